What follows belongs to an exercise in optimizing a design on an open flow for a short achievable clock period and few clock cycles; a production flow would make more cautious choices.
RTL that was checked went through simulation tests only; none was proved equivalent to the original.
The runs stand in the order in which they began. Some may have run side by side, so a run need not build on the results above it, and the first need not be the original design.
The series may have gaps, and a smaller design here may also do less where the tests do not look.
For runs 2 to 4, only the layout was checked, not whether the RTL still works.
Power is estimated from default activity; no workload was simulated.

File: flow/config.mk
export PLATFORM = sky130hd
export DESIGN_NAME = ARM
export DESIGN_NICKNAME = ARM
export VERILOG_FILES = /design/flow/design.v
export SDC_FILE = /design/flow/constraint.sdc
export NUM_CORES = 4
export LEC_CHECK = 0
export CAP_MARGIN = 20
export CORE_MARGIN = 2
export CORE_UTILIZATION = 40
export SLEW_MARGIN = 20
File: flow/constraint.sdc
create_clock -name core_clock -period 11.0 [get_ports {clk}]
set_input_delay 2.2000 -clock core_clock [delete_from_list [all_inputs] [get_ports {clk}]]
set_output_delay 2.2000 -clock core_clock [all_outputs]
set_load 0.01 [all_outputs]
File: flow/design.v
module pc_module(
    input [31:0] pc_in,
    input freeze,
    input clk,
    input rst,
    output reg [31:0] pc_out
);
always @(posedge clk, posedge rst) begin
    if (rst == 1) begin
        pc_out <= 0;
    end
    else if(freeze == 1) begin
        pc_out <= pc_out;
    end
    else begin
        pc_out <= pc_in;
    end
end
endmodule 
module adder(
    input [31:0] a,
    input [31:0] b,
    input rst,
    output [31:0] result
);
assign result = rst ? 32'b0: a+b;
endmodule  
module multiplexer(
    input [31:0] a,
    input [31:0] b,
    input select,
    output [31:0] out
);
assign out = select ? b : a;
endmodule  
module instruction_fetch(
    input clk,
    input rst,
    input freeze,
    input branch_taken,
    input [31:0] branch_adr,
    output [31:0] pc_out,
    output [31:0] imem_addr,
    input [31:0] imem_data,
    output [31:0] instruction 
);
wire [31:0] pc_wire;
wire [31:0] mux_out;
wire [31:0] pc_out_wire;
pc_module pcm(.pc_in    (mux_out),.freeze   (freeze && !branch_taken),.clk   (clk),.rst  (rst),.pc_out   (pc_wire));
multiplexer mux(.a  (pc_out_wire),.b    (branch_adr),.select    (branch_taken),.out     (mux_out));
adder adder(.a     (pc_wire),.b    (32'd4), .rst     (rst), .result    (pc_out_wire));
assign imem_addr = pc_wire;
assign instruction = rst ? 32'b0 : imem_data;
assign pc_out = rst ? 32'b0 : pc_out_wire;
endmodule
module instruction_fetch_register(
    input clk,
    input rst,
    input freeze,
    input flush,
    input [31:0] pc_in,
    input [31:0] instruction_in,
    output reg [31:0] pc,
    output reg [31:0] instruction
);
always@(posedge clk, posedge rst) begin
    if (rst) begin
        pc <= 32'b0;
        instruction <= 32'b0;			
    end else if (flush) begin
        pc <= 32'b0;
        instruction <= 32'b0;			
    end
    else if(freeze == 1'b0) begin
        pc <= pc_in;
        instruction <= instruction_in;
    end else begin
        pc <= pc;
        instruction <= instruction;
    end
end
endmodule  
module control_unit (
  input [1:0] mode,
  input [3:0] opcode,
  input s,
  output [3:0] execute_command,
  output mem_read, mem_write,
  output wb_enable,
  output b,
  output update_state
);
  assign update_state = s && mode == 2'b00;
  assign b = (opcode[3] == 1'b0 && mode == 2'b10) ? 1'b1 : 1'b0;
  assign wb_enable = ((mode == 2'b00 && (opcode == 4'b1101 || opcode == 4'b1111 || opcode == 4'b0100 || opcode == 4'b0101 || opcode == 4'b0010 || opcode == 4'b0110 || opcode == 4'b0000 || opcode == 4'b1100 || opcode == 4'b0001)) || (opcode == 4'b0100 && s == 1'b1 && mode == 2'b01)) ? 1'b1 : 0;
  assign mem_read = (opcode == 4'b0100 && mode == 2'b01 && s == 1'b1 ) ? 1 : 0;
  assign mem_write = (opcode == 4'b0100 && mode == 2'b01 && s == 1'b0 ) ? 1 : 0;
  assign execute_command = (opcode == 4'b1101 ? 4'b0001 : (opcode == 4'b1111 ? 4'b1001 : (opcode == 4'b0100 ? 4'b0010 :
   (opcode == 4'b0101 ? 4'b0011 : (opcode == 4'b0010 ? 4'b0100 : (opcode == 4'b0110 ?  4'b0101 : (opcode == 4'b0000 ? 4'b0110 : (opcode == 4'b1100 ? 4'b0111 :
   (opcode == 4'b0001 ? 4'b1000 : (opcode == 4'b1010 ? 4'b0100 : (opcode == 4'b1101 ? 4'b0110 : (opcode == 4'b1000 ? 4'b0110 : 4'b0))))))))))));
endmodule
module condition_check (
    input[3:0] condition,
    input[3:0] condState,
    output check
);
    assign check = ((condition == 4'b0000 && condState[2] == 1'b1) || (condition == 4'b0001 && condState[2] == 1'b0) || (condition == 4'b0010 && condState[1] == 1'b1)
    || (condition == 4'b0011 && condState[1] == 1'b0) || (condition == 4'b0100 && condState[3] == 1'b1) || (condition == 4'b0101 && condState[3] == 1'b0) 
    || (condition == 4'b0110 && condState[0] == 1'b1) || (condition == 4'b0111 && condState[0] == 1'b0) || (condition == 4'b1000 && condState[1] == 1'b1 && condState[2] == 1'b0)
    || (condition == 4'b1001 && (condState[1] == 1'b0 || condState[2] == 1'b1)) || (condition == 4'b1010 && condState[3] == condState[0]) || (condition == 4'b1011 && condState[3] != condState[0]) 
    || (condition == 4'b1100 && condState[2] == 1'b0 && condState[3] == condState[0]) || (condition == 4'b1101 && (condState[2] == 1'b1 || condState[3] != condState[0])) || (condition == 4'b1110) || (condition == 4'b1111)) ? 1'b1 : 1'b0;
endmodule
module register_file ( 
  input clk, rst,
  input[3:0] src1, src2, dest_wb, 
  input[31:0] result_wb, 
  input write_back_enable,
  output [31:0] reg1, reg2
);
  reg[31:0] regs[15:0];
  assign reg1 = (write_back_enable && dest_wb == src1) ? result_wb : regs[src1];
  assign reg2 = (write_back_enable && dest_wb == src2) ? result_wb : regs[src2];
  integer i;
	always @(posedge clk, posedge rst) begin
		if (rst) begin
			for (i = 0; i < 16; i = i + 1) begin
				regs[i] <= i;
			end
		end
		else if (write_back_enable) begin 
			regs[dest_wb] <= result_wb;
		end
	end
endmodule
module instrcution_decode(
    input clk,
    input rst,
    input [31:0] instruction,
    input [31:0] result_wb,
    input write_back_enable,
    input [3:0] dest_wb,
    input hazard,
    input [3:0] sr,
    input [31:0] pc_in,
    output wb_en,
    output mem_r_en,
    output mem_w_en,
    output b,
    output s,
    output [3:0] exec_cmd,
    output [31:0] val_rn,
    output [31:0] val_rm,
    output imm,
    output [11:0] shift_operand,
    output [23:0] signed_imm_24,
    output [3:0] dest,
    output [3:0] src1,
    output [3:0] src2,
    output two_src,
    output [31:0] pc_out
);
assign shift_operand = instruction[11:0];
assign imm = instruction[25];
assign signed_imm_24 = instruction[23:0];
assign pc_out = pc_in;
assign dest = instruction[15:12];
wire check;
wire[3:0] exec_cmd_wire;
wire mem_r_en_wire;
wire mem_w_en_wire;
wire wb_en_wire;
wire b_wire;
wire s_wire;
assign two_src = !instruction[25] || mem_w_en_wire;
control_unit cu(
    .mode   (instruction[27:26]),
    .opcode (instruction[24:21]),
    .s  (instruction[20]),
    .execute_command    (exec_cmd_wire),
    .mem_read   (mem_r_en_wire),
    .mem_write  (mem_w_en_wire),
    .wb_enable  (wb_en_wire),
    .b  (b_wire),
    .update_state   (s_wire)
);
condition_check cc(
    .condition  (instruction[31:28]),
    .condState  (sr),
    .check  (check)
);
wire cond_or_hazard;
assign cond_or_hazard = hazard || !check;
assign s = !cond_or_hazard ? s_wire : 0;
assign b = !cond_or_hazard ? b_wire : 0;
assign wb_en = !cond_or_hazard ? wb_en_wire : 0;
assign mem_w_en = !cond_or_hazard ? mem_w_en_wire : 0;
assign mem_r_en = !cond_or_hazard ? mem_r_en_wire : 0;
wire [3:0] src2_wire;
assign exec_cmd = !cond_or_hazard ? exec_cmd_wire : 0;
assign src1 = instruction[19:16];
assign src2 = src2_wire;
assign src2_wire = mem_w_en_wire ? dest : instruction[3:0];
register_file rf(
    .clk   (clk),
    .rst   (rst),
    .src1  (instruction[19:16]),
    .src2  (src2_wire),
    .dest_wb   (dest_wb),
    .result_wb (result_wb),
    .write_back_enable (write_back_enable),
    .reg1  (val_rn),
    .reg2  (val_rm)
);
endmodule  
module instruction_decode_register(
    input clk,
    input rst,
    input flush,
    input wb_en_in,
    input mem_r_en_in,
    input mem_w_en_in,
    input b_in,
    input s_in,
    input [3:0] exe_cmd_in,
    input [31:0] pc_in,
    input [31:0] val_rn_in,
    input [31:0] val_rm_in,
    input imm_in,
    input [11:0] shift_operand_in,
    input [23:0] signed_imm_24_in,
    input [3:0] dest_in,
    input [3:0] sr_in,
    input [3:0] src1_in,
    input [3:0] src2_in,
    output reg wb_en,
    output reg mem_r_en,
    output reg mem_w_en,
    output reg b,
    output reg s,
    output reg [3:0] exe_cmd,
    output reg [31:0] pc,
    output reg [31:0] val_rn,
    output reg [31:0] val_rm,
    output reg imm,
    output reg [11:0] shift_operand,
    output reg [23:0] signed_imm_24,
    output reg [3:0] dest,
    output reg [3:0] sr_out,
    output reg [3:0] src1_out,
    output reg [3:0] src2_out
);
always@(posedge clk, posedge rst) begin
    if (rst) begin
        wb_en <= 0;
        mem_r_en <= 0;
        mem_w_en <= 0;
        b <= 0;
        s <= 0;
        exe_cmd <= 0;
        pc <= 0;
        val_rm <= 0;
        val_rn <= 0;
        imm <= 0;
        shift_operand <= 0;
        signed_imm_24 <= 0;
        dest <= 0;
        src1_out <= 0;
        src2_out <= 0;
        sr_out <= 0;
    end else if (flush) begin
        wb_en <= 0;
        mem_r_en <= 0;
        mem_w_en <= 0;
        b <= 0;
        s <= 0;
        exe_cmd <= 0;
        pc <= 0;
        val_rm <= 0;
        val_rn <= 0;
        imm <= 0;
        shift_operand <= 0;
        signed_imm_24 <= 0;
        dest <= 0;
        src1_out <= 0;
        src2_out <= 0;
        sr_out <= 0;
    end else begin
        wb_en <= wb_en_in;
        mem_r_en <= mem_r_en_in;
        mem_w_en <= mem_w_en_in;
        b <= b_in;
        s <= s_in;
        exe_cmd <= exe_cmd_in;
        pc <= pc_in;
        val_rm <= val_rm_in;
        val_rn <= val_rn_in;
        imm <= imm_in;
        shift_operand <= shift_operand_in;
        signed_imm_24 <= signed_imm_24_in;
        dest <= dest_in;
        src1_out <= src1_in;
        src2_out <= src2_in;
        sr_out <= sr_in;
    end
end
endmodule  
module alu(
    input[3:0] exec_command,
    input[31:0] in1,
    input[31:0] in2,
    input carry_in,
    output[31:0] result,
    output c,
    output n,
    output z,
    output v
);
    wire [32:0] result_extend;
    wire [32:0] in1_extend;
    wire [32:0] in2_extend;
    assign in1_extend = {in1[31],in1};
    assign in2_extend = {in2[31],in2};
    assign result_extend = exec_command == 4'b0001 ? in2_extend : (exec_command == 4'b1001 ? ~in2_extend : (exec_command == 4'b0010 ? (in2_extend + in1_extend) : 
    (exec_command == 4'b0011 ? (in1_extend + in2_extend + carry_in) : (exec_command == 4'b0100 ? (in1_extend - in2_extend) : (exec_command == 4'b0101 ? (in1_extend - in2_extend - 1) : 
    (exec_command == 4'b0110 ? (in1_extend & in2_extend) : (exec_command == 4'b0111 ? (in1_extend | in2_extend) : (exec_command == 4'b1000 ? (in2_extend ^ in1_extend) : 
    (in1_extend))))))))) ;
    assign result = result_extend[31:0];
    assign c = result_extend[32] == 1'b1 && result_extend[31] == 1'b0;
    assign n = result[31];
    assign z = (result == 0);
    assign v = ((exec_command == 4'b0010 || exec_command == 4'b0011) && in1[31] == in2[31] && in1[31] != result[31]) || ((exec_command == 4'b0100 || exec_command == 4'b0101) && in1[31] == ~in2[31] && in1[31] != result[31]);
endmodule  
module val2_gen(
    input[31:0] val_rm,
    input imm,
    input mem_en,
    input [11:0] shift_operand,
    output reg [31:0] result
);
wire [31:0] imm8 = {24'b0, shift_operand[7:0]};
wire [4:0] imm_rot = {shift_operand[11:8], 1'b0};
wire [4:0] sh_amt = shift_operand[11:7];
wire [63:0] imm_dbl = {imm8, imm8} >> imm_rot;
wire [63:0] rm_dbl = {val_rm, val_rm} >> sh_amt;
always @(*) begin
    if(mem_en == 1) begin
       result = {20'b0, shift_operand};
    end
    else if (imm == 1) begin
        result = imm_dbl[31:0];
    end else if(imm == 0 && shift_operand[4] == 0) begin
        case (shift_operand[6:5])
            2'b00: result = val_rm << sh_amt;
            2'b01: result = val_rm >> sh_amt;
            2'b10: result = val_rm >>> sh_amt;
            default: result = rm_dbl[31:0];
        endcase
    end else begin
        result = val_rm;
    end
end
endmodule
module status_register(
    input clk,
    input rst,
    input n,
    input z,
    input c,
    input v,
    input s,
    output [3:0] cond
);
reg[3:0] cond_reg;
always @(posedge clk, posedge rst) begin
    if(rst == 1'b1) begin
        cond_reg <= 4'b0;
    end else if (s == 1'b1) begin
        cond_reg <= {n,z,c,v};
    end
end
assign cond = s == 1'b1 ? {n,z,c,v} : cond_reg;
endmodule
module execution(
    input clk,
    input rst,
    input s,
    input [3:0] exec_cmd,
    input mem_r_en, mem_w_en,
    input [31:0] pc,
    input [31:0] val_rn,val_rm,
    input imm,
    input [11:0] shift_operand,
    input [23:0] signed_imm_24,
    input [3:0] sr,
    output[31:0] alu_result,br_addr,
    output[3:0] status,
    output[31:0] val_rm_out
);
wire[31:0] signed_imm_24_extended;
assign signed_imm_24_extended = {signed_imm_24[23],signed_imm_24[23],signed_imm_24[23],signed_imm_24[23],signed_imm_24[23],signed_imm_24[23],signed_imm_24[23],signed_imm_24[23],signed_imm_24};
assign br_addr = pc + (signed_imm_24_extended << 2);
wire mem_en;
wire c,n,z,v;
assign mem_en = mem_r_en | mem_w_en;
wire [31:0] mux_before_alu_out_wire;
wire[31:0] val2_gen_wire;
val2_gen val2_gen(
    .val_rm (val_rm_out),
    .imm    (imm),
    .mem_en (mem_en),
    .shift_operand  (shift_operand),
    .result (val2_gen_wire)
);
alu alu(
    .exec_command (exec_cmd),
    .in1    (mux_before_alu_out_wire),
    .in2    (val2_gen_wire),
    .carry_in   (sr[1]),
    .result (alu_result),
    .c  (c),
    .n  (n),
    .z  (z),
    .v  (v)
);
status_register sreg(
    .clk   (clk),
    .rst   (rst),
    .n (n),
    .z (z),
    .c (c),
    .v (v),
    .s (s),
    .cond  (status)
);
assign val_rm_out = val_rm;
assign mux_before_alu_out_wire = val_rn;
endmodule 
module execution_register(
    input clk,
    input rst,
    input wb_en_in,
    input mem_r_en_in,
    input mem_w_en_in,
    input [31:0] alu_result_in,
    input [31:0] st_val_in,
    input [3:0] dest_in,
    output reg wb_en,
    output reg mem_r_en,
    output reg mem_w_en,
    output reg [31:0] alu_result,
    output reg [31:0] st_val,
    output reg [3:0] dest
);
always @(posedge clk, posedge rst) begin
    if (rst) begin
        wb_en <= 0;
        mem_r_en <= 0;
        mem_w_en <= 0;
        alu_result <= 0;
        st_val <= 0;
        dest <= 0;
    end else begin
        wb_en <= wb_en_in;
        mem_r_en <= mem_r_en_in;
        mem_w_en <= mem_w_en_in;
        alu_result <= alu_result_in;
        st_val <= st_val_in;
        dest <= dest_in;
    end
end
endmodule  
module memory_register(
    input clk,
    input rst,
    input wb_en_in,
    input mem_r_en_in,
    input [31:0] alu_result_in,
    input [31:0] mem_read_value_in,
    input [3:0] dest_in,
    output reg [31:0] alu_result,
    output reg [31:0] mem_read_value,
    output reg [3:0] dest,
    output reg wb_en,
    output reg mem_r_en
);
always @(posedge clk, posedge rst) begin
    if (rst) begin
        alu_result <= 0;
        mem_read_value <= 0;
        dest <= 0;
        wb_en <= 0;
        mem_r_en <= 0;
    end else begin
        dest <= dest_in;
        mem_read_value <= mem_read_value_in;
        alu_result <= alu_result_in;
        wb_en <= wb_en_in;
        mem_r_en <= mem_r_en_in;
    end
end
endmodule  
module write_back(
    input [31:0] alu_result,
    input [31:0] mem_result,
    input mem_r_en,
    output [31:0] out
);
assign out = mem_r_en ? mem_result : alu_result;
endmodule  
module hazard_detection_unit_old(
    input [3:0] src1,
    input [3:0] src2,
    input [3:0] exe_dest,
    input exe_wb_en,
    input mem_wb_en,
    input two_src,
    input [3:0] mem_dest,
    output reg hazard_detected
);
always @(*) begin
    if(mem_wb_en && src1 == mem_dest) begin
        hazard_detected <= 1;
    end else if(exe_wb_en && src1 == exe_dest) begin
        hazard_detected <= 1;
    end else if(two_src && mem_wb_en && src2 == mem_dest) begin
        hazard_detected <= 1;
    end else if(two_src && exe_wb_en && src2 == exe_dest) begin
        hazard_detected <= 1;
    end else begin
        hazard_detected <= 0;
    end
end
endmodule  
module ARM(
    input clk,
    input rst,
    output [31:0] imem_addr,
    input [31:0] imem_data,
    output [31:0] dmem_addr,
    output [31:0] dmem_wdata,
    output dmem_we,
    input [31:0] dmem_rdata
);
wire hazard;
wire branch_taken;
wire [31:0] branch_adr;
wire [31:0] pc_if_out;
wire [31:0] instruction_if_out;
instruction_fetch inst_fetch(
	.clk	(clk),
	.rst	(rst),
	.freeze	(hazard),
	.branch_taken	(branch_taken),
	.branch_adr	(branch_adr),
	.pc_out	(pc_if_out),
	.imem_addr	(imem_addr),
	.imem_data	(imem_data),
	.instruction	(instruction_if_out)
);
wire [31:0] pc_if_reg_out;
wire [31:0] instruction_if_reg_out;
instruction_fetch_register inst_fetch_reg(
	.clk	(clk),
	.rst	(rst),
	.freeze	(hazard),
	.flush	(branch_taken),
	.pc_in(pc_if_out),
	.instruction_in	(instruction_if_out),
	.pc	(pc_if_reg_out),
	.instruction	(instruction_if_reg_out)
);
wire[31:0] result_wb;
wire write_back_enable;
wire [3:0] dest_wb;
wire [3:0] sr;
wire wb_en_id_out;
wire mem_r_en_id_out;
wire mem_w_en_id_out;
wire b_id_out;
wire s_id_out;
wire [3:0] exec_cmd_id_out;
wire [31:0] val_rn_id_out;
wire [31:0] val_rm_id_out;
wire imm_id_out;
wire [11:0] shift_operand_id_out;
wire [23:0] signed_imm_24_id_out;
wire [3:0] dest_id_out;
wire [3:0] src1_id_out;
wire [3:0] src2_id_out;
wire two_src_id_out;
wire [31:0] pc_id_out;
instrcution_decode inst_decode(
	.clk	(clk),
	.rst	(rst),
	.instruction	(instruction_if_reg_out),
	.result_wb	(result_wb),
	.write_back_enable	(write_back_enable),
	.dest_wb	(dest_wb),
	.hazard	(hazard),
	.sr	(sr),
	.pc_in	(pc_if_reg_out),
	.wb_en	(wb_en_id_out),
	.mem_r_en	(mem_r_en_id_out),
	.mem_w_en	(mem_w_en_id_out),
	.b	(b_id_out),
	.s	(s_id_out),
	.exec_cmd	(exec_cmd_id_out),
	.val_rn	(val_rn_id_out),
	.val_rm	(val_rm_id_out),
	.imm		(imm_id_out),
	.shift_operand	(shift_operand_id_out),
	.signed_imm_24	(signed_imm_24_id_out),
	.dest	(dest_id_out),
	.src1	(src1_id_out),
	.src2	(src2_id_out),
	.two_src	(two_src_id_out),
	.pc_out	(pc_id_out)
);
wire wb_en_id_reg_out;
wire mem_r_en_id_reg_out;
wire mem_w_en_id_reg_out;
wire b_id_reg_out;
wire s_id_reg_out;
wire [3:0] exe_cmd_id_reg_out;
wire [31:0] pc_id_reg_out;
wire [31:0] val_rn_id_reg_out;
wire [31:0] val_rm_id_reg_out;
wire imm_id_reg_out;
wire [11:0] shift_operand_id_reg_out;
wire [23:0] signed_imm_24_id_reg_out;
wire [3:0] dest_id_reg_out;
wire [3:0] sr_id_reg_out;
wire [3:0] src1_id_reg_out;
wire [3:0] src2_id_reg_out;
instruction_decode_register inst_decode_reg(
	.clk	(clk),
	.rst	(rst),
	.flush	(branch_taken),
	.wb_en_in	(wb_en_id_out),
	.mem_r_en_in	(mem_r_en_id_out),
	.mem_w_en_in	(mem_w_en_id_out),
	.b_in	(b_id_out),
	.s_in	(s_id_out),
	.exe_cmd_in	(exec_cmd_id_out),
	.pc_in	(pc_id_out),
	.val_rn_in	(val_rn_id_out),
	.val_rm_in	(val_rm_id_out),
	.imm_in	(imm_id_out),
	.shift_operand_in	(shift_operand_id_out),
	.signed_imm_24_in	(signed_imm_24_id_out),
	.dest_in	(dest_id_out),
	.sr_in	(sr),
	.src1_in	(src1_id_out),
	.src2_in	(src2_id_out),
	.wb_en	(wb_en_id_reg_out),
	.mem_r_en	(mem_r_en_id_reg_out),
	.mem_w_en	(mem_w_en_id_reg_out),
	.b (branch_taken),
	.s (s_id_reg_out),
	.exe_cmd	(exe_cmd_id_reg_out),
	.pc	(pc_id_reg_out),
	.val_rn	(val_rn_id_reg_out),
	.val_rm	(val_rm_id_reg_out),
	.imm	(imm_id_reg_out),
	.shift_operand	(shift_operand_id_reg_out),
	.signed_imm_24	(signed_imm_24_id_reg_out),
	.dest	(dest_id_reg_out),
	.sr_out	(sr_id_reg_out),
	.src1_out	(src1_id_reg_out),
	.src2_out	(src2_id_reg_out)
);
wire [31:0] alu_result_exe_reg_out;
wire [31:0] alu_result_exe_out;
wire [31:0] val_rm_exe_out;
execution exe(
	.clk	(clk),
	.rst 	(rst),
	.s	(s_id_reg_out),
	.exec_cmd	(exe_cmd_id_reg_out),
	.mem_r_en	(mem_r_en_id_reg_out),
	.mem_w_en	(mem_w_en_id_reg_out),
	.pc	(pc_id_reg_out),
	.val_rn	(val_rn_id_reg_out),
	.val_rm	(val_rm_id_reg_out),
	.imm	(imm_id_reg_out),
	.shift_operand	(shift_operand_id_reg_out),
	.signed_imm_24	(signed_imm_24_id_reg_out),
	.sr	(sr_id_reg_out),
	.alu_result	(alu_result_exe_out),
	.br_addr	(branch_adr),
	.status	(sr),
	.val_rm_out	(val_rm_exe_out)
);
wire wb_en_exe_reg_out;
wire mem_r_en_exe_reg_out;
wire mem_w_en_exe_reg_out;
wire [3:0] dest_exe_reg_out;
wire [31:0] val_rm_exe_reg_out;
execution_register exe_reg(
	.clk	(clk),
	.rst	(rst),
	.wb_en_in	(wb_en_id_reg_out),
	.mem_r_en_in	(mem_r_en_id_reg_out),
	.mem_w_en_in	(mem_w_en_id_reg_out),
	.alu_result_in	(alu_result_exe_out),
	.st_val_in	(val_rm_exe_out),
	.dest_in	(dest_id_reg_out),
	.wb_en	(wb_en_exe_reg_out),
	.mem_r_en	(mem_r_en_exe_reg_out),
	.mem_w_en	(mem_w_en_exe_reg_out),
	.alu_result	(alu_result_exe_reg_out),
	.st_val	(val_rm_exe_reg_out),
	.dest	(dest_exe_reg_out)
);
wire [31:0] mem_result_out;
assign dmem_addr = alu_result_exe_reg_out;
assign dmem_wdata = val_rm_exe_reg_out;
assign dmem_we = mem_w_en_exe_reg_out;
assign mem_result_out = mem_r_en_exe_reg_out ? dmem_rdata : 32'b0;
wire [31:0] alu_result_mem_reg_out;
wire [31:0] mem_read_val_mem_reg_out;
wire mem_r_en_mem_reg_out;
memory_register mem_reg(
	.clk	(clk),
	.rst	(rst),
	.wb_en_in	(wb_en_exe_reg_out),
	.mem_r_en_in	(mem_r_en_exe_reg_out),
	.alu_result_in	(alu_result_exe_reg_out),
	.mem_read_value_in	(mem_result_out),
	.dest_in	(dest_exe_reg_out),
	.alu_result	(alu_result_mem_reg_out),
	.mem_read_value	(mem_read_val_mem_reg_out),
	.dest	(dest_wb),
	.wb_en	(write_back_enable),
	.mem_r_en	(mem_r_en_mem_reg_out)
);
write_back wb(
	.alu_result	(alu_result_mem_reg_out),
	.mem_result	(mem_read_val_mem_reg_out),
	.mem_r_en	(mem_r_en_mem_reg_out),
	.out	(result_wb)
);
hazard_detection_unit_old hdu(
	.src1	(src1_id_out),
	.src2	(src2_id_out),
	.exe_dest	(dest_id_reg_out),
	.exe_wb_en	(wb_en_id_reg_out),
	.mem_wb_en	(wb_en_exe_reg_out),
	.two_src	(two_src_id_out),
	.mem_dest	(dest_exe_reg_out),
	.hazard_detected	(hazard)
);
endmodule  
File: flow/run.sh
#!/bin/bash
# synth_recipe.tcl (not shown) runs the flow's synth.tcl, then flattens the netlist and writes it again
# the make line also repeats each setting of config.mk as NAME=value (left out here)
make -C /OpenROAD-flow-scripts/flow DESIGN_CONFIG=/design/flow/config.mk WORK_HOME=/design/flow/orfs CLKGATE_MAP_FILE= SYNTH_SCRIPT=/design/flow/synth_recipe.tcl finish
==> flow_metrics.env, run 1 <==
export IMPL_instances_no_fill=8123
export IMPL_min_path_type="flip-flop to flip-flop"
export IMPL_yosys_top_cells_count="dfrtp_1 (852), nor2_1 (706), a21oi_1 (630), nand2_1 (495), clkbuf_1 (410)"
export IMPL_multi_input_area_mm2=0.03079
export IMPL_ys_flop_type="dfrtp_1"
export IMPL_leakage_nw=26.10
export IMPL_antenna_found_initial=22
export IMPL_via_count=54390
export IMPL_cts_buffers=97
export IMPL_dpl_cell_area_mm2=0.05905
export IMPL_ant_nets=0
export IMPL_syn_num_nets=6473
export IMPL_finalWeightedCongestion=1.059
export IMPL_totalWireLength_um=266600
export IMPL_crit_path_max_incr_delay_ns=0.94
export IMPL_crit_fanout=46
export IMPL_die_area_mm2=0.1405
export IMPL_root_buffer="clkbuf_16"
export IMPL_fmax_mhz=98.74
export IMPL_critPathTopFamily="compound AO/OA/AOI/OAI gates"
export IMPL_vias_per_cell=6.696
export IMPL_drv_cap=0
export IMPL_yosysWarnings=10
export IMPL_grt_first_pass_wirelength_um=380100
export IMPL_port_buffers=162
export IMPL_skew_ns=0.08810
export IMPL_rsz0062_at_grt="no"
export IMPL_slew_violations=0
export IMPL_start_util_pct=40.16
export IMPL_clk_latency_ns=0.76
export IMPL_drt_iter0_drc=7630
export IMPL_worstSetupStartpointType="flip-flop"
export IMPL_n_fill_cell=13250
export IMPL_reg2reg_slack_ns=0.87
export IMPL_required_ns=11.61
export IMPL_final_cell_area_mm2=0.06259
export IMPL_syn_to_final_growth_pct=13.79
export IMPL_cp_end_kind="flip-flop"
export IMPL_grt_overflow_total=0
export IMPL_fin_crit_ns=10.13
export IMPL_crit_arrival_ns=10.73
export IMPL_die_x_um=374.8
export IMPL_relSlewSlack_pct=18.23
export IMPL_post_cts_buffers=0
export IMPL_setup_violations=0
export IMPL_cts_resized=0
export IMPL_drt_pass1_iterations=8
export IMPL_netlist_instances=6275
export IMPL_synth_seq_cells=884
export IMPL_criticalPathCategory="flip-flop to flip-flop"
export IMPL_cts_tree="done"
export IMPL_remaining_drc_errors=0
export IMPL_fin_nets=6439
export IMPL_synth_cell_types=114
export IMPL_htreeDepth=3
export IMPL_ys_seq_area_share_pct=40.29
export IMPL_top_register="inst_decode.rf.regs"
export IMPL_hold_buffers=0
export IMPL_ios=163
export IMPL_period_share_pct=92.07
export IMPL_worst_pin_slew_ns=1.227
export IMPL_regArea_mm2=0.02218
export IMPL_drive_gt1_share_pct=11.62
export IMPL_grt_max_degree=160
export IMPL_synth_top_area_share_pct=38.76
export IMPL_grtUsageTotal_pct=37.11
export IMPL_grt_pass1_vias=52600
export IMPL_synthTopCellsByArea="dfrtp_1 (39%), a21oi_1 (5.7%), nor2_1 (4.8%)"
export IMPL_clockBufferDepth=3
export IMPL_synth_top_cell_by_area="dfrtp_1"
export IMPL_syn_cell_area_mm2=0.05501
export IMPL_max_vdd_ir_drop_mv=0.2277
export IMPL_yosysMostFrequentCell="dfrtp_1"
export IMPL_core_area_mm2=0.1370
export IMPL_cp_num_buf_inv=3
export IMPL_rows=136
export IMPL_wl_per_cell_um=32.82
export IMPL_die_h_um=374.8
export IMPL_hold_violations=0
export IMPL_cts_sinks=884
export IMPL_hpwlAfterDp_um=177100
export IMPL_synth_edf_count=0
export IMPL_power_density_mw_per_mm2=411.6
export IMPL_status="complete, no violations"
export IMPL_crit_slowest_cell="nor4_2"
export IMPL_syn_avg_cell_area_um2=8.766
export IMPL_place_inst=7936
export IMPL_power_total_mw=25.77
export IMPL_clkTransAtPathRegs_ns=0.07
export IMPL_largest_reg_flops=512
export IMPL_async_reset_ff_share_pct=100.0
metal layers:
metal | up-vias | wire length, um | track usage, %
met5 | - | 114 | 0
met4 | 18 | 17820 | 21.24
met3 | 984 | 30140 | 9.282
met2 | 3699 | 113600 | 54.80
met1 | 26590 | 104900 | 49.42
li1 | 23100 | - | -
worst paths after layout:
path / start / to / cells after the start
min: exe_reg.alu_result[28] / mem_reg.alu_result[28] / 0
max in group asynchronous: rst / inst_decode.rf.regs[7][13] / 4
max: inst_decode_reg.shift_operand[7] / inst_decode_reg.mem_r_en / 25
min in group asynchronous: rst / exe_reg.alu_result[4] / 2
max reg2reg: inst_decode_reg.shift_operand[7] / inst_decode_reg.mem_r_en / 25
min reg2reg: exe_reg.alu_result[28] / mem_reg.alu_result[28] / 0
cells in the final DEF, fill, tap and decap left out, types with 98 or more instances in the layout:
cell type        count
a21oi_1            630
a22o_1             107
a22oi_1            341
buf_4              202
clkbuf_16           98
clkdlybuf4s50_1    162
dfrtp_1            844
ha_1               129
inv_1              144
mux2i_1            104
nand2_1            494
nand3_1            181
nor2_1             670
nor3_1             103
o21ai_0            387
final cells by class:
| cell class | instances | share of cell area [%] |
|---|---|---|
| diodes | 4 | 0.01599 |
| multi-input cells | 4736 | 49.18 |
| flip-flops and latches | 884 | 35.44 |
| repair buffers | 371 | 5.223 |
| clock inverters | 55 | 1.287 |
| inverters | 151 | 0.9115 |
| clock buffers | 128 | 4.354 |
| well taps | 1794 | 3.586 |
metrics by stage:
stage / util (%) / setup TNS [ns] / worst slack [ns] / hold WS [ns]
4_1_cts: 45.68 / 0 / 1.064 / 0.3780
5_1_grt: 45.69 / 0 / 0.1476 / 0.3870
3_3_place_gp: 43.09 / 0 / 1.179 / 0.3556
2_1_floorplan: - / -3339.63 / -6.626 / 0.3519
6_report: 45.69 / 0 / 0.8726 / 0.3762
3_5_place_dp: 43.10 / 0 / 1.134 / 0.3631
cell families (layout without fill, tap and decap cells):
group | after synthesis | in the layout | synth area share, %
buffers and inverters | 655 | 705 | 4.631
adders and majority gates | 132 | 132 | 3.043
muxes | 277 | 277 | 6.512
and+or+nand+nor | 2018 | 2018 | 17.35
other | 0 | 4 | 0
AOI/OAI and AO/OA | 2149 | 2149 | 25.61
xor gates and xnor gates | 160 | 160 | 2.561
DFF | 884 | 884 | 40.29
where the power goes:
part,internal (mW),switching [mW],total (mW),leakage [nW]
Sequential,4.46,1.54,6.00,11.6
Clock,2.10,1.53,3.63,1.70
Combinational,5.26,10.9,16.1,12.8
Testbench counts, summed over its fixed seeds: cycles 105,820.
==> run 2: changes to the inputs <==
==> flow/design.v (replaced) <==
module ARM(
    input clk,
    input rst,
    output [31:0] imem_addr,
    input [31:0] imem_data,
    output [31:0] dmem_addr,
    output [31:0] dmem_wdata,
    output dmem_we,
    input [31:0] dmem_rdata
);
reg [31:0] pc;
reg        d_valid;
reg [31:0] d_ins;
reg [31:0] d_pc4;
reg [31:0] d_tgt;
reg        d_pred;
reg        e_valid;
reg [3:0]  e_cond;
reg        e_wb, e_setf, e_ld, e_st, e_b, e_pred;
reg [3:0]  e_op;         
reg        e_dp;         
reg [3:0]  e_rd;
reg [31:0] e_a, e_m;
reg        e_fa, e_fm;   
reg        e_useimm;
reg [31:0] e_imm;
reg        e_shen;
reg [1:0]  e_shtype;
reg [4:0]  e_shamt;
reg [31:0] e_alt;
reg        m_wb, m_ld, m_st;
reg [3:0]  m_rd;
reg [31:0] m_res, m_sdata;
reg [3:0]  flags;        
reg [31:0] regs [0:15];
wire [31:0] w_val = m_ld ? dmem_rdata : m_res;
assign dmem_addr  = m_res;
assign dmem_wdata = m_sdata;
assign dmem_we    = m_st;
wire c_n = flags[3], c_z = flags[2], c_c = flags[1], c_v = flags[0];
reg cond_pass;
always @(*) begin
    case (e_cond)
        4'h0: cond_pass = c_z;
        4'h1: cond_pass = !c_z;
        4'h2: cond_pass = c_c;
        4'h3: cond_pass = !c_c;
        4'h4: cond_pass = c_n;
        4'h5: cond_pass = !c_n;
        4'h6: cond_pass = c_v;
        4'h7: cond_pass = !c_v;
        4'h8: cond_pass = c_c && !c_z;
        4'h9: cond_pass = !c_c || c_z;
        4'hA: cond_pass = c_n == c_v;
        4'hB: cond_pass = c_n != c_v;
        4'hC: cond_pass = !c_z && (c_n == c_v);
        4'hD: cond_pass = c_z || (c_n != c_v);
        default: cond_pass = 1'b1;
    endcase
end
wire [31:0] op_a = (e_fa && m_wb) ? m_res : e_a;
wire [31:0] op_m = (e_fm && m_wb) ? m_res : e_m;
wire [63:0] rm_dbl = {op_m, op_m} >> e_shamt;
reg [31:0] sh;
always @(*) begin
    if (!e_shen) sh = op_m;
    else case (e_shtype)
        2'b00: sh = op_m << e_shamt;
        2'b11: sh = rm_dbl[31:0];
        default: sh = op_m >> e_shamt;
    endcase
end
wire [31:0] op_b = e_useimm ? e_imm : sh;
wire is_add = e_op == 4'b0100;
wire is_adc = e_op == 4'b0101;
wire is_sub = e_op == 4'b0010 || e_op == 4'b1010;
wire is_sbc = e_op == 4'b0110;
wire arith  = is_add || is_adc || is_sub || is_sbc;
wire inv_b  = is_sub || is_sbc;
wire cin    = is_sub ? 1'b1 : (is_adc ? c_c : 1'b0);
wire [31:0] b_in = inv_b ? ~op_b : op_b;
wire [32:0] sum = {1'b0, op_a} + {1'b0, b_in} + {32'b0, cin};
wire sum33 = op_a[31] ^ b_in[31] ^ sum[32];
reg [31:0] lres;
always @(*) begin
    case (e_op)
        4'b1101: lres = op_b;
        4'b1111: lres = ~op_b;
        4'b0000, 4'b1000: lres = op_a & op_b;
        4'b1100: lres = op_a | op_b;
        4'b0001: lres = op_a ^ op_b;
        default: lres = op_a;
    endcase
end
wire [31:0] res = arith ? sum[31:0] : lres;
wire f_n = res[31];
wire f_z = (res == 32'b0);
wire f_c = arith && sum33 && !sum[31];
wire f_v = ((is_add || is_adc) && op_a[31] == op_b[31] && op_a[31] != sum[31]) ||
           ((is_sub || is_sbc) && op_a[31] != op_b[31] && op_a[31] != sum[31]);
wire e_go   = e_valid && cond_pass;
wire e_take = e_go && e_b;
wire mispredict = e_valid && e_b && (e_take != e_pred);
wire [3:0] i_cond = d_ins[31:28];
wire [1:0] i_mode = d_ins[27:26];
wire       i_I    = d_ins[25];
wire [3:0] i_op   = d_ins[24:21];
wire       i_S    = d_ins[20];
wire [3:0] i_rn   = d_ins[19:16];
wire [3:0] i_rd   = d_ins[15:12];
wire       i_dp   = i_mode == 2'b00;
wire       i_mem  = i_mode == 2'b01 && i_op == 4'b0100;
wire       i_ld   = i_mem && i_S;
wire       i_st   = i_mem && !i_S;
wire       i_b    = i_mode == 2'b10 && !i_op[3];
wire       i_dpwb = i_op == 4'b1101 || i_op == 4'b1111 || i_op == 4'b0100 || i_op == 4'b0101 ||
                    i_op == 4'b0010 || i_op == 4'b0110 || i_op == 4'b0000 || i_op == 4'b1100 ||
                    i_op == 4'b0001;
wire       i_wb   = (i_dp && i_dpwb) || i_ld;
wire       i_setf = i_dp && i_S;
wire [3:0] i_rm   = i_st ? i_rd : d_ins[3:0];
wire       i_use_n = i_mem || (i_dp && i_op != 4'b1101 && i_op != 4'b1111);
wire       i_use_m = i_st || (i_dp && !i_I);
wire [31:0] imm8 = {24'b0, d_ins[7:0]};
wire [63:0] imm_dbl = {imm8, imm8} >> {d_ins[11:8], 1'b0};
wire [31:0] i_imm = i_mem ? {20'b0, d_ins[11:0]} : imm_dbl[31:0];
wire [31:0] rd_a = (m_wb && m_rd == i_rn) ? w_val : regs[i_rn];
wire [31:0] rd_m = (m_wb && m_rd == i_rm) ? w_val : regs[i_rm];
wire stall = d_valid && e_valid && e_ld &&
             ((i_use_n && e_rd == i_rn) || (i_use_m && e_rd == i_rm));
wire [31:0] pc4 = pc + 32'd4;
wire        f_b = imem_data[27:26] == 2'b10 && !imem_data[24];
wire [31:0] f_tgt = pc4 + {{6{imem_data[23]}}, imem_data[23:0], 2'b00};
wire        f_pred = f_b && (imem_data[31:29] == 3'b111 || imem_data[23]);
assign imem_addr = pc;
always @(posedge clk, posedge rst) begin
    if (rst) begin
        pc <= 32'b0;
    end else if (mispredict) begin
        pc <= e_alt;
    end else if (!stall) begin
        pc <= f_pred ? f_tgt : pc4;
    end
end
always @(posedge clk, posedge rst) begin
    if (rst) begin
        d_valid <= 1'b0;
        d_ins <= 32'b0;
        d_pc4 <= 32'b0;
        d_tgt <= 32'b0;
        d_pred <= 1'b0;
    end else if (mispredict) begin
        d_valid <= 1'b0;
    end else if (!stall) begin
        d_valid <= 1'b1;
        d_ins <= imem_data;
        d_pc4 <= pc4;
        d_tgt <= f_tgt;
        d_pred <= f_pred;
    end
end
always @(posedge clk, posedge rst) begin
    if (rst) begin
        e_valid <= 1'b0;
        e_cond <= 4'b0;
        e_wb <= 1'b0; e_setf <= 1'b0; e_ld <= 1'b0; e_st <= 1'b0; e_b <= 1'b0; e_pred <= 1'b0;
        e_op <= 4'b0; e_dp <= 1'b0; e_rd <= 4'b0;
        e_a <= 32'b0; e_m <= 32'b0; e_fa <= 1'b0; e_fm <= 1'b0;
        e_useimm <= 1'b0; e_imm <= 32'b0;
        e_shen <= 1'b0; e_shtype <= 2'b0; e_shamt <= 5'b0;
        e_alt <= 32'b0;
    end else begin
        e_valid <= d_valid && !stall && !mispredict;
        e_cond <= i_cond;
        e_wb <= i_wb; e_setf <= i_setf; e_ld <= i_ld; e_st <= i_st; e_b <= i_b; e_pred <= d_pred;
        e_op <= i_op; e_dp <= i_dp; e_rd <= i_rd;
        e_a <= rd_a; e_m <= rd_m;
        e_fa <= e_valid && e_wb && e_rd == i_rn;
        e_fm <= e_valid && e_wb && e_rd == i_rm;
        e_useimm <= i_mem || i_I;
        e_imm <= i_imm;
        e_shen <= !d_ins[4];
        e_shtype <= d_ins[6:5];
        e_shamt <= d_ins[11:7];
        e_alt <= d_pred ? d_pc4 : d_tgt;
    end
end
always @(posedge clk, posedge rst) begin
    if (rst) begin
        m_wb <= 1'b0; m_ld <= 1'b0; m_st <= 1'b0;
        m_rd <= 4'b0; m_res <= 32'b0; m_sdata <= 32'b0;
    end else begin
        m_wb <= e_go && e_wb;
        m_ld <= e_go && e_ld;
        m_st <= e_go && e_st;
        m_rd <= e_rd;
        m_res <= res;
        m_sdata <= op_m;
    end
end
always @(posedge clk, posedge rst) begin
    if (rst) begin
        flags <= 4'b0;
    end else if (e_go && e_setf) begin
        flags <= {f_n, f_z, f_c, f_v};
    end
end
integer i;
always @(posedge clk, posedge rst) begin
    if (rst) begin
        for (i = 0; i < 16; i = i + 1) regs[i] <= i;
    end else if (m_wb) begin
        regs[m_rd] <= w_val;
    end
end
endmodule
==> run 2 against run 1 <==
Compared with the run above:
- maximum frequency is 12% higher
- non-clock buffer count down 49
- design area shrank 8.1%
- critical path type unchanged
- largest cell class unchanged
- largest power group unchanged
==> flow_metrics.env, run 2 <==
export IMPL_status="complete, no violations"
export IMPL_wl_met2_um=92320
export IMPL_root_buffer="clkbuf_16"
export IMPL_cp_end_kind="flip-flop"
export IMPL_grt_first_pass_wirelength_um=320100
export IMPL_hold_violations=0
export IMPL_synth_top_cell_by_area="dfrtp_1"
export IMPL_crit_path_max_incr_delay_ns=0.92
export IMPL_timing_setup_tns_ns=0
export IMPL_setup_violations=0
export IMPL_largest_reg_flops=512
export IMPL_ant_nets=0
export IMPL_synth_edf_count=0
export IMPL_antenna_found_initial=17
export IMPL_clk_latency_ns=0.74
export IMPL_rsz0062_at_grt="no"
export IMPL_drive_gt1_share_pct=11.26
export IMPL_cts_resized=0
export IMPL_port_buffers=162
export IMPL_grt_overflow_total=0
export IMPL_grtUsageTotal_pct=33.46
export IMPL_fin_util_pct=45.86
export IMPL_remaining_drc_errors=0
export IMPL_htreeDepth=3
export IMPL_slew_violations=0
export IMPL_n_fill_cell=11960
export IMPL_skew_ns=0.05122
export IMPL_via_count=46990
export IMPL_wl_per_cell_um=30.73
export IMPL_fmax_mhz=110.2
export IMPL_drt_iter0_drc=7124
export IMPL_ios=163
export IMPL_netlist_instances=5455
export IMPL_cts_buffers=95
export IMPL_grt_pass1_vias=45920
export IMPL_drt_pass1_iterations=8
export IMPL_crit_slowest_cell="dfrtp_1"
export IMPL_hpwlAfterDp_um=138100
export IMPL_final_cell_mix="dfrtp_1 (837), a21oi_1 (602), nor2_1 (598)"
export IMPL_die_x_um=359.1
export IMPL_yosysMostFrequentCell="dfrtp_1"
export IMPL_synthTopCellsByArea="dfrtp_1 (42%), a21oi_1 (6.0%), a22oi_1 (5.7%)"
export IMPL_ys_seq_area_share_pct=43.39
export IMPL_die_area_mm2=0.1289
export IMPL_max_vdd_ir_drop_mv=0.2122
export IMPL_syn_avg_cell_area_um2=9.246
export IMPL_worstSetupStartpointType="flip-flop"
export IMPL_cts_tree="done"
export IMPL_crit_fanout=24
export IMPL_start_util_pct=40.22
export IMPL_grt_max_degree=183
export IMPL_clockBufferDepth=3
export IMPL_top_layer_used="met5"
export IMPL_async_reset_ff_share_pct=100.0
export IMPL_fin_nets=5645
export IMPL_finalWeightedCongestion=1.059
export IMPL_synth_seq_cells=873
export IMPL_crit_arrival_ns=9.74
export IMPL_preCtsSetupSlack_ns=2.325
export IMPL_cts_sinks=873
export IMPL_hold_buffers=0
export IMPL_ys_flop_type="dfrtp_1"
export IMPL_yosysWarnings=2
export IMPL_syn_num_nets=5651
export IMPL_synth_top_area_share_pct=41.73
export IMPL_leakage_nw=22.83
export IMPL_worst_pin_slew_ns=1.153
export IMPL_wl_met1_um=87710
export IMPL_totalWireLength_um=220900
export IMPL_vias_per_cell=6.537
export IMPL_period_share_pct=82.49
export IMPL_mostFrequentLayoutCell="dfrtp_1"
export IMPL_min_path_type="flip-flop to flip-flop"
export IMPL_power_density_mw_per_mm2=301.1
export IMPL_clkTransAtPathRegs_ns=0.06
export IMPL_relSlewSlack_pct=23.14
export IMPL_top_register="regs"
export IMPL_die_h_um=359.1
export IMPL_yosys_top_cells_count="dfrtp_1 (841), nor2_1 (629), a21oi_1 (602), nand2_1 (556), a22oi_1 (382)"
export IMPL_syn_to_final_growth_pct=14.04
export IMPL_wl_met3_um=27670
export IMPL_drv_cap=0
export IMPL_fin_ws_ns=1.926
export IMPL_post_cts_buffers=0
export IMPL_core_area_mm2=0.1254
export IMPL_synth_cell_types=93
export IMPL_required_ns=11.66
export IMPL_syn_cell_area_mm2=0.05044
export IMPL_criticalPathCategory="flip-flop to flip-flop"
export IMPL_fin_crit_ns=9.074
export IMPL_rows=130
export IMPL_path_cells="and2_1 > buf_4 > mux2i_1 > inv_1 > a222oi_1 > a21oi_1 > o31ai_1 > a41oi_1 > xnor2_1 > ha_1 > nor2b_1 > o31ai_1 > a21oi_1 > a211o_1 > o211ai_1 > a31oi_1 > or4_1 > o211ai_1 > a31oi_1 > or4b_1 > nor4_1 > nand4b_1 > nor4_1 > a21o_1"
-- run 2: cell count changes after synthesis, moves of 33 or more --
cell / before / now
nor2b_1: 92 / 13
a22oi_1: 341 / 382
nand3_1: 181 / 130
a22o_1: 107 / 55
clkbuf_1: 410 / 353
nor2_1: 706 / 629
xor2_1: 69 / 36
nand2_1: 495 / 556
nor3_1: 112 / 58
mux4_2: 55 / 110
mux2i_1: 125 / 213
o21ai_0: 388 / 262
a211oi_1: 61 / 23
mux2_2: 97 / 52
-- run 2: worst paths after layout --
check                      cells after the start      start  slack, ns     endpoint
max                                           24       m_wb       1.93     flags[2]
max in group asynchronous                      4        rst       6.64         m_ld
min in group asynchronous                      2        rst       1.96  regs[8][13]
min                                            0  d_ins[30]       0.38    e_cond[2]
max reg2reg                                   24       m_wb       1.93     flags[2]
min reg2reg                                    0  d_ins[30]       0.38    e_cond[2]
-- run 2: cell type report --
class | instances | area, um^2 | share of cell area, %
flip-flops and latches | 873 | 21890 | 38.06
multi-input cells | 4024 | 26740 | 46.48
clock buffers | 134 | 2675 | 4.651
diodes | 8 | 20.02 | 0.03481
repair buffers | 322 | 2873 | 4.995
clock inverters | 45 | 755.7 | 1.314
well taps | 1650 | 2064 | 3.589
inverters | 133 | 503.0 | 0.8745
-- run 2: where the power goes --
part / internal (mW) / switching [mW]
registers: 4.52 / 1.47
logic: 3.13 / 4.67
clock network: 2.09 / 1.45
-- run 2: metal layers --
| layer | up-vias | GRT usage [%] |
|---|---|---|
| met3 | 772 | 10.96 |
| li1 | 19990 | - |
| met5 | - | 0.1850 |
| met1 | 23060 | 44.85 |
| met2 | 3151 | 48.10 |
| met4 | 20 | 17.23 |
-- run 2: metrics by stage --
step           std cells  instance area [um^2]  power [mW]  hold WS [ns]
2_1_floorplan       5455                 50440       10.47        0.3519
3_3_place_gp        7001                 54060       13.43        0.3589
3_5_place_dp        7002                 54070       13.50        0.3677
4_1_cts             7181                 57500       17.08        0.3775
5_1_grt             7181                 57500       18.19        0.3877
6_report            7189                 57520       17.32        0.3777
-- run 2: kinds of logic after synthesis --
kind of cell	share of synthesized area, %
compound gates	22.28
buf+inv	4.356
xor+xnor	2.449
simple gates	13.92
fa+ha+maj	3.270
flops	43.39
mux	10.33
-- run 2: worst max-delay path: cells and delay by family (launching register included) --
kind            cells  cell delay [ns]
xor+xnor            1             0.38
compound gates     12             3.86
flops               1             0.92
fa+ha+maj           1             0.27
buf+inv             2             0.53
simple gates        7             2.61
mux                 1             0.42
==> run 3: changes to the inputs <==
--- a/flow/config.mk
+++ b/flow/config.mk
@@ -5,7 +5,10 @@
 export SDC_FILE = /design/flow/constraint.sdc
 export NUM_CORES = 4
 export LEC_CHECK = 0
+export ABC_CLOCK_PERIOD_IN_PS = 3000
 export CAP_MARGIN = 20
 export CORE_MARGIN = 2
 export CORE_UTILIZATION = 40
+export SETUP_SLACK_MARGIN = 5
 export SLEW_MARGIN = 20
+export TNS_END_PERCENT = 100
==> run 3 against run 2 <==
Compared with the run above:
- global-route usage increased by 1.1 points
- first-iteration DRC count shrank 0.31%
- synthesized cell count unchanged
- critical path type unchanged
- highest routed layer unchanged
- critical endpoint unchanged
- total power is 2.5% higher
- still clean
- maximum frequency rose by 36%
- hold slack worse by 0.0052 ns
- largest cell class unchanged
==> flow_metrics.env, run 3 <==
export IMPL_status="complete, no violations"
export IMPL_mostFrequentLayoutCell="dfrtp_1"
export IMPL_reg2reg_from="e_fm"
export IMPL_yosysWarnings=2
export IMPL_period_share_pct=60.51
export IMPL_totalWireLength_um=228300
export IMPL_yosys_top_cells_count="dfrtp_1 (841), nor2_1 (629), a21oi_1 (602), nand2_1 (556), a22oi_1 (382)"
export IMPL_hold_depth=0
export IMPL_drv_cap=0
export IMPL_min_from="d_ins[28]"
export IMPL_final_cell_mix="dfrtp_1 (831), a21oi_1 (595), nor2_1 (587)"
export IMPL_ant_nets=0
export IMPL_vias_per_cell=6.552
export IMPL_relSlewSlack_pct=25.92
export IMPL_worst_pin_slew_ns=1.107
export IMPL_start_util_pct=40.22
export IMPL_root_buffer="clkbuf_16"
export IMPL_clockBufferDepth=3
export IMPL_hpwlAfterDp_um=142500
export IMPL_port_buffers=162
export IMPL_core_area_mm2=0.1254
export IMPL_max_vdd_ir_drop_mv=0.1710
export IMPL_critPathLaunch="e_fm"
export IMPL_ios=163
export IMPL_finalWeightedCongestion=1.009
export IMPL_ys_flop_type="dfrtp_1"
export IMPL_crit_slowest_cell="or4b_4"
export IMPL_yosysMostFrequentCell="dfrtp_1"
export IMPL_cp_end_kind="flip-flop"
export IMPL_met3_usage_pct=11.63
export IMPL_cts_tree="done"
export IMPL_synth_cell_types=93
export IMPL_synth_edf_count=0
export IMPL_grt_busiest_layer="met2"
export IMPL_slew_violations=0
export IMPL_synth_top_area_share_pct=41.73
export IMPL_drive_gt1_share_pct=14.03
export IMPL_min_path_type="flip-flop to flip-flop"
export IMPL_required_ns=11.68
export IMPL_rsz0062_at_grt="yes"
export IMPL_fmax_mhz=150.2
export IMPL_cts_sinks=873
export IMPL_antenna_found_initial=7
export IMPL_cp_num_buf_inv=4
export IMPL_drt_pass1_iterations=8
export IMPL_syn_num_nets=5651
export IMPL_grtUsageTotal_pct=34.61
export IMPL_syn_avg_cell_area_um2=9.246
export IMPL_fin_nets=5703
export IMPL_syn_to_final_growth_pct=16.46
export IMPL_grtUsageMet1_pct=47.03
export IMPL_rows=130
export IMPL_die_area_mm2=0.1289
export IMPL_critPathTopFamily="simple AND/OR/NAND/NOR gates"
export IMPL_cts_buffers=96
export IMPL_preCtsSetupSlack_ns=2.605
export IMPL_grt_use_met2_pct=49.72
export IMPL_remaining_drc_errors=0
export IMPL_synthTopCellsByArea="dfrtp_1 (42%), a21oi_1 (6.0%), a22oi_1 (5.7%)"
export IMPL_via_count=47450
export IMPL_synth_seq_cells=873
export IMPL_die_x_um=359.1
export IMPL_drt_iter0_drc=7102
export IMPL_netlist_instances=5455
export IMPL_leakage_nw=23.27
export IMPL_wl_per_cell_um=31.52
export IMPL_r2r_end="flags[2]"
export IMPL_largest_reg_flops=512
export IMPL_power_density_mw_per_mm2=302.3
export IMPL_top_register="regs"
export IMPL_worstSetupStartpointType="flip-flop"
export IMPL_grt_overflow_total=0
export IMPL_fin_ws_ns=4.344
export IMPL_setup_violations=0
export IMPL_fin_crit_ns=6.656
export IMPL_htreeDepth=3
export IMPL_hold_buffers=0
export IMPL_grt_max_degree=148
export IMPL_reg2reg_depth=25
export IMPL_clk_latency_ns=0.74
export IMPL_skew_ns=0.05583
export IMPL_die_h_um=359.1
export IMPL_reg2reg_slack_ns=4.34
export IMPL_crit_path_max_incr_delay_ns=0.59
export IMPL_clkTransAtPathRegs_ns=0.06
export IMPL_grt_pass1_vias=45600
export IMPL_synth_top_cell_by_area="dfrtp_1"
export IMPL_ys_seq_area_share_pct=43.39
export IMPL_hold_violations=0
export IMPL_hold_end="e_cond[0]"
export IMPL_crit_fanout=7
export IMPL_async_reset_ff_share_pct=100.0
export IMPL_criticalPathCategory="flip-flop to flip-flop"
export IMPL_crit_arrival_ns=7.33
export IMPL_syn_cell_area_mm2=0.05044
export IMPL_fin_util_pct=46.84
export IMPL_grt_first_pass_wirelength_um=328600
[run 3: cell counts after synthesis]
Identical to the previous run, type by type.
[run 3: area by class of cell]
class | instances | area, um^2
Fill cell | 11870 | 66670
Multi-Input combinational cell | 4026 | 27380
Sequential cell | 873 | 21900
Timing Repair Buffer | 376 | 3456
Clock buffer | 137 | 2789
Tap cell | 1650 | 2064
Clock inverter | 44 | 600.6
Inverter | 133 | 528.0
Timing Repair inverter | 1 | 8.758
Antenna cell | 2 | 5.005
[run 3: worst max path at each step]
stage	endpoint	slack, ns	depth (start not counted)
after global placement	flags[2]	2.76	23
after CTS	flags[2]	4.45	23
after detailed placement	flags[2]	2.60	23
after global routing	flags[2]	4.25	26
final	flags[2]	4.34	25
after floorplan	d_ins[0]	-3.18	1
[run 3: worst reg2reg max path, delay by kind of cell (launching register included)]
kind | cells | cell delay (ns)
compound gates | 8 | 1.49
fa+ha+maj | 1 | 0.37
simple gates | 8 | 2.00
buf+inv | 4 | 0.60
flops | 1 | 0.56
xor+xnor | 1 | 0.10
mux | 3 | 1.50
[run 3: metrics by stage]
| step | power (mW) | instances | hold WS, ns | area (um^2) | setup TNS, ns |
|---|---|---|---|---|---|
| after floorplan | 10.48 | 5455 | 0.3519 | 50450 | -2670.76 |
| after global placement | 13.53 | 6999 | 0.3578 | 54070 | 0 |
| after detailed placement | 13.57 | 7000 | 0.3609 | 54090 | 0 |
| after CTS | 17.42 | 7235 | 0.3742 | 58500 | 0 |
| after global routing | 18.64 | 7240 | 0.3833 | 58730 | 0 |
| final | 17.76 | 7242 | 0.3725 | 58740 | 0 |
[run 3: logic make-up (layout without fill, tap and decap cells)]
family | Yosys count | count (layout) | share of synthesized area [%]
flip-flops | 873 | 873 | 43.39
buffers and inverters | 558 | 691 | 4.356
adder cells (fa/ha/maj) | 130 | 130 | 3.270
XOR/XNOR | 141 | 141 | 2.449
other | 0 | 2 | 0
AO/OA/AOI/OAI | 1751 | 1751 | 22.28
multiplexers | 376 | 376 | 10.33
AND/OR/NAND/NOR | 1626 | 1628 | 13.92
[run 3: what timing repair did]
item                       in CTS  in global routing
pin swaps                      33                 17
setup endpoints to repair      32                 16
resized for setup             118                 44
buffers inserted               49                  5
gates cloned                    5                  0
[run 3: power breakdown]
group	total (mW)	leakage [nW]	internal [mW]	switching (mW)
Sequential	6.02	9.15	4.52	1.50
Clock	3.47	1.66	2.02	1.46
Combinational	8.26	12.5	3.37	4.90
[run 3: per-layer routing]
metal	vias up	wire, um
met5	-	65
met4	10	12300
met3	757	28830
met2	3087	95590
met1	23460	91510
li1	20140	-
==> run 4: changes to the inputs <==
--- a/flow/design.v
+++ b/flow/design.v
@@ -20,13 +20,8 @@
 reg [3:0]  e_op;         
 reg        e_dp;         
 reg [3:0]  e_rd;
-reg [31:0] e_a, e_m;
-reg        e_fa, e_fm;   
-reg        e_useimm;
-reg [31:0] e_imm;
-reg        e_shen;
-reg [1:0]  e_shtype;
-reg [4:0]  e_shamt;
+reg [31:0] e_a, e_op2, e_sd;    
+reg        e_fa, e_fb, e_fsd;  
 reg [31:0] e_alt;
 reg        m_wb, m_ld, m_st;
 reg [3:0]  m_rd;
@@ -58,19 +53,9 @@
         default: cond_pass = 1'b1;
     endcase
 end
-wire [31:0] op_a = (e_fa && m_wb) ? m_res : e_a;
-wire [31:0] op_m = (e_fm && m_wb) ? m_res : e_m;
-wire [63:0] rm_dbl = {op_m, op_m} >> e_shamt;
-reg [31:0] sh;
-always @(*) begin
-    if (!e_shen) sh = op_m;
-    else case (e_shtype)
-        2'b00: sh = op_m << e_shamt;
-        2'b11: sh = rm_dbl[31:0];
-        default: sh = op_m >> e_shamt;
-    endcase
-end
-wire [31:0] op_b = e_useimm ? e_imm : sh;
+wire [31:0] op_a = e_fa ? m_res : e_a;
+wire [31:0] op_b = e_fb ? m_res : e_op2;
+wire [31:0] op_sd = e_fsd ? m_res : e_sd;
 wire is_add = e_op == 4'b0100;
 wire is_adc = e_op == 4'b0101;
 wire is_sub = e_op == 4'b0010 || e_op == 4'b1010;
@@ -94,7 +79,8 @@
 end
 wire [31:0] res = arith ? sum[31:0] : lres;
 wire f_n = res[31];
-wire f_z = (res == 32'b0);
+wire [31:0] zx = (op_a ^ b_in) ^ {op_a[30:0] | b_in[30:0], cin};
+wire f_z = arith ? (zx == 32'b0) : (lres == 32'b0);
 wire f_c = arith && sum33 && !sum[31];
 wire f_v = ((is_add || is_adc) && op_a[31] == op_b[31] && op_a[31] != sum[31]) ||
            ((is_sub || is_sbc) && op_a[31] != op_b[31] && op_a[31] != sum[31]);
@@ -126,8 +112,23 @@
 wire [31:0] i_imm = i_mem ? {20'b0, d_ins[11:0]} : imm_dbl[31:0];
 wire [31:0] rd_a = (m_wb && m_rd == i_rn) ? w_val : regs[i_rn];
 wire [31:0] rd_m = (m_wb && m_rd == i_rm) ? w_val : regs[i_rm];
-wire stall = d_valid && e_valid && e_ld &&
-             ((i_use_n && e_rd == i_rn) || (i_use_m && e_rd == i_rm));
+wire       i_useimm = i_mem || i_I;
+wire [4:0] i_shamt  = d_ins[11:7];
+wire       i_shift  = !i_useimm && !d_ins[4] && i_shamt != 5'd0;
+wire [63:0] rm_dbl = {rd_m, rd_m} >> i_shamt;
+reg [31:0] sh;
+always @(*) begin
+    case (d_ins[6:5])
+        2'b00: sh = rd_m << i_shamt;
+        2'b11: sh = rm_dbl[31:0];
+        default: sh = rd_m >> i_shamt;
+    endcase
+end
+wire [31:0] i_op2 = i_useimm ? i_imm : (i_shift ? sh : rd_m);
+wire e_hit_n = e_valid && e_wb && e_rd == i_rn;
+wire e_hit_m = e_valid && e_wb && e_rd == i_rm;
+wire stall = d_valid && ((e_ld && ((i_use_n && e_hit_n) || (i_use_m && e_hit_m))) ||
+                         (i_shift && e_hit_m));
 wire [31:0] pc4 = pc + 32'd4;
 wire        f_b = imem_data[27:26] == 2'b10 && !imem_data[24];
 wire [31:0] f_tgt = pc4 + {{6{imem_data[23]}}, imem_data[23:0], 2'b00};
@@ -165,23 +166,18 @@
         e_cond <= 4'b0;
         e_wb <= 1'b0; e_setf <= 1'b0; e_ld <= 1'b0; e_st <= 1'b0; e_b <= 1'b0; e_pred <= 1'b0;
         e_op <= 4'b0; e_dp <= 1'b0; e_rd <= 4'b0;
-        e_a <= 32'b0; e_m <= 32'b0; e_fa <= 1'b0; e_fm <= 1'b0;
-        e_useimm <= 1'b0; e_imm <= 32'b0;
-        e_shen <= 1'b0; e_shtype <= 2'b0; e_shamt <= 5'b0;
+        e_a <= 32'b0; e_op2 <= 32'b0; e_sd <= 32'b0;
+        e_fa <= 1'b0; e_fb <= 1'b0; e_fsd <= 1'b0;
         e_alt <= 32'b0;
     end else begin
         e_valid <= d_valid && !stall && !mispredict;
         e_cond <= i_cond;
         e_wb <= i_wb; e_setf <= i_setf; e_ld <= i_ld; e_st <= i_st; e_b <= i_b; e_pred <= d_pred;
         e_op <= i_op; e_dp <= i_dp; e_rd <= i_rd;
-        e_a <= rd_a; e_m <= rd_m;
-        e_fa <= e_valid && e_wb && e_rd == i_rn;
-        e_fm <= e_valid && e_wb && e_rd == i_rm;
-        e_useimm <= i_mem || i_I;
-        e_imm <= i_imm;
-        e_shen <= !d_ins[4];
-        e_shtype <= d_ins[6:5];
-        e_shamt <= d_ins[11:7];
+        e_a <= rd_a; e_op2 <= i_op2; e_sd <= rd_m;
+        e_fa <= e_hit_n && cond_pass;
+        e_fb <= e_hit_m && cond_pass && !i_useimm;
+        e_fsd <= e_hit_m && cond_pass;
         e_alt <= d_pred ? d_pc4 : d_tgt;
     end
 end
@@ -195,7 +191,7 @@
         m_st <= e_go && e_st;
         m_rd <= e_rd;
         m_res <= res;
-        m_sdata <= op_m;
+        m_sdata <= op_sd;
     end
 end
 always @(posedge clk, posedge rst) begin
==> flow/flow/run.sh (new file) <==
#!/bin/bash
# The standard layout (standard.sh), with timing repair aiming for
# setup slack well beyond the 11 ns clock so that the achieved period shrinks.
set -uo pipefail
bash standard.sh SETUP_SLACK_MARGIN=7.5 finish > standard_flow.log 2>&1
==> flow/standard.sh (new file) <==
#!/bin/bash
# synth_recipe.tcl (not shown) runs the flow's synth.tcl, then flattens the netlist and writes it again
# the make line also repeats each setting of config.mk as NAME=value (left out here)
make -C /OpenROAD-flow-scripts/flow DESIGN_CONFIG=/design/flow/config.mk WORK_HOME=/design/flow/orfs CLKGATE_MAP_FILE= SYNTH_SCRIPT=/design/flow/synth_recipe.tcl "${@:-finish}"
--- a/flow/config.mk
+++ b/flow/config.mk
@@ -9,6 +9,5 @@
 export CAP_MARGIN = 20
 export CORE_MARGIN = 2
 export CORE_UTILIZATION = 40
-export SETUP_SLACK_MARGIN = 5
 export SLEW_MARGIN = 20
 export TNS_END_PERCENT = 100
removed: flow/run.sh
==> run 4 against run 3 <==
Compared with the run above:
- sequential cell count down 8
- design area up 32%
- die area up 13%
- register-to-register slack better by 2.1 ns
- wire length up 59%
- largest power group unchanged
- still clean
- largest cell class unchanged
- area after synthesis up 13%
- count of clock-buffer cells in the layout down 1
- global-route usage up 13 points
- clock power up 5%
==> flow_metrics.env, run 4 <==
export IMPL_grt_pass1_vias=60790
export IMPL_drive_gt1_share_pct=30.50
export IMPL_fin_util_pct=54.73
export IMPL_clockBufferDepth=3
export IMPL_cts_sinks=865
export IMPL_yosys_top_cells_count="dfrtp_1 (833), nand2_1 (682), a21oi_1 (619), nor2_1 (596), o21ai_0 (485)"
export IMPL_die_h_um=381.7
export IMPL_drt_pass1_iterations=14
export IMPL_min_path_type="flip-flop to flip-flop"
export IMPL_remaining_drc_errors=0
export IMPL_netlist_instances=6598
export IMPL_largest_reg_flops=512
export IMPL_fin_nets=7404
export IMPL_cts_buffers=102
export IMPL_status="complete, no violations"
export IMPL_hold_violations=0
export IMPL_mostFrequentLayoutCell="dfrtp_1"
export IMPL_yosysMostFrequentCell="dfrtp_1"
export IMPL_final_cell_mix="dfrtp_1 (752), nand2_1 (622), buf_4 (558)"
export IMPL_rows=138
export IMPL_hpwlAfterDp_um=211600
export IMPL_relSlewSlack_pct=13.28
export IMPL_grt_overflow_total=0
export IMPL_die_area_mm2=0.1457
export IMPL_r2r_end="e_op2[4]"
export IMPL_ys_flop_type="dfrtp_1"
export IMPL_pwr_share_clk_pct=15.2
export IMPL_grt_first_pass_wirelength_um=489600
export IMPL_fmax_mhz=217.9
export IMPL_ios=163
export IMPL_hold_buffers=0
export IMPL_skew_ns=0.08676
export IMPL_period_share_pct=41.72
export IMPL_syn_avg_cell_area_um2=8.650
export IMPL_syn_num_nets=6823
export IMPL_worst_pin_slew_ns=1.296
export IMPL_totalWireLength_um=362800
export IMPL_grtUsageTotal_pct=47.62
export IMPL_critPathLaunch="d_ins[27]"
export IMPL_synthTopCellsByArea="dfrtp_1 (37%), a21oi_1 (5.4%), mux2i_1 (5.1%)"
export IMPL_start_util_pct=40.31
export IMPL_power_density_mw_per_mm2=307.6
export IMPL_synth_cell_types=115
export IMPL_syn_to_final_growth_pct=35.77
export IMPL_max_vdd_ir_drop_mv=0.2080
export IMPL_syn_cell_area_mm2=0.05707
export IMPL_worstSetupStartpointType="flip-flop"
export IMPL_fin_crit_ns=4.590
export IMPL_criticalPathCategory="flip-flop to flip-flop"
export IMPL_slew_violations=0
export IMPL_via_count=66950
export IMPL_synth_top_cell_by_area="dfrtp_1"
export IMPL_swShare_pct=48.46
export IMPL_power_frac_seq_pct=26.2
export IMPL_clk_latency_ns=0.83
export IMPL_ys_seq_area_share_pct=38.00
export IMPL_drv_cap=0
export IMPL_required_ns=11.66
export IMPL_crit_fanout=7
export IMPL_finalWeightedCongestion=1.123
export IMPL_drt_iter0_drc=13770
export IMPL_fin_hold_ws_ns=0.3737
export IMPL_synth_edf_count=0
export IMPL_cp_end_kind="flip-flop"
export IMPL_ant_nets=0
export IMPL_wl_per_cell_um=39.42
export IMPL_root_buffer="clkbuf_16"
export IMPL_synth_top_area_share_pct=36.52
export IMPL_combPwrFrac_pct=58.6
export IMPL_reg2reg_depth=16
export IMPL_antenna_found_initial=29
export IMPL_top_register="regs"
export IMPL_crit_arrival_ns=5.25
export IMPL_setup_violations=0
export IMPL_reg2reg_slack_ns=6.41
export IMPL_async_reset_ff_share_pct=100.0
export IMPL_p_sw_mw=11.55
export IMPL_vias_per_cell=7.275
export IMPL_cts_tree="done"
export IMPL_reg2reg_from="d_ins[27]"
export IMPL_clkTransAtPathRegs_ns=0.07
export IMPL_grt_max_degree=163
export IMPL_rsz0062_at_grt="yes"
export IMPL_p_int_mw=12.28
export IMPL_leakage_nw=31.59
export IMPL_synth_seq_cells=865
export IMPL_htreeDepth=3
export IMPL_port_buffers=162
export IMPL_core_area_mm2=0.1416
export IMPL_yosysWarnings=2
export IMPL_worstSetupEndpoint="e_op2[4]"
export IMPL_n_fill_cell=12400
export IMPL_die_x_um=381.7
run 4: cell types whose count changed in the layout (fill, tap and decap cells not counted), moves of 56 or more:
cell             previous run  this run
o21ai_0                   256       390
dfrtp_2                     8        64
a22oi_1                   380       288
dfrtp_1                   831       752
buf_4                     194       558
buf_12                      8        98
buf_6                       6       178
clkdlybuf4s50_1           162        27
mux4_2                    110        30
mux2_2                     52       121
nand2_1                   550       622
run 4: logic make-up (layout without fill, tap and decap cells):
group / after synthesis / after routing / share of synthesized area (%)
buf+inv: 746 / 1403 / 5.338
compound gates: 2225 / 2225 / 25.46
other cells: 0 / 50 / 0
simple gates: 1951 / 1958 / 15.73
xor+xnor: 201 / 201 / 3.085
fa+ha+maj: 159 / 159 / 3.525
flops: 865 / 865 / 38.00
mux: 451 / 451 / 8.861
run 4: how the worst min path moves through the flow:
stage,from,endpoint,slack (ns),cells after the start
floorplan,d_ins[24],e_op[3],0.35,0
global placement,d_pc4[1],e_alt[1],0.36,0
detailed placement,d_ins[30],e_cond[2],0.36,0
CTS,d_ins[30],e_cond[2],0.37,0
global route,d_ins[29],e_cond[1],0.39,0
finish,d_ins[30],e_cond[2],0.37,0
run 4: area by class of cell:
type	instances	area (um^2)	share of cell area, %
multi-input cells	4994	37260	48.09
clock inverters	51	640.6	0.8268
well taps	1890	2365	3.052
repair inverters	1	16.27	0.02099
inverters	166	694.4	0.8962
flip-flops and latches	865	21830	28.17
diodes	50	125.1	0.1615
clock buffers	136	2810	3.627
repair buffers	1049	11740	15.16
run 4: power by group through the flow:
stage,Clock [mW],Combinational [mW],Sequential [mW]
4_1_cts,3.60,12.4,6.03
3_3_place_gp,0,9.59,6.25
6_report,3.63,14.0,6.24
3_5_place_dp,0,9.66,6.27
2_1_floorplan,0,6.21,5.40
5_1_grt,3.73,14.3,6.25
run 4: metrics by stage:
step | cell area [um^2] | power [mW] | instances | setup TNS [ns] | setup WS (ns)
after floorplan | 57660 | 11.61 | 6598 | -2552.14 | -3.064
after detailed placement | 61320 | 15.92 | 8287 | 0 | 4.907
after global routing | 77390 | 24.32 | 9162 | 0 | 6.341
final | 77490 | 23.83 | 9202 | 0 | 6.410
after global placement | 61270 | 15.84 | 8287 | 0 | 4.881
after CTS | 74610 | 22.01 | 9016 | 0 | 6.488
run 4: layer usage:
metal | up-vias | global-route usage, % | share of wire (%)
met2 | 6650 | 62.32 | 37
met5 | - | 6.118 | 0.30
met1 | 32450 | 57.63 | 36
met4 | 35 | 34.16 | 10
met3 | 2297 | 26.30 | 16
li1 | 25510 | - | -
run 4: critical path, stage by stage, from the launching register on:
cell and delay [ns]:
dfrtp_2 0.44, nor4b_4 0.38, buf_12 0.16, nand2_8 0.07
buf_16 0.16, buf_12 0.14, buf_16 0.15, a21o_4 0.24
a222oi_1 0.69, a41o_1 0.43, mux2i_1 0.12, buf_4 0.20
mux2i_4 0.19, mux2i_2 0.13, mux2_4 0.32, a221o_1 0.36
a221o_1 0.30
run 4: timing repair:
| action | in CTS | in global routing |
|---|---|---|
| gates cloned | 62 | 11 |
| buffers inserted | 480 | 123 |
| setup endpoints to repair | 731 | 502 |
| pin swaps | 248 | 189 |
| resized for setup | 1460 | 368 |
==> run 5: changes to the inputs <==
--- a/flow/design.v
+++ b/flow/design.v
@@ -1,3 +1,34 @@
+module ks_add #(parameter W = 32) (
+    input  [W-1:0] a,
+    input  [W-1:0] b,
+    input          cin,
+    output [W-1:0] s,
+    output         cout
+);
+localparam LV = (W > 16) ? 5 : (W > 8) ? 4 : (W > 4) ? 3 : (W > 2) ? 2 : 1;
+wire [W-1:0] p = a ^ b;
+wire [W-1:0] g = a & b;
+wire [W-1:0] gg [0:LV];
+wire [W-1:0] pp [0:LV];
+assign gg[0] = {g[W-1:1], g[0] | (p[0] & cin)};
+assign pp[0] = p;
+genvar l, i;
+generate
+    for (l = 0; l < LV; l = l + 1) begin : lvl
+        for (i = 0; i < W; i = i + 1) begin : bit_
+            if (i >= (1 << l)) begin : comb
+                assign gg[l+1][i] = gg[l][i] | (pp[l][i] & gg[l][i - (1 << l)]);
+                assign pp[l+1][i] = pp[l][i] & pp[l][i - (1 << l)];
+            end else begin : pass
+                assign gg[l+1][i] = gg[l][i];
+                assign pp[l+1][i] = pp[l][i];
+            end
+        end
+    end
+endgenerate
+assign s = p ^ {gg[LV][W-2:0], cin};
+assign cout = gg[LV][W-1];
+endmodule
 module ARM(
     input clk,
     input rst,
@@ -11,6 +42,9 @@
 reg [31:0] pc;
 reg        d_valid;
 reg [31:0] d_ins;
+reg [31:0] d_a, d_m, d_d;        
+reg        d_mh_a, d_mh_m, d_mh_d;  
+reg        d_wh_a, d_wh_m, d_wh_d;  
 reg [31:0] d_pc4;
 reg [31:0] d_tgt;
 reg        d_pred;
@@ -18,14 +52,14 @@
 reg [3:0]  e_cond;
 reg        e_wb, e_setf, e_ld, e_st, e_b, e_pred;
 reg [3:0]  e_op;         
-reg        e_dp;         
 reg [3:0]  e_rd;
-reg [31:0] e_a, e_op2, e_sd;    
+reg [31:0] e_a, e_op2, e_sd;   
 reg        e_fa, e_fb, e_fsd;  
 reg [31:0] e_alt;
 reg        m_wb, m_ld, m_st;
 reg [3:0]  m_rd;
 reg [31:0] m_res, m_sdata;
+reg [31:0] w_q;          
 reg [3:0]  flags;        
 reg [31:0] regs [0:15];
 wire [31:0] w_val = m_ld ? dmem_rdata : m_res;
@@ -53,8 +87,8 @@
         default: cond_pass = 1'b1;
     endcase
 end
-wire [31:0] op_a = e_fa ? m_res : e_a;
-wire [31:0] op_b = e_fb ? m_res : e_op2;
+wire [31:0] op_a  = e_fa  ? m_res : e_a;
+wire [31:0] op_b  = e_fb  ? m_res : e_op2;
 wire [31:0] op_sd = e_fsd ? m_res : e_sd;
 wire is_add = e_op == 4'b0100;
 wire is_adc = e_op == 4'b0101;
@@ -64,7 +98,8 @@
 wire inv_b  = is_sub || is_sbc;
 wire cin    = is_sub ? 1'b1 : (is_adc ? c_c : 1'b0);
 wire [31:0] b_in = inv_b ? ~op_b : op_b;
-wire [32:0] sum = {1'b0, op_a} + {1'b0, b_in} + {32'b0, cin};
+wire [32:0] sum;
+ks_add #(32) alu_add (.a(op_a), .b(b_in), .cin(cin), .s(sum[31:0]), .cout(sum[32]));
 wire sum33 = op_a[31] ^ b_in[31] ^ sum[32];
 reg [31:0] lres;
 always @(*) begin
@@ -78,8 +113,8 @@
     endcase
 end
 wire [31:0] res = arith ? sum[31:0] : lres;
+wire [31:0] zx = (op_a ^ b_in) ^ {op_a[30:0] | b_in[30:0], cin};
 wire f_n = res[31];
-wire [31:0] zx = (op_a ^ b_in) ^ {op_a[30:0] | b_in[30:0], cin};
 wire f_z = arith ? (zx == 32'b0) : (lres == 32'b0);
 wire f_c = arith && sum33 && !sum[31];
 wire f_v = ((is_add || is_adc) && op_a[31] == op_b[31] && op_a[31] != sum[31]) ||
@@ -94,6 +129,7 @@
 wire       i_S    = d_ins[20];
 wire [3:0] i_rn   = d_ins[19:16];
 wire [3:0] i_rd   = d_ins[15:12];
+wire [3:0] i_rm   = d_ins[3:0];
 wire       i_dp   = i_mode == 2'b00;
 wire       i_mem  = i_mode == 2'b01 && i_op == 4'b0100;
 wire       i_ld   = i_mem && i_S;
@@ -104,35 +140,46 @@
                     i_op == 4'b0001;
 wire       i_wb   = (i_dp && i_dpwb) || i_ld;
 wire       i_setf = i_dp && i_S;
-wire [3:0] i_rm   = i_st ? i_rd : d_ins[3:0];
 wire       i_use_n = i_mem || (i_dp && i_op != 4'b1101 && i_op != 4'b1111);
-wire       i_use_m = i_st || (i_dp && !i_I);
+wire       i_use_m = i_dp && !i_I;
+wire       i_use_d = i_st;
 wire [31:0] imm8 = {24'b0, d_ins[7:0]};
 wire [63:0] imm_dbl = {imm8, imm8} >> {d_ins[11:8], 1'b0};
 wire [31:0] i_imm = i_mem ? {20'b0, d_ins[11:0]} : imm_dbl[31:0];
-wire [31:0] rd_a = (m_wb && m_rd == i_rn) ? w_val : regs[i_rn];
-wire [31:0] rd_m = (m_wb && m_rd == i_rm) ? w_val : regs[i_rm];
+wire [31:0] id_a = d_mh_a ? w_val : (d_wh_a ? w_q : d_a);
+wire [31:0] id_m = d_mh_m ? w_val : (d_wh_m ? w_q : d_m);
+wire [31:0] id_d = d_mh_d ? w_val : (d_wh_d ? w_q : d_d);
 wire       i_useimm = i_mem || i_I;
 wire [4:0] i_shamt  = d_ins[11:7];
-wire       i_shift  = !i_useimm && !d_ins[4] && i_shamt != 5'd0;
-wire [63:0] rm_dbl = {rd_m, rd_m} >> i_shamt;
+wire       i_shift  = i_dp && !i_I && !d_ins[4] && i_shamt != 5'd0;
+wire [31:0] sh_in = d_mh_m ? m_res : (d_wh_m ? w_q : d_m);
+wire [63:0] rm_dbl = {sh_in, sh_in} >> i_shamt;
 reg [31:0] sh;
 always @(*) begin
     case (d_ins[6:5])
-        2'b00: sh = rd_m << i_shamt;
+        2'b00: sh = sh_in << i_shamt;
         2'b11: sh = rm_dbl[31:0];
-        default: sh = rd_m >> i_shamt;
+        default: sh = sh_in >> i_shamt;
     endcase
 end
-wire [31:0] i_op2 = i_useimm ? i_imm : (i_shift ? sh : rd_m);
+wire [31:0] i_op2 = i_useimm ? i_imm : (i_shift ? sh : id_m);
 wire e_hit_n = e_valid && e_wb && e_rd == i_rn;
 wire e_hit_m = e_valid && e_wb && e_rd == i_rm;
-wire stall = d_valid && ((e_ld && ((i_use_n && e_hit_n) || (i_use_m && e_hit_m))) ||
-                         (i_shift && e_hit_m));
+wire e_hit_d = e_valid && e_wb && e_rd == i_rd;
+wire stall = d_valid && ((e_ld && ((i_use_n && e_hit_n) || (i_use_m && e_hit_m) ||
+                                   (i_use_d && e_hit_d))) ||
+                         (i_shift && (e_hit_m || (m_ld && d_mh_m))));
+wire e_wr = e_go && e_wb;
 wire [31:0] pc4 = pc + 32'd4;
-wire        f_b = imem_data[27:26] == 2'b10 && !imem_data[24];
-wire [31:0] f_tgt = pc4 + {{6{imem_data[23]}}, imem_data[23:0], 2'b00};
-wire        f_pred = f_b && (imem_data[31:29] == 3'b111 || imem_data[23]);
+wire [31:0] f_ins = imem_data;
+wire        f_b = f_ins[27:26] == 2'b10 && !f_ins[24];
+wire [31:0] f_tgt;
+ks_add #(32) tgt_add (.a(pc4), .b({{6{f_ins[23]}}, f_ins[23:0], 2'b00}), .cin(1'b0),
+                      .s(f_tgt), .cout());
+wire        f_pred = f_b && (f_ins[31:29] == 3'b111 || f_ins[23]);
+wire [3:0]  f_rn = f_ins[19:16];
+wire [3:0]  f_rd = f_ins[15:12];
+wire [3:0]  f_rm = f_ins[3:0];
 assign imem_addr = pc;
 always @(posedge clk, posedge rst) begin
     if (rst) begin
@@ -147,14 +194,30 @@
     if (rst) begin
         d_valid <= 1'b0;
         d_ins <= 32'b0;
+        d_a <= 32'b0; d_m <= 32'b0; d_d <= 32'b0;
+        d_mh_a <= 1'b0; d_mh_m <= 1'b0; d_mh_d <= 1'b0;
+        d_wh_a <= 1'b0; d_wh_m <= 1'b0; d_wh_d <= 1'b0;
         d_pc4 <= 32'b0;
         d_tgt <= 32'b0;
         d_pred <= 1'b0;
     end else if (mispredict) begin
         d_valid <= 1'b0;
-    end else if (!stall) begin
+    end else if (stall) begin
+        d_a <= id_a; d_m <= id_m; d_d <= id_d;
+        d_mh_a <= e_wr && e_rd == i_rn;
+        d_mh_m <= e_wr && e_rd == i_rm;
+        d_mh_d <= e_wr && e_rd == i_rd;
+        d_wh_a <= 1'b0; d_wh_m <= 1'b0; d_wh_d <= 1'b0;
+    end else begin
         d_valid <= 1'b1;
-        d_ins <= imem_data;
+        d_ins <= f_ins;
+        d_a <= regs[f_rn]; d_m <= regs[f_rm]; d_d <= regs[f_rd];
+        d_mh_a <= e_wr && e_rd == f_rn;
+        d_mh_m <= e_wr && e_rd == f_rm;
+        d_mh_d <= e_wr && e_rd == f_rd;
+        d_wh_a <= m_wb && m_rd == f_rn;
+        d_wh_m <= m_wb && m_rd == f_rm;
+        d_wh_d <= m_wb && m_rd == f_rd;
         d_pc4 <= pc4;
         d_tgt <= f_tgt;
         d_pred <= f_pred;
@@ -165,7 +228,7 @@
         e_valid <= 1'b0;
         e_cond <= 4'b0;
         e_wb <= 1'b0; e_setf <= 1'b0; e_ld <= 1'b0; e_st <= 1'b0; e_b <= 1'b0; e_pred <= 1'b0;
-        e_op <= 4'b0; e_dp <= 1'b0; e_rd <= 4'b0;
+        e_op <= 4'b0; e_rd <= 4'b0;
         e_a <= 32'b0; e_op2 <= 32'b0; e_sd <= 32'b0;
         e_fa <= 1'b0; e_fb <= 1'b0; e_fsd <= 1'b0;
         e_alt <= 32'b0;
@@ -173,11 +236,11 @@
         e_valid <= d_valid && !stall && !mispredict;
         e_cond <= i_cond;
         e_wb <= i_wb; e_setf <= i_setf; e_ld <= i_ld; e_st <= i_st; e_b <= i_b; e_pred <= d_pred;
-        e_op <= i_op; e_dp <= i_dp; e_rd <= i_rd;
-        e_a <= rd_a; e_op2 <= i_op2; e_sd <= rd_m;
+        e_op <= i_op; e_rd <= i_rd;
+        e_a <= id_a; e_op2 <= i_op2; e_sd <= id_d;
         e_fa <= e_hit_n && cond_pass;
         e_fb <= e_hit_m && cond_pass && !i_useimm;
-        e_fsd <= e_hit_m && cond_pass;
+        e_fsd <= e_hit_d && cond_pass;
         e_alt <= d_pred ? d_pc4 : d_tgt;
     end
 end
@@ -196,6 +259,13 @@
 end
 always @(posedge clk, posedge rst) begin
     if (rst) begin
+        w_q <= 32'b0;
+    end else begin
+        w_q <= w_val;
+    end
+end
+always @(posedge clk, posedge rst) begin
+    if (rst) begin
         flags <= 4'b0;
     end else if (e_go && e_setf) begin
         flags <= {f_n, f_z, f_c, f_v};
==> flow/run.sh (new file) <==
#!/bin/bash
# synth_recipe.tcl (not shown) runs the flow's synth.tcl, then flattens the netlist and writes it again
# the make line also repeats each setting of config.mk as NAME=value (left out here)
make -C /OpenROAD-flow-scripts/flow DESIGN_CONFIG=/design/flow/config.mk WORK_HOME=/design/flow/orfs CLKGATE_MAP_FILE= SYNTH_SCRIPT=/design/flow/synth_recipe.tcl finish
--- a/flow/config.mk
+++ b/flow/config.mk
@@ -9,5 +9,6 @@
 export CAP_MARGIN = 20
 export CORE_MARGIN = 2
 export CORE_UTILIZATION = 40
+export SETUP_SLACK_MARGIN = 5
 export SLEW_MARGIN = 20
 export TNS_END_PERCENT = 100
removed: flow/flow/run.sh
removed: flow/standard.sh
==> run 5 against run 4 <==
Compared with the run above:
- still clean
- sequential cell count increased by 134
- design area is 13% lower
- synthesized cell count up 4.3%
- critical path type is now input pin to flip-flop
- critical endpoint is now d_tgt[28]
- largest cell class unchanged
- largest power group unchanged
==> flow_metrics.env, run 5 <==
export IMPL_top_register="regs"
export IMPL_hpwlAfterDp_um=168200
export IMPL_power_density_mw_per_mm2=300.3
export IMPL_reg2reg_slack_ns=5.63
export IMPL_syn_avg_cell_area_um2=8.732
export IMPL_async_reset_ff_share_pct=100.0
export IMPL_combPwrFrac_pct=44.3
export IMPL_wl_per_cell_um=30.75
export IMPL_slew_violations=0
export IMPL_grtUsageTotal_pct=34.76
export IMPL_period_share_pct=50.59
export IMPL_required_ns=11.66
export IMPL_setup_violations=0
export IMPL_drv_cap=0
export IMPL_crit_fanout=12
export IMPL_worst_pin_slew_ns=1.200
export IMPL_mostFrequentLayoutCell="dfrtp_1"
export IMPL_grt_max_degree=178
export IMPL_ios=163
export IMPL_p_sw_mw=9.239
export IMPL_ant_nets=0
export IMPL_drt_iter0_drc=9371
export IMPL_skew_ns=0.07020
export IMPL_yosysWarnings=3
export IMPL_grt_first_pass_wirelength_um=391500
export IMPL_rsz0062_at_grt="no"
export IMPL_syn_cell_area_mm2=0.06010
export IMPL_hold_violations=0
export IMPL_min_path_type="flip-flop to flip-flop"
export IMPL_synth_top_area_share_pct=40.26
export IMPL_grt_overflow_total=0
export IMPL_antenna_found_initial=23
export IMPL_dpl_cell_area_mm2=0.06374
export IMPL_cts_tree="done"
export IMPL_fin_crit_ns=5.565
export IMPL_cts_resized=0
export IMPL_via_count=58030
export IMPL_preCtsSetupSlack_ns=4.733
export IMPL_status="complete, no violations"
export IMPL_criticalPathCategory="input pin to flip-flop"
export IMPL_cts_sinks=999
export IMPL_fin_nets=6961
export IMPL_cts_buffers=112
export IMPL_port_buffers=162
export IMPL_crit_slowest_cell="clkdlybuf4s50_1"
export IMPL_htreeDepth=3
export IMPL_final_cell_mix="dfrtp_1 (951), nand2_1 (805), a21oi_1 (680)"
export IMPL_cp_end_kind="flip-flop"
export IMPL_vias_per_cell=6.555
export IMPL_yosys_top_cells_count="dfrtp_1 (967), nand2_1 (807), a21oi_1 (681), nor2_1 (643), o21ai_0 (616)"
export IMPL_path_cells="clkdlybuf4s50_1 > ha_1 > fa_1 > a21oi_1 > o211ai_1 > a221oi_2 > o221ai_1 > a2111oi_0 > nor3_1 > xor2_1 > mux2_2"
export IMPL_netlist_instances=6883
export IMPL_finalWeightedCongestion=1.029
export IMPL_post_cts_buffers=0
export IMPL_fin_hold_ws_ns=0.3724
export IMPL_worstSetupStartpointType="input pin"
export IMPL_grt_pass1_vias=54870
export IMPL_max_vdd_ir_drop_mv=0.1680
export IMPL_synth_seq_cells=999
export IMPL_synth_edf_count=0
export IMPL_critPathTopFamily="compound AO/OA/AOI/OAI gates"
export IMPL_die_x_um=391.6
export IMPL_pwr_share_clk_pct=19.5
export IMPL_largest_reg_flops=512
export IMPL_power_total_mw=20.30
export IMPL_root_buffer="clkbuf_16"
export IMPL_clockBufferDepth=3
export IMPL_power_frac_seq_pct=36.2
export IMPL_synthTopCellsByArea="dfrtp_1 (40%), a22oi_1 (7.4%), a21oi_1 (5.7%)"
export IMPL_p_int_mw=11.06
export IMPL_remaining_drc_errors=0
export IMPL_place_inst=8638
export IMPL_die_h_um=391.6
export IMPL_syn_num_nets=7108
export IMPL_fin_ws_ns=5.435
export IMPL_drive_gt1_share_pct=9.640
export IMPL_drt_pass1_iterations=11
export IMPL_hold_buffers=0
export IMPL_syn_to_final_growth_pct=12.47
export IMPL_die_area_mm2=0.1534
export IMPL_cp_num_buf_inv=1
export IMPL_crit_path_max_incr_delay_ns=0.76
export IMPL_relSlewSlack_pct=19.23
export IMPL_timing_setup_tns_ns=0
export IMPL_fin_util_pct=45.18
export IMPL_leakage_nw=26.80
export IMPL_clk_latency_ns=0.79
export IMPL_ys_flop_type="dfrtp_1"
export IMPL_instances_no_fill=8853
export IMPL_n_fill_cell=14590
export IMPL_swShare_pct=45.51
export IMPL_crit_arrival_ns=6.22
export IMPL_ys_seq_area_share_pct=41.66
export IMPL_totalWireLength_um=272300
export IMPL_clkTransAtPathRegs_ns=0.06
export IMPL_start_util_pct=40.18
export IMPL_rows=142
export IMPL_synth_cell_types=91
export IMPL_final_cell_area_mm2=0.06760
export IMPL_yosysMostFrequentCell="dfrtp_1"
export IMPL_fmax_mhz=179.7
export IMPL_synth_top_cell_by_area="dfrtp_1"
export IMPL_core_area_mm2=0.1496
## run 5: cells by family after synthesis
logic type / count (synthesis) / share of synthesized area (%)
and+or+nand+nor: 1898 / 13.57
xor gates and xnor gates: 216 / 3.170
AOI/OAI and AO/OA: 2443 / 25.38
buffers and inverters: 771 / 5.075
DFF: 999 / 41.66
muxes: 397 / 7.800
adders and majority gates: 159 / 3.347
## run 5: worst paths after layout
check | from | to | cells after the start
worst max-delay path | imem_data[0] | d_tgt[28] | 11
worst min-delay path | d_pc4[1] | e_alt[1] | 0
worst max register to register | e_fb | flags[0] | 14
worst min register to register | d_pc4[1] | e_alt[1] | 0
max in group asynchronous | rst | regs[3][5] | 4
min in group asynchronous | rst | m_sdata[21] | 2
## run 5: area by class of cell
class                           count  area (um^2)  area share, %
Multi-Input combinational cell   5113        32540          48.14
Timing Repair Buffer              322         2898          4.287
Antenna cell                       11        27.53        0.04072
Clock buffer                      160         3173          4.694
Tap cell                         2016         2522          3.732
Inverter                          188        714.4          1.057
Sequential cell                   999        25060          37.07
Clock inverter                     44        658.1         0.9736
## run 5: routing by layer
| metal | global-route usage [%] | part of all wire (%) |
|---|---|---|
| met5 | 0.2871 | 0.054 |
| met3 | 12.24 | 13 |
| met1 | 45.16 | 39 |
| met2 | 50.53 | 42 |
| met4 | 18.54 | 6.8 |
## run 5: power groups by stage
stage | Combinational (mW) | Sequential, mW | Clock, mW
floorplan | 5.77 | 6.67 | 0
finish | 8.99 | 7.35 | 3.96
global placement | 8.59 | 7.23 | 0
CTS | 8.76 | 7.22 | 4.00
global route | 9.73 | 7.49 | 4.15
detailed placement | 8.72 | 7.27 | 0
Testbench counts for the RTL of run 5, summed over its fixed seeds: cycles 79,639.
==> run 6: changes to the inputs <==
--- a/flow/design.v
+++ b/flow/design.v
@@ -46,7 +46,6 @@
 reg        d_mh_a, d_mh_m, d_mh_d;  
 reg        d_wh_a, d_wh_m, d_wh_d;  
 reg [31:0] d_pc4;
-reg [31:0] d_tgt;
 reg        d_pred;
 reg        e_valid;
 reg [3:0]  e_cond;
@@ -146,6 +145,9 @@
 wire [31:0] imm8 = {24'b0, d_ins[7:0]};
 wire [63:0] imm_dbl = {imm8, imm8} >> {d_ins[11:8], 1'b0};
 wire [31:0] i_imm = i_mem ? {20'b0, d_ins[11:0]} : imm_dbl[31:0];
+wire [31:0] i_tgt;
+ks_add #(32) id_tgt_add (.a(d_pc4), .b({{6{d_ins[23]}}, d_ins[23:0], 2'b00}), .cin(1'b0),
+                         .s(i_tgt), .cout());
 wire [31:0] id_a = d_mh_a ? w_val : (d_wh_a ? w_q : d_a);
 wire [31:0] id_m = d_mh_m ? w_val : (d_wh_m ? w_q : d_m);
 wire [31:0] id_d = d_mh_d ? w_val : (d_wh_d ? w_q : d_d);
@@ -198,7 +200,6 @@
         d_mh_a <= 1'b0; d_mh_m <= 1'b0; d_mh_d <= 1'b0;
         d_wh_a <= 1'b0; d_wh_m <= 1'b0; d_wh_d <= 1'b0;
         d_pc4 <= 32'b0;
-        d_tgt <= 32'b0;
         d_pred <= 1'b0;
     end else if (mispredict) begin
         d_valid <= 1'b0;
@@ -219,7 +220,6 @@
         d_wh_m <= m_wb && m_rd == f_rm;
         d_wh_d <= m_wb && m_rd == f_rd;
         d_pc4 <= pc4;
-        d_tgt <= f_tgt;
         d_pred <= f_pred;
     end
 end
@@ -241,7 +241,7 @@
         e_fa <= e_hit_n && cond_pass;
         e_fb <= e_hit_m && cond_pass && !i_useimm;
         e_fsd <= e_hit_d && cond_pass;
-        e_alt <= d_pred ? d_pc4 : d_tgt;
+        e_alt <= d_pred ? d_pc4 : i_tgt;
     end
 end
 always @(posedge clk, posedge rst) begin
==> flow/flow/run.sh (new file) <==
#!/bin/bash
# The standard layout (standard.sh), with timing repair aiming for
# setup slack well beyond the 11 ns clock so that the achieved period shrinks.
set -uo pipefail
bash standard.sh SETUP_SLACK_MARGIN=7.5 finish > standard_flow.log 2>&1
==> flow/standard.sh (new file) <==
#!/bin/bash
# synth_recipe.tcl (not shown) runs the flow's synth.tcl, then flattens the netlist and writes it again
# the make line also repeats each setting of config.mk as NAME=value (left out here)
make -C /OpenROAD-flow-scripts/flow DESIGN_CONFIG=/design/flow/config.mk WORK_HOME=/design/flow/orfs CLKGATE_MAP_FILE= SYNTH_SCRIPT=/design/flow/synth_recipe.tcl "${@:-finish}"
--- a/flow/config.mk
+++ b/flow/config.mk
@@ -9,6 +9,5 @@
 export CAP_MARGIN = 20
 export CORE_MARGIN = 2
 export CORE_UTILIZATION = 40
-export SETUP_SLACK_MARGIN = 5
 export SLEW_MARGIN = 20
 export TNS_END_PERCENT = 100
removed: flow/run.sh
==> run 6 against run 5 <==
Compared with the run above:
- design area increased by 18%
- final cell count rose by 6.1%
- global-route usage up 1.5 points
- critical path depth up 3
- critical endpoint is now pc[28]
- largest cell class unchanged
- largest power group unchanged
==> flow_metrics.env, run 6 <==
export IMPL_drt_iter0_drc=11120
export IMPL_fin_crit_ns=4.261
export IMPL_htreeDepth=3
export IMPL_via_count=64420
export IMPL_grt_first_pass_wirelength_um=407200
export IMPL_final_cell_mix="dfrtp_1 (866), nand2_1 (675), a21oi_1 (646)"
export IMPL_cts_sinks=969
export IMPL_largest_reg_flops=512
export IMPL_yosysMostFrequentCell="dfrtp_1"
export IMPL_leakage_nw=32.05
export IMPL_ys_flop_type="dfrtp_1"
export IMPL_cp_num_buf_inv=2
export IMPL_setup_violations=0
export IMPL_crit_slowest_cell="fa_2"
export IMPL_ant_nets=0
export IMPL_netlist_instances=6925
export IMPL_grt_max_degree=156
export IMPL_path_cells="buf_12 > ha_4 > fa_2 > a21oi_2 > o21ai_2 > a21oi_2 > o211ai_1 > buf_4 > o31ai_4 > o21bai_4 > nand3_2 > mux2_4 > o311a_1 > o31ai_1"
export IMPL_synthMuxAreaShare_pct=7.943
export IMPL_syn_to_final_growth_pct=32.86
export IMPL_wl_per_cell_um=34.11
export IMPL_status="complete, no violations"
export IMPL_relSlewSlack_pct=15.64
export IMPL_crit_arrival_ns=4.89
export IMPL_synth_top_area_share_pct=39.13
export IMPL_finalWeightedCongestion=0.9878
export IMPL_max_vdd_ir_drop_mv=0.1409
export IMPL_critPathTopFamily="compound AO/OA/AOI/OAI gates"
export IMPL_grtUsageTotal_pct=36.21
export IMPL_fmax_mhz=234.7
export IMPL_grt_overflow_total=0
export IMPL_place_inst=8598
export IMPL_synth_top_cell_by_area="dfrtp_1"
export IMPL_reg2reg_slack_ns=6.92
export IMPL_ios=163
export IMPL_min_path_type="flip-flop to flip-flop"
export IMPL_r2r_end="pc[31]"
export IMPL_top_register="regs"
export IMPL_die_area_mm2=0.1529
export IMPL_cts_tree="done"
export IMPL_worstSetupStartpointType="input pin"
export IMPL_hpwlAfterDp_um=162800
export IMPL_async_reset_ff_share_pct=100.0
export IMPL_drt_pass1_iterations=17
export IMPL_synthSimpleGateAreaFrac_pct=13.44
export IMPL_rows=142
export IMPL_ys_seq_area_share_pct=40.53
export IMPL_clockBufferDepth=3
export IMPL_drive_gt1_share_pct=26.55
export IMPL_instances_no_fill=9397
export IMPL_fin_hold_ws_ns=0.3748
export IMPL_worstSetupEndpoint="pc[28]"
export IMPL_period_share_pct=38.74
export IMPL_synthTopCellsByArea="dfrtp_1 (39%), a22oi_1 (7.3%), a21oi_1 (5.9%)"
export IMPL_yosys_top_cells_count="dfrtp_1 (937), nand2_1 (726), a21oi_1 (708), nor2_1 (643), o21ai_0 (582)"
export IMPL_antenna_found_initial=36
export IMPL_power_total_mw=20.64
export IMPL_drv_cap=0
export IMPL_power_density_mw_per_mm2=259.3
export IMPL_mostFrequentLayoutCell="dfrtp_1"
export IMPL_syn_cell_area_mm2=0.05992
export IMPL_synth_top_family_by_area="compound AO/OA/AOI/OAI gates"
export IMPL_grt_pass1_vias=56980
export IMPL_synth_compound_area_share_pct=25.66
export IMPL_die_x_um=391.1
export IMPL_reg2reg_depth=18
export IMPL_cp_end_kind="flip-flop"
export IMPL_yosysWarnings=3
export IMPL_skew_ns=0.07261
export IMPL_critPathLaunch="imem_data[0]"
export IMPL_slew_violations=0
export IMPL_remaining_drc_errors=0
export IMPL_crit_top_cell="a21oi_2"
export IMPL_hold_buffers=0
export IMPL_vias_per_cell=6.856
export IMPL_clk_latency_ns=0.79
export IMPL_worst_pin_slew_ns=1.252
export IMPL_root_buffer="clkbuf_16"
export IMPL_cts_buffers=106
export IMPL_crit_path_max_incr_delay_ns=0.36
export IMPL_core_area_mm2=0.1492
export IMPL_synth_seq_cells=969
export IMPL_required_ns=11.63
export IMPL_synthAdderAreaFrac_pct=3.996
export IMPL_timing_setup_tns_ns=0
export IMPL_hold_violations=0
export IMPL_start_util_pct=40.15
export IMPL_rsz0062_at_grt="yes"
export IMPL_synth_xor_area_share_pct=3.493
export IMPL_fin_nets=7591
export IMPL_port_buffers=162
export IMPL_die_h_um=391.1
export IMPL_synth_cell_types=78
export IMPL_reg2reg_from="pc[2]"
export IMPL_crit_fanout=2
export IMPL_clkTransAtPathRegs_ns=0.06
export IMPL_totalWireLength_um=320600
export IMPL_syn_avg_cell_area_um2=8.653
export IMPL_criticalPathCategory="input pin to flip-flop"
export IMPL_cp_depth=14
export IMPL_syn_num_nets=7180
export IMPL_synth_edf_count=0
run 6: cell types whose count changed after synthesis, sizes merged, moves of 23 or more:
cell / previous run / this run
nand2: 807 / 727
nand2b: 24 / 51
a21o: 28 / 53
o32ai: 27 / 4
dfrtp: 967 / 937
o22ai: 140 / 110
xor2: 71 / 100
clkbuf: 451 / 483
a21oi: 683 / 708
mux2i: 243 / 318
buf: 132 / 101
o211ai: 36 / 60
ha: 156 / 185
run 6: final cells by class:
class,count,area [um^2]
sequential,969,24390
inverter,183,698.2
tap,1944,2432
antenna,29,72.57
clock buffer,150,3062
fill,13110,69630
clock inverter,46,566.8
timing repair buffer,883,10380
multi-input combinational,5193,38020
run 6: where the power goes:
group	switching (mW)	internal (mW)
Combinational	6.00	4.25
Clock	1.65	2.16
Sequential	1.62	4.97
Total	9.27	11.4
run 6: how the worst min path moves through the flow:
| stage | from | end | cells past startpoint |
|---|---|---|---|
| 3_5_place_dp | d_ins[31] | e_cond[3] | 0 |
| 4_1_cts | d_ins[31] | e_cond[3] | 0 |
| 2_1_floorplan | e_rd[0] | m_rd[0] | 0 |
| 5_1_grt | d_pc4[0] | e_alt[0] | 0 |
| 6_report | d_ins[31] | e_cond[3] | 0 |
| 3_3_place_gp | d_ins[30] | e_cond[2] | 0 |
run 6: logic make-up after synthesis:
family | count (synthesis)
buffers and inverters | 767
AND/OR/NAND/NOR | 1859
flip-flops | 969
multiplexers | 432
XOR/XNOR | 239
AO/OA/AOI/OAI | 2470
adder cells (fa/ha/maj) | 189
run 6: per-stage QoR:
stage,worst slack [ns],cell area [um^2],utilization [%]
2_1_floorplan,-4.519,60480,-
3_3_place_gp,4.888,63880,42.80
3_5_place_dp,4.857,63910,42.82
4_1_cts,6.761,72400,48.51
5_1_grt,6.691,79550,53.30
6_report,6.739,79610,53.35
run 6: timing repair:
action                                  4_1_cts  5_1_grt
cloned                                       21       57
buffers inserted                            221      275
endpoints found under the setup margin      655      697
gates resized for setup                    1175      744
pin swaps                                   123      426
run 6: per-layer routing:
| metal | routed length (um) | track usage [%] | share of wire, % |
|---|---|---|---|
| met3 | 45470 | 11.65 | 14 |
| met2 | 129400 | 52.49 | 40 |
| met5 | 440 | 0.6380 | 0.14 |
| met1 | 114200 | 46.66 | 36 |
| met4 | 31020 | 22.32 | 9.7 |
Testbench counts for the RTL of run 6, summed over its fixed seeds: cycles 79,639.
==> run 7: changes to the inputs <==
--- a/flow/design.v
+++ b/flow/design.v
@@ -50,11 +50,17 @@
 reg        e_valid;
 reg [3:0]  e_cond;
 reg        e_wb, e_setf, e_ld, e_st, e_b, e_pred;
-reg [3:0]  e_op;         
+reg        e_arith;      
+reg        e_invb;       
+reg        e_cin1;       
+reg        e_cinc;       
+reg        e_land, e_lor, e_leor, e_lmov, e_lmvn, e_lrn;   
 reg [3:0]  e_rd;
 reg [31:0] e_a, e_op2, e_sd;   
 reg        e_fa, e_fb, e_fsd;  
 reg [31:0] e_alt;
+reg        e_zk;         
+reg        e_eq;         
 reg        m_wb, m_ld, m_st;
 reg [3:0]  m_rd;
 reg [31:0] m_res, m_sdata;
@@ -87,38 +93,49 @@
     endcase
 end
 wire [31:0] op_a  = e_fa  ? m_res : e_a;
-wire [31:0] op_b  = e_fb  ? m_res : e_op2;
+wire [31:0] b_in  = e_fb  ? (m_res ^ {32{e_invb}}) : e_op2;
 wire [31:0] op_sd = e_fsd ? m_res : e_sd;
-wire is_add = e_op == 4'b0100;
-wire is_adc = e_op == 4'b0101;
-wire is_sub = e_op == 4'b0010 || e_op == 4'b1010;
-wire is_sbc = e_op == 4'b0110;
-wire arith  = is_add || is_adc || is_sub || is_sbc;
-wire inv_b  = is_sub || is_sbc;
-wire cin    = is_sub ? 1'b1 : (is_adc ? c_c : 1'b0);
-wire [31:0] b_in = inv_b ? ~op_b : op_b;
+wire arith  = e_arith;
+wire cin    = e_cin1 || (e_cinc && c_c);
 wire [32:0] sum;
 ks_add #(32) alu_add (.a(op_a), .b(b_in), .cin(cin), .s(sum[31:0]), .cout(sum[32]));
 wire sum33 = op_a[31] ^ b_in[31] ^ sum[32];
-reg [31:0] lres;
-always @(*) begin
-    case (e_op)
-        4'b1101: lres = op_b;
-        4'b1111: lres = ~op_b;
-        4'b0000, 4'b1000: lres = op_a & op_b;
-        4'b1100: lres = op_a | op_b;
-        4'b0001: lres = op_a ^ op_b;
-        default: lres = op_a;
-    endcase
-end
+wire [31:0] lres = ({32{e_lmov}} & b_in) | ({32{e_lmvn}} & ~b_in) |
+                   ({32{e_land}} & (op_a & b_in)) | ({32{e_lor}} & (op_a | b_in)) |
+                   ({32{e_leor}} & (op_a ^ b_in)) | ({32{e_lrn}} & op_a);
 wire [31:0] res = arith ? sum[31:0] : lres;
 wire [31:0] zx = (op_a ^ b_in) ^ {op_a[30:0] | b_in[30:0], cin};
 wire f_n = res[31];
 wire f_z = arith ? (zx == 32'b0) : (lres == 32'b0);
 wire f_c = arith && sum33 && !sum[31];
-wire f_v = ((is_add || is_adc) && op_a[31] == op_b[31] && op_a[31] != sum[31]) ||
-           ((is_sub || is_sbc) && op_a[31] != op_b[31] && op_a[31] != sum[31]);
+wire f_v = arith && op_a[31] == b_in[31] && op_a[31] != sum[31];
 wire e_go   = e_valid && cond_pass;
+wire e_setsf = e_valid && e_setf;
+wire nz = (e_setsf && cond_pass) ? e_eq : c_z;
+reg id_cond;
+always @(*) begin
+    case (d_ins[31:28])
+        4'h0: id_cond = nz;
+        4'h1: id_cond = !nz;
+        4'h2: id_cond = c_c;
+        4'h3: id_cond = !c_c;
+        4'h4: id_cond = c_n;
+        4'h5: id_cond = !c_n;
+        4'h6: id_cond = c_v;
+        4'h7: id_cond = !c_v;
+        4'h8: id_cond = c_c && !c_z;
+        4'h9: id_cond = !c_c || c_z;
+        4'hA: id_cond = c_n == c_v;
+        4'hB: id_cond = c_n != c_v;
+        4'hC: id_cond = !c_z && (c_n == c_v);
+        4'hD: id_cond = c_z || (c_n != c_v);
+        default: id_cond = 1'b1;
+    endcase
+end
+wire id_known = !e_setsf || (d_ins[31:29] == 3'b000 && e_zk);
+wire id_isb   = d_valid && d_ins[27:26] == 2'b10 && !d_ins[24];
+wire id_redirect = id_isb && id_known && (id_cond != d_pred);
+wire id_pred = (id_isb && id_known) ? id_cond : d_pred;
 wire e_take = e_go && e_b;
 wire mispredict = e_valid && e_b && (e_take != e_pred);
 wire [3:0] i_cond = d_ins[31:28];
@@ -165,6 +182,10 @@
     endcase
 end
 wire [31:0] i_op2 = i_useimm ? i_imm : (i_shift ? sh : id_m);
+wire i_cin1  = i_op == 4'b0010 || i_op == 4'b1010;
+wire [31:0] id_a_nold = d_mh_a ? m_res : (d_wh_a ? w_q : d_a);
+wire i_invb  = i_cin1 || i_op == 4'b0110;
+wire i_arith = i_invb || i_op == 4'b0100 || i_op == 4'b0101;
 wire e_hit_n = e_valid && e_wb && e_rd == i_rn;
 wire e_hit_m = e_valid && e_wb && e_rd == i_rm;
 wire e_hit_d = e_valid && e_wb && e_rd == i_rd;
@@ -183,26 +204,33 @@
 wire [3:0]  f_rd = f_ins[15:12];
 wire [3:0]  f_rm = f_ins[3:0];
 assign imem_addr = pc;
+wire [31:0] pc_seq = f_pred ? f_tgt : pc4;
+wire [31:0] pc_alt = mispredict ? e_alt : (id_redirect ? (d_pred ? d_pc4 : i_tgt) : pc);
+wire        pc_use_alt = mispredict || id_redirect || stall;
 always @(posedge clk, posedge rst) begin
     if (rst) begin
         pc <= 32'b0;
-    end else if (mispredict) begin
-        pc <= e_alt;
-    end else if (!stall) begin
-        pc <= f_pred ? f_tgt : pc4;
+    end else begin
+        pc <= pc_use_alt ? pc_alt : pc_seq;
     end
 end
 always @(posedge clk, posedge rst) begin
     if (rst) begin
         d_valid <= 1'b0;
+    end else if (mispredict || id_redirect) begin
+        d_valid <= 1'b0;
+    end else if (!stall) begin
+        d_valid <= 1'b1;
+    end
+end
+always @(posedge clk, posedge rst) begin
+    if (rst) begin
         d_ins <= 32'b0;
         d_a <= 32'b0; d_m <= 32'b0; d_d <= 32'b0;
         d_mh_a <= 1'b0; d_mh_m <= 1'b0; d_mh_d <= 1'b0;
         d_wh_a <= 1'b0; d_wh_m <= 1'b0; d_wh_d <= 1'b0;
         d_pc4 <= 32'b0;
         d_pred <= 1'b0;
-    end else if (mispredict) begin
-        d_valid <= 1'b0;
     end else if (stall) begin
         d_a <= id_a; d_m <= id_m; d_d <= id_d;
         d_mh_a <= e_wr && e_rd == i_rn;
@@ -210,7 +238,6 @@
         d_mh_d <= e_wr && e_rd == i_rd;
         d_wh_a <= 1'b0; d_wh_m <= 1'b0; d_wh_d <= 1'b0;
     end else begin
-        d_valid <= 1'b1;
         d_ins <= f_ins;
         d_a <= regs[f_rn]; d_m <= regs[f_rm]; d_d <= regs[f_rd];
         d_mh_a <= e_wr && e_rd == f_rn;
@@ -228,20 +255,33 @@
         e_valid <= 1'b0;
         e_cond <= 4'b0;
         e_wb <= 1'b0; e_setf <= 1'b0; e_ld <= 1'b0; e_st <= 1'b0; e_b <= 1'b0; e_pred <= 1'b0;
-        e_op <= 4'b0; e_rd <= 4'b0;
+        e_arith <= 1'b0; e_invb <= 1'b0; e_cin1 <= 1'b0; e_cinc <= 1'b0;
+        e_land <= 1'b0; e_lor <= 1'b0; e_leor <= 1'b0; e_lmov <= 1'b0; e_lmvn <= 1'b0; e_lrn <= 1'b0;
+        e_rd <= 4'b0;
         e_a <= 32'b0; e_op2 <= 32'b0; e_sd <= 32'b0;
         e_fa <= 1'b0; e_fb <= 1'b0; e_fsd <= 1'b0;
         e_alt <= 32'b0;
+        e_zk <= 1'b0; e_eq <= 1'b0;
     end else begin
         e_valid <= d_valid && !stall && !mispredict;
         e_cond <= i_cond;
-        e_wb <= i_wb; e_setf <= i_setf; e_ld <= i_ld; e_st <= i_st; e_b <= i_b; e_pred <= d_pred;
-        e_op <= i_op; e_rd <= i_rd;
-        e_a <= id_a; e_op2 <= i_op2; e_sd <= id_d;
+        e_wb <= i_wb; e_setf <= i_setf; e_ld <= i_ld; e_st <= i_st; e_b <= i_b; e_pred <= id_pred;
+        e_arith <= i_arith; e_invb <= i_invb; e_cin1 <= i_cin1; e_cinc <= i_op == 4'b0101;
+        e_land <= i_op == 4'b0000 || i_op == 4'b1000;
+        e_lor  <= i_op == 4'b1100;
+        e_leor <= i_op == 4'b0001;
+        e_lmov <= i_op == 4'b1101;
+        e_lmvn <= i_op == 4'b1111;
+        e_lrn  <= !i_arith && i_op != 4'b0000 && i_op != 4'b1000 && i_op != 4'b1100 &&
+                  i_op != 4'b0001 && i_op != 4'b1101 && i_op != 4'b1111;
+        e_rd <= i_rd;
+        e_a <= id_a; e_op2 <= i_op2 ^ {32{i_invb}}; e_sd <= id_d;
         e_fa <= e_hit_n && cond_pass;
         e_fb <= e_hit_m && cond_pass && !i_useimm;
         e_fsd <= e_hit_d && cond_pass;
         e_alt <= d_pred ? d_pc4 : i_tgt;
+        e_zk <= i_dp && i_I && i_cin1 && !(d_mh_a && m_ld) && !e_hit_n;
+        e_eq <= id_a_nold == i_imm;
     end
 end
 always @(posedge clk, posedge rst) begin
==> run 7 against run 6 <==
Compared with the run above:
- still clean
- design area is 4.0% lower
- first-iteration DRC count fell by 2.8%
- clock power is essentially flat
- die area grew 1.1%
- register-to-register slack lost 0.05 ns
- sequential cell count grew 8
- critical endpoint is now pc[31]
- highest routed layer unchanged
==> flow_metrics.env, run 7 <==
export IMPL_syn_num_nets=7114
export IMPL_hpwlAfterDp_um=174400
export IMPL_skew_ns=0.09146
export IMPL_synthAdderAreaFrac_pct=2.817
export IMPL_synth_top_area_share_pct=39.03
export IMPL_criticalPathCategory="flip-flop to flip-flop"
export IMPL_async_reset_ff_share_pct=100.0
export IMPL_final_cell_mix="dfrtp_1 (863), a21oi_1 (748), nor2_1 (680)"
export IMPL_synth_top_family_by_area="compound AO/OA/AOI/OAI gates"
export IMPL_synth_edf_count=0
export IMPL_synth_top_cell_by_area="dfrtp_1"
export IMPL_clkTransAtPathRegs_ns=0.06
export IMPL_vias_per_cell=6.813
export IMPL_cp_end_kind="flip-flop"
export IMPL_root_buffer="clkbuf_16"
export IMPL_setup_violations=0
export IMPL_syn_avg_cell_area_um2=8.763
export IMPL_port_buffers=162
export IMPL_rsz0062_at_grt="yes"
export IMPL_fin_nets=7304
export IMPL_yosys_top_cells_count="dfrtp_1 (945), a21oi_1 (817), nor2_1 (734), nand2_1 (565), a22oi_1 (552)"
export IMPL_worst_pin_slew_ns=1.267
export IMPL_die_area_mm2=0.1546
export IMPL_grt_pass1_vias=57870
export IMPL_largest_reg_flops=512
export IMPL_synthSimpleGateAreaFrac_pct=14.15
export IMPL_drt_iter0_drc=10820
export IMPL_htreeDepth=3
export IMPL_clk_latency_ns=0.79
export IMPL_die_x_um=393.2
export IMPL_synth_xor_area_share_pct=3.612
export IMPL_clockBufferDepth=3
export IMPL_grt_overflow_total=0
export IMPL_drv_cap=0
export IMPL_dpl_cell_area_mm2=0.06440
export IMPL_worstSetupStartpointType="flip-flop"
export IMPL_rows=142
export IMPL_min_path_type="flip-flop to flip-flop"
export IMPL_power_density_mw_per_mm2=206.4
export IMPL_slew_violations=0
export IMPL_drive_gt1_share_pct=24.83
export IMPL_die_h_um=393.2
export IMPL_syn_cell_area_mm2=0.06059
export IMPL_grt_max_degree=162
export IMPL_fmax_mhz=242.2
export IMPL_ios=163
export IMPL_required_ns=11.64
export IMPL_crit_arrival_ns=4.77
export IMPL_netlist_instances=6914
export IMPL_fin_crit_ns=4.129
export IMPL_relSlewSlack_pct=15.50
export IMPL_hold_buffers=0
export IMPL_final_cell_area_mm2=0.07642
export IMPL_core_area_mm2=0.1501
export IMPL_top_register="regs"
export IMPL_status="complete, no violations"
export IMPL_synth_cell_types=96
export IMPL_syn_to_final_growth_pct=26.13
export IMPL_cts_sinks=977
export IMPL_synth_seq_cells=977
export IMPL_synthMuxAreaShare_pct=7.831
export IMPL_cts_buffers=106
export IMPL_yosysWarnings=3
export IMPL_ys_seq_area_share_pct=40.42
export IMPL_power_total_mw=15.77
export IMPL_totalWireLength_um=307400
export IMPL_cts_tree="done"
export IMPL_max_vdd_ir_drop_mv=0.1460
export IMPL_hold_violations=0
export IMPL_wl_per_cell_um=33.36
export IMPL_grt_first_pass_wirelength_um=421500
export IMPL_crit_fanout=4
export IMPL_ys_flop_type="dfrtp_1"
export IMPL_start_util_pct=40.36
export IMPL_timing_setup_tns_ns=0
export IMPL_synthTopCellsByArea="dfrtp_1 (39%), a22oi_1 (6.8%), a21oi_1 (6.7%)"
export IMPL_period_share_pct=37.54
export IMPL_ant_nets=0
export IMPL_remaining_drc_errors=0
export IMPL_synth_compound_area_share_pct=25.97
export IMPL_via_count=62790
export IMPL_finalWeightedCongestion=1.031
export IMPL_antenna_found_initial=12
export IMPL_leakage_nw=30.08
export IMPL_mostFrequentLayoutCell="dfrtp_1"
export IMPL_grtUsageTotal_pct=37.48
export IMPL_drt_pass1_iterations=14
export IMPL_yosysMostFrequentCell="dfrtp_1"
## run 7: kinds of logic (layout without fill, tap and decap cells)
| group | Yosys count | count (layout) |
|---|---|---|
| AO/OA/AOI/OAI | 2465 | 2465 |
| flip-flops | 977 | 977 |
| other | 0 | 8 |
| AND/OR/NAND/NOR | 1912 | 1916 |
| adder cells (fa/ha/maj) | 134 | 134 |
| buffers and inverters | 806 | 1077 |
| XOR/XNOR | 249 | 249 |
| multiplexers | 371 | 375 |
## run 7: layout make-up
cell class | count | area [um^2]
antenna | 8 | 20.02
clock buffer | 148 | 3030
clock inverter | 49 | 649.4
fill | 13610 | 73720
inverter | 188 | 726.9
multi-input combinational | 5139 | 37430
sequential | 977 | 24620
tap | 2016 | 2522
timing repair buffer | 692 | 7418
## run 7: timing repair
action | CTS | global route
cloned | 15 | 24
pin swaps | 119 | 251
buffers inserted | 201 | 140
gates resized for setup | 1208 | 470
endpoints found under the setup margin | 946 | 648
## run 7: through the flow
stage	util (%)	instances	setup WS, ns	hold slack (ns)
6_report	50.90	9217	6.871	0.4006
3_5_place_dp	42.90	8631	4.852	0.3897
5_1_grt	50.89	9211	6.706	0.4146
2_1_floorplan	-	6914	-4.630	0.3519
4_1_cts	48.30	9044	6.943	0.4017
3_3_place_gp	42.90	8631	4.910	0.3795
## run 7: report_power, final
part / internal, mW / leakage [nW] / switching, mW
Sequential: 4.41 / 10.2 / 0.861
Clock: 2.19 / 1.79 / 1.64
Combinational: 2.72 / 18.1 / 3.95
## run 7: final timing paths
check / start / endpoint / slack [ns] / cells after the start
max: pc[9] / pc[31] / 6.87 / 17
min: d_pc4[1] / e_alt[1] / 0.40 / 0
max reg2reg: pc[9] / pc[31] / 6.87 / 17
min reg2reg: d_pc4[1] / e_alt[1] / 0.40 / 0
max in group asynchronous: rst / d_ins[3] / 7.61 / 4
min in group asynchronous: rst / regs[11][31] / 1.87 / 2
## run 7: critical path, cell delays in order, from the launching register on
cell and delay, ns:
dfrtp_2 0.39, and4_4 0.22, nand4_1 0.19, buf_4 0.23, nor3_1 0.32, xor2_2 0.45
ha_4 0.30, and3_4 0.17, and3_4 0.17, o22ai_4 0.17, o21ai_2 0.10, o21ai_2 0.14
buf_6 0.15, a21oi_4 0.08, o41ai_4 0.25, mux2i_1 0.26, xnor2_1 0.09, a221o_1 0.34
## run 7: per-layer routing
| metal | vias to the layer above | GRT usage (%) | routed length [um] |
|---|---|---|---|
| met3 | 1569 | 15.78 | 44780 |
| met2 | 5065 | 53.56 | 125600 |
| met5 | - | 1.212 | 552 |
| met4 | 20 | 22.77 | 24370 |
| li1 | 25810 | - | - |
| met1 | 30330 | 46.65 | 112100 |
Testbench counts for the RTL of run 7, summed over its fixed seeds: cycles 78,028.
==> run 8: changes to the inputs <==
--- a/flow/design.v
+++ b/flow/design.v
@@ -197,8 +197,9 @@
 wire [31:0] f_ins = imem_data;
 wire        f_b = f_ins[27:26] == 2'b10 && !f_ins[24];
 wire [31:0] f_tgt;
-ks_add #(32) tgt_add (.a(pc4), .b({{6{f_ins[23]}}, f_ins[23:0], 2'b00}), .cin(1'b0),
-                      .s(f_tgt), .cout());
+ks_add #(30) tgt_add (.a(pc[31:2]), .b({{6{f_ins[23]}}, f_ins[23:0]}), .cin(1'b1),
+                      .s(f_tgt[31:2]), .cout());
+assign f_tgt[1:0] = pc[1:0];
 wire        f_pred = f_b && (f_ins[31:29] == 3'b111 || f_ins[23]);
 wire [3:0]  f_rn = f_ins[19:16];
 wire [3:0]  f_rd = f_ins[15:12];
==> run 8 against run 7 <==
Compared with the run above:
- global-route usage fell by 0.91 points
- sequential share of layout area increased by 0.78 points
- clock power rose by 4%
- area after synthesis increased by 0.54%
- critical path type is now input pin to flip-flop
- combinational power fell by 3.4%
- wire length down 3.4%
- critical path depth fell by 1
- final cell count is 0.20% lower
- still clean
- largest cell class unchanged
==> flow_metrics.env, run 8 <==
export IMPL_crit_arrival_ns=4.75
export IMPL_synthTopCellsByArea="dfrtp_1 (39%), a22oi_1 (7.0%), a21oi_1 (6.8%)"
export IMPL_fmax_mhz=242.7
export IMPL_n_fill_cell=13990
export IMPL_power_total_mw=15.76
export IMPL_skew_ns=0.08115
export IMPL_crit_fanout=3
export IMPL_port_buffers=162
export IMPL_mostFrequentLayoutCell="dfrtp_1"
export IMPL_grt_overflow_total=0
export IMPL_hold_violations=0
export IMPL_root_buffer="clkbuf_16"
export IMPL_fin_nets=7263
export IMPL_leakage_nw=29.35
export IMPL_async_reset_ff_share_pct=100.0
export IMPL_syn_cell_area_mm2=0.06091
export IMPL_cts_sinks=977
export IMPL_drt_iter0_drc=9661
export IMPL_timing_setup_tns_ns=0
export IMPL_syn_avg_cell_area_um2=8.703
export IMPL_cts_buffers=109
export IMPL_die_area_mm2=0.1554
export IMPL_period_share_pct=37.45
export IMPL_ant_nets=0
export IMPL_yosys_top_cells_count="dfrtp_1 (945), a21oi_1 (826), nor2_1 (716), a22oi_1 (565), nand2_1 (564)"
export IMPL_required_ns=11.63
export IMPL_start_util_pct=40.20
export IMPL_top_register="regs"
export IMPL_drive_gt1_share_pct=21.82
export IMPL_worstSetupStartpointType="input pin"
export IMPL_drv_cap=0
export IMPL_synth_top_family_by_area="compound AO/OA/AOI/OAI gates"
export IMPL_synth_seq_cells=977
export IMPL_antenna_found_initial=16
export IMPL_synth_cell_types=93
export IMPL_wl_per_cell_um=32.30
export IMPL_max_vdd_ir_drop_mv=0.1530
export IMPL_status="complete, no violations"
export IMPL_hpwlAfterDp_um=174500
export IMPL_fin_crit_ns=4.120
export IMPL_cp_end_kind="flip-flop"
export IMPL_yosysMostFrequentCell="dfrtp_1"
export IMPL_netlist_instances=6999
export IMPL_synth_compound_area_share_pct=25.68
export IMPL_criticalPathCategory="input pin to flip-flop"
export IMPL_finalWeightedCongestion=1.009
export IMPL_setup_violations=0
export IMPL_via_count=61980
export IMPL_htreeDepth=3
export IMPL_synthAdderAreaFrac_pct=2.658
export IMPL_grtUsageTotal_pct=36.57
export IMPL_die_h_um=394.2
export IMPL_syn_num_nets=7192
export IMPL_die_x_um=394.2
export IMPL_cts_tree="done"
export IMPL_grt_first_pass_wirelength_um=420900
export IMPL_grt_max_degree=152
export IMPL_synth_edf_count=0
export IMPL_rows=143
export IMPL_ios=163
export IMPL_clockBufferDepth=3
export IMPL_totalWireLength_um=297100
export IMPL_clkTransAtPathRegs_ns=0.07
export IMPL_slew_violations=0
export IMPL_synthMuxAreaShare_pct=8.013
export IMPL_ys_flop_type="dfrtp_1"
export IMPL_worst_pin_slew_ns=1.092
export IMPL_rsz0062_at_grt="yes"
export IMPL_final_cell_mix="dfrtp_1 (861), a21oi_1 (783), nor2_1 (667)"
export IMPL_core_area_mm2=0.1515
export IMPL_vias_per_cell=6.737
export IMPL_grt_pass1_vias=58220
export IMPL_largest_reg_flops=512
export IMPL_synth_top_cell_by_area="dfrtp_1"
export IMPL_power_density_mw_per_mm2=211.2
export IMPL_min_path_type="flip-flop to flip-flop"
export IMPL_drt_pass1_iterations=12
export IMPL_ys_seq_area_share_pct=40.20
export IMPL_remaining_drc_errors=0
export IMPL_relSlewSlack_pct=27.19
export IMPL_multi_input_area_mm2=0.03698
export IMPL_synth_top_area_share_pct=38.82
export IMPL_regArea_mm2=0.02462
export IMPL_synthSimpleGateAreaFrac_pct=14.41
export IMPL_yosysWarnings=4
export IMPL_clk_latency_ns=0.79
export IMPL_syn_to_final_growth_pct=22.49
export IMPL_synth_xor_area_share_pct=3.652
[run 8: logic make-up after synthesis]
logic type                 after synthesis
xor gates and xnor gates               254
buffers and inverters                  842
adders and majority gates              127
DFF                                    977
and+or+nand+nor                       1944
AOI/OAI and AO/OA                     2471
muxes                                  384
[run 8: path summary, 6_finish.rpt]
kind	startpoint	to	slack, ns	depth (start not counted)
setup / recovery	imem_data[0]	pc[14]	6.88	16
hold / removal	d_pc4[0]	e_alt[0]	0.40	0
max in group asynchronous	rst	flags[3]	7.75	4
setup reg to reg	e_invb	flags[1]	7.04	16
hold reg to reg	d_pc4[0]	e_alt[0]	0.40	0
min in group asynchronous	rst	regs[14][6]	2.03	3
[run 8: report_power, final]
part	total, mW	internal (mW)	leakage [nW]	switching, mW
registers	5.33	4.44	10.2	0.886
logic	6.44	2.62	17.3	3.82
clock network	3.99	2.32	1.89	1.67
total	15.8	9.38	29.3	6.38
[run 8: repair_timing]
action                      CTS  global route
pin swaps                    90           145
gates resized for setup    1095           357
setup endpoints to repair   667           802
hold buffers                  0             0
buffers inserted            141            93
gates cloned                 17            11
[run 8: cell type report]
| class | count | share of cell area (%) |
|---|---|---|
| clock inverter | 55 | 1.041 |
| clock buffer | 149 | 4.157 |
| antenna | 6 | 0.02012 |
| sequential | 977 | 33.00 |
| timing repair buffer | 577 | 7.697 |
| multi-input combinational | 5195 | 49.57 |
| inverter | 210 | 1.117 |
| tap | 2030 | 3.404 |
[run 8: critical path, stage by stage]
cell      delay [ns]
buf_12          0.11
clkinv_8        0.04
ha_4            0.12
inv_2           0.04
fa_2            0.35
a211oi_2        0.25
o21ai_2         0.09
buf_4           0.13
o211ai_1        0.15
nand3_1         0.14
a21o_1          0.21
a21o_1          0.19
a211oi_2        0.24
o31ai_2         0.10
a221oi_1        0.30
nor3_1          0.10
[run 8: through the flow]
step	area (um^2)	hold slack, ns	instances	setup WS [ns]	util (%)
after floorplan	61260	0.3519	6999	-4.630	-
after global placement	64760	0.3792	8727	4.750	42.73
after detailed placement	64760	0.3885	8727	4.784	42.73
after CTS	72090	0.3955	9089	6.860	47.57
after global routing	74600	0.4231	9193	6.758	49.23
final	74610	0.4027	9199	6.880	49.24
[run 8: routing by layer]
metal  GRT usage, %  routed length [um]  vias to the layer above
met1          46.98              111800                    30020
met4          19.86               20550                       20
met2          52.77              123500                     4693
met5              0                 393                        -
li1               -                   -                    25890
met3          14.08               40860                     1353
Testbench counts for the RTL of run 8, summed over its fixed seeds: cycles 78,028.
==> run 9: changes to the inputs <==
--- a/flow/design.v
+++ b/flow/design.v
@@ -189,9 +189,10 @@
 wire e_hit_n = e_valid && e_wb && e_rd == i_rn;
 wire e_hit_m = e_valid && e_wb && e_rd == i_rm;
 wire e_hit_d = e_valid && e_wb && e_rd == i_rd;
-wire stall = d_valid && ((e_ld && ((i_use_n && e_hit_n) || (i_use_m && e_hit_m) ||
-                                   (i_use_d && e_hit_d))) ||
-                         (i_shift && (e_hit_m || (m_ld && d_mh_m))));
+wire stall = d_valid && ((cond_pass && ((e_ld && ((i_use_n && e_hit_n) || (i_use_m && e_hit_m) ||
+                                                  (i_use_d && e_hit_d))) ||
+                                        (i_shift && e_hit_m))) ||
+                         (i_shift && m_ld && d_mh_m));
 wire e_wr = e_go && e_wb;
 wire [31:0] pc4 = pc + 32'd4;
 wire [31:0] f_ins = imem_data;
==> run 9 against run 8 <==
Compared with the run above:
- global-route usage grew 1.6 points
- still clean on timing, DRC and antenna
- wire length increased by 4.0%
- register-to-register slack better by 0.22 ns
==> flow_metrics.env, run 9 <==
export IMPL_netlist_instances=6849
export IMPL_timing_setup_tns_ns=0
export IMPL_drt_iter0_drc=10980
export IMPL_grt_max_degree=166
export IMPL_n_fill_cell=13710
export IMPL_ant_nets=0
export IMPL_totalWireLength_um=309100
export IMPL_power_density_mw_per_mm2=206.5
export IMPL_die_area_mm2=0.1541
export IMPL_grt_first_pass_wirelength_um=427100
export IMPL_largest_reg_flops=512
export IMPL_cts_tree="done"
export IMPL_fin_crit_ns=4.046
export IMPL_max_vdd_ir_drop_mv=0.1266
export IMPL_crit_slowest_cell="clkdlybuf4s50_1"
export IMPL_synth_seq_cells=977
export IMPL_final_cell_mix="dfrtp_1 (865), a21oi_1 (695), nor2_1 (644)"
export IMPL_power_total_mw=15.82
export IMPL_crit_arrival_ns=4.68
export IMPL_rsz0062_at_grt="yes"
export IMPL_worstSetupStartpointType="input pin"
export IMPL_drv_cap=0
export IMPL_criticalPathCategory="input pin to flip-flop"
export IMPL_remaining_drc_errors=0
export IMPL_grtUsageMet1_pct=48.24
export IMPL_yosys_top_cells_count="dfrtp_1 (945), a21oi_1 (737), nor2_1 (698), nand2_1 (582), clkbuf_1 (489)"
export IMPL_synthTopCellsByArea="dfrtp_1 (39%), a21oi_1 (6.1%), a22oi_1 (5.7%)"
export IMPL_antenna_found_initial=28
export IMPL_vias_per_cell=6.856
export IMPL_die_x_um=392.6
export IMPL_slew_violations=0
export IMPL_synth_top_cell_by_area="dfrtp_1"
export IMPL_cp_num_buf_inv=1
export IMPL_min_path_type="flip-flop to flip-flop"
export IMPL_syn_num_nets=7042
export IMPL_top_register="regs"
export IMPL_syn_cell_area_mm2=0.06040
export IMPL_finalWeightedCongestion=1.013
export IMPL_fmax_mhz=247.2
export IMPL_cts_buffers=107
export IMPL_p_sw_mw=6.443
export IMPL_async_reset_ff_share_pct=100.0
export IMPL_rows=142
export IMPL_p_int_mw=9.379
export IMPL_clkTransAtPathRegs_ns=0.06
export IMPL_setup_violations=0
export IMPL_hpwlAfterDp_um=177900
export IMPL_cts_sinks=977
export IMPL_preCtsSetupSlack_ns=5.013
export IMPL_die_h_um=392.6
export IMPL_cp_end_kind="flip-flop"
export IMPL_hold_violations=0
export IMPL_power_frac_seq_pct=34.7
export IMPL_status="complete, no violations"
export IMPL_grt_overflow_total=0
export IMPL_crit_path_max_incr_delay_ns=0.52
export IMPL_critPathTopFamily="compound AO/OA/AOI/OAI gates"
export IMPL_drive_gt1_share_pct=24.15
export IMPL_ios=163
export IMPL_ys_seq_area_share_pct=40.55
export IMPL_swShare_pct=40.72
export IMPL_clk_latency_ns=0.78
export IMPL_path_cells="clkdlybuf4s50_1 > ha_4 > o21a_1 > o2111ai_1 > a21o_4 > a311oi_4 > a31oi_1 > xor2_1 > o31ai_1 > a221o_1"
export IMPL_met3_usage_pct=14.96
export IMPL_via_count=62970
export IMPL_yosysMostFrequentCell="dfrtp_1"
export IMPL_worst_pin_slew_ns=1.230
export IMPL_synth_cell_types=102
export IMPL_synth_top_area_share_pct=39.15
export IMPL_yosysWarnings=4
export IMPL_mostFrequentLayoutCell="dfrtp_1"
export IMPL_root_buffer="clkbuf_16"
export IMPL_syn_avg_cell_area_um2=8.819
export IMPL_fin_ws_ns=6.954
export IMPL_fin_hold_ws_ns=0.3959
export IMPL_relSlewSlack_pct=17.73
export IMPL_start_util_pct=40.28
export IMPL_grt_use_met2_pct=54.16
export IMPL_htreeDepth=3
export IMPL_skew_ns=0.08598
export IMPL_clockBufferDepth=3
export IMPL_ys_flop_type="dfrtp_1"
export IMPL_grt_busiest_layer="met2"
export IMPL_required_ns=11.64
export IMPL_grtUsageTotal_pct=38.13
export IMPL_crit_fanout=6
export IMPL_leakage_nw=30.29
export IMPL_pwr_share_clk_pct=24.3
export IMPL_grt_pass1_vias=58310
export IMPL_wl_per_cell_um=33.66
export IMPL_synth_edf_count=0
export IMPL_combPwrFrac_pct=41.0
export IMPL_drt_pass1_iterations=13
export IMPL_period_share_pct=36.78
export IMPL_syn_to_final_growth_pct=26.86
export IMPL_port_buffers=162
export IMPL_hold_buffers=0
export IMPL_core_area_mm2=0.1500
export IMPL_fin_nets=7260
-- run 9: final timing paths --
check / startpoint / endpoint / slack, ns / depth (start not counted)
max: imem_data[21] / pc[28] / 6.95 / 10
min: d_pc4[0] / e_alt[0] / 0.40 / 0
max reg2reg: e_fb / flags[1] / 7.26 / 15
min reg2reg: d_pc4[0] / e_alt[0] / 0.40 / 0
max in group asynchronous: rst / m_res[10] / 7.64 / 4
min in group asynchronous: rst / regs[2][31] / 2.17 / 3
-- run 9: power by group through the flow --
stage               clock, mW  sequential (mW)  combinational (mW)
CTS                      3.87             5.39                5.83
floorplan                   0             5.18                3.22
detailed placement          0             5.62                4.81
finish                   3.85             5.49                6.48
global route             4.01             5.54                6.84
global placement            0             5.61                4.73
-- run 9: cell families (layout without fill, tap and decap cells) --
logic type,Yosys count,in the layout,share of synthesized area (%)
AND/OR/NAND/NOR,1895,1896,14.10
AO/OA/AOI/OAI,2407,2409,25.74
XOR/XNOR,259,259,3.756
other,0,11,0
adder cells (fa/ha/maj),127,127,2.681
flip-flops,977,977,40.55
buffers and inverters,783,1080,5.100
multiplexers,401,410,8.081
-- run 9: metal layers --
metal  share of wire [%]  up-vias
li1                    -    25640
met1                  36    30440
met2                  41     5259
met3                  15     1598
met4                 8.0       38
met5                0.28        -
-- run 9: area by class of cell --
class | count | area, um^2 | area share, %
clock inverter | 54 | 658.1 | 0.8589
inverter | 173 | 670.6 | 0.8753
clock buffer | 146 | 3057 | 3.989
antenna | 11 | 27.53 | 0.03592
multi-input combinational | 5101 | 37300 | 48.68
sequential | 977 | 24610 | 32.12
tap | 2016 | 2522 | 3.292
timing repair buffer | 707 | 7779 | 10.15
-- run 9: repair_timing --
item / in CTS / in global routing
gates resized for setup: 1216 / 444
setup buffers: 225 / 113
pin swaps: 137 / 189
cloned: 27 / 18
endpoints found under the setup margin: 799 / 659
-- run 9: through the flow --
step | std cells | util [%] | cell area, um^2
2_1_floorplan | 6849 | - | 60780
3_3_place_gp | 8591 | 42.95 | 64400
3_5_place_dp | 8591 | 42.95 | 64410
5_1_grt | 9174 | 51.08 | 76590
4_1_cts | 9043 | 48.81 | 73190
6_report | 9185 | 51.10 | 76620
Testbench counts for the RTL of run 9, summed over its fixed seeds: cycles 77,837.
==> run 10: changes to the inputs <==
--- a/flow/design.v
+++ b/flow/design.v
@@ -132,7 +132,7 @@
         default: id_cond = 1'b1;
     endcase
 end
-wire id_known = !e_setsf || (d_ins[31:29] == 3'b000 && e_zk);
+wire id_known = !e_setsf || (d_ins[31:29] == 3'b000 && e_zk) || d_ins[31:29] == 3'b111;
 wire id_isb   = d_valid && d_ins[27:26] == 2'b10 && !d_ins[24];
 wire id_redirect = id_isb && id_known && (id_cond != d_pred);
 wire id_pred = (id_isb && id_known) ? id_cond : d_pred;
@@ -197,11 +197,16 @@
 wire [31:0] pc4 = pc + 32'd4;
 wire [31:0] f_ins = imem_data;
 wire        f_b = f_ins[27:26] == 2'b10 && !f_ins[24];
-wire [31:0] f_tgt;
-ks_add #(30) tgt_add (.a(pc[31:2]), .b({{6{f_ins[23]}}, f_ins[23:0]}), .cin(1'b1),
-                      .s(f_tgt[31:2]), .cout());
-assign f_tgt[1:0] = pc[1:0];
-wire        f_pred = f_b && (f_ins[31:29] == 3'b111 || f_ins[23]);
+wire [10:0] f_lo;
+ks_add #(10) tgt_add (.a(pc[11:2]), .b(f_ins[9:0]), .cin(1'b1), .s(f_lo[9:0]), .cout(f_lo[10]));
+wire [19:0] pc_hi_p1, pc_hi_m1;
+ks_add #(20) hi_inc (.a(pc[31:12]), .b(20'h00000), .cin(1'b1), .s(pc_hi_p1), .cout());
+ks_add #(20) hi_dec (.a(pc[31:12]), .b(20'hfffff), .cin(1'b0), .s(pc_hi_m1), .cout());
+wire        f_neg = f_ins[23];
+wire        f_short = f_ins[23:10] == 14'h0000 || f_ins[23:10] == 14'h3fff;
+wire [19:0] f_hi = (f_lo[10] == f_neg) ? pc[31:12] : (f_lo[10] ? pc_hi_p1 : pc_hi_m1);
+wire [31:0] f_tgt = {f_hi, f_lo[9:0], pc[1:0]};
+wire        f_pred = f_b && f_short && (f_ins[31:29] == 3'b111 || f_ins[23]);
 wire [3:0]  f_rn = f_ins[19:16];
 wire [3:0]  f_rd = f_ins[15:12];
 wire [3:0]  f_rm = f_ins[3:0];
==> run 10 against run 9 <==
Compared with the run above:
- critical path depth unchanged
- sequential share of layout area rose by 1.3 points
- wire length fell by 2.5%
- area after synthesis shrank 1.1%
- design area is 3.9% lower
- critical path type unchanged
==> flow_metrics.env, run 10 <==
export IMPL_async_reset_ff_share_pct=100.0
export IMPL_rsz0062_at_grt="yes"
export IMPL_synthMuxAreaShare_pct=6.886
export IMPL_syn_cell_area_mm2=0.05974
export IMPL_instances_no_fill=9013
export IMPL_vias_per_cell=6.848
export IMPL_synthSimpleGateAreaFrac_pct=14.46
export IMPL_grt_max_degree=116
export IMPL_drv_cap=0
export IMPL_hold_violations=0
export IMPL_period_share_pct=39.86
export IMPL_power_density_mw_per_mm2=206.0
export IMPL_synth_top_area_share_pct=39.58
export IMPL_die_x_um=390.5
export IMPL_synth_top_family_by_area="compound AO/OA/AOI/OAI gates"
export IMPL_syn_to_final_growth_pct=23.29
export IMPL_leakage_nw=28.67
export IMPL_synth_compound_area_share_pct=26.53
export IMPL_min_path_type="flip-flop to flip-flop"
export IMPL_htreeDepth=3
export IMPL_crit_arrival_ns=5.05
export IMPL_antenna_found_initial=12
export IMPL_power_total_mw=15.17
export IMPL_rows=141
export IMPL_fin_crit_ns=4.384
export IMPL_fin_nets=7162
export IMPL_final_cell_mix="dfrtp_1 (858), a21oi_1 (725), nor2_1 (722)"
export IMPL_totalWireLength_um=301300
export IMPL_cts_buffers=109
export IMPL_synthAdderAreaFrac_pct=2.354
export IMPL_synth_top_cell_by_area="dfrtp_1"
export IMPL_fin_hold_ws_ns=0.4000
export IMPL_drive_gt1_share_pct=22.13
export IMPL_remaining_drc_errors=0
export IMPL_synth_seq_cells=977
export IMPL_ios=163
export IMPL_ys_flop_type="dfrtp_1"
export IMPL_fin_util_pct=49.76
export IMPL_cts_sinks=977
export IMPL_n_fill_cell=13680
export IMPL_max_vdd_ir_drop_mv=0.1459
export IMPL_yosys_top_cells_count="dfrtp_1 (945), a21oi_1 (794), nor2_1 (778), clkbuf_1 (543), nand2_1 (521)"
export IMPL_clk_latency_ns=0.79
export IMPL_hpwlAfterDp_um=175100
export IMPL_relSlewSlack_pct=25.86
export IMPL_grt_pass1_vias=57930
export IMPL_crit_fanout=5
export IMPL_netlist_instances=6917
export IMPL_via_count=61720
export IMPL_cts_tree="done"
export IMPL_ys_seq_area_share_pct=40.99
export IMPL_setup_violations=0
export IMPL_clockBufferDepth=3
export IMPL_die_h_um=390.5
export IMPL_synth_cell_types=80
export IMPL_finalWeightedCongestion=1.052
export IMPL_drt_iter0_drc=10010
export IMPL_largest_reg_flops=512
export IMPL_skew_ns=0.05252
export IMPL_syn_num_nets=7093
export IMPL_slew_violations=0
export IMPL_fmax_mhz=228.1
export IMPL_yosysWarnings=5
export IMPL_criticalPathCategory="input pin to flip-flop"
export IMPL_ant_nets=0
export IMPL_cp_end_kind="flip-flop"
export IMPL_mostFrequentLayoutCell="dfrtp_1"
export IMPL_core_area_mm2=0.1480
export IMPL_synth_xor_area_share_pct=3.665
export IMPL_root_buffer="clkbuf_16"
export IMPL_required_ns=11.66
export IMPL_grt_overflow_total=0
export IMPL_top_register="regs"
export IMPL_drt_pass1_iterations=10
export IMPL_synth_edf_count=0
export IMPL_yosysMostFrequentCell="dfrtp_1"
export IMPL_place_inst=8538
export IMPL_worstSetupStartpointType="input pin"
export IMPL_port_buffers=162
export IMPL_syn_avg_cell_area_um2=8.637
export IMPL_worst_pin_slew_ns=1.112
export IMPL_wl_per_cell_um=33.43
export IMPL_timing_setup_tns_ns=0
export IMPL_die_area_mm2=0.1525
export IMPL_grt_first_pass_wirelength_um=422600
export IMPL_start_util_pct=40.36
export IMPL_clkTransAtPathRegs_ns=0.06
export IMPL_status="complete, no violations"
export IMPL_synthTopCellsByArea="dfrtp_1 (40%), a21oi_1 (6.7%), a22oi_1 (5.9%)"
export IMPL_grtUsageTotal_pct=37.83
run 10: cell type report:
type	count	area, um^2	area share [%]
antenna	7	17.52	0.02378
timing repair buffer	572	6092	8.271
multi-input combinational	5145	35990	48.87
timing repair inverter	2	10.01	0.01359
clock inverter	61	808.3	1.097
clock buffer	140	2974	4.038
inverter	179	704.4	0.9564
sequential	977	24640	33.46
tap	1930	2415	3.278
run 10: repair_timing:
item / 4_1_cts / 5_1_grt
resized for setup: 1139 / 372
buffers inserted: 158 / 67
hold buffers: 0 / 0
cloned: 34 / 8
pin swaps: 94 / 117
setup endpoints to repair: 1098 / 502
run 10: layer usage:
metal	global-route usage [%]	vias up	share of wire (%)	routed length [um]
met3	13.92	1501	14	41710
met4	22.82	12	8.0	23960
li1	-	25450	-	-
met1	48.12	29840	37	111400
met2	54.56	4917	41	124200
met5	0	-	0.028	83
run 10: through the flow:
stage	area [um^2]	setup slack (ns)
after floorplan	60120	-4.630
after global placement	63400	4.122
after detailed placement	63420	4.058
after CTS	71370	6.734
after global routing	73640	6.562
final	73660	6.616
run 10: cells by family after synthesis:
| kind of cell | count (synthesis) |
|---|---|
| multiplexers | 366 |
| buffers and inverters | 806 |
| adder cells (fa/ha/maj) | 110 |
| flip-flops | 977 |
| AND/OR/NAND/NOR | 1927 |
| XOR/XNOR | 250 |
| AO/OA/AOI/OAI | 2481 |
run 10: critical path, stage by stage:
cell	delay (ns)
clkdlybuf4s50_1	0.63
ha_4	0.42
nor2_2	0.08
o31a_4	0.40
bufbuf_16	0.29
or3_1	0.36
a31o_2	0.28
nor3_2	0.15
a211oi_1	0.07
o21ai_1	0.16
run 10: path summary, 6_finish.rpt:
check,from,slack [ns],end,cells after the start
worst max register to register,e_cond[1],7.11,pc[12],14
max in group asynchronous,rst,7.71,regs[12][3],5
worst min-delay path,d_pc4[0],0.40,e_alt[0],0
worst max-delay path,imem_data[7],6.62,pc[23],10
min in group asynchronous,rst,2.02,regs[14][18],2
worst min register to register,d_pc4[0],0.40,e_alt[0],0
run 10: power by group:
part | internal, mW | switching (mW)
clock network | 2.27 | 1.67
registers | 4.46 | 0.912
logic | 2.34 | 3.52
Testbench counts for the RTL of run 10, summed over its fixed seeds: cycles 77,837.
==> run 11: changes to the inputs <==
--- a/flow/design.v
+++ b/flow/design.v
@@ -132,7 +132,7 @@
         default: id_cond = 1'b1;
     endcase
 end
-wire id_known = !e_setsf || (d_ins[31:29] == 3'b000 && e_zk) || d_ins[31:29] == 3'b111;
+wire id_known = !e_setsf || (d_ins[31:29] == 3'b000 && e_zk);
 wire id_isb   = d_valid && d_ins[27:26] == 2'b10 && !d_ins[24];
 wire id_redirect = id_isb && id_known && (id_cond != d_pred);
 wire id_pred = (id_isb && id_known) ? id_cond : d_pred;
@@ -197,16 +197,11 @@
 wire [31:0] pc4 = pc + 32'd4;
 wire [31:0] f_ins = imem_data;
 wire        f_b = f_ins[27:26] == 2'b10 && !f_ins[24];
-wire [10:0] f_lo;
-ks_add #(10) tgt_add (.a(pc[11:2]), .b(f_ins[9:0]), .cin(1'b1), .s(f_lo[9:0]), .cout(f_lo[10]));
-wire [19:0] pc_hi_p1, pc_hi_m1;
-ks_add #(20) hi_inc (.a(pc[31:12]), .b(20'h00000), .cin(1'b1), .s(pc_hi_p1), .cout());
-ks_add #(20) hi_dec (.a(pc[31:12]), .b(20'hfffff), .cin(1'b0), .s(pc_hi_m1), .cout());
-wire        f_neg = f_ins[23];
-wire        f_short = f_ins[23:10] == 14'h0000 || f_ins[23:10] == 14'h3fff;
-wire [19:0] f_hi = (f_lo[10] == f_neg) ? pc[31:12] : (f_lo[10] ? pc_hi_p1 : pc_hi_m1);
-wire [31:0] f_tgt = {f_hi, f_lo[9:0], pc[1:0]};
-wire        f_pred = f_b && f_short && (f_ins[31:29] == 3'b111 || f_ins[23]);
+wire [31:0] f_tgt;
+ks_add #(30) tgt_add (.a(pc[31:2]), .b({{6{f_ins[23]}}, f_ins[23:0]}), .cin(1'b1),
+                      .s(f_tgt[31:2]), .cout());
+assign f_tgt[1:0] = pc[1:0];
+wire        f_pred = f_b && (f_ins[31:29] == 3'b111 || f_ins[23]);
 wire [3:0]  f_rn = f_ins[19:16];
 wire [3:0]  f_rd = f_ins[15:12];
 wire [3:0]  f_rm = f_ins[3:0];
==> flow/flow/run.sh (replaced) <==
#!/bin/bash
# The standard layout (standard.sh), with timing repair aiming for
# setup slack well beyond the 11 ns clock so that the achieved period shrinks,
# and the port buffers made plain buffers instead of the delay cells that
# buffer_ports picks by default.
set -uo pipefail
bash standard.sh SETUP_SLACK_MARGIN=7.5 "BUFFER_PORTS_ARGS=-buffer_cell sky130_fd_sc_hd__buf_4" finish > standard_flow.log 2>&1
==> run 11 against run 10 <==
Compared with the run above:
- register-to-register slack improved by 0.20 ns
- design area decreased by 0.80%
- hold slack improved by 0.0011 ns
- total power increased by 1.6%
- largest power group unchanged
- count of clock-buffer cells in the layout increased by 18
- utilization decreased by 1.0 points
- largest cell class unchanged
- critical path depth increased by 6
- area after synthesis increased by 1.1%
- combinational power increased by 4.1%
- critical path type unchanged
- non-clock buffer count decreased by 39
- global-route usage decreased by 1.0 points
==> flow_metrics.env, run 11 <==
export IMPL_path_cells="buf_12 > inv_8 > ha_4 > inv_2 > fa_2 > a21o_1 > a41oi_2 > o21ai_4 > nand3_2 > a21o_1 > a311oi_2 > buf_4 > xor2_1 > a21oi_1 > or3_1 > a31oi_1"
export IMPL_htreeDepth=3
export IMPL_preCtsSetupSlack_ns=5.916
export IMPL_drt_pass1_iterations=8
export IMPL_wl_met3_um=39440
export IMPL_final_cell_area_mm2=0.07307
export IMPL_grt_max_degree=139
export IMPL_crit_path_max_incr_delay_ns=0.33
export IMPL_root_buffer="clkbuf_16"
export IMPL_drive_gt1_share_pct=21.17
export IMPL_syn_num_nets=7042
export IMPL_fin_crit_ns=4.061
export IMPL_crit_top_cell="a21o_1"
export IMPL_leakage_nw=28.77
export IMPL_core_area_mm2=0.1500
export IMPL_clockBufferDepth=3
export IMPL_min_path_type="flip-flop to flip-flop"
export IMPL_syn_avg_cell_area_um2=8.819
export IMPL_worst_pin_slew_ns=1.205
export IMPL_period_share_pct=36.91
export IMPL_crit_fanout=3
export IMPL_syn_cell_area_mm2=0.06040
export IMPL_top_register="regs"
export IMPL_dpl_cell_area_mm2=0.06391
export IMPL_max_vdd_ir_drop_mv=0.1241
export IMPL_fmax_mhz=246.3
export IMPL_ios=163
export IMPL_grtUsageTotal_pct=36.83
export IMPL_async_reset_ff_share_pct=100.0
export IMPL_die_h_um=392.6
export IMPL_skew_ns=0.07659
export IMPL_cts_buffers=107
export IMPL_wl_per_cell_um=32.74
export IMPL_rsz0062_at_grt="yes"
export IMPL_synth_seq_cells=977
export IMPL_syn_to_final_growth_pct=20.97
export IMPL_totalWireLength_um=294700
export IMPL_die_area_mm2=0.1541
export IMPL_relSlewSlack_pct=19.66
export IMPL_ys_flop_type="dfrtp_1"
export IMPL_mostFrequentLayoutCell="dfrtp_1"
export IMPL_cp_end_kind="flip-flop"
export IMPL_remaining_drc_errors=0
export IMPL_slew_violations=0
export IMPL_largest_reg_flops=512
export IMPL_final_cell_mix="dfrtp_1 (859), a21oi_1 (707), nor2_1 (651)"
export IMPL_via_count=61150
export IMPL_yosysWarnings=4
export IMPL_grt_overflow_total=0
export IMPL_synthTopCellsByArea="dfrtp_1 (39%), a21oi_1 (6.1%), a22oi_1 (5.7%)"
export IMPL_yosys_top_cells_count="dfrtp_1 (945), a21oi_1 (737), nor2_1 (698), nand2_1 (582), clkbuf_1 (489)"
export IMPL_grt_first_pass_wirelength_um=414600
export IMPL_synth_top_cell_by_area="dfrtp_1"
export IMPL_drt_iter0_drc=10540
export IMPL_clkTransAtPathRegs_ns=0.06
export IMPL_setup_violations=0
export IMPL_hold_violations=0
export IMPL_antenna_found_initial=15
export IMPL_status="complete, no violations"
export IMPL_power_density_mw_per_mm2=210.9
export IMPL_yosysMostFrequentCell="dfrtp_1"
export IMPL_die_x_um=392.6
export IMPL_criticalPathCategory="input pin to flip-flop"
export IMPL_crit_slowest_cell="fa_2"
export IMPL_fin_ws_ns=6.940
export IMPL_cts_sinks=977
export IMPL_ant_nets=0
export IMPL_rows=142
export IMPL_fin_nets=7081
export IMPL_port_buffers=162
export IMPL_clk_latency_ns=0.78
export IMPL_wl_met1_um=110100
export IMPL_synth_top_area_share_pct=39.15
export IMPL_wl_met2_um=121400
export IMPL_netlist_instances=6849
export IMPL_synth_edf_count=0
export IMPL_drv_cap=0
export IMPL_top_layer_used="met5"
export IMPL_worstSetupStartpointType="input pin"
export IMPL_ys_seq_area_share_pct=40.55
export IMPL_crit_arrival_ns=4.74
export IMPL_synth_cell_types=102
export IMPL_cts_tree="done"
export IMPL_grt_pass1_vias=57300
export IMPL_vias_per_cell=6.792
export IMPL_start_util_pct=40.28
export IMPL_required_ns=11.67
export IMPL_timing_setup_tns_ns=0
export IMPL_hpwlAfterDp_um=176500
export IMPL_finalWeightedCongestion=1.049
==> run 11: kinds of logic after synthesis <==
kind of cell / after synthesis / synth area share (%)
buffers and inverters: 783 / 5.100
and+or+nand+nor: 1895 / 14.10
muxes: 401 / 8.081
adders and majority gates: 127 / 2.681
AOI/OAI and AO/OA: 2407 / 25.74
xor gates and xnor gates: 259 / 3.756
DFF: 977 / 40.55
==> run 11: cell type report <==
cell class	instances	area (um^2)
Sequential cell	977	24620
Antenna cell	5	12.51
Multi-Input combinational cell	5095	36120
Timing Repair inverter	1	5.005
Fill cell	13990	76890
Clock buffer	158	3132
Clock inverter	44	599.3
Timing Repair Buffer	533	5385
Tap cell	2016	2522
Inverter	173	668.1
==> run 11: worst paths after layout <==
check / start / endpoint / slack, ns / cells after the start
max: imem_data[0] / pc[26] / 6.94 / 16
min: d_pc4[0] / e_alt[0] / 0.40 / 0
max reg2reg: e_invb / m_res[30] / 7.31 / 19
min reg2reg: d_pc4[0] / e_alt[0] / 0.40 / 0
max in group asynchronous: rst / m_res[8] / 7.53 / 4
min in group asynchronous: rst / e_alt[18] / 1.58 / 2
==> run 11: through the flow <==
stage               power, mW  instances  utilization, %  hold WS (ns)
global route            16.02       8997           48.72        0.4163
detailed placement      10.36       8578           42.62        0.3867
CTS                     14.87       8919           47.39        0.3999
finish                  15.41       9002           48.73        0.4011
global placement        10.29       8578           42.60        0.3803
floorplan               8.407       6849               -        0.3519
==> run 11: critical path: cells and delay by family <==
kind / cells / cell delay (ns)
and+or+nand+nor: 2 / 0.46
adders and majority gates: 2 / 0.47
AOI/OAI and AO/OA: 7 / 1.10
buffers and inverters: 4 / 0.37
xor gates and xnor gates: 1 / 0.15
==> run 11: routing by layer <==
layer	vias to the layer above	GRT usage (%)
met1	29530	47.12
met3	1496	13.46
li1	25260	-
met2	4839	52.92
met4	24	21.93
met5	-	0.3828
==> run 11: timing repair <==
action                     4_1_cts  5_1_grt
hold buffers                     0        0
cloned                          10       10
pin swaps                       77      104
resized for setup              552      288
buffers inserted               129       68
setup endpoints to repair      601      807
==> run 11: power breakdown <==
group | total [mW] | switching, mW | internal, mW | leakage, nW
clock network | 3.86 | 1.65 | 2.22 | 1.80
registers | 5.44 | 0.961 | 4.48 | 10.2
logic | 6.10 | 3.62 | 2.48 | 16.8
Testbench counts for the RTL of run 11, summed over its fixed seeds: cycles 77,837.
==> run 12: changes to the inputs <==
==> flow/flow/run.sh (replaced) <==
#!/bin/bash
# The standard layout (standard.sh), with timing repair aiming for
# setup slack well beyond the 11 ns clock so that the achieved period shrinks.
set -uo pipefail
bash standard.sh SETUP_SLACK_MARGIN=7.0 finish > standard_flow.log 2>&1
==> run 12 against run 11 <==
Compared with the run above:
- combinational power is 7.7% lower
- die area unchanged
- maximum frequency shrank 0.80%
- worst setup slack lost 0.033 ns
- design area decreased by 3.7%
- synthesized cell count did not move
- non-clock buffer count down 84
- final cell count fell by 1.1%
- first-iteration DRC count decreased by 9.5%
==> flow_metrics.env, run 12 <==
export IMPL_crit_path_max_incr_delay_ns=0.55
export IMPL_status="complete, no violations"
export IMPL_cts_buffers=106
export IMPL_netlist_instances=6849
export IMPL_n_fill_cell=14280
export IMPL_start_util_pct=40.28
export IMPL_cp_num_buf_inv=2
export IMPL_instances_no_fill=8907
export IMPL_syn_num_nets=7042
export IMPL_fin_crit_ns=4.093
export IMPL_ant_nets=0
export IMPL_syn_to_final_growth_pct=16.54
export IMPL_crit_fanout=32
export IMPL_htreeDepth=3
export IMPL_cts_sinks=977
export IMPL_die_h_um=392.6
export IMPL_worstSetupStartpointType="input pin"
export IMPL_hpwlAfterDp_um=176500
export IMPL_synth_cell_types=102
export IMPL_vias_per_cell=6.713
export IMPL_yosysWarnings=4
export IMPL_grt_max_degree=168
export IMPL_die_x_um=392.6
export IMPL_reg2reg_depth=18
export IMPL_skew_ns=0.06072
export IMPL_drt_iter0_drc=9544
export IMPL_max_vdd_ir_drop_mv=0.1291
export IMPL_grtUsageTotal_pct=36.14
export IMPL_clkTransAtPathRegs_ns=0.06
export IMPL_syn_cell_area_mm2=0.06040
export IMPL_synth_xor_area_share_pct=3.756
export IMPL_fmax_mhz=244.3
export IMPL_rows=142
export IMPL_top_register="regs"
export IMPL_drv_cap=0
export IMPL_synthAdderAreaFrac_pct=2.681
export IMPL_path_cells="clkbuf_4 > nand2b_1 > nor2_4 > buf_4 > a22o_1 > a221oi_1 > nand3_1 > o22ai_1 > a21oi_1"
export IMPL_synth_top_family_by_area="compound AO/OA/AOI/OAI gates"
export IMPL_synth_edf_count=0
export IMPL_slew_violations=0
export IMPL_min_from="d_pc4[1]"
export IMPL_cp_end_kind="flip-flop"
export IMPL_place_inst=8588
export IMPL_fin_util_pct=46.94
export IMPL_die_area_mm2=0.1541
export IMPL_crit_arrival_ns=4.71
export IMPL_min_path_type="flip-flop to flip-flop"
export IMPL_ys_flop_type="dfrtp_1"
export IMPL_yosysMostFrequentCell="dfrtp_1"
export IMPL_final_cell_mix="dfrtp_1 (869), a21oi_1 (725), nor2_1 (653)"
export IMPL_cts_tree="done"
export IMPL_rsz0062_at_grt="yes"
export IMPL_power_total_mw=15.03
export IMPL_power_density_mw_per_mm2=213.5
export IMPL_port_buffers=162
export IMPL_root_buffer="clkbuf_16"
export IMPL_grt_first_pass_wirelength_um=407200
export IMPL_synthTopCellsByArea="dfrtp_1 (39%), a21oi_1 (6.1%), a22oi_1 (5.7%)"
export IMPL_relSlewSlack_pct=24.04
export IMPL_wl_per_cell_um=32.17
export IMPL_period_share_pct=37.21
export IMPL_required_ns=11.62
export IMPL_crit_slowest_cell="o22ai_1"
export IMPL_largest_reg_flops=512
export IMPL_timing_setup_tns_ns=0
export IMPL_synth_top_area_share_pct=39.15
export IMPL_ys_seq_area_share_pct=40.55
export IMPL_async_reset_ff_share_pct=100.0
export IMPL_synth_compound_area_share_pct=25.74
export IMPL_remaining_drc_errors=0
export IMPL_finalWeightedCongestion=1.027
export IMPL_drt_pass1_iterations=11
export IMPL_fin_nets=6991
export IMPL_synth_seq_cells=977
export IMPL_reg2reg_from="m_res[5]"
export IMPL_yosys_top_cells_count="dfrtp_1 (945), a21oi_1 (737), nor2_1 (698), nand2_1 (582), clkbuf_1 (489)"
export IMPL_ios=163
export IMPL_synthMuxAreaShare_pct=8.081
export IMPL_synth_top_cell_by_area="dfrtp_1"
export IMPL_via_count=59790
export IMPL_mostFrequentLayoutCell="dfrtp_1"
export IMPL_grt_pass1_vias=55680
export IMPL_clk_latency_ns=0.77
export IMPL_totalWireLength_um=286500
export IMPL_setup_violations=0
export IMPL_hold_end="e_alt[1]"
export IMPL_synthSimpleGateAreaFrac_pct=14.10
export IMPL_r2r_end="flags[3]"
export IMPL_antenna_found_initial=14
export IMPL_reg2reg_slack_ns=6.99
export IMPL_syn_avg_cell_area_um2=8.819
export IMPL_hold_depth=0
export IMPL_fin_hold_ws_ns=0.3990
export IMPL_drive_gt1_share_pct=15.42
export IMPL_hold_violations=0
export IMPL_grt_overflow_total=0
export IMPL_leakage_nw=27.69
export IMPL_criticalPathCategory="input pin to flip-flop"
export IMPL_worst_pin_slew_ns=1.139
export IMPL_clockBufferDepth=3
export IMPL_critPathTopFamily="compound AO/OA/AOI/OAI gates"
export IMPL_core_area_mm2=0.1500
run 12: changes by cell type in the layout (fill, tap and decap cells not counted), sizes merged, moves of 2 or more:
| cell | before | now |
|---|---|---|
| bufinv | 10 | 17 |
| dlygate4sd2 | 0 | 13 |
| diode | 5 | 3 |
| buf | 521 | 297 |
| clkbuf | 168 | 147 |
| clkdlybuf4s50 | 0 | 129 |
| mux2i | 236 | 233 |
| clkinv | 22 | 29 |
| clkinvlp | 13 | 10 |
run 12: report_power, final:
group / switching, mW / leakage, nW / internal [mW] / total [mW]
combinational: 3.39 / 15.7 / 2.24 / 5.63
sequential: 0.968 / 10.2 / 4.48 / 5.45
clock: 1.65 / 1.84 / 2.29 / 3.95
run 12: kinds of logic (layout without fill, tap and decap cells):
| kind of cell | after synthesis | after routing |
|---|---|---|
| AO/OA/AOI/OAI | 2407 | 2409 |
| adder cells (fa/ha/maj) | 127 | 127 |
| buffers and inverters | 783 | 820 |
| XOR/XNOR | 259 | 259 |
| multiplexers | 401 | 401 |
| other | 0 | 3 |
| flip-flops | 977 | 977 |
| AND/OR/NAND/NOR | 1895 | 1895 |
run 12: what timing repair did:
action                     in CTS  in global routing
setup endpoints to repair     333                264
hold buffers                    0                  0
gates resized for setup       302                155
cloned                          4                  1
buffers inserted               87                 26
pin swaps                      41                 57
run 12: how the worst max path moves through the flow:
| stage | slack, ns | cells after the start | start | end |
|---|---|---|---|---|
| 6_report | 6.91 | 9 | imem_data[15] | d_d[21] |
| 5_1_grt | 6.82 | 17 | m_res[7] | flags[3] |
| 4_1_cts | 6.93 | 18 | m_res[5] | flags[3] |
| 3_5_place_dp | 5.02 | 15 | imem_data[0] | pc[30] |
| 3_3_place_gp | 4.99 | 15 | imem_data[0] | pc[30] |
| 2_1_floorplan | -4.63 | 1 | rst | d_a[0] |
run 12: through the flow:
stage	cell area (um^2)	worst slack, ns
2_1_floorplan	60680	-4.630
3_5_place_dp	64330	5.015
3_3_place_gp	64310	4.994
6_report	70390	6.907
4_1_cts	69610	6.927
5_1_grt	70380	6.821
run 12: routing by layer:
metal  up-vias  part of all wire [%]  GRT usage [%]
met2      4431                    41          51.71
met4        23                   7.3          20.65
met5         -                  0.11         0.4785
li1      25040                     -              -
met1     29020                    38          46.82
met3      1276                    13          13.11
run 12: area by class of cell:
cell class	instances	area, um^2	area share (%)
multi-input cells	5091	34630	49.20
diodes	3	7.507	0.01067
repair buffers	449	4136	5.877
inverters	173	660.6	0.9386
well taps	2016	2522	3.584
flip-flops and latches	977	24600	34.95
clock buffers	141	2934	4.168
clock inverters	57	892.1	1.267

[separate check: timing with driven ports]
How much do the figures lean on ideal ports? The routed layouts below were timed once more, with nothing changed but the port constraints.
Step 1 (the two cells are an assumption about what drives the block):
set clk [get_ports {clk}]
set_driving_cell -lib_cell sky130_fd_sc_hd__clkbuf_16 $clk
set_driving_cell -lib_cell sky130_fd_sc_hd__buf_2 [delete_from_list [all_inputs] $clk]
Step 2 adds t to the input delays and takes it off the output delays; t is the mean of the earliest and latest rising clock arrival at the registers after step 1. Input paths then give back, and output paths get back, about the clock's delay inside the block.
Slacks: ideal / step 1 / step 2; pairs: ideal / step 1.
run | shift t [ns] | slack for setup (ns) | latest minus earliest clock arrival (ns)
run 1 | 0.802 | 0.873 / 0.873 / 0.873 | 0.094 / 0.094
run 2 | 0.788 | 1.926 / 1.926 / 1.926 | 0.051 / 0.052
run 3 | 0.791 | 4.344 / 4.344 / 4.344 | 0.068 / 0.068
run 4 | 0.869 | 6.410 / 6.410 / 5.624 | 0.088 / 0.087
run 5 | 0.845 | 5.435 / 5.454 / 4.609 | 0.098 / 0.097
run 6 | 0.831 | 6.739 / 6.745 / 5.914 | 0.085 / 0.084
run 7 | 0.832 | 6.871 / 6.871 / 6.048 | 0.093 / 0.093
run 8 | 0.835 | 6.880 / 6.907 / 6.073 | 0.086 / 0.085
run 9 | 0.823 | 6.954 / 6.977 / 6.155 | 0.092 / 0.093
run 10 | 0.847 | 6.616 / 6.674 / 5.827 | 0.053 / 0.053
run 11 | 0.827 | 6.939 / 6.818 / 5.991 | 0.086 / 0.086
run 12 | 0.816 | 6.907 / 6.905 / 6.090 | 0.063 / 0.063
After both steps setup and hold are still met in every run listed. For run 11, which loses most, drivers alone change the setup slack by -0.121 ns; drivers and shift together by -0.948 ns.
